Background: an optimization exercise with open tools, aiming at small area, a short achievable clock period and few clock cycles. Do not read the settings as production practice.
RTL that was checked went through simulation tests only; none was proved equivalent to the original.
Order is by start time. A run may have started before the one above it ended, and the first run may already hold edits.
The series may have gaps, and a smaller design here may also do less where the tests do not look.
The RTL of runs 3 to 17 and 28 to 30 was laid out without a check of its function.
Power figures rest on the tool's default switching activity, not on a simulated workload.

$ cat flow/design.v
module vsa16(clock, rst, PC,instruction,ALUOutput,datain,dataout,wr);
    input	  clock;		 
	input 	  rst;
    output [11:0] PC;			 
    input [15:0]  instruction;		 
    output [15:0] ALUOutput;		 
    input [15:0]  datain;		 
    output [15:0] dataout;		 
    output	  wr;
    reg [15:0]	  Registers[0:3];	 
    reg [11:0]	  PC;			 
    reg [11:0]	  NPC;			 
    reg [15:0]	  IR;			 
    reg [15:0]	  A;			 
    reg [15:0]	  B;			 
    reg [15:0]	  ALUOutput;		 
    reg		  Cond;			 
    reg [15:0]	  LMD;			 
    reg [2:0]	  State;		 
    integer	  i;			 
    wire [2:0]	  opcode = IR[2:0];
    wire [1:0]	  adFld1 = IR[4:3];
    wire [1:0]	  adFld2 = IR[6:5];
    wire [1:0]	  adFld3 = IR[8:7];
    wire [8:0]	  immFld = IR[15:7];
    wire [6:0]	  funFld = IR[15:9];
    parameter	  IF = 3'd0,		 
		  ID = 3'd1,		 
		  EX = 3'd2,		 
		  MEM = 3'd3,		 
		  WB = 3'd4;		 
    parameter	  LW    = 3'd0,
		  SW    = 3'd1,
		  BEQZ  = 3'd2,
		  ALUop = 3'd3,
		  ADDI  = 3'd4,
		  SUBI  = 3'd5;
    parameter	  ADD = 7'd0,
		  SUB = 7'd1,
		  AND = 7'd2,
		  OR  = 7'd3,
		  XOR = 7'd4,
		  SRL = 7'd5;
    wire	  memRef = opcode == LW || opcode == SW;
    wire	  regRegALU = opcode == ALUop;
    wire	  regImmALU = opcode == ADDI || opcode == SUBI;
    wire	  branch = opcode == BEQZ;
    wire [15:0]	  Imm = {{8{immFld[8]}},immFld[7:0]};
    assign dataout = B;
    assign wr = (State == MEM) & (opcode == SW);
    task initialize;
	begin
	for (i = 0; i < 4; i = i + 1)
	    Registers[i] = 16'd0;
	PC = 12'd0;
	NPC = 12'd0;
	IR = 16'd0;
	A = 16'd0;
	B = 16'd0;
	ALUOutput = 16'd0;
	Cond = 1'd0;
	LMD = 16'd0;
	State = IF;
    end  
	endtask
    always @ (posedge clock) begin
	if (rst) initialize;
	else begin
	case (State)
	  IF: begin
	      NPC = PC + 12'd2;
	      IR = instruction;
	  end  
	  ID: begin
	      A = Registers[adFld1];
	      B = Registers[adFld2];
	  end  
	  EX: begin
	      if (memRef) begin
		  ALUOutput = A + Imm;
	      end  
	      else if (regRegALU) begin
		  if (funFld == ADD)
		      ALUOutput = A + B;
		  else if (funFld == SUB)
		      ALUOutput = A - B;
		  else if (funFld == AND)
		      ALUOutput = A & B;
		  else if (funFld == OR)
		      ALUOutput = A | B;
		  else if (funFld == XOR)
		      ALUOutput = A ^ B;
		  else if (funFld == SRL)
		      ALUOutput = {1'd0,A[15:1]};
	      end  
	      else if (regImmALU) begin
		  if (opcode == ADDI)
		      ALUOutput = A + Imm;
		  else if (opcode == SUBI)
		      ALUOutput = A - Imm;
	      end  
	      else if (branch) begin
		  ALUOutput = {4'd0,NPC} + {Imm,1'b0};
		  Cond = A == 16'd0;
	      end  
	  end  
	  MEM: begin
	      if (memRef) begin
		  if (opcode == LW)
		      LMD = datain;
	      end  
	      if (branch) begin
		  if (Cond)
		      PC = ALUOutput[11:0];
		  else
		      PC = NPC;
	      end else begin
		  PC = NPC;
	      end  
	  end  
	  WB: begin
	      if (regRegALU) begin
		  if (adFld3 != 2'd0)
		      Registers[adFld3] = ALUOutput;
	      end else if (regImmALU) begin
		  if (adFld2 != 2'd0)
		      Registers[adFld2] = ALUOutput;
	      end else if (opcode == LW) begin
		  if (adFld2 != 2'd0)
		      Registers[adFld2] = LMD;
	      end
	  end  
	endcase  
	if (State == 3'd4)
	    State = 3'd0;
	else
	    State = State + 3'd1;
	end  
    end  
endmodule  
$ cat flow/run.sh
#!/bin/bash
# synth_recipe.tcl (not shown) runs the flow's synth.tcl, then flattens the netlist and writes it again
# the make line also repeats each setting of config.mk as NAME=value (left out here)
make -C /OpenROAD-flow-scripts/flow DESIGN_CONFIG=/design/flow/config.mk WORK_HOME=/design/flow/orfs CLKGATE_MAP_FILE= SYNTH_SCRIPT=/design/flow/synth_recipe.tcl finish
$ cat flow/config.mk
export PLATFORM = sky130hd
export DESIGN_NAME = vsa16
export DESIGN_NICKNAME = vsa16
export VERILOG_FILES = /design/flow/design.v
export SDC_FILE = /design/flow/constraint.sdc
export NUM_CORES = 4
export LEC_CHECK = 0
export CAP_MARGIN = 20
export CORE_MARGIN = 2
export CORE_UTILIZATION = 40
export SLEW_MARGIN = 20
$ cat flow/constraint.sdc
create_clock -name core_clock -period 7.0 [get_ports {clock}]
set_input_delay 1.4000 -clock core_clock [delete_from_list [all_inputs] [get_ports {clock}]]
set_output_delay 1.4000 -clock core_clock [all_outputs]
set_load 0.01 [all_outputs]
==> flow_summary.toml, run 1 <==
[worst_setup_path]
path_max_fanout = 27
endpoint_kind = "output pin"
r2r_setup_slack_ps = 3420
arrival_ps = 2570
critical_path_class = "register to output pin"
cp-start-kind = "register"
cp_data_required_time_ps = 5600

[global_route]
antenna_found_initial = 0
track_usage_pct = 24.9
gr-total-overflow = 0
grt_start_max_net_pins = 96
grt_pass1_vias = 10162
grt_first_pass_wirelength_mm = 59.7

[cts]
root_buffer = "clkbuf_16"
cts_tree = "built"
clockBufferDepth = 2
hold_buffers = 0
numCtsBuffers = 17
cts_setup_buffers = 0
clk_latency_ps = 440
h-tree-depth = 4
cts_resized = 0
cts.sinks = 172
clk_pin_slew_ps = 70

[timing]
setup_violations = 0
hold_slack_ps = 456
worstMarginPinSlew_ps = 1150
slew_viol_final = 0
period_share_pct = 56.8
rsz0062_at_grt = "false"
setup_tns_ps = 0
maxSlewHeadroom_pct = 22.8
timing.final.hold_violations = 0
post-route-min-period_ps = 3970
skew_ps = 7.83
max_freq_mhz = 252

[floorplan]
dieArea_um2 = 31200
fp.dieW_um = 177
start_util_pct = 40.5
std_cell_rows = 63
coreArea_um2 = 29500
ioPinCount = 79
die_height_um = 177

[outcome]
status = "finished clean"

[synthesis]
ys_seq_area_share_pct = 28.9
synth_fp_nets = 1602
synthTopCellsByArea = "dfxtp_1 (29%), ha_1 (10%), mux4_2 (6.0%), a21oi_1 (6.0%), a211oi_1 (5.9%)"
synth_edf_count = 0
ys_async_sr_fraction_pct = 0
yosysMostFrequentCell = "nand2_1"
ys_types = 75
ys.warnings.count = 2
syn-cell-area_um2 = 11900
synth_ff_type = "dfxtp_1"
synth_area_leader_cell = "dfxtp_1"
synth_area_per_cell_um2 = 8.13
synth_common_cells = "nand2_1 (183), dfxtp_1 (172), a21oi_1 (143), nor2_1 (143), ha_1 (95)"
syn_inst = 1468
synth_top_area_share_pct = 28.9
synth-seq-cells = 172

[min_path]
hp-class = "register to register"

[power]
irDropWorstVdd_v = 0.000121
p_per_area_nw_per_um2 = 193
p_leak_nw = 4.95

[drt]
routedWlPerCell_um = 20.6
drt_iter0_drc = 986
drt-total-wl_mm = 38.8
drc_errors = 0
vias = 10897
routed_via_density = 5.78
drtPass1Iterations = 5
ant_nets = 0

[place]
place_congestion = 0.930
io_buffer_count = 78
hpwlAfterDp_mm = 28.8
dp_cells = 1854

[cells_and_area]
nets = 1617
antenna_cells = 0
syn2layout_area_growth_pct = 13.3
drive_gt1_share_pct = 7.16
fin_cells = 1885

[job]
cap_violations = 0
==> metal layers <==
layer  up-vias  track usage [%]  share of wire (%)
met5         -                0                  0
met4         0             9.75                3.4
met3        78             4.47                6.2
met2       360             39.1                 45
met1      5200             33.8                 46
li1       5259                -                  -
==> cell usage in the layout, fill, tap and decap left out, drive strengths merged, types with 15 or more instances in the layout <==
| master | count |
|---|---|
| mux4 | 32 |
| nor3 | 21 |
| clkdlybuf4s50 | 77 |
| o21ai | 70 |
| a21o | 16 |
| xnor2 | 42 |
| nand2 | 183 |
| nor2b | 29 |
| clkbuf | 21 |
| inv | 79 |
| a211oi | 94 |
| nand3 | 20 |
| ha | 95 |
| a21oi | 145 |
| buf | 18 |
| mux2i | 37 |
| xor2 | 17 |
| nor2 | 145 |
| nand2b | 15 |
| dfxtp | 172 |
==> critical path, cell delays in order (launching register included) <==
cell and delay (ps):
dfxtp_1 390, ha_1 170, ha_1 750, and3_1 290, clkdlybuf4s50_1 530
==> sequential cells by signal (all words and copies together), names as in the netlist <==
register / cells
A: 16
LMD: 16
PC: 12
State: 3
B: 16
NPC: 12
IR: 16
Registers: 64
ALUOutput: 16
Cond: 1
==> worst paths after layout <==
check        startpoint            end  cells after the start
max            State[0]             wr                      4
min reg2reg      LMD[0]         LMD[0]                      2
min              LMD[0]         LMD[0]                      2
max reg2reg      IR[15]  ALUOutput[15]                     10
==> power breakdown <==
group | switching (mW) | total, mW | leakage [nW] | internal [mW]
Clock | 0.421 | 0.945 | 0.282 | 0.523
Sequential | 0.0805 | 1.10 | 1.39 | 1.02
Combinational | 0.350 | 0.570 | 3.27 | 0.220
Total | 0.852 | 2.61 | 4.95 | 1.76
==> area by class of cell <==
class,instances,area (um^2)
well taps,390,488
clock buffers,21,470
inverters,76,285
flip-flops and latches,172,3440
repair buffers,95,906
clock inverters,10,106
fillers,2927,16000
multi-input cells,1121,7820
==> per-stage QoR <==
stage,util (%),cell area [um^2],power (mW),worst slack [ps]
after global placement,43.9,12900,1.68,3510
after floorplan,-,11900,1.48,4130
final,45.8,13500,2.61,3030
after CTS,45.8,13500,2.62,3030
after global routing,45.8,13500,2.71,2910
after detailed placement,43.9,12900,1.68,3490
==> cells by family (layout without fill, tap and decap cells) <==
| kind of cell | after synthesis | in the layout | share of synthesized area (%) |
|---|---|---|---|
| AO/OA/AOI/OAI | 429 | 429 | 23.4 |
| XOR/XNOR | 59 | 59 | 4.33 |
| adder cells (fa/ha/maj) | 100 | 100 | 10.8 |
| buffers and inverters | 175 | 202 | 5.89 |
| flip-flops | 172 | 172 | 28.9 |
| multiplexers | 74 | 74 | 9.65 |
| AND/OR/NAND/NOR | 459 | 459 | 17.1 |
Testbench counts, summed over its fixed seeds: cycles 111,786.
==> inputs of run 2 (changes only) <==
==> flow/design.v (replaced) <==
module vsa16(clock, rst, PC, instruction, ALUOutput, datain, dataout, wr);
    input         clock;
    input         rst;
    output [11:0] PC;
    input  [15:0] instruction;
    output [15:0] ALUOutput;
    input  [15:0] datain;
    output [15:0] dataout;
    output        wr;
    reg [10:0] pc_q;                 
    reg [15:0] R1, R2, R3;           
    reg [15:0] ALUOutput;            
    reg        m_we;                 
    reg        m_ld;                 
    reg [1:0]  m_rd;
    reg        wr;                   
    reg [1:0]  m_rs2;                
    assign PC = {pc_q, 1'b0};
    wire [2:0]  op  = instruction[2:0];
    wire [1:0]  rs1 = instruction[4:3];
    wire [1:0]  rs2 = instruction[6:5];
    wire [1:0]  rd  = instruction[8:7];
    wire [2:0]  fn  = instruction[11:9];    
    wire [15:0] imm = {{7{instruction[15]}}, instruction[15:7]};
    wire is_lw   = op == 3'd0;
    wire is_sw   = op == 3'd1;
    wire is_beqz = op == 3'd2;
    wire is_rr   = op == 3'd3;
    wire is_addi = op == 3'd4;
    wire is_subi = op == 3'd5;
    wire [15:0] wdata = m_ld ? datain : ALUOutput;
    wire fwd1 = m_we && m_rd == rs1;
    wire fwd2 = m_we && m_rd == rs2;
    reg [15:0] A, B;
    always @(*) begin
        if (fwd1) A = wdata;
        else case (rs1)
            2'd1: A = R1;
            2'd2: A = R2;
            2'd3: A = R3;
            default: A = 16'd0;
        endcase
        if (fwd2) B = wdata;
        else case (rs2)
            2'd1: B = R1;
            2'd2: B = R2;
            2'd3: B = R3;
            default: B = 16'd0;
        endcase
    end
    wire        sub  = is_subi | (is_rr & fn == 3'd1);
    wire [15:0] op2  = is_rr ? B : imm;
    wire [15:0] sum  = A + (sub ? ~op2 : op2) + {15'd0, sub};
    reg  [15:0] res;
    always @(*) begin
        if (!is_rr)
            res = sum;
        else case (fn)
            3'd0, 3'd1: res = sum;
            3'd2: res = A & B;
            3'd3: res = A | B;
            3'd4: res = A ^ B;
            default: res = {1'b0, A[15:1]};
        endcase
    end
    wire [1:0] dest = is_rr ? rd : ((is_lw | is_addi | is_subi) ? rs2 : 2'd0);
    wire        taken = is_beqz & (A == 16'd0);
    wire [10:0] npc   = pc_q + 11'd1;
    wire [10:0] tpc   = pc_q + 11'd1 + imm[10:0];
    reg [15:0] sd;
    always @(*) begin
        case (m_rs2)
            2'd1: sd = R1;
            2'd2: sd = R2;
            2'd3: sd = R3;
            default: sd = 16'd0;
        endcase
    end
    assign dataout = sd;
    always @(posedge clock) begin
        ALUOutput <= res;
        m_ld  <= is_lw;
        m_rd  <= dest;
        m_rs2 <= rs2;
        if (rst) begin
            pc_q <= 11'd0;
            m_we <= 1'b0;
            wr   <= 1'b0;
        end else begin
            pc_q <= taken ? tpc : npc;
            m_we <= dest != 2'd0;
            wr   <= is_sw;
        end
    end
    always @(posedge clock) begin
        if (rst) begin
            R1 <= 16'd0;
            R2 <= 16'd0;
            R3 <= 16'd0;
        end else if (m_we) begin
            if (m_rd == 2'd1) R1 <= wdata;
            if (m_rd == 2'd2) R2 <= wdata;
            if (m_rd == 2'd3) R3 <= wdata;
        end
    end
endmodule
==> flow_summary.toml, run 2 <==
[cts]
clk_pin_slew_ps = 70
cts_tree = "built"
hold_buffers = 0
clockBufferDepth = 2
cts_resized = 0
h-tree-depth = 3
root_buffer = "clkbuf_16"
clk_latency_ps = 360
cts.sinks = 82
cts_setup_buffers = 0
numCtsBuffers = 9

[floorplan]
start_util_pct = 40.6
dieArea_um2 = 19200
std_cell_rows = 49
ioPinCount = 79
coreArea_um2 = 17900
die_height_um = 139
fp.dieW_um = 139

[synthesis]
ys_seq_area_share_pct = 22.6
yosysMostFrequentCell = "nor2_1"
synth_xor_area_share_pct = 4.94
synth_top_area_share_pct = 22.6
synth_common_cells = "nor2_1 (91), dfxtp_1 (82), a211oi_1 (57), ha_1 (57), o21ai_0 (55)"
syn-cell-area_um2 = 7260
ys.warnings.count = 1
synthTopCellsByArea = "dfxtp_1 (23%), ha_1 (9.8%), mux2_2 (6.5%), a211oi_1 (5.9%), nor2_1 (4.7%)"
synth_area_leader_cell = "dfxtp_1"
synth_edf_count = 0
synth_fp_nets = 1001
ys_types = 72
synth-seq-cells = 82
synth_top_family_by_area = "compound AO/OA/AOI/OAI gates"
syn_inst = 908
synth_ff_type = "dfxtp_1"
synth_compound_area_share_pct = 28.3
ys_async_sr_fraction_pct = 0
synth_mux_area_share_pct = 11.3
synth_area_per_cell_um2 = 8.00
yosys.area_share.simple_pct = 15.5
synthAdderAreaFrac_pct = 10.4

[power]
p_leak_nw = 3.38
p_sw_mw = 0.554
clock_power_share_pct = 31.4
p_sw_share_pct = 35.2
power.internal_mw = 1.02
irDropWorstVdd_v = 0.000122
p_per_area_nw_per_um2 = 186
p_comb_share_pct = 33.4
seqPwrFrac_pct = 35.2

[timing]
hold_slack_ps = 527
skew_ps = 11.1
setup_violations = 0
setup_tns_ps = 0
maxSlewHeadroom_pct = 30.2
post-route-min-period_ps = 5580
period_share_pct = 79.7
worstMarginPinSlew_ps = 1050
timing.final.hold_violations = 0
max_freq_mhz = 179
rsz0062_at_grt = "false"
slew_viol_final = 0

[cells_and_area]
drive_gt1_share_pct = 9.89
antenna_cells = 0
syn2layout_area_growth_pct = 16.5
final_cell_mix = "nor2_1 (89), dfxtp_1 (82), clkdlybuf4s50_1 (76)"
nets = 1039
nFillCells = 1803
final_common_cell = "nor2_1"

[global_route]
track_usage_pct = 23.1
grt_first_pass_wirelength_mm = 35.7
gr-total-overflow = 0
grt_start_max_net_pins = 64
antenna_found_initial = 0
grt_pass1_vias = 6278

[worst_setup_path]
endpoint_kind = "register"
critical_path_class = "input pin to register"
r2r-start = "m_ld"
crit_start = "instruction[6]"
r2r_setup_slack_ps = 2260
timing.rr.end = "ALUOutput[12]"
arrival_ps = 5860
cp-start-kind = "input pin"
path_max_fanout = 16
cp_data_required_time_ps = 7280
r2r_cells = 15

[place]
place_congestion = 0.898
io_buffer_count = 77
hpwlAfterDp_mm = 16.9

[drt]
drtPass1Iterations = 7
drt_iter0_drc = 594
drc_errors = 0
drt-total-wl_mm = 22.6
ant_nets = 0
vias = 6836
routedWlPerCell_um = 19.2
routed_via_density = 5.80

[min_path]
hold_path_depth = 2
hp-start = "R1[15]"
hold-path-endpoint = "R1[15]"
hp-class = "register to register"

[outcome]
status = "finished clean"

[job]
cap_violations = 0
[run 2: cell count changes after synthesis, moves of 20 or more]
cell,change
nand2_1,-130
a21oi_1,-113
dfxtp_1,-90
nor2_1,-52
mux2_2,+39
ha_1,-38
a211oi_1,-36
mux4_2,-32
a22oi_1,+25
inv_1,-24
a22o_1,+20
[run 2: power groups by stage]
stage               clock network (mW)  logic [mW]  registers [mW]
global placement                     0       0.518           0.565
detailed placement                   0       0.522           0.565
CTS                              0.501       0.525           0.554
finish                           0.495       0.527           0.554
floorplan                            0       0.333           0.553
global route                     0.519       0.573           0.559
[run 2: kinds of logic (layout without fill, tap and decap cells)]
logic type / after synthesis / after routing
AND/OR/NAND/NOR: 240 / 240
adder cells (fa/ha/maj): 59 / 59
flip-flops: 82 / 82
AO/OA/AOI/OAI: 287 / 287
multiplexers: 76 / 76
other: 1 / 1
buffers and inverters: 122 / 164
XOR/XNOR: 41 / 41
[run 2: through the flow]
step | instances | cell area, um^2 | setup WS (ps) | utilization (%) | power (mW)
after detailed placement | 1164 | 8170 | 1120 | 45.6 | 1.09
after global placement | 1164 | 8170 | 1220 | 45.6 | 1.08
after global routing | 1179 | 8460 | 1100 | 47.3 | 1.65
after floorplan | 908 | 7260 | 2160 | - | 0.887
after CTS | 1179 | 8460 | 1460 | 47.3 | 1.58
final | 1179 | 8460 | 1420 | 47.3 | 1.58
[run 2: final cells by class]
type	instances	area [um^2]	area share [%]
Clock inverter	4	51.3	0.606
Clock buffer	11	243	2.87
Timing Repair Buffer	97	916	10.8
Multi-Input combinational cell	704	5120	60.6
Sequential cell	82	1640	19.4
Inverter	52	198	2.34
Tap cell	229	287	3.39
[run 2: worst max path at each step]
stage / to / depth (start not counted) / slack (ps)
finish: ALUOutput[14] / 17 / 1420
global route: ALUOutput[14] / 17 / 1100
CTS: ALUOutput[14] / 17 / 1460
detailed placement: ALUOutput[14] / 17 / 1120
global placement: ALUOutput[14] / 17 / 1220
floorplan: ALUOutput[12] / 19 / 2160
[run 2: layer usage]
layer  GRT usage (%)  wire, um
met1            32.9     10600
met2            37.2     10500
met3            2.14      1050
met4            7.23       483
met5               0         0
[run 2: critical path, cell delays in order]
cell and delay (ps):
clkdlybuf4s50_1 680, buf_4 330, mux2_1 350, a22oi_1 350
o22ai_4 140, inv_4 130, a211oi_1 90, or2_2 320
fa_1 400, nor2b_1 120, o21ai_0 100, a21boi_0 260
o21ai_0 190, a211oi_1 390, o21ai_0 230, a211o_1 300
o211ai_1 70
Testbench counts for the RTL of run 2, summed over its fixed seeds: cycles 22,626.
==> inputs of run 3 (changes only) <==
==> flow/design.v (replaced) <==
module vsa16(clock, rst, PC, instruction, ALUOutput, datain, dataout, wr);
    input         clock;
    input         rst;
    output [11:0] PC;
    input  [15:0] instruction;
    output [15:0] ALUOutput;
    input  [15:0] datain;
    output [15:0] dataout;
    output        wr;
    reg [10:0] pc_q;                 
    reg [15:0] R1, R2, R3;           
    reg [15:0] xa;                   
    reg [15:0] xb;                   
    reg        xc;                   
    reg [2:0]  xf;                   
    reg        x_we;                 
    reg        x_ld;                 
    reg [1:0]  x_rd;
    reg        wr;                   
    reg [1:0]  x_rs2;                
    assign PC = {pc_q, 1'b0};
    wire [15:0] sum = xa + xb + {15'd0, xc};
    assign ALUOutput = sum;
    reg [15:0] res;
    always @(*) begin
        case (xf)
            3'd2: res = xa & xb;
            3'd3: res = xa | xb;
            3'd4: res = xa ^ xb;
            3'd5: res = {1'b0, xa[15:1]};
            default: res = sum;
        endcase
    end
    wire [15:0] wdata = x_ld ? datain : res;
    reg [15:0] sd;
    always @(*) begin
        case (x_rs2)
            2'd1: sd = R1;
            2'd2: sd = R2;
            2'd3: sd = R3;
            default: sd = 16'd0;
        endcase
    end
    assign dataout = sd;
    wire [2:0]  op  = instruction[2:0];
    wire [1:0]  rs1 = instruction[4:3];
    wire [1:0]  rs2 = instruction[6:5];
    wire [1:0]  rd  = instruction[8:7];
    wire [2:0]  fn  = instruction[11:9];    
    wire [15:0] imm = {{7{instruction[15]}}, instruction[15:7]};
    wire is_lw   = op == 3'd0;
    wire is_sw   = op == 3'd1;
    wire is_beqz = op == 3'd2;
    wire is_rr   = op == 3'd3;
    wire is_addi = op == 3'd4;
    wire is_subi = op == 3'd5;
    wire fwd1 = x_we && x_rd == rs1;
    wire fwd2 = x_we && x_rd == rs2;
    reg [15:0] A, B;
    always @(*) begin
        if (fwd1) A = wdata;
        else case (rs1)
            2'd1: A = R1;
            2'd2: A = R2;
            2'd3: A = R3;
            default: A = 16'd0;
        endcase
        if (fwd2) B = wdata;
        else case (rs2)
            2'd1: B = R1;
            2'd2: B = R2;
            2'd3: B = R3;
            default: B = 16'd0;
        endcase
    end
    wire        sub  = is_subi | (is_rr & fn == 3'd1);
    wire [15:0] op2  = is_rr ? B : imm;
    wire [2:0]  f    = (is_rr && fn > 3'd1) ? fn : 3'd0;
    wire [1:0] dest = is_rr ? rd : ((is_lw | is_addi | is_subi) ? rs2 : 2'd0);
    wire        taken = is_beqz & (A == 16'd0);
    wire [10:0] npc   = pc_q + 11'd1;
    wire [10:0] tpc   = pc_q + 11'd1 + imm[10:0];
    always @(posedge clock) begin
        xa    <= A;
        xb    <= sub ? ~op2 : op2;
        xc    <= sub;
        xf    <= f;
        x_ld  <= is_lw;
        x_rd  <= dest;
        x_rs2 <= rs2;
        if (rst) begin
            pc_q <= 11'd0;
            x_we <= 1'b0;
            wr   <= 1'b0;
        end else begin
            pc_q <= taken ? tpc : npc;
            x_we <= dest != 2'd0;
            wr   <= is_sw;
        end
    end
    always @(posedge clock) begin
        if (rst) begin
            R1 <= 16'd0;
            R2 <= 16'd0;
            R3 <= 16'd0;
        end else if (x_we) begin
            if (x_rd == 2'd1) R1 <= wdata;
            if (x_rd == 2'd2) R2 <= wdata;
            if (x_rd == 2'd3) R3 <= wdata;
        end
    end
endmodule
--- a/flow/config.mk
+++ b/flow/config.mk
@@ -7,2 +7,3 @@
 export LEC_CHECK = 0
+export ABC_AREA = 1
 export CAP_MARGIN = 20
@@ -10,2 +11,3 @@
 export CORE_UTILIZATION = 40
+export SETUP_SLACK_MARGIN = 3.4
 export SLEW_MARGIN = 20
==> flow_summary.toml, run 3 <==
[synthesis]
synth_area_per_cell_um2 = 6.25
synth_compound_area_share_pct = 19.6
ys_async_sr_fraction_pct = 0
synth_mux_area_share_pct = 0.523
synth_ff_type = "dfxtp_1"
ys_seq_area_share_pct = 26.7
synth_fp_nets = 1305
synthAdderAreaFrac_pct = 7.81
synth_area_leader_cell = "dfxtp_1"
ys.warnings.count = 1
synth_common_cells = "nand2_1 (285), inv_1 (233), a21oi_1 (110)"
synth_edf_count = 0
synth_top_family_by_area = "simple AND/OR/NAND/NOR gates"
synth_xor_area_share_pct = 4.12
synth-seq-cells = 102
syn-cell-area_um2 = 7660
synth_top_area_share_pct = 26.7
yosys.area_share.simple_pct = 26.6
syn_inst = 1225
ys_types = 43
synthTopCellsByArea = "dfxtp_1 (27%), nand2_1 (14%), inv_1 (11%), a21oi_1 (7.2%), ha_1 (7.0%)"
yosysMostFrequentCell = "nand2_1"

[global_route]
grt_start_max_net_pins = 53
grt_first_pass_wirelength_mm = 39.7
grt_pass1_vias = 7337
antenna_found_initial = 0
gr-total-overflow = 0
track_usage_pct = 24.8

[cts]
hold_buffers = 0
cts.sinks = 102
cts_tree = "built"
clk_pin_slew_ps = 70
root_buffer = "clkbuf_16"
clockBufferDepth = 2
h-tree-depth = 3
clk_latency_ps = 350
numCtsBuffers = 9

[timing]
skew_ps = 11.6
slew_viol_final = 0
period_share_pct = 50.2
max_freq_mhz = 285
setup_tns_ps = 0
maxSlewHeadroom_pct = 30.0
rsz0062_at_grt = "true"
hold_slack_ps = 552
post-route-min-period_ps = 3510
setup_violations = 0
worstMarginPinSlew_ps = 1050
timing.final.hold_violations = 0

[power]
p_leak_nw = 4.49
clock_power_share_pct = 28.3
p_sw_mw = 0.602
p_comb_share_pct = 33.3
p_per_area_nw_per_um2 = 182
power.internal_mw = 1.07
seqPwrFrac_pct = 38.4
irDropWorstVdd_v = 0.000113
p_sw_share_pct = 36.0

[floorplan]
die_height_um = 142
coreArea_um2 = 18800
std_cell_rows = 50
dieArea_um2 = 20300
fp.dieW_um = 142
ioPinCount = 79
start_util_pct = 40.8

[job]
cap_violations = 0

[place]
io_buffer_count = 77
place_congestion = 0.941
hpwlAfterDp_mm = 18.9

[outcome]
status = "finished clean"

[drt]
drt-total-wl_mm = 25.1
routed_via_density = 5.27
drtPass1Iterations = 6
drt_iter0_drc = 680
ant_nets = 0
drc_errors = 0
routedWlPerCell_um = 16.5
vias = 8045

[cells_and_area]
drive_gt1_share_pct = 9.21
syn2layout_area_growth_pct = 19.7
antenna_cells = 0
final_cell_mix = "nand2_1 (271), inv_1 (228), a21oi_1 (107)"
nets = 1368
final_common_cell = "nand2_1"

[worst_setup_path]
endpoint_kind = "output pin"
cp-start-kind = "register"
arrival_ps = 2110
cp_data_required_time_ps = 5600
critical_path_class = "register to output pin"
path_max_fanout = 3

[min_path]
hp-class = "register to register"
-- run 3: changes by cell type after synthesis, moves of 32 or more --
cell and delta:
nand3_1 +55, a21oi_1 +80, clkbuf_1 -32, nand2_1 +232, xnor2_1 -33, inv_1 +184
mux2_2 -42, a211oi_1 -57
-- run 3: cells by family (layout without fill, tap and decap cells) --
group / Yosys count / in the layout
simple gates: 489 / 489
mux: 4 / 4
xor+xnor: 36 / 36
compound gates: 264 / 264
flops: 102 / 102
other cells: 1 / 1
fa+ha+maj: 46 / 46
buf+inv: 283 / 350
-- run 3: timing repair --
item | in CTS | in global routing
cloned | 0 | 1
pin swaps | 7 | 10
gates resized for setup | 59 | 52
setup buffers | 5 | 3
setup endpoints to repair | 41 | 44
-- run 3: worst max-delay path: stages (launching register included) --
cell	delay, ps
dfxtp_4	360
fa_2	240
inv_2	50
fa_2	360
inv_2	80
nand2_2	60
nand2_2	90
nand3_4	80
nand2_4	80
nand2_2	60
nand2_1	70
nand2_1	60
nand2_1	50
buf_2	120
-- run 3: final timing paths --
kind	from	to	cells after the start	slack, ps
setup / recovery	xa[0]	ALUOutput[14]	13	3490
hold / removal	R3[0]	R3[0]	2	550
setup reg to reg	xa[0]	pc_q[2]	20	4000
hold reg to reg	R3[0]	R3[0]	2	550
-- run 3: power groups by stage --
stage / logic (mW) / registers, mW / clock network, mW
6_report: 0.556 / 0.642 / 0.472
5_1_grt: 0.618 / 0.646 / 0.500
4_1_cts: 0.536 / 0.642 / 0.483
3_5_place_dp: 0.515 / 0.655 / 0
3_3_place_gp: 0.513 / 0.654 / 0
2_1_floorplan: 0.325 / 0.648 / 0
-- run 3: area by class of cell --
type,count,area (um^2)
Multi-Input combinational cell,840,4740
Clock inverter,3,21.3
Sequential cell,102,2060
Clock buffer,12,246
Inverter,243,918
Fill cell,2024,9600
Tap cell,234,293
Timing Repair Buffer,92,885
-- run 3: metrics by stage --
stage	setup WS [ps]	util, %	power (mW)	instances	instance area (um^2)
after floorplan	3970	-	0.973	1225	7660
after global placement	2680	45.6	1.17	1502	8550
after detailed placement	2580	45.6	1.17	1502	8550
after CTS	3190	48.2	1.66	1522	9040
after global routing	3340	48.8	1.76	1526	9170
final	3490	48.8	1.67	1526	9170
-- run 3: metal layers --
layer / global-route usage (%) / vias to the layer above / share of wire, %
met5: 0 / - / 0
li1: - / 4062 / -
met2: 38.2 / 305 / 44
met1: 36.6 / 3648 / 49
met3: 3.53 / 30 / 6.0
met4: 5.32 / 0 / 1.4
==> inputs of run 4 (changes only) <==
--- a/flow/config.mk
+++ b/flow/config.mk
@@ -11,3 +11,3 @@
 export CORE_UTILIZATION = 40
-export SETUP_SLACK_MARGIN = 3.4
+export SETUP_SLACK_MARGIN = 4.0
 export SLEW_MARGIN = 20
==> flow_summary.toml, run 4 <==
[worst_setup_path]
critical_path_class = "register to output pin"
path_max_fanout = 3
r2r_cells = 26
cp_data_required_time_ps = 5600
cp-start-kind = "register"
arrival_ps = 2110
endpoint_kind = "output pin"

[cts]
root_buffer = "clkbuf_16"
h-tree-depth = 3
clk_latency_ps = 360
cts_tree = "built"
clk_pin_slew_ps = 70
clockBufferDepth = 2
numCtsBuffers = 9
cts.sinks = 102

[synthesis]
ys.warnings.count = 1
syn_inst = 1225
synth_common_cells = "nand2_1 (285), inv_1 (233), a21oi_1 (110)"
synth-seq-cells = 102
synth_top_area_share_pct = 26.7
synth_ff_type = "dfxtp_1"
syn-cell-area_um2 = 7660
synthTopCellsByArea = "dfxtp_1 (27%), nand2_1 (14%), inv_1 (11%), a21oi_1 (7.2%), ha_1 (7.0%)"
ys_types = 43
synth_fp_nets = 1305
ys_seq_area_share_pct = 26.7
synth_area_per_cell_um2 = 6.25
synth_area_leader_cell = "dfxtp_1"
ys_async_sr_fraction_pct = 0
synth_edf_count = 0
yosysMostFrequentCell = "nand2_1"

[timing]
maxSlewHeadroom_pct = 27.6
layout_setup_ws_ps = 3490
max_freq_mhz = 285
worstMarginPinSlew_ps = 1080
post-route-min-period_ps = 3510
timing.final.hold_violations = 0
slew_viol_final = 0
period_share_pct = 50.1
setup_tns_ps = 0
setup_violations = 0
skew_ps = 11.4
rsz0062_at_grt = "true"

[power]
irDropWorstVdd_v = 0.000126
total_power_mw = 1.84
p_leak_nw = 4.85
p_per_area_nw_per_um2 = 184

[global_route]
antenna_found_initial = 0
grt_first_pass_wirelength_mm = 40.0
grt_start_max_net_pins = 53
grt_pass1_vias = 7486
gr-total-overflow = 0
track_usage_pct = 25.3

[floorplan]
die_height_um = 142
start_util_pct = 40.8
ioPinCount = 79
dieArea_um2 = 20300
std_cell_rows = 50
fp.dieW_um = 142
coreArea_um2 = 18800

[cells_and_area]
final_cell_mix = "nand2_1 (245), inv_1 (221), a21oi_1 (101)"
syn2layout_area_growth_pct = 30.4
final_common_cell = "nand2_1"
drive_gt1_share_pct = 19.0
antenna_cells = 0
final_util_pct = 53.2
nFillCells = 1908
nets = 1408
fin_cells = 1566

[drt]
drc_errors = 0
drtPass1Iterations = 6
drt_iter0_drc = 609
drt-total-wl_mm = 25.9
routed_via_density = 5.23
ant_nets = 0
routedWlPerCell_um = 16.5
vias = 8192

[min_path]
hp-class = "register to register"
hold_path_depth = 2

[place]
hpwlAfterDp_mm = 18.8
dp_cells = 1501
io_buffer_count = 77
pre_cts_slack_ps = 2520
place_congestion = 0.879

[job]
cap_violations = 0

[outcome]
status = "finished clean"
run 4: worst max-delay path: stages, from the launching register on:
cell     delay [ps]
dfxtp_2         330
fa_2            420
inv_2            70
fa_2            220
inv_4            50
nand2_4          70
nand2_4          50
nand3_4          70
nand2_4          70
nand2_2          80
nand2_1          50
nand2_1          90
nand2_2          50
buf_6           110
run 4: cells by family after synthesis:
| family | synth area share (%) |
|---|---|
| adders and majority gates | 7.81 |
| AOI/OAI and AO/OA | 19.6 |
| buffers and inverters | 14.6 |
| and+or+nand+nor | 26.6 |
| DFF | 26.7 |
| other | 0.0490 |
| muxes | 0.523 |
| xor gates and xnor gates | 4.12 |
run 4: layer usage:
metal | global-route usage, % | wire length [um]
met5 | 0 | 0
met2 | 40.5 | 11700
met1 | 35.8 | 12200
met4 | 7.30 | 550
met3 | 3.06 | 1530
run 4: worst paths after layout:
path / start / end / slack (ps)
worst min-delay path: R3[1] / R3[1] / 550
worst max-delay path: xc / ALUOutput[14] / 3490
worst min register to register: R3[1] / R3[1] / 550
worst max register to register: xc / pc_q[8] / 3650
run 4: final cells by class:
cell class | count | area (um^2) | area share [%]
multi-input combinational | 840 | 5170 | 51.8
sequential | 102 | 2080 | 20.8
timing repair buffer | 132 | 1210 | 12.1
inverter | 243 | 927 | 9.29
tap | 234 | 293 | 2.93
clock buffer | 10 | 229 | 2.29
clock inverter | 5 | 75.1 | 0.752
run 4: through the flow:
stage | hold slack (ps) | area, um^2
6_report | 548 | 9980
4_1_cts | 553 | 9770
2_1_floorplan | 505 | 7670
3_3_place_gp | 530 | 8560
5_1_grt | 588 | 9980
3_5_place_dp | 537 | 8560
run 4: what timing repair did:
action                                 4_1_cts  5_1_grt
hold buffers                                 0        0
gates resized for setup                    256       58
cloned                                       1        0
setup endpoints to repair                   66       58
pin swaps                                   34       27
endpoints found under the hold margin        0        0
buffers inserted                            41        8
run 4: where the power goes:
| group | switching [mW] | internal [mW] | total (mW) | leakage (nW) |
|---|---|---|---|---|
| logic | 0.396 | 0.271 | 0.667 | 3.85 |
| clock network | 0.220 | 0.310 | 0.529 | 0.152 |
| registers | 0.0302 | 0.615 | 0.645 | 0.841 |
==> inputs of run 5 (changes only) <==
--- a/flow/design.v
+++ b/flow/design.v
@@ -21,3 +21,4 @@
     assign PC = {pc_q, 1'b0};
-    wire [15:0] sum = xa + xb + {15'd0, xc};
+    wire [16:0] sum17 = {xa, xc} + {xb, xc};
+    wire [15:0] sum = sum17[16:1];
     assign ALUOutput = sum;
==> flow/flow/run.sh (new file) <==
#!/bin/bash
# Standard ORFS layout (standard.sh, unchanged synthesis), with two
# placement/sizing settings changed:
#  - port buffers are plain buf cells instead of the platform's default
#    delay-buffer choice;
#  - the resizer may swap cells across footprints (MATCH_CELL_FOOTPRINT=0),
#    so port buffers and other cells can be sized to the timing they see.
# Every tool's output is in orfs/logs/ (one log per ORFS step); make's own
# output is in flow_make.log.
set -euo pipefail
bash standard.sh MATCH_CELL_FOOTPRINT=0 \
  "BUFFER_PORTS_ARGS=-buffer_cell sky130_fd_sc_hd__buf_1" \
  finish > flow_make.log 2>&1
==> flow/standard.sh (new file) <==
#!/bin/bash
# synth_recipe.tcl (not shown) runs the flow's synth.tcl, then flattens the netlist and writes it again
# the make line also repeats each setting of config.mk as NAME=value (left out here)
make -C /OpenROAD-flow-scripts/flow DESIGN_CONFIG=/design/flow/config.mk WORK_HOME=/design/flow/orfs CLKGATE_MAP_FILE= SYNTH_SCRIPT=/design/flow/synth_recipe.tcl "${@:-finish}"
--- a/flow/config.mk
+++ b/flow/config.mk
@@ -11,3 +11,3 @@
 export CORE_UTILIZATION = 40
-export SETUP_SLACK_MARGIN = 4.0
+export SETUP_SLACK_MARGIN = 3.4
 export SLEW_MARGIN = 20
removed: flow/run.sh
==> flow_summary.toml, run 5 <==
[synthesis]
synth-seq-cells = 102
yosysMostFrequentCell = "nand2_1"
synthTopCellsByArea = "dfxtp_1 (27%), nand2_1 (15%), inv_1 (11%), ha_1 (7.3%), a21oi_1 (6.2%)"
ys_seq_area_share_pct = 27.0
synth_fp_nets = 1299
synth_top_area_share_pct = 27.0
synth_edf_count = 0
syn-cell-area_um2 = 7570
ys_async_sr_fraction_pct = 0
synth_area_per_cell_um2 = 6.21
ys_types = 39
ys.warnings.count = 1
synth_common_cells = "nand2_1 (295), inv_1 (231), dfxtp_1 (102)"
synth_area_leader_cell = "dfxtp_1"
syn_inst = 1219
synth_ff_type = "dfxtp_1"

[timing]
skew_ps = 10.3
period_share_pct = 49.7
setup_violations = 0
max_freq_mhz = 287
slew_viol_final = 0
setup_tns_ps = 0
maxSlewHeadroom_pct = 33.5
layout_setup_ws_ps = 3520
worstMarginPinSlew_ps = 997
post-route-min-period_ps = 3480
timing.final.hold_violations = 0
rsz0062_at_grt = "false"
hold_slack_ps = 545

[worst_setup_path]
worst_path_most_repeated_cell = "nand2_1"
critical_path_class = "register to output pin"
crit_chain = "inv_1 -> ha_1 -> nand2_1 -> nor2_2 -> nand4_1 -> nand3_1 -> nand2_1 -> nand2_1 -> buf_1"
slowest_stage = "ha_1"
r2r_cells = 11
timing.rr.end = "pc_q[8]"
cp_data_required_time_ps = 5600
slowest_delay_ps = 400
r2r_setup_slack_ps = 3860
cp-start-kind = "register"
endpoint_kind = "output pin"
arrival_ps = 2080
path_max_fanout = 6
r2r-start = "xf[2]"

[floorplan]
die_height_um = 142
ioPinCount = 79
start_util_pct = 40.6
coreArea_um2 = 18600
fp.dieW_um = 142
std_cell_rows = 50
dieArea_um2 = 20100

[cts]
root_buffer = "clkbuf_16"
numCtsBuffers = 9
clk_latency_ps = 350
cts_tree = "built"
clockBufferDepth = 2
h-tree-depth = 3
clk_pin_slew_ps = 70
hold_buffers = 0
cts.sinks = 102

[drt]
drt-met1-wl_mm = 11.5
routedWlPerCell_um = 15.6
wl_met2_mm = 10.2
ant_nets = 0
topRoutingLayerUsed = "met4"
vias = 7795
drt-total-wl_mm = 23.7
drtPass1Iterations = 5
drc_errors = 0
wl_met3_mm = 1.49
routed_via_density = 5.14
drt_iter0_drc = 495

[power]
irDropWorstVdd_v = 0.000122
p_leak_nw = 4.19
p_per_area_nw_per_um2 = 193

[global_route]
gr-total-overflow = 0
grt_pass1_vias = 6957
track_usage_pct = 23.5
grt_start_max_net_pins = 44
antenna_found_initial = 0
grt_first_pass_wirelength_mm = 37.2

[place]
pre_cts_slack_ps = 2540
hpwlAfterDp_mm = 18.2
placed_area_um2 = 8030
io_buffer_count = 77
place_congestion = 0.888

[job]
cap_violations = 0

[cells_and_area]
nets = 1359
antenna_cells = 0
final_cell_mix = "nand2_1 (289), inv_1 (230), dfxtp_1 (94)"
fin_area_um2 = 8540
final_common_cell = "nand2_1"
drive_gt1_share_pct = 6.78
syn2layout_area_growth_pct = 12.8

[min_path]
hold_path_depth = 2
hp-class = "register to register"
hold-path-endpoint = "R1[1]"
hp-start = "R1[1]"

[outcome]
status = "finished clean"
run 5: changes by cell type after synthesis, moves of 4 or more:
cell and delta:
nand2_1 +10, nor2_1 +7, a21oi_1 -16, clkbuf_1 +7, nand3_1 -5, buf_1 -4, o21ai_0 +6, and2_1 +4
o22ai_1 -6
run 5: routing by layer:
metal / up-vias / track usage [%]
li1: 4024 / -
met1: 3501 / 34.1
met5: - / 0
met3: 30 / 3.75
met4: 0 / 7.21
met2: 240 / 35.8
run 5: per-stage QoR:
stage	utilization (%)	cells	power, mW
3_3_place_gp	43.1	1498	1.11
6_report	45.8	1518	1.65
5_1_grt	45.8	1518	1.75
2_1_floorplan	-	1219	0.965
4_1_cts	45.0	1516	1.63
3_5_place_dp	43.1	1498	1.11
run 5: worst max path at each step:
stage	endpoint	cells after the start	from
after floorplan	pc_q[5]	15	instruction[3]
final	ALUOutput[11]	9	xa[7]
after global routing	ALUOutput[14]	14	xa[1]
after global placement	pc_q[5]	16	instruction[3]
after CTS	ALUOutput[15]	12	xc
after detailed placement	pc_q[7]	15	instruction[3]
run 5: cell families after synthesis:
logic type,synth area share [%]
simple gates,27.6
buf+inv,14.1
compound gates,18.8
flops,27.0
fa+ha+maj,7.80
xor+xnor,4.28
mux,0.397
other cells,0.0495
run 5: critical path, delay by kind of cell, from the launching register on:
kind | cells | cell delay, ps
buffers and inverters | 2 | 210
AND/OR/NAND/NOR | 6 | 750
flip-flops | 1 | 370
adder cells (fa/ha/maj) | 1 | 400
run 5: timing repair:
action,CTS,global route
resized for setup,12,37
cloned,1,0
pin swaps,1,3
buffers inserted,1,2
setup endpoints to repair,14,21
run 5: cell type report:
cell class              instances  area (um^2)
well taps                     234          293
clock buffers                  13          260
multi-input cells             841         4620
clock inverters                 3         42.5
repair buffers                 86          373
flip-flops and latches        102         2050
inverters                     239          901
fillers                      2062        10100
run 5: power breakdown:
part | switching (mW) | leakage (nW) | internal, mW
clock network | 0.218 | 0.146 | 0.297
registers | 0.0294 | 0.836 | 0.615
logic | 0.333 | 3.20 | 0.158
total | 0.580 | 4.19 | 1.07
==> inputs of run 6 (changes only) <==
==> flow/design.v (replaced) <==
module vsa16(clock, rst, PC, instruction, ALUOutput, datain, dataout, wr);
    input         clock;
    input         rst;
    output [11:0] PC;
    input  [15:0] instruction;
    output [15:0] ALUOutput;
    input  [15:0] datain;
    output [15:0] dataout;
    output        wr;
    reg [10:0] pc_q;                 
    reg [15:0] R1, R2, R3;           
    reg [3:1]  xs1;                  
    reg [3:1]  xs2;                  
    reg [8:0]  ximm;                 
    reg        xrr;                  
    reg        xc;                   
    reg [2:0]  xf;                   
    reg        x_we;                 
    reg        x_ld;                 
    reg [1:0]  x_rd;
    reg        wr;                   
    assign PC = {pc_q, 1'b0};
    wire [15:0] A = ({16{xs1[1]}} & R1) | ({16{xs1[2]}} & R2) | ({16{xs1[3]}} & R3);
    wire [15:0] B = ({16{xs2[1]}} & R1) | ({16{xs2[2]}} & R2) | ({16{xs2[3]}} & R3);
    wire [15:0] op2 = xrr ? (xc ? ~B : B) : {{7{ximm[8]}}, ximm};
    wire [16:0] sum17 = {A, xc} + {op2, xc};
    wire [15:0] sum = sum17[16:1];
    assign ALUOutput = sum;
    assign dataout   = B;
    reg [15:0] res;
    always @(*) begin
        case (xf)
            3'd2: res = A & B;
            3'd3: res = A | B;
            3'd4: res = A ^ B;
            3'd5: res = {1'b0, A[15:1]};
            default: res = sum;
        endcase
    end
    wire [15:0] wdata = x_ld ? datain : res;
    wire [2:0]  op  = instruction[2:0];
    wire [1:0]  rs1 = instruction[4:3];
    wire [1:0]  rs2 = instruction[6:5];
    wire [1:0]  rd  = instruction[8:7];
    wire [2:0]  fn  = instruction[11:9];    
    wire [8:0]  imm = instruction[15:7];
    wire is_lw   = op == 3'd0;
    wire is_sw   = op == 3'd1;
    wire is_beqz = op == 3'd2;
    wire is_rr   = op == 3'd3;
    wire is_addi = op == 3'd4;
    wire is_subi = op == 3'd5;
    wire sub = is_subi | (is_rr & fn == 3'd1);
    wire [1:0] dest = is_rr ? rd : ((is_lw | is_addi | is_subi) ? rs2 : 2'd0);
    wire zw = wdata == 16'd0;
    reg  za;
    always @(*) begin
        if (x_we && x_rd == rs1)
            za = zw;
        else case (rs1)
            2'd1: za = R1 == 16'd0;
            2'd2: za = R2 == 16'd0;
            2'd3: za = R3 == 16'd0;
            default: za = 1'b1;
        endcase
    end
    wire        taken = is_beqz & za;
    wire [10:0] npc   = pc_q + 11'd1;
    wire [10:0] tpc   = pc_q + 11'd1 + {{2{imm[8]}}, imm};
    always @(posedge clock) begin
        xs1  <= {rs1 == 2'd3, rs1 == 2'd2, rs1 == 2'd1};
        xs2  <= {rs2 == 2'd3, rs2 == 2'd2, rs2 == 2'd1};
        ximm <= is_subi ? ~imm : imm;
        xrr  <= is_rr;
        xc   <= sub;
        xf   <= is_rr ? fn : 3'd0;
        x_ld <= is_lw;
        x_rd <= dest;
        if (rst) begin
            pc_q <= 11'd0;
            x_we <= 1'b0;
            wr   <= 1'b0;
        end else begin
            pc_q <= taken ? tpc : npc;
            x_we <= dest != 2'd0;
            wr   <= is_sw;
        end
    end
    always @(posedge clock) begin
        if (rst) begin
            R1 <= 16'd0;
            R2 <= 16'd0;
            R3 <= 16'd0;
        end else if (x_we) begin
            if (x_rd == 2'd1) R1 <= wdata;
            if (x_rd == 2'd2) R2 <= wdata;
            if (x_rd == 2'd3) R3 <= wdata;
        end
    end
endmodule
==> flow_summary.toml, run 6 <==
[worst_setup_path]
cp-start-kind = "register"
endpoint_kind = "output pin"
critical_path_class = "register to output pin"
r2r-start = "xs2[3]"
path_max_fanout = 7
cp_data_required_time_ps = 5600
arrival_ps = 2640
crit_start = "xs2[1]"

[power]
p_leak_nw = 4.78
p_sw_share_pct = 36.0
total_power_mw = 1.45
p_comb_share_pct = 31.4
seqPwrFrac_pct = 36.4
p_sw_mw = 0.524
power.internal_mw = 0.930
p_per_area_nw_per_um2 = 155
irDropWorstVdd_v = 0.0000898
clock_power_share_pct = 32.2

[cts]
clk_latency_ps = 350
h-tree-depth = 3
cts_tree = "built"
root_buffer = "clkbuf_16"
cts.sinks = 84
clockBufferDepth = 2
numCtsBuffers = 9
clk_pin_slew_ps = 70
hold_buffers = 0

[global_route]
grt_first_pass_wirelength_mm = 37.3
gr-total-overflow = 0
track_usage_pct = 24.2
grt_pass1_vias = 7145
grt_start_max_net_pins = 29
antenna_found_initial = 0

[floorplan]
start_util_pct = 40.5
coreArea_um2 = 17800
std_cell_rows = 49
dieArea_um2 = 19100
fp.dieW_um = 138
ioPinCount = 79
die_height_um = 138

[timing]
rsz0062_at_grt = "true"
hold_slack_ps = 576
worstMarginPinSlew_ps = 1000
skew_ps = 9.33
maxSlewHeadroom_pct = 32.9
post-route-min-period_ps = 4040
timing.final.hold_violations = 0
period_share_pct = 57.7
max_freq_mhz = 248
slew_viol_final = 0
layout_setup_ws_ps = 2960
setup_violations = 0
setup_tns_ps = 0

[place]
place_congestion = 0.885
hpwlAfterDp_mm = 17.2
io_buffer_count = 77
dp_cells = 1485
pre_cts_slack_ps = 2310

[min_path]
hp-start = "R1[2]"
hp-class = "register to register"

[synthesis]
yosysMostFrequentCell = "nand2_1"
synth_fp_nets = 1311
synth_ff_type = "dfxtp_1"
ys.warnings.count = 1
syn_inst = 1217
ys_seq_area_share_pct = 23.3
synth-seq-cells = 84
synth_area_per_cell_um2 = 5.93
synth_edf_count = 0
synthTopCellsByArea = "dfxtp_1 (23%), nand2_1 (19%), inv_1 (11%), ha_1 (10%), nor2_1 (6.5%)"
synth_common_cells = "nand2_1 (369), inv_1 (205), nor2_1 (125)"
ys_types = 43
synth_area_leader_cell = "dfxtp_1"
syn-cell-area_um2 = 7220
ys_async_sr_fraction_pct = 0
synth_top_area_share_pct = 23.3

[drt]
routedWlPerCell_um = 15.1
drc_errors = 0
ant_nets = 0
vias = 8092
drtPass1Iterations = 5
drt-total-wl_mm = 24.0
drt_iter0_drc = 705
routed_via_density = 5.10

[cells_and_area]
syn2layout_area_growth_pct = 29.4
multiInputGateArea_um2 = 5200
final_cell_mix = "nand2_1 (310), inv_1 (185), nor2_1 (114)"
nets = 1446
final_common_cell = "nand2_1"
fin_cells = 1586
seqCellArea_um2 = 1710
top_regs = "R1 (16), R2 (16), R3 (16)"
nFillCells = 1816
antenna_cells = 0
drive_gt1_share_pct = 21.5

[outcome]
status = "finished clean"

[job]
cap_violations = 0
## run 6: cell types whose count changed in the layout (fill, tap and decap cells not counted), sizes merged, moves of 18 or more
cell,delta
buf,+75
o221ai,-31
o21ai,-38
inv,-24
nor2,+30
dfxtp,-18
a21oi,-43
nand3,+21
nand2,+84
## run 6: area by class of cell
type                       count  share of cell area (%)
timing repair buffer         166                    11.3
clock buffer                   9                    2.41
multi-input combinational    877                    55.6
inverter                     214                    8.63
sequential                    84                    18.3
tap                          229                    3.07
clock inverter                 7                   0.642
## run 6: kinds of logic after synthesis
logic type / after synthesis / share of synthesized area [%]
compound gates: 149 / 11.8
flops: 84 / 23.3
fa+ha+maj: 60 / 10.6
xor+xnor: 24 / 2.91
other cells: 1 / 0.0519
simple gates: 642 / 37.4
buf+inv: 257 / 13.9
## run 6: repair_timing
item | 4_1_cts | 5_1_grt
pin swaps | 45 | 50
buffers inserted | 72 | 12
resized for setup | 121 | 96
endpoints found under the setup margin | 39 | 29
cloned | 1 | 0
## run 6: path summary, 6_finish.rpt
path	end	slack (ps)	cells after the start
max reg2reg	pc_q[8]	3190	32
max	ALUOutput[13]	2960	17
min reg2reg	R1[2]	580	2
min	R1[2]	580	2
## run 6: metrics by stage
stage,util (%),instance area (um^2)
floorplan,-,7270
global placement,43.0,7660
detailed placement,43.0,7680
CTS,50.2,8950
global route,52.4,9350
finish,52.4,9350
## run 6: critical path: stages (launching register included)
cell,delay (ps)
dfxtp_4,390
buf_8,160
buf_6,110
nand2_2,70
nand3_4,90
inv_2,70
o21ai_2,50
o21ai_1,120
inv_1,70
ha_4,240
nand2_1,160
inv_1,60
nand2_1,60
nand2_1,70
a21oi_1,220
nand3_1,130
nand2_1,90
clkbuf_2,120
## run 6: routing by layer
metal  up-vias  track usage, %  part of all wire, %
li1       4073               -                    -
met1      3693            34.6                   47
met2       292            38.2                   45
met3        34            2.84                  6.4
met4         0            7.47                  2.3
met5         -               0                    0
## run 6: power by group through the flow
stage	Combinational, mW	Clock, mW	Sequential, mW
final	0.456	0.467	0.530
after global routing	0.504	0.492	0.532
after floorplan	0.251	0	0.525
after global placement	0.337	0	0.543
after CTS	0.419	0.472	0.528
after detailed placement	0.338	0	0.543
==> inputs of run 7 (changes only) <==
==> flow/design.v: back to that of run 5 <==
--- a/flow/config.mk
+++ b/flow/config.mk
@@ -11,3 +11,3 @@
 export CORE_UTILIZATION = 40
-export SETUP_SLACK_MARGIN = 3.4
+export SETUP_SLACK_MARGIN = 3.6
 export SLEW_MARGIN = 20
==> flow_summary.toml, run 7 <==
[cells_and_area]
final_cell_mix = "nand2_1 (277), inv_1 (222), o21ai_0 (89), a21oi_1 (89), nor2_1 (87)"
antenna_cells = 0
seqCellArea_um2 = 2070
syn2layout_area_growth_pct = 16.2
multiInputGateArea_um2 = 4780
drive_gt1_share_pct = 11.2
nFillCells = 2013
nets = 1369
final_common_cell = "nand2_1"

[drt]
drc_errors = 0
ant_nets = 0
drt-total-wl_mm = 24.2
vias = 7954
drtPass1Iterations = 5
routedWlPerCell_um = 15.8
drt_iter0_drc = 562
routed_via_density = 5.21

[synthesis]
syn_inst = 1219
synth_top_area_share_pct = 27.0
synth_area_leader_cell = "dfxtp_1"
synthTopCellsByArea = "dfxtp_1 (27%), nand2_1 (15%), inv_1 (11%), ha_1 (7.3%), a21oi_1 (6.2%)"
ys_async_sr_fraction_pct = 0
ys_types = 39
ys_seq_area_share_pct = 27.0
synth_area_per_cell_um2 = 6.21
synth_edf_count = 0
syn-cell-area_um2 = 7570
yosysMostFrequentCell = "nand2_1"
synth_common_cells = "nand2_1 (295), inv_1 (231), dfxtp_1 (102)"
synth_ff_type = "dfxtp_1"
synth-seq-cells = 102
ys.warnings.count = 1
synth_fp_nets = 1299

[worst_setup_path]
path_max_fanout = 3
cp-start-kind = "register"
arrival_ps = 1980
cp_top_family = "simple AND/OR/NAND/NOR gates"
crit_chain = "inv_2 -> fa_2 -> inv_2 -> nand2_2 -> nand2_2 -> nand3_2 -> nand2_2 -> nand3_2 -> nand2_1 -> nand2_1 -> nand2_1 -> buf_2"
cp_data_required_time_ps = 5600
slowest_delay_ps = 400
critical_path_class = "register to output pin"
endpoint_kind = "output pin"
slowest_stage = "fa_2"
cp_num_buf_inv = 3

[place]
io_buffer_count = 77
place_congestion = 0.888
hpwlAfterDp_mm = 18.2

[global_route]
grt_pass1_vias = 7150
grt_start_max_net_pins = 44
antenna_found_initial = 0
gr-total-overflow = 0
track_usage_pct = 24.0
grt_first_pass_wirelength_mm = 38.0

[floorplan]
std_cell_rows = 50
dieArea_um2 = 20100
fp.dieW_um = 142
die_height_um = 142
start_util_pct = 40.6
ioPinCount = 79
coreArea_um2 = 18600

[cts]
cts.sinks = 102
clockBufferDepth = 2
cts_tree = "built"
numCtsBuffers = 9
clk_pin_slew_ps = 60
root_buffer = "clkbuf_16"
hold_buffers = 0
clk_latency_ps = 360
h-tree-depth = 3

[timing]
period_share_pct = 48.3
timing.final.hold_violations = 0
slew_viol_final = 0
maxSlewHeadroom_pct = 32.5
rsz0062_at_grt = "true"
hold_slack_ps = 549
setup_violations = 0
max_freq_mhz = 296
setup_tns_ps = 0
skew_ps = 10.8
worstMarginPinSlew_ps = 1010
post-route-min-period_ps = 3380

[job]
cap_violations = 0

[power]
irDropWorstVdd_v = 0.000123
p_leak_nw = 4.28
p_per_area_nw_per_um2 = 191

[min_path]
hp-class = "register to register"

[outcome]
status = "finished clean"
-- run 7: layout make-up --
class / count / share of cell area (%)
clock buffers: 13 / 2.96
clock inverters: 3 / 0.484
inverters: 239 / 10.2
multi-input cells: 841 / 54.3
flip-flops and latches: 102 / 23.5
well taps: 234 / 3.33
repair buffers: 95 / 5.15
repair inverters: 1 / 0.0569
-- run 7: what timing repair did --
action                                  4_1_cts  5_1_grt
hold endpoints to repair                      0        0
gates resized for setup                      61       46
setup buffers                                 6        6
pin swaps                                     6       14
endpoints found under the setup margin       21       34
cloned                                        1        1
-- run 7: logic make-up (layout without fill, tap and decap cells) --
| kind of cell | Yosys count | after routing | share of synthesized area (%) |
|---|---|---|---|
| AOI/OAI and AO/OA | 249 | 249 | 18.8 |
| xor gates and xnor gates | 37 | 37 | 4.28 |
| adders and majority gates | 46 | 46 | 7.80 |
| buffers and inverters | 277 | 351 | 14.1 |
| DFF | 102 | 102 | 27.0 |
| muxes | 3 | 3 | 0.397 |
| other | 1 | 1 | 0.0495 |
| and+or+nand+nor | 504 | 505 | 27.6 |
-- run 7: metal layers --
metal	GRT usage (%)	share of wire, %	up-vias
met5	0	0	-
met4	7.42	2.1	0
met3	3.85	6.2	40
met2	36.7	43	256
met1	34.5	48	3615
li1	-	-	4043
-- run 7: worst paths after layout --
path	slack [ps]	from	end	cells after the start
worst max-delay path	3620	xc	ALUOutput[15]	12
worst min-delay path	550	R3[1]	R3[1]	2
worst max register to register	3860	xf[2]	pc_q[8]	11
worst min register to register	550	R3[1]	R3[1]	2
-- run 7: report_power, final --
part / total, mW / switching [mW] / leakage (nW) / internal [mW]
combinational: 0.524 / 0.347 / 3.30 / 0.177
clock: 0.515 / 0.218 / 0.146 / 0.297
sequential: 0.646 / 0.0300 / 0.840 / 0.616
-- run 7: through the flow --
step	area, um^2	std cells	power, mW	setup slack (ps)	util [%]
2_1_floorplan	7570	1219	0.965	3880	-
3_3_place_gp	8030	1498	1.11	2750	43.1
3_5_place_dp	8030	1498	1.11	2540	43.1
4_1_cts	8650	1521	1.67	3590	46.4
5_1_grt	8800	1528	1.78	3490	47.2
6_report	8800	1528	1.68	3620	47.2
-- run 7: tightest hold or removal path, delay by kind of cell (launching register included) --
family         cells  cell delay (ps)
AO/OA/AOI/OAI      2              190
flip-flops         1              320
==> inputs of run 8 (changes only) <==
--- a/flow/config.mk
+++ b/flow/config.mk
@@ -11,3 +11,3 @@
 export CORE_UTILIZATION = 40
-export SETUP_SLACK_MARGIN = 3.6
+export SETUP_SLACK_MARGIN = 3.8
 export SLEW_MARGIN = 20
==> flow_summary.toml, run 8 <==
[outcome]
status = "finished clean"

[floorplan]
die_height_um = 142
coreArea_um2 = 18600
fp.dieW_um = 142
start_util_pct = 40.6
std_cell_rows = 50
ioPinCount = 79
dieArea_um2 = 20100

[cts]
hold_buffers = 0
clockBufferDepth = 2
clk_pin_slew_ps = 70
cts.sinks = 102
numCtsBuffers = 9
h-tree-depth = 3
root_buffer = "clkbuf_16"
clk_latency_ps = 350
cts_tree = "built"

[place]
pre_cts_slack_ps = 2540
place_congestion = 0.888
io_buffer_count = 77
hpwlAfterDp_mm = 18.2

[drt]
vias = 8210
drc_errors = 0
drt-met1-wl_mm = 11.7
drt_iter0_drc = 606
routedWlPerCell_um = 16.4
routed_via_density = 5.24
topRoutingLayerUsed = "met4"
wl_met2_mm = 11.5
drtPass1Iterations = 5
drt-total-wl_mm = 25.7
wl_met3_mm = 1.86
ant_nets = 0

[worst_setup_path]
cp_data_required_time_ps = 5600
arrival_ps = 2010
endpoint_kind = "output pin"
critical_path_class = "register to output pin"
cp-start-kind = "register"
path_max_fanout = 6

[global_route]
grt_first_pass_wirelength_mm = 39.0
antenna_found_initial = 0
gr-total-overflow = 0
grt_start_max_net_pins = 44
grt_pass1_vias = 7385
track_usage_pct = 24.5

[cells_and_area]
drive_gt1_share_pct = 22.3
nets = 1408
final_cell_mix = "nand2_1 (232), inv_1 (208), o21ai_0 (86)"
final_common_cell = "nand2_1"
antenna_cells = 0
syn2layout_area_growth_pct = 28.2

[synthesis]
ys_seq_area_share_pct = 27.0
synth_area_per_cell_um2 = 6.21
synth_common_cells = "nand2_1 (295), inv_1 (231), dfxtp_1 (102)"
synth_top_area_share_pct = 27.0
synth_fp_nets = 1299
syn_inst = 1219
synth_ff_type = "dfxtp_1"
synth-seq-cells = 102
synth_edf_count = 0
ys_async_sr_fraction_pct = 0
syn-cell-area_um2 = 7570
ys.warnings.count = 1
synth_area_leader_cell = "dfxtp_1"
ys_types = 39
yosysMostFrequentCell = "nand2_1"
synthTopCellsByArea = "dfxtp_1 (27%), nand2_1 (15%), inv_1 (11%), ha_1 (7.3%), a21oi_1 (6.2%)"

[timing]
period_share_pct = 48.7
rsz0062_at_grt = "true"
hold_slack_ps = 545
timing.final.hold_violations = 0
setup_tns_ps = 0
worstMarginPinSlew_ps = 1040
post-route-min-period_ps = 3410
setup_violations = 0
maxSlewHeadroom_pct = 30.7
skew_ps = 10.9
layout_setup_ws_ps = 3590
max_freq_mhz = 293
slew_viol_final = 0

[power]
p_leak_nw = 4.74
irDropWorstVdd_v = 0.000122
p_per_area_nw_per_um2 = 187

[min_path]
hp-class = "register to register"

[job]
cap_violations = 0
run 8: cell counts after synthesis:
No cell type changed its count.
run 8: worst paths after layout:
path	from	endpoint	slack (ps)	cells past startpoint
max	xa[3]	ALUOutput[10]	3590	12
min	R1[1]	R1[1]	550	2
max reg2reg	xa[3]	pc_q[6]	3950	20
min reg2reg	R1[1]	R1[1]	550	2
run 8: cell type report:
class                   instances  area, um^2
fillers                      1889        8930
multi-input cells             841        5280
flip-flops and latches        102        2080
inverters                     239         917
repair buffers                134         832
well taps                     234         293
clock buffers                  13         260
clock inverters                 3        42.5
repair inverters                1        5.00
run 8: routing by layer:
layer	track usage (%)	vias up
met1	34.7	3731
met2	38.3	316
li1	-	4119
met5	0	-
met3	3.98	44
met4	7.63	0
run 8: report_power, final:
part	leakage, nW	internal, mW	total [mW]	switching [mW]
Combinational	3.75	0.240	0.649	0.409
Sequential	0.842	0.617	0.648	0.0312
Clock	0.146	0.297	0.514	0.218
run 8: cell families after synthesis:
kind of cell / after synthesis / synth area share [%]
flip-flops: 102 / 27.0
other: 1 / 0.0495
XOR/XNOR: 37 / 4.28
multiplexers: 3 / 0.397
buffers and inverters: 277 / 14.1
adder cells (fa/ha/maj): 46 / 7.80
AO/OA/AOI/OAI: 249 / 18.8
AND/OR/NAND/NOR: 504 / 27.6
run 8: worst max-delay path: stages (launching register included):
cell and delay (ps):
dfxtp_2 350, inv_2 50, ha_4 330, nand2_2 70, nand2_2 130, nand2_1 110
nand2_1 110, nand2_2 70, nand3_2 80, nand2_2 60, and2_4 160, inv_2 40
buf_6 90
run 8: per-stage QoR:
step	total power, mW	util [%]	cell area (um^2)	instances
5_1_grt	1.91	52.1	9710	1567
3_5_place_dp	1.11	43.1	8030	1498
3_3_place_gp	1.11	43.1	8030	1498
2_1_floorplan	0.965	-	7570	1219
4_1_cts	1.72	48.8	9090	1546
6_report	1.81	52.1	9710	1567
run 8: what timing repair did:
item	CTS	global route
setup endpoints to repair	38	49
hold endpoints to repair	0	0
buffers inserted	30	20
gates resized for setup	161	133
pin swaps	35	60
cloned	2	1
==> inputs of run 9 (changes only) <==
--- a/flow/config.mk
+++ b/flow/config.mk
@@ -7,3 +7,3 @@
 export LEC_CHECK = 0
-export ABC_AREA = 1
+export ABC_AREA = 0
 export CAP_MARGIN = 20
@@ -11,3 +11,3 @@
 export CORE_UTILIZATION = 40
-export SETUP_SLACK_MARGIN = 3.8
+export SETUP_SLACK_MARGIN = 3.5
 export SLEW_MARGIN = 20
==> flow_summary.toml, run 9 <==
[power]
total_power_mw = 1.80
irDropWorstVdd_v = 0.000134
p_per_area_nw_per_um2 = 194
p_leak_nw = 3.56

[global_route]
grt_start_max_net_pins = 65
grt_first_pass_wirelength_mm = 36.5
grt_pass1_vias = 6380
gr-total-overflow = 0
track_usage_pct = 23.3
antenna_found_initial = 0

[drt]
ant_nets = 0
routed_via_density = 5.81
drtPass1Iterations = 5
drt-total-wl_mm = 24.1
routedWlPerCell_um = 19.4
vias = 7217
drc_errors = 0
drt_iter0_drc = 537

[synthesis]
synth_ff_type = "dfxtp_1"
synth_common_cells = "dfxtp_1 (102), a21oi_1 (87), nand2_1 (83)"
synth_area_leader_cell = "dfxtp_1"
synthTopCellsByArea = "dfxtp_1 (28%), mux2_2 (8.0%), ha_1 (7.4%), a21oi_1 (5.9%), nand2_1 (4.2%)"
synth_area_per_cell_um2 = 8.05
synth_top_family_by_area = "compound AO/OA/AOI/OAI gates"
synth_xor_area_share_pct = 6.26
ys_types = 74
synth_mux_area_share_pct = 9.53
ys_async_sr_fraction_pct = 0
syn_inst = 922
yosys.area_share.simple_pct = 15.7
syn-cell-area_um2 = 7420
synth_top_area_share_pct = 27.5
synthAdderAreaFrac_pct = 7.96
synth-seq-cells = 102
synth_fp_nets = 1002
ys.warnings.count = 1
yosysMostFrequentCell = "dfxtp_1"
synth_compound_area_share_pct = 26.5
synth_edf_count = 0
ys_seq_area_share_pct = 27.5

[worst_setup_path]
endpoint_kind = "output pin"
r2r_setup_slack_ps = 3510
cp_num_buf_inv = 4
cp_top_family = "simple AND/OR/NAND/NOR gates"
slowest_stage = "or3_4"
path_max_fanout = 3
slowest_delay_ps = 360
cp-start-kind = "register"
arrival_ps = 2460
cp_data_required_time_ps = 5600
crit_chain = "inv_2 -> fa_2 -> and2b_2 -> o2111ai_4 -> a21oi_4 -> buf_4 -> buf_6 -> or3_4 -> and2_1 -> clkbuf_2"
critical_path_class = "register to output pin"

[min_path]
hp-class = "register to register"

[cts]
clockBufferDepth = 2
clk_latency_ps = 350
root_buffer = "clkbuf_16"
numCtsBuffers = 9
cts_tree = "built"
clk_pin_slew_ps = 70
cts.sinks = 102
h-tree-depth = 3

[cells_and_area]
final_common_cell = "dfxtp_1"
antenna_cells = 0
nets = 1089
fin_area_um2 = 9280
drive_gt1_share_pct = 25.8
final_cell_mix = "dfxtp_1 (91), nand2_1 (81), nor2_1 (74), a21oi_1 (74), buf_1 (61)"
nFillCells = 1720
syn2layout_area_growth_pct = 25.1

[job]
cap_violations = 0

[timing]
rsz0062_at_grt = "true"
post-route-min-period_ps = 3860
setup_violations = 0
slew_viol_final = 0
worstMarginPinSlew_ps = 993
timing.final.hold_violations = 0
setup_tns_ps = 0
max_freq_mhz = 259
maxSlewHeadroom_pct = 33.8
period_share_pct = 55.2
skew_ps = 7.26

[floorplan]
die_height_um = 140
dieArea_um2 = 19700
start_util_pct = 41.0
coreArea_um2 = 18100
fp.dieW_um = 140
ioPinCount = 79
std_cell_rows = 49

[place]
place_congestion = 0.900
placed_area_um2 = 7880
io_buffer_count = 77
hpwlAfterDp_mm = 16.8

[outcome]
status = "finished clean"
[run 9: cell count changes in the layout (fill, tap and decap cells not counted), sizes merged, moves of 29 or more]
cell and delta:
mux2 +53, a211oi +35, nand2 -213, xnor2 +29
inv -192, o21ai -57, nand3 -43
[run 9: timing repair]
item	4_1_cts	5_1_grt
buffers inserted	29	26
resized for setup	113	55
hold buffers	0	0
setup endpoints to repair	34	33
gates cloned	1	2
pin swaps	28	30
[run 9: cell families after synthesis]
family | count (synthesis)
AO/OA/AOI/OAI | 282
AND/OR/NAND/NOR | 255
buffers and inverters | 119
flip-flops | 102
multiplexers | 64
XOR/XNOR | 53
adder cells (fa/ha/maj) | 46
other | 1
[run 9: power breakdown]
group | internal [mW] | switching, mW
Clock | 0.285 | 0.219
Sequential | 0.614 | 0.0347
Combinational | 0.280 | 0.368
[run 9: worst paths after layout]
kind	startpoint	to	depth (start not counted)
max reg2reg	xb[0]	pc_q[10]	15
min	R1[2]	R1[2]	2
min reg2reg	R1[2]	R1[2]	2
max	xb[0]	ALUOutput[7]	10
[run 9: per-stage QoR]
stage          hold slack [ps]  cells  utilization [%]  setup slack (ps)
6_report                   485   1242             51.3              3140
5_1_grt                    514   1242             51.3              3060
4_1_cts                    487   1214             48.9              3070
3_5_place_dp               478   1169             43.6              1910
3_3_place_gp               476   1169             43.6              2010
2_1_floorplan              452    922                -              3280
[run 9: layer usage]
metal | GRT usage [%] | share of wire, % | vias to the layer above
met5 | 0 | 0 | -
met4 | 8.19 | 2.7 | 0
met3 | 3.18 | 5.8 | 35
met2 | 33.6 | 43 | 247
met1 | 35.2 | 48 | 3453
li1 | - | - | 3482
[run 9: cell type report]
cell class / instances / area [um^2] / area share (%)
clock buffers: 12 / 246 / 2.66
clock inverters: 3 / 45.0 / 0.485
inverters: 45 / 169 / 1.82
multi-input cells: 702 / 5510 / 59.4
flip-flops and latches: 102 / 2060 / 22.2
well taps: 229 / 287 / 3.09
repair buffers: 149 / 963 / 10.4
[run 9: tightest hold or removal path, cell delays in order, from the launching register on]
cell and delay (ps):
dfxtp_1 330, nand2_1 60, a21oi_1 50
==> inputs of run 10 (changes only) <==
==> flow/flow/run.sh (replaced) <==
#!/bin/bash
# Standard ORFS layout (standard.sh, unchanged register set), with
# these settings changed on make's command line:
#  - port buffers are plain buf cells instead of the platform's default
#    delay-buffer choice;
#  - the resizer may swap cells across footprints (MATCH_CELL_FOOTPRINT=0),
#    so port buffers and other cells can be sized to the timing they see;
#  - SYNTH_OPERATIONS_ARGS=-nofsm
# Every tool's output is in orfs/logs/ (one log per ORFS step); make's own
# output is in flow_make.log.
set -euo pipefail
bash standard.sh MATCH_CELL_FOOTPRINT=0 \
  "BUFFER_PORTS_ARGS=-buffer_cell sky130_fd_sc_hd__buf_1" \
  SYNTH_OPERATIONS_ARGS=-nofsm \
  finish > flow_make.log 2>&1
--- a/flow/config.mk
+++ b/flow/config.mk
@@ -7,3 +7,3 @@
 export LEC_CHECK = 0
-export ABC_AREA = 0
+export ABC_AREA = 1
 export CAP_MARGIN = 20
==> flow_summary.toml, run 10 <==
[synthesis]
synth_common_cells = "nand2_1 (230), inv_1 (185), dfxtp_1 (102)"
synth_xor_area_share_pct = 3.89
synth_top_family_by_area = "simple AND/OR/NAND/NOR gates"
synth_edf_count = 0
synth_fp_nets = 1159
synth-seq-cells = 102
synth_area_leader_cell = "dfxtp_1"
ys.warnings.count = 1
synth_mux_area_share_pct = 0
ys_async_sr_fraction_pct = 0
synth_top_area_share_pct = 28.3
syn-cell-area_um2 = 7210
synth_ff_type = "dfxtp_1"
yosys.area_share.simple_pct = 23.7
syn_inst = 1066
synthAdderAreaFrac_pct = 11.6
ys_types = 45
synthTopCellsByArea = "dfxtp_1 (28%), nand2_1 (12%), inv_1 (9.6%), ha_1 (8.0%), o21ai_0 (5.2%)"
synth_compound_area_share_pct = 19.1
synth_area_per_cell_um2 = 6.76
ys_seq_area_share_pct = 28.3
yosysMostFrequentCell = "nand2_1"

[global_route]
track_usage_pct = 22.7
gr-total-overflow = 0
grt_first_pass_wirelength_mm = 35.0
grt_start_max_net_pins = 33
antenna_found_initial = 0
grt_pass1_vias = 6570

[worst_setup_path]
r2r_cells = 25
endpoint_kind = "output pin"
critical_path_class = "register to output pin"
cp_data_required_time_ps = 5600
cp-start-kind = "register"
path_max_fanout = 2
arrival_ps = 2430

[floorplan]
fp.dieW_um = 138
die_height_um = 138
coreArea_um2 = 17800
ioPinCount = 79
start_util_pct = 40.4
dieArea_um2 = 19100
std_cell_rows = 49

[timing]
slew_viol_final = 0
skew_ps = 10.9
setup_tns_ps = 0
max_freq_mhz = 261
period_share_pct = 54.8
timing.final.hold_violations = 0
post-route-min-period_ps = 3830
maxSlewHeadroom_pct = 37.6
worstMarginPinSlew_ps = 934
layout_setup_ws_ps = 3170
setup_violations = 0
rsz0062_at_grt = "true"
hold_slack_ps = 545

[drt]
drtPass1Iterations = 5
drt-total-wl_mm = 21.9
drt_iter0_drc = 648
drc_errors = 0
routed_via_density = 5.09
routedWlPerCell_um = 15.8
ant_nets = 0
vias = 7054

[cells_and_area]
drive_gt1_share_pct = 16.4
multiInputGateArea_um2 = 4540
syn2layout_area_growth_pct = 18.3
nets = 1244
nFillCells = 1845
final_common_cell = "nand2_1"
final_util_pct = 47.8
antenna_cells = 0
fin_cells = 1385
final_cell_mix = "nand2_1 (211), inv_1 (172), dfxtp_1 (80)"
fin_area_um2 = 8530
seqCellArea_um2 = 2080

[place]
dp_cells = 1342
place_congestion = 0.896
pre_cts_slack_ps = 3090
placed_area_um2 = 7630
hpwlAfterDp_mm = 16.0
io_buffer_count = 77

[cts]
numCtsBuffers = 9
clk_pin_slew_ps = 70
cts.sinks = 102
root_buffer = "clkbuf_16"
h-tree-depth = 3
cts_tree = "built"
clk_latency_ps = 350
clockBufferDepth = 2

[power]
p_leak_nw = 3.96
total_power_mw = 1.67
irDropWorstVdd_v = 0.0000992
p_per_area_nw_per_um2 = 196

[job]
cap_violations = 0

[min_path]
hp-class = "register to register"
hold_path_depth = 2

[outcome]
status = "finished clean"
-- run 10: cell types whose count changed after synthesis, moves of 15 or more --
cell	before	now
a211oi_1	35	0
a21oi_1	87	71
a221oi_1	23	0
a22o_1	19	0
clkbuf_1	50	18
inv_1	45	185
mux2_2	53	0
nand2_1	83	230
o21ai_0	36	75
o21ai_1	3	25
o221ai_1	3	23
o22ai_1	8	23
xnor2_1	32	11
-- run 10: timing repair --
item / 4_1_cts / 5_1_grt
setup buffers: 15 / 9
resized for setup: 76 / 46
pin swaps: 25 / 18
hold buffers: 0 / 0
setup endpoints to repair: 23 / 31
gates cloned: 3 / 0
-- run 10: worst max-delay path, stage by stage (launching register included) --
cell      delay, ps
dfxtp_2         320
fa_2            390
nand2_2          80
nand2_2          70
nand3_2          80
nand2_2          70
inv_2            90
o21bai_4         80
a31o_4          250
fa_2            350
xor2_2          150
buf_2           150
-- run 10: cell type report --
type,count,area share (%)
Multi-Input combinational cell,731,53.2
Tap cell,229,3.36
Clock buffer,12,3.01
Sequential cell,102,24.4
Inverter,199,8.93
Timing Repair Buffer,108,6.62
Clock inverter,4,0.528
-- run 10: layer usage --
layer  share of wire (%)  wire [um]  GRT usage [%]  up-vias
met1                  48      10500           32.9     3179
met5                   0          0              0        -
met3                 5.6       1240           2.53       40
met4                 2.3        505           8.00        0
met2                  44       9660           35.0      237
li1                    -          -              -     3598
-- run 10: kinds of logic (layout without fill, tap and decap cells) --
| kind of cell | count (synthesis) | count (layout) |
|---|---|---|
| adders and majority gates | 59 | 59 |
| buffers and inverters | 236 | 323 |
| AOI/OAI and AO/OA | 239 | 239 |
| and+or+nand+nor | 397 | 400 |
| other | 1 | 1 |
| DFF | 102 | 102 |
| xor gates and xnor gates | 32 | 32 |
-- run 10: report_power, final --
part | switching [mW] | total [mW] | leakage [nW] | internal, mW
clock network | 0.220 | 0.516 | 0.152 | 0.295
logic | 0.313 | 0.505 | 2.97 | 0.192
registers | 0.0319 | 0.649 | 0.841 | 0.617
total | 0.565 | 1.67 | 3.96 | 1.10
-- run 10: path summary, 6_finish.rpt --
check	from	end	slack, ps
min	R2[2]	R2[2]	540
max reg2reg	xc	pc_q[8]	3450
min reg2reg	R2[2]	R2[2]	540
max	xc	ALUOutput[14]	3170
==> inputs of run 11 (changes only) <==
==> flow/design.v (replaced) <==
module vsa16(clock, rst, PC, instruction, ALUOutput, datain, dataout, wr);
    input         clock;
    input         rst;
    output [11:0] PC;
    input  [15:0] instruction;
    output [15:0] ALUOutput;
    input  [15:0] datain;
    output [15:0] dataout;
    output        wr;
    reg [10:0] pc_q;                 
    reg [15:0] R1, R2, R3;           
    reg [15:0] ALUOutput;            
    reg        m_we;                 
    reg        m_ld;                 
    reg [1:0]  m_rd;
    reg        wr;                   
    reg [1:0]  m_rs2;                
    assign PC = {pc_q, 1'b0};
    wire [2:0]  op  = instruction[2:0];
    wire [1:0]  rs1 = instruction[4:3];
    wire [1:0]  rs2 = instruction[6:5];
    wire [1:0]  rd  = instruction[8:7];
    wire [2:0]  fn  = instruction[11:9];    
    wire [15:0] imm = {{7{instruction[15]}}, instruction[15:7]};
    wire is_lw   = op == 3'd0;
    wire is_sw   = op == 3'd1;
    wire is_beqz = op == 3'd2;
    wire is_rr   = op == 3'd3;
    wire is_addi = op == 3'd4;
    wire is_subi = op == 3'd5;
    wire [15:0] wdata = m_ld ? datain : ALUOutput;
    wire fwd1 = m_we && m_rd == rs1;
    wire fwd2 = m_we && m_rd == rs2;
    reg [15:0] A, B;
    always @(*) begin
        if (fwd1) A = wdata;
        else case (rs1)
            2'd1: A = R1;
            2'd2: A = R2;
            2'd3: A = R3;
            default: A = 16'd0;
        endcase
        if (fwd2) B = wdata;
        else case (rs2)
            2'd1: B = R1;
            2'd2: B = R2;
            2'd3: B = R3;
            default: B = 16'd0;
        endcase
    end
    wire        sub  = is_subi | (is_rr & fn == 3'd1);
    wire [15:0] op2  = is_rr ? B : imm;
    wire [15:0] op2x = sub ? ~op2 : op2;
    wire [16:0] sum17 = {A, sub} + {op2x, sub};
    wire [15:0] sum  = sum17[16:1];
    reg  [15:0] res;
    always @(*) begin
        if (!is_rr)
            res = sum;
        else case (fn)
            3'd0, 3'd1: res = sum;
            3'd2: res = A & B;
            3'd3: res = A | B;
            3'd4: res = A ^ B;
            default: res = {1'b0, A[15:1]};
        endcase
    end
    wire [1:0] dest = is_rr ? rd : ((is_lw | is_addi | is_subi) ? rs2 : 2'd0);
    wire        taken = is_beqz & (A == 16'd0);
    wire [10:0] npc   = pc_q + 11'd1;
    wire [10:0] tpc   = pc_q + 11'd1 + imm[10:0];
    reg [15:0] sd;
    always @(*) begin
        case (m_rs2)
            2'd1: sd = R1;
            2'd2: sd = R2;
            2'd3: sd = R3;
            default: sd = 16'd0;
        endcase
    end
    assign dataout = sd;
    always @(posedge clock) begin
        ALUOutput <= res;
        m_ld  <= is_lw;
        m_rd  <= dest;
        m_rs2 <= rs2;
        if (rst) begin
            pc_q <= 11'd0;
            m_we <= 1'b0;
            wr   <= 1'b0;
        end else begin
            pc_q <= taken ? tpc : npc;
            m_we <= dest != 2'd0;
            wr   <= is_sw;
        end
    end
    always @(posedge clock) begin
        if (rst) begin
            R1 <= 16'd0;
            R2 <= 16'd0;
            R3 <= 16'd0;
        end else if (m_we) begin
            if (m_rd == 2'd1) R1 <= wdata;
            if (m_rd == 2'd2) R2 <= wdata;
            if (m_rd == 2'd3) R3 <= wdata;
        end
    end
endmodule
==> flow/flow/run.sh (replaced) <==
#!/bin/bash
# Standard ORFS layout (standard.sh, unchanged synthesis), with two
# placement/sizing settings changed:
#  - port buffers are plain buf cells instead of the platform's default
#    delay-buffer choice;
#  - the resizer may swap cells across footprints (MATCH_CELL_FOOTPRINT=0),
#    so port buffers and other cells can be sized to the timing they see.
# Every tool's output is in orfs/logs/ (one log per ORFS step); make's own
# output is in flow_make.log.
set -euo pipefail
bash standard.sh MATCH_CELL_FOOTPRINT=0 \
  "BUFFER_PORTS_ARGS=-buffer_cell sky130_fd_sc_hd__buf_1" \
  finish > flow_make.log 2>&1
--- a/flow/config.mk
+++ b/flow/config.mk
@@ -11,3 +11,3 @@
 export CORE_UTILIZATION = 40
-export SETUP_SLACK_MARGIN = 3.5
+export SETUP_SLACK_MARGIN = 3.6
 export SLEW_MARGIN = 20
==> flow_summary.toml, run 11 <==
[outcome]
status = "finished clean"

[synthesis]
ys.warnings.count = 1
ys_types = 45
synth-seq-cells = 82
ys_seq_area_share_pct = 23.6
synth_ff_type = "dfxtp_1"
synth_common_cells = "nand2_1 (214), inv_1 (156), o21ai_0 (138)"
syn_inst = 1067
synth_edf_count = 0
synth_area_per_cell_um2 = 6.53
yosysMostFrequentCell = "nand2_1"
syn-cell-area_um2 = 6960
synthTopCellsByArea = "dfxtp_1 (24%), nand2_1 (12%), ha_1 (10%), o21ai_0 (9.9%), inv_1 (8.4%)"
synth_area_leader_cell = "dfxtp_1"
synth_top_area_share_pct = 23.6
synth_fp_nets = 1160
ys_async_sr_fraction_pct = 0

[drt]
drt-total-wl_mm = 26.1
drtPass1Iterations = 7
drc_errors = 0
drt_iter0_drc = 943
ant_nets = 0
routed_via_density = 5.63
vias = 7986
routedWlPerCell_um = 18.4

[cts]
root_buffer = "clkbuf_16"
cts_tree = "built"
clk_pin_slew_ps = 70
h-tree-depth = 3
hold_buffers = 0
numCtsBuffers = 9
cts.sinks = 82
clk_latency_ps = 360
clockBufferDepth = 2

[worst_setup_path]
crit_chain = "clkbuf_2 -> inv_2 -> nor2_4 -> buf_12 -> buf_4 -> clkinvlp_4 -> nand2_2 -> o21ai_2 -> xor2_1 -> ha_1 -> a21oi_2 -> o21ai_1 -> a21oi_1 -> o21ai_2 -> xor2_1 -> nand2_1 -> nand2_1 -> o211ai_1 -> nand2_1"
path_max_fanout = 6
r2r-start = "m_ld"
cp_top_family = "buffers and inverters"
crit_start = "instruction[1]"
cp_num_buf_inv = 5
cp_num_cells = 19
cp-start-kind = "input pin"
r2r_setup_slack_ps = 3670
worst_path_most_repeated_cell = "nand2_1"
slowest_stage = "ha_1"
endpoint = "ALUOutput[9]"
timing.rr.end = "ALUOutput[11]"
slowest_delay_ps = 370
endpoint_kind = "register"
critical_path_class = "input pin to register"
arrival_ps = 4020
cp_data_required_time_ps = 7240
r2r_cells = 14

[cells_and_area]
nets = 1282
drive_gt1_share_pct = 22.1
fin_cells = 1419
syn2layout_area_growth_pct = 30.9
antenna_cells = 0
final_cell_mix = "nand2_1 (186), inv_1 (144), o21ai_0 (98)"
fin_area_um2 = 9110
nFillCells = 1741
final_common_cell = "nand2_1"

[timing]
worstMarginPinSlew_ps = 922
skew_ps = 15.2
setup_violations = 0
rsz0062_at_grt = "true"
setup_tns_ps = 0
timing.final.hold_violations = 0
post-route-min-period_ps = 3770
period_share_pct = 53.9
slew_viol_final = 0
max_freq_mhz = 265
maxSlewHeadroom_pct = 37.9
hold_slack_ps = 499

[power]
clock_power_share_pct = 29.5
p_per_area_nw_per_um2 = 171
seqPwrFrac_pct = 34.3
p_leak_nw = 4.00
p_comb_share_pct = 36.2
total_power_mw = 1.56
p_sw_share_pct = 39.1
irDropWorstVdd_v = 0.000128
p_sw_mw = 0.609
power.internal_mw = 0.950

[global_route]
grt_first_pass_wirelength_mm = 39.4
gr-total-overflow = 0
antenna_found_initial = 1
grt_start_max_net_pins = 56
track_usage_pct = 27.5
grt_pass1_vias = 7315

[floorplan]
start_util_pct = 40.5
ioPinCount = 79
std_cell_rows = 48
dieArea_um2 = 18500
die_height_um = 136
coreArea_um2 = 17200
fp.dieW_um = 136

[place]
dp_cells = 1333
place_congestion = 0.929
io_buffer_count = 77
placed_area_um2 = 7470
hpwlAfterDp_mm = 17.2

[job]
cap_violations = 0

[min_path]
hp-class = "register to register"
==> run 11: timing repair <==
action	CTS	global route
buffers inserted	41	20
hold endpoints to repair	0	0
setup endpoints to repair	32	30
pin swaps	37	36
gates cloned	7	2
resized for setup	156	60
==> run 11: through the flow <==
stage	utilization, %	setup slack [ps]
finish	53.0	3230
global route	53.0	3080
CTS	50.5	3340
detailed placement	43.5	1810
global placement	43.5	1850
floorplan	-	3260
==> run 11: worst min-delay path, stage by stage, from the launching register on <==
cell	delay, ps
dfxtp_1	310
inv_1	80
a21oi_1	60
==> run 11: area by class of cell <==
cell class / instances / area [um^2] / area share (%)
sequential: 82 / 1640 / 18.0
timing repair inverter: 3 / 22.5 / 0.247
tap: 225 / 282 / 3.09
clock inverter: 4 / 27.5 / 0.302
clock buffer: 12 / 246 / 2.71
multi-input combinational: 775 / 5220 / 57.3
timing repair buffer: 145 / 968 / 10.6
inverter: 173 / 704 / 7.73
==> run 11: how the worst min path moves through the flow <==
stage          cells after the start    start       to
2_1_floorplan                      2   R1[12]   R1[12]
3_3_place_gp                       2   R1[15]   R1[15]
3_5_place_dp                       2   R1[15]   R1[15]
4_1_cts                            2   R1[15]   R1[15]
5_1_grt                            1  pc_q[0]  pc_q[0]
6_report                           2   R1[14]   R1[14]
==> run 11: kinds of logic (layout without fill, tap and decap cells) <==
kind of cell | after synthesis | count (layout) | synth area share [%]
xor gates and xnor gates | 37 | 37 | 4.65
DFF | 82 | 82 | 23.6
and+or+nand+nor | 342 | 347 | 21.2
buffers and inverters | 215 | 337 | 12.3
AOI/OAI and AO/OA | 331 | 331 | 27.5
other | 1 | 1 | 0.0539
adders and majority gates | 59 | 59 | 10.7
==> run 11: power groups by stage <==
stage	Combinational (mW)	Sequential (mW)	Clock [mW]
after CTS	0.506	0.535	0.463
after global routing	0.609	0.539	0.486
after detailed placement	0.424	0.545	0
after floorplan	0.289	0.545	0
final	0.564	0.535	0.460
after global placement	0.424	0.545	0
==> run 11: metal layers <==
metal  track usage [%]  vias up  wire length [um]
met2              44.3      336             12000
met4              13.9        2              1260
met3              4.10       86              1730
met1              35.8     3729             11100
met5                 0        -                 8
li1                  -     3833                 -
==> inputs of run 12 (changes only) <==
--- a/flow/design.v
+++ b/flow/design.v
@@ -96,12 +96,10 @@
     end
+    wire [15:0] wd  = rst ? 16'd0 : wdata;
+    wire        we1 = rst | (m_we & m_rd == 2'd1);
+    wire        we2 = rst | (m_we & m_rd == 2'd2);
+    wire        we3 = rst | (m_we & m_rd == 2'd3);
     always @(posedge clock) begin
-        if (rst) begin
-            R1 <= 16'd0;
-            R2 <= 16'd0;
-            R3 <= 16'd0;
-        end else if (m_we) begin
-            if (m_rd == 2'd1) R1 <= wdata;
-            if (m_rd == 2'd2) R2 <= wdata;
-            if (m_rd == 2'd3) R3 <= wdata;
-        end
+        if (we1) R1 <= wd;
+        if (we2) R2 <= wd;
+        if (we3) R3 <= wd;
     end
==> flow_summary.toml, run 12 <==
[outcome]
status = "finished clean"

[worst_setup_path]
worst_path_most_repeated_cell = "o21ai_1"
cp_data_required_time_ps = 7210
cp-start-kind = "input pin"
critical_path_class = "input pin to register"
path_max_fanout = 6
slowest_stage = "ha_1"
endpoint_kind = "register"
slowest_delay_ps = 290
arrival_ps = 4050
crit_chain = "buf_8 -> clkinvlp_4 -> nand2_2 -> nand2_4 -> nand3_4 -> buf_6 -> o2111ai_4 -> o21ai_2 -> o21ai_1 -> xor2_1 -> ha_1 -> a21oi_1 -> o21ai_1 -> inv_1 -> nand2_1 -> or2_2 -> nand3_1 -> o21ai_0"

[cts]
cts_tree = "built"
numCtsBuffers = 9
h-tree-depth = 3
cts.sinks = 82
clockBufferDepth = 2
clk_pin_slew_ps = 70
clk_latency_ps = 350
root_buffer = "clkbuf_16"

[synthesis]
synth_top_area_share_pct = 20.9
synth-seq-cells = 82
syn-cell-area_um2 = 6910
synthTopCellsByArea = "edfxtp_1 (21%), nand2_1 (13%), ha_1 (11%), dfxtp_1 (9.9%), inv_1 (8.6%)"
synth_area_per_cell_um2 = 7.08
synth_fp_nets = 1069
ys_seq_area_share_pct = 30.7
synth_ff_type = "edfxtp_1"
ys_types = 46
synth_area_leader_cell = "edfxtp_1"
ys.warnings.count = 1
yosysMostFrequentCell = "nand2_1"
syn_inst = 975
synth_common_cells = "nand2_1 (240), inv_1 (159), o21ai_0 (82)"
synth_edf_count = 48
ys_async_sr_fraction_pct = 0

[drt]
routed_via_density = 5.47
ant_nets = 0
drt_iter0_drc = 716
drtPass1Iterations = 5
vias = 7282
drc_errors = 0
drt-total-wl_mm = 23.8
routedWlPerCell_um = 17.9

[timing]
setup_tns_ps = 0
max_freq_mhz = 261
maxSlewHeadroom_pct = 23.9
period_share_pct = 54.8
rsz0062_at_grt = "true"
setup_violations = 0
worstMarginPinSlew_ps = 1130
hold_slack_ps = 527
post-route-min-period_ps = 3830
timing.final.hold_violations = 0
skew_ps = 10.7
slew_viol_final = 0

[power]
p_sw_share_pct = 41.5
clock_power_share_pct = 21.6
p_leak_nw = 4.02
seqPwrFrac_pct = 33.8
p_sw_mw = 0.837
power.internal_mw = 1.18
p_per_area_nw_per_um2 = 230
irDropWorstVdd_v = 0.000131
total_power_mw = 2.01
p_comb_share_pct = 44.7

[cells_and_area]
final_common_cell = "nand2_1"
nFillCells = 1710
final_util_pct = 51.3
drive_gt1_share_pct = 18.6
seqCellArea_um2 = 2120
multiInputGateArea_um2 = 4630
antenna_cells = 0
final_cell_mix = "nand2_1 (221), inv_1 (150), buf_1 (72)"
nets = 1195
fin_cells = 1331
syn2layout_area_growth_pct = 26.8

[job]
cap_violations = 0

[global_route]
grt_start_max_net_pins = 33
gr-total-overflow = 0
grt_pass1_vias = 6596
antenna_found_initial = 0
track_usage_pct = 26.1
grt_first_pass_wirelength_mm = 36.4

[place]
dp_cells = 1257
place_congestion = 0.862
hpwlAfterDp_mm = 16.9
io_buffer_count = 77

[min_path]
hp-class = "register to register"

[floorplan]
dieArea_um2 = 18300
std_cell_rows = 48
die_height_um = 135
coreArea_um2 = 17100
ioPinCount = 79
start_util_pct = 40.5
fp.dieW_um = 135
run 12: cell count changes in the layout (fill, tap and decap cells not counted), sizes merged, moves of 5 or more:
cell,before,now
o21ai,157,95
clkbuf,19,14
nor3,15,10
nand2,228,243
o211ai,9,14
edfxtp,0,48
nor2,47,66
xor2,34,29
a21oi,96,55
dfxtp,82,34
inv,167,160
run 12: layout make-up:
type	count	share of cell area, %
timing repair inverter	1	0.0572
clock inverter	6	0.386
inverter	162	7.12
clock buffer	10	2.62
tap	225	3.22
sequential	82	24.2
timing repair buffer	140	9.47
multi-input combinational	705	52.9
run 12: timing repair:
action | CTS | global route
pin swaps | 41 | 17
gates resized for setup | 104 | 24
cloned | 6 | 0
setup buffers | 42 | 10
hold buffers | 0 | 0
endpoints found under the setup margin | 35 | 31
run 12: kinds of logic after synthesis:
family | after synthesis | share of synthesized area [%]
compound gates | 230 | 20.3
fa+ha+maj | 60 | 11.0
flops | 82 | 30.7
mux | 1 | 0.145
simple gates | 375 | 22.6
other cells | 1 | 0.0543
xor+xnor | 34 | 4.31
buf+inv | 192 | 10.9
run 12: per-stage QoR:
stage	instance area, um^2	worst slack, ps
5_1_grt	8760	2950
4_1_cts	8580	3230
2_1_floorplan	7110	3280
3_3_place_gp	7580	2130
6_report	8760	3170
3_5_place_dp	7580	2130
run 12: final timing paths:
check	start	to	slack [ps]	cells after the start
worst min register to register	pc_q[0]	pc_q[0]	530	1
worst max register to register	m_rd[0]	ALUOutput[7]	3810	17
worst max-delay path	instruction[6]	ALUOutput[7]	3170	18
worst min-delay path	pc_q[0]	pc_q[0]	530	1
run 12: worst max-delay path: cells and delay by family:
| kind | cells | cell delay (ps) |
|---|---|---|
| XOR/XNOR | 1 | 160 |
| AND/OR/NAND/NOR | 6 | 810 |
| AO/OA/AOI/OAI | 6 | 890 |
| adder cells (fa/ha/maj) | 1 | 290 |
| buffers and inverters | 4 | 490 |
run 12: power by group through the flow:
stage          logic, mW  clock network, mW  registers (mW)
6_report           0.900              0.434           0.680
5_1_grt            0.990              0.464           0.690
4_1_cts            0.841              0.444           0.679
3_5_place_dp       0.739                  0           0.690
3_3_place_gp       0.732                  0           0.690
2_1_floorplan      0.502                  0           0.684
run 12: per-layer routing:
layer	GRT usage [%]	wire [um]
met4	10.0	898
met2	43.2	11100
met5	0	0
met1	34.3	10400
met3	4.38	1400
==> inputs of run 13 (changes only) <==
==> flow/design.v (replaced) <==
module vsa16(clock, rst, PC, instruction, ALUOutput, datain, dataout, wr);
    input         clock;
    input         rst;
    output [11:0] PC;
    input  [15:0] instruction;
    output [15:0] ALUOutput;
    input  [15:0] datain;
    output [15:0] dataout;
    output        wr;
    reg [10:0] pc_q;                 
    reg [15:0] R1, R2, R3;           
    reg [15:0] xa;                   
    reg [15:0] xb;                   
    reg        xc;                   
    reg [3:0]  xf;                   
    reg        x_we;                 
    reg        x_ld;                 
    reg [1:0]  x_rd;
    reg        wr;                   
    reg [1:0]  x_rs2;                
    assign PC = {pc_q, 1'b0};
    wire [16:0] sum17 = {xa, xc} + {xb, xc};
    wire [15:0] sum = sum17[16:1];
    assign ALUOutput = sum;
    wire [15:0] p = xa ^ xb;
    wire [15:0] g = xa & xb;
    wire [15:0] res = ({16{xf[0]}} & sum)
                    | ({16{xf[1]}} & g)
                    | ({16{xf[2]}} & p)
                    | ({16{xf[3]}} & {1'b0, xa[15:1]});
    wire [15:0] wdata = x_ld ? datain : res;
    reg [15:0] sd;
    always @(*) begin
        case (x_rs2)
            2'd1: sd = R1;
            2'd2: sd = R2;
            2'd3: sd = R3;
            default: sd = 16'd0;
        endcase
    end
    assign dataout = sd;
    wire [2:0]  op  = instruction[2:0];
    wire [1:0]  rs1 = instruction[4:3];
    wire [1:0]  rs2 = instruction[6:5];
    wire [1:0]  rd  = instruction[8:7];
    wire [2:0]  fn  = instruction[11:9];    
    wire [15:0] imm = {{7{instruction[15]}}, instruction[15:7]};
    wire is_lw   = op == 3'd0;
    wire is_sw   = op == 3'd1;
    wire is_beqz = op == 3'd2;
    wire is_rr   = op == 3'd3;
    wire is_addi = op == 3'd4;
    wire is_subi = op == 3'd5;
    wire fwd1 = x_we && x_rd == rs1;
    wire fwd2 = x_we && x_rd == rs2;
    reg [15:0] A, B;
    always @(*) begin
        if (fwd1) A = wdata;
        else case (rs1)
            2'd1: A = R1;
            2'd2: A = R2;
            2'd3: A = R3;
            default: A = 16'd0;
        endcase
        if (fwd2) B = wdata;
        else case (rs2)
            2'd1: B = R1;
            2'd2: B = R2;
            2'd3: B = R3;
            default: B = 16'd0;
        endcase
    end
    wire        sub  = is_subi | (is_rr & fn == 3'd1);
    wire [15:0] op2  = is_rr ? B : imm;
    wire [3:0]  f    = {is_rr & fn >= 3'd5, is_rr & (fn == 3'd3 | fn == 3'd4), is_rr & (fn == 3'd2 | fn == 3'd3), ~is_rr | fn <= 3'd1};
    wire [1:0] dest = is_rr ? rd : ((is_lw | is_addi | is_subi) ? rs2 : 2'd0);
    wire        taken = is_beqz & (A == 16'd0);
    wire [10:0] npc   = pc_q + 11'd1;
    wire [10:0] tpc   = pc_q + 11'd1 + imm[10:0];
    always @(posedge clock) begin
        xa    <= A;
        xb    <= sub ? ~op2 : op2;
        xc    <= sub;
        xf    <= f;
        x_ld  <= is_lw;
        x_rd  <= dest;
        x_rs2 <= rs2;
        if (rst) begin
            pc_q <= 11'd0;
            x_we <= 1'b0;
            wr   <= 1'b0;
        end else begin
            pc_q <= taken ? tpc : npc;
            x_we <= dest != 2'd0;
            wr   <= is_sw;
        end
    end
    always @(posedge clock) begin
        if (rst) begin
            R1 <= 16'd0;
            R2 <= 16'd0;
            R3 <= 16'd0;
        end else if (x_we) begin
            if (x_rd == 2'd1) R1 <= wdata;
            if (x_rd == 2'd2) R2 <= wdata;
            if (x_rd == 2'd3) R3 <= wdata;
        end
    end
endmodule
==> flow_summary.toml, run 13 <==
[global_route]
track_usage_pct = 23.5
grt_start_max_net_pins = 53
gr-total-overflow = 0
grt_pass1_vias = 6233
grt_first_pass_wirelength_mm = 33.8
antenna_found_initial = 0

[synthesis]
synthTopCellsByArea = "dfxtp_1 (30%), nand2_1 (16%), inv_1 (6.2%), o21ai_0 (5.8%), a21oi_1 (5.7%)"
synth_area_per_cell_um2 = 6.57
synthAdderAreaFrac_pct = 5.45
syn-cell-area_um2 = 6930
synth_ff_type = "dfxtp_1"
synth-seq-cells = 103
synth_mux_area_share_pct = 0
ys_types = 41
synth_xor_area_share_pct = 4.67
synth_common_cells = "nand2_1 (304), inv_1 (114), dfxtp_1 (103)"
synth_area_leader_cell = "dfxtp_1"
synth_top_area_share_pct = 29.7
synth_fp_nets = 1118
yosysMostFrequentCell = "nand2_1"
synth_compound_area_share_pct = 20.2
ys_seq_area_share_pct = 29.7
ys.warnings.count = 1
syn_inst = 1055
synth_top_family_by_area = "simple AND/OR/NAND/NOR gates"
synth_edf_count = 0
yosys.area_share.simple_pct = 30.5
ys_async_sr_fraction_pct = 0

[worst_setup_path]
path_max_fanout = 3
cp-start-kind = "register"
critical_path_class = "register to output pin"
arrival_ps = 1990
cp_data_required_time_ps = 5600
endpoint_kind = "output pin"

[cts]
clockBufferDepth = 2
root_buffer = "clkbuf_16"
h-tree-depth = 3
cts_tree = "built"
cts.sinks = 103
clk_pin_slew_ps = 70
clk_latency_ps = 350
numCtsBuffers = 9
hold_buffers = 0

[timing]
setup_violations = 0
post-route-min-period_ps = 3390
slew_viol_final = 0
worstMarginPinSlew_ps = 865
skew_ps = 7.89
timing.final.hold_violations = 0
setup_tns_ps = 0
layout_setup_ws_ps = 3610
rsz0062_at_grt = "true"
max_freq_mhz = 295
maxSlewHeadroom_pct = 42.0
period_share_pct = 48.4
hold_slack_ps = 544

[drt]
routed_via_density = 5.30
drtPass1Iterations = 7
drt_iter0_drc = 626
routedWlPerCell_um = 16.3
drt-total-wl_mm = 21.9
drc_errors = 0
vias = 7122
ant_nets = 0

[place]
io_buffer_count = 77
place_congestion = 0.893
pre_cts_slack_ps = 3260
hpwlAfterDp_mm = 16.1

[floorplan]
ioPinCount = 79
fp.dieW_um = 136
std_cell_rows = 48
dieArea_um2 = 18400
die_height_um = 136
coreArea_um2 = 17100
start_util_pct = 40.5

[power]
p_per_area_nw_per_um2 = 206
irDropWorstVdd_v = 0.000127
p_leak_nw = 3.52

[cells_and_area]
antenna_cells = 0
nets = 1179
drive_gt1_share_pct = 12.2
nFillCells = 1812
syn2layout_area_growth_pct = 16.0
final_common_cell = "nand2_1"
final_cell_mix = "nand2_1 (290), inv_1 (109), dfxtp_1 (94)"

[outcome]
status = "finished clean"

[min_path]
hp-class = "register to register"

[job]
cap_violations = 0
## run 13: changes by cell type after synthesis, moves of 17 or more
cell and delta:
a21oi_1 +24, dfxtp_1 +69, edfxtp_1 -48, ha_1 -32, inv_1 -45, nand2_1 +64, nand3_1 +28, nor2_1 -17
## run 13: worst paths after layout
path,start,end,slack (ps),cells past startpoint
hold / removal,R1[12],R1[12],540,2
setup / recovery,xa[0],ALUOutput[15],3610,12
setup reg to reg,pc_q[2],pc_q[10],4220,17
hold reg to reg,R1[12],R1[12],540,2
## run 13: cells by family after synthesis
family                     after synthesis
AOI/OAI and AO/OA                      231
and+or+nand+nor                        485
adders and majority gates               29
xor gates and xnor gates                37
other                                    1
DFF                                    103
buffers and inverters                  169
## run 13: routing by layer
| metal | up-vias | GRT usage (%) | share of wire, % |
|---|---|---|---|
| met4 | 0 | 6.89 | 1.8 |
| met1 | 3224 | 35.8 | 50 |
| li1 | 3627 | - | - |
| met3 | 22 | 2.96 | 5.8 |
| met5 | - | 0 | 0 |
| met2 | 249 | 34.5 | 43 |
## run 13: report_power, final
part	internal (mW)	switching, mW	leakage (nW)
Combinational	0.164	0.309	2.53
Clock	0.313	0.223	0.147
Sequential	0.620	0.0303	0.845
## run 13: area by class of cell
cell class	count	area (um^2)	area share, %
Inverter	126	479	5.96
Multi-Input combinational cell	784	4490	55.8
Clock buffer	12	236	2.94
Sequential cell	103	2080	25.8
Tap cell	225	282	3.50
Clock inverter	3	68.8	0.856
Timing Repair Buffer	92	410	5.10
## run 13: stage by stage
step | total power [mW] | area, um^2 | cells | util (%)
floorplan | 0.950 | 6930 | 1055 | -
global placement | 1.08 | 7390 | 1320 | 43.2
detailed placement | 1.08 | 7390 | 1320 | 43.2
CTS | 1.62 | 7790 | 1336 | 45.5
global route | 1.74 | 8040 | 1345 | 47.0
finish | 1.66 | 8040 | 1345 | 47.0
## run 13: what timing repair did
action | in CTS | in global routing
gates cloned | 0 | 1
setup endpoints to repair | 10 | 31
buffers inserted | 1 | 7
pin swaps | 4 | 8
resized for setup | 24 | 52
## run 13: worst max-delay path, cell delays in order (launching register included)
cell,delay [ps]
dfxtp_4,370
inv_2,40
fa_2,390
inv_2,90
nand3_2,80
nand2_2,100
nand2_2,60
nand2_2,70
nand2_1,70
nand3b_1,110
nand2_1,70
inv_1,60
clkbuf_2,120
==> inputs of run 14 (changes only) <==
--- a/flow/config.mk
+++ b/flow/config.mk
@@ -11,3 +11,3 @@
 export CORE_UTILIZATION = 40
-export SETUP_SLACK_MARGIN = 3.6
+export SETUP_SLACK_MARGIN = 3.4
 export SLEW_MARGIN = 20
==> flow_summary.toml, run 14 <==
[timing]
setup_violations = 0
rsz0062_at_grt = "true"
maxSlewHeadroom_pct = 42.6
worstMarginPinSlew_ps = 857
slew_viol_final = 0
period_share_pct = 49.7
skew_ps = 6.43
post-route-min-period_ps = 3480
timing.final.hold_violations = 0
setup_tns_ps = 0
max_freq_mhz = 288

[cells_and_area]
final_util_pct = 45.2
antenna_cells = 0
final_common_cell = "nand2_1"
final_cell_mix = "nand2_1 (300), inv_1 (113), dfxtp_1 (102)"
syn2layout_area_growth_pct = 11.5
drive_gt1_share_pct = 6.93
nets = 1170

[synthesis]
ys_async_sr_fraction_pct = 0
synth_ff_type = "dfxtp_1"
synth-seq-cells = 103
synthTopCellsByArea = "dfxtp_1 (30%), nand2_1 (16%), inv_1 (6.2%), o21ai_0 (5.8%), a21oi_1 (5.7%)"
syn_inst = 1055
synth_edf_count = 0
synth_fp_nets = 1118
ys.warnings.count = 1
synth_common_cells = "nand2_1 (304), inv_1 (114), dfxtp_1 (103)"
synth_top_area_share_pct = 29.7
yosysMostFrequentCell = "nand2_1"
synth_area_leader_cell = "dfxtp_1"
synth_area_per_cell_um2 = 6.57
ys_types = 41
syn-cell-area_um2 = 6930
ys_seq_area_share_pct = 29.7

[drt]
routed_via_density = 5.26
vias = 7029
ant_nets = 0
drt-total-wl_mm = 21.3
drt_iter0_drc = 600
routedWlPerCell_um = 15.9
drtPass1Iterations = 5
drc_errors = 0

[power]
p_per_area_nw_per_um2 = 209
p_leak_nw = 3.46
irDropWorstVdd_v = 0.000129
total_power_mw = 1.61

[job]
cap_violations = 0

[place]
hpwlAfterDp_mm = 16.1
place_congestion = 0.893
io_buffer_count = 77

[min_path]
hp-start = "R3[10]"
hp-class = "register to register"
hold-path-endpoint = "R3[10]"
hold_path_depth = 2

[floorplan]
die_height_um = 136
start_util_pct = 40.5
dieArea_um2 = 18400
std_cell_rows = 48
ioPinCount = 79
fp.dieW_um = 136
coreArea_um2 = 17100

[global_route]
grt_start_max_net_pins = 53
track_usage_pct = 23.4
antenna_found_initial = 0
gr-total-overflow = 0
grt_pass1_vias = 6167
grt_first_pass_wirelength_mm = 33.5

[worst_setup_path]
r2r_setup_slack_ps = 4230
critical_path_class = "register to output pin"
r2r-start = "pc_q[2]"
timing.rr.end = "pc_q[10]"
r2r_cells = 17
path_max_fanout = 6
cp_data_required_time_ps = 5600
cp-start-kind = "register"
endpoint_kind = "output pin"
arrival_ps = 2080

[cts]
root_buffer = "clkbuf_16"
h-tree-depth = 3
clk_pin_slew_ps = 70
cts.sinks = 103
numCtsBuffers = 9
cts_tree = "built"
clockBufferDepth = 2
cts_setup_buffers = 0
clk_latency_ps = 350

[outcome]
status = "finished clean"
run 14: cell counts after synthesis:
Identical to the previous run, type by type.
run 14: logic make-up (layout without fill, tap and decap cells):
logic type	Yosys count	count (layout)	synth area share [%]
AO/OA/AOI/OAI	231	231	20.2
flip-flops	103	103	29.7
buffers and inverters	169	225	9.44
other	1	1	0.0541
XOR/XNOR	37	37	4.67
adder cells (fa/ha/maj)	29	29	5.45
AND/OR/NAND/NOR	485	485	30.5
run 14: where the power goes:
part           total [mW]  internal [mW]  switching (mW)
clock               0.533          0.313           0.220
sequential          0.644          0.619          0.0246
combinational       0.436          0.140           0.297
total                1.61           1.07           0.541
run 14: how the worst max path moves through the flow:
stage,start,to,slack [ps],cells past startpoint
5_1_grt,xa[0],ALUOutput[15],3390,12
3_3_place_gp,instruction[3],pc_q[1],3280,17
4_1_cts,xa[0],ALUOutput[15],3420,12
6_report,xa[1],ALUOutput[14],3520,9
2_1_floorplan,instruction[10],pc_q[10],4030,14
3_5_place_dp,instruction[3],pc_q[0],3260,17
run 14: worst max-delay path: stages (launching register included):
cell and delay [ps]:
dfxtp_1 310, ha_1 370, or2_1 280, nand3_1 120, nand2_1 120, nand3_1 110, nand2_1 60, nand2_1 70
and2_1 130, buf_1 160
run 14: per-layer routing:
layer | vias to the layer above | routed length [um] | track usage [%]
li1 | 3602 | - | -
met1 | 3153 | 10700 | 35.8
met2 | 252 | 8950 | 34.3
met3 | 22 | 1290 | 2.92
met4 | 0 | 329 | 6.25
met5 | - | 0 | 0
run 14: timing repair:
action / CTS / global route
hold buffers: 0 / 0
setup endpoints to repair: 1 / 9
resized for setup: 1 / 11
run 14: layout make-up:
cell class	count	area, um^2
sequential	103	2060
fill	1842	9390
inverter	126	475
clock inverter	3	68.8
multi-input combinational	783	4260
clock buffer	12	236
tap	225	282
timing repair buffer	84	342
run 14: per-stage QoR:
stage                     area (um^2)  hold slack [ps]  std cells  setup slack (ps)
final                            7730              544       1336              3520
after global routing             7730              566       1336              3390
after CTS                        7690              546       1335              3420
after detailed placement         7390              525       1320              3260
after global placement           7390              521       1320              3280
after floorplan                  6930              505       1055              4030
==> inputs of run 15 (changes only) <==
--- a/flow/design.v
+++ b/flow/design.v
@@ -21,7 +21,18 @@
     assign PC = {pc_q, 1'b0};
-    wire [16:0] sum17 = {xa, xc} + {xb, xc};
-    wire [15:0] sum = sum17[16:1];
-    assign ALUOutput = sum;
     wire [15:0] p = xa ^ xb;
     wire [15:0] g = xa & xb;
+    reg  [15:0] pg, pp;              
+    integer     l, k;
+    always @(*) begin
+        pg = {g[14:0], xc};
+        pp = {p[14:0], 1'b0};
+        for (l = 0; l < 4; l = l + 1)
+            for (k = 15; k >= 0; k = k - 1)
+                if ((k >> l) & 1) begin
+                    pg[k] = pg[k] | (pp[k] & pg[((k >> l) << l) - 1]);
+                    pp[k] = pp[k] & pp[((k >> l) << l) - 1];
+                end
+    end
+    wire [15:0] sum = p ^ pg;
+    assign ALUOutput = sum;
     wire [15:0] res = ({16{xf[0]}} & sum)
--- a/flow/config.mk
+++ b/flow/config.mk
@@ -11,3 +11,3 @@
 export CORE_UTILIZATION = 40
-export SETUP_SLACK_MARGIN = 3.4
+export SETUP_SLACK_MARGIN = 3.6
 export SLEW_MARGIN = 20
==> flow_summary.toml, run 15 <==
[outcome]
status = "finished clean"

[cts]
h-tree-depth = 3
clockBufferDepth = 2
root_buffer = "clkbuf_16"
cts_tree = "built"
clk_latency_ps = 350
clk_pin_slew_ps = 70
cts.sinks = 103
numCtsBuffers = 9

[synthesis]
ys_async_sr_fraction_pct = 0
synth_area_per_cell_um2 = 6.81
synth_top_family_by_area = "simple AND/OR/NAND/NOR gates"
synth_mux_area_share_pct = 0
syn_inst = 976
synth_area_leader_cell = "dfxtp_1"
ys.warnings.count = 1
synth_fp_nets = 1042
yosys.area_share.simple_pct = 26.9
yosysMostFrequentCell = "nand2_1"
synth_top_area_share_pct = 31.0
syn-cell-area_um2 = 6640
synth_common_cells = "nand2_1 (244), inv_1 (111), dfxtp_1 (103)"
ys_seq_area_share_pct = 31.0
synthTopCellsByArea = "dfxtp_1 (31%), nand2_1 (14%), o21ai_0 (7.2%), inv_1 (6.3%), a21oi_1 (6.3%)"
synth_compound_area_share_pct = 21.2
synth-seq-cells = 103
synthAdderAreaFrac_pct = 6.59
ys_types = 45
synth_xor_area_share_pct = 4.75
synth_ff_type = "dfxtp_1"
synth_edf_count = 0

[timing]
hold_slack_ps = 544
skew_ps = 9.12
rsz0062_at_grt = "true"
post-route-min-period_ps = 3550
worstMarginPinSlew_ps = 664
setup_violations = 0
layout_setup_ws_ps = 3450
slew_viol_final = 0
max_freq_mhz = 282
maxSlewHeadroom_pct = 55.3
setup_tns_ps = 0
timing.final.hold_violations = 0
period_share_pct = 50.7

[worst_setup_path]
critical_path_class = "register to output pin"
cp-start-kind = "register"
path_max_fanout = 4
arrival_ps = 2150
cp_data_required_time_ps = 5600
endpoint_kind = "output pin"
r2r_cells = 22

[cells_and_area]
antenna_cells = 0
final_cell_mix = "nand2_1 (228), inv_1 (106), o21ai_0 (96)"
final_common_cell = "nand2_1"
nets = 1118
drive_gt1_share_pct = 14.3
final_util_pct = 47.9
syn2layout_area_growth_pct = 18.4
nFillCells = 1684

[power]
p_leak_nw = 3.37
p_per_area_nw_per_um2 = 212
irDropWorstVdd_v = 0.000146

[drt]
ant_nets = 0
routedWlPerCell_um = 16.2
drc_errors = 0
drtPass1Iterations = 5
drt-total-wl_mm = 20.7
routed_via_density = 5.23
drt_iter0_drc = 563
vias = 6679

[min_path]
hp-class = "register to register"
hold_path_depth = 2

[global_route]
grt_start_max_net_pins = 57
grt_pass1_vias = 6074
antenna_found_initial = 0
grt_first_pass_wirelength_mm = 32.7
track_usage_pct = 23.3
gr-total-overflow = 0

[floorplan]
start_util_pct = 40.5
dieArea_um2 = 17700
std_cell_rows = 47
die_height_um = 133
fp.dieW_um = 133
coreArea_um2 = 16400
ioPinCount = 79

[place]
hpwlAfterDp_mm = 15.4
pre_cts_slack_ps = 3170
place_congestion = 0.895
io_buffer_count = 77

[job]
cap_violations = 0
[run 15: cell count changes after synthesis, moves of 6 or more]
cell / before / now
nand3_1: 68 / 47
inv_2: 9 / 2
and2_1: 16 / 10
o22ai_1: 2 / 8
o21ai_0: 80 / 96
nor2_1: 46 / 58
nand2_1: 304 / 244
o21bai_1: 7 / 1
[run 15: cell families after synthesis]
| group | after synthesis |
|---|---|
| buffers and inverters | 152 |
| other | 1 |
| adders and majority gates | 32 |
| AOI/OAI and AO/OA | 243 |
| and+or+nand+nor | 409 |
| DFF | 103 |
| xor gates and xnor gates | 36 |
[run 15: repair_timing]
item / in CTS / in global routing
gates resized for setup: 55 / 44
hold buffers: 0 / 0
pin swaps: 12 / 23
gates cloned: 0 / 1
buffers inserted: 13 / 5
setup endpoints to repair: 31 / 26
[run 15: layout make-up]
class / count / area (um^2) / share of cell area (%)
tap: 220 / 275 / 3.50
multi-input combinational: 722 / 4230 / 53.8
timing repair buffer: 101 / 524 / 6.66
inverter: 115 / 438 / 5.57
sequential: 103 / 2080 / 26.4
clock inverter: 5 / 82.6 / 1.05
clock buffer: 10 / 239 / 3.04
[run 15: worst paths after layout]
check / from / to / slack [ps]
hold / removal: R3[12] / R3[12] / 540
hold reg to reg: R3[12] / R3[12] / 540
setup reg to reg: xa[2] / pc_q[3] / 3780
setup / recovery: xa[6] / ALUOutput[8] / 3450
[run 15: worst max-delay path: stages, from the launching register on]
cell and delay, ps:
dfxtp_2 340, ha_4 300, nand2_4 70, nor2_4 110, nand3_2 70, nand2_2 70
inv_2 40, fa_2 330, or2_4 230, and2_4 140, buf_6 110
[run 15: power breakdown]
group          switching [mW]  internal (mW)  total, mW
Clock                   0.224          0.322      0.546
Combinational           0.292          0.174      0.466
Sequential             0.0332          0.621      0.654
[run 15: per-layer routing]
metal	GRT usage [%]	routed length, um
met3	2.38	1040
met2	36.1	9010
met1	34.1	10200
met5	0	0
met4	6.87	429
[run 15: stage by stage]
stage	power [mW]	cells	instance area, um^2
floorplan	0.932	976	6640
global placement	1.06	1242	7070
detailed placement	1.06	1242	7070
CTS	1.64	1270	7680
global route	1.75	1276	7870
finish	1.67	1276	7870
==> inputs of run 16 (changes only) <==
--- a/flow/config.mk
+++ b/flow/config.mk
@@ -11,3 +11,3 @@
 export CORE_UTILIZATION = 40
-export SETUP_SLACK_MARGIN = 3.6
+export SETUP_SLACK_MARGIN = 3.4
 export SLEW_MARGIN = 20
==> flow_summary.toml, run 16 <==
[drt]
drt-total-wl_mm = 20.3
routedWlPerCell_um = 16.0
routed_via_density = 5.20
drc_errors = 0
drt_iter0_drc = 588
drtPass1Iterations = 6
vias = 6613
ant_nets = 0

[cts]
cts.sinks = 103
clk_latency_ps = 350
root_buffer = "clkbuf_16"
numCtsBuffers = 9
h-tree-depth = 3
clockBufferDepth = 2
cts_tree = "built"
clk_pin_slew_ps = 70

[worst_setup_path]
cp_num_cells = 10
slowest_stage = "dfxtp_2"
r2r_cells = 22
critical_path_class = "register to output pin"
r2r_setup_slack_ps = 3670
timing.rr.end = "pc_q[3]"
endpoint_kind = "output pin"
crit_chain = "ha_4 -> nand2_2 -> nor2_2 -> nand3_2 -> nand2_2 -> inv_2 -> fa_2 -> or2_4 -> and2_4 -> buf_6"
cp-start-kind = "register"
r2r-start = "xa[6]"
arrival_ps = 2170
path_max_fanout = 4
cp_top_family = "simple AND/OR/NAND/NOR gates"
cp_num_buf_inv = 2
slowest_delay_ps = 340
worst_path_most_repeated_cell = "nand2_2"
cp_data_required_time_ps = 5600

[place]
hpwlAfterDp_mm = 15.4
place_congestion = 0.895
placed_area_um2 = 7070
dp_cells = 1242
io_buffer_count = 77

[power]
p_comb_share_pct = 26.4
total_power_mw = 1.62
p_sw_mw = 0.531
p_per_area_nw_per_um2 = 213
power.internal_mw = 1.09
p_sw_share_pct = 32.7
seqPwrFrac_pct = 40.1
p_leak_nw = 3.28
clock_power_share_pct = 33.5
irDropWorstVdd_v = 0.000146

[synthesis]
synth_common_cells = "nand2_1 (244), inv_1 (111), dfxtp_1 (103)"
ys_async_sr_fraction_pct = 0
yosysMostFrequentCell = "nand2_1"
synthTopCellsByArea = "dfxtp_1 (31%), nand2_1 (14%), o21ai_0 (7.2%), inv_1 (6.3%), a21oi_1 (6.3%)"
syn_inst = 976
synth_edf_count = 0
synth-seq-cells = 103
ys.warnings.count = 1
synth_area_per_cell_um2 = 6.81
ys_seq_area_share_pct = 31.0
synth_area_leader_cell = "dfxtp_1"
syn-cell-area_um2 = 6640
synth_ff_type = "dfxtp_1"
ys_types = 45
synth_top_area_share_pct = 31.0
synth_fp_nets = 1042

[global_route]
grt_start_max_net_pins = 57
grt_first_pass_wirelength_mm = 32.3
grt_pass1_vias = 6009
gr-total-overflow = 0
antenna_found_initial = 0
track_usage_pct = 23.0

[cells_and_area]
final_cell_mix = "nand2_1 (238), inv_1 (109), o21ai_0 (96)"
syn2layout_area_growth_pct = 14.6
fin_area_um2 = 7610
antenna_cells = 0
nets = 1114
nFillCells = 1725
drive_gt1_share_pct = 9.51
final_common_cell = "nand2_1"
fin_cells = 1272

[min_path]
hold_path_depth = 2
hp-start = "R3[12]"
hold-path-endpoint = "R3[12]"
hp-class = "register to register"

[timing]
rsz0062_at_grt = "true"
setup_tns_ps = 0
max_freq_mhz = 280
setup_violations = 0
worstMarginPinSlew_ps = 848
maxSlewHeadroom_pct = 43.3
period_share_pct = 50.9
timing.final.hold_violations = 0
slew_viol_final = 0
post-route-min-period_ps = 3570
skew_ps = 8.10

[floorplan]
ioPinCount = 79
start_util_pct = 40.5
die_height_um = 133
dieArea_um2 = 17700
coreArea_um2 = 16400
fp.dieW_um = 133
std_cell_rows = 47

[job]
cap_violations = 0

[outcome]
status = "finished clean"
[run 16: final cells by class]
class	instances	area, um^2	area share (%)
Tap cell	220	275	3.62
Sequential cell	103	2070	27.2
Inverter	115	434	5.70
Multi-Input combinational cell	721	4050	53.2
Clock inverter	5	82.6	1.08
Clock buffer	10	239	3.14
Timing Repair Buffer	98	457	6.00
[run 16: cells by family (layout without fill, tap and decap cells)]
kind of cell / after synthesis / after routing / synth area share [%]
buffers and inverters: 152 / 228 / 9.47
adders and majority gates: 32 / 32 / 6.59
AOI/OAI and AO/OA: 243 / 243 / 21.2
DFF: 103 / 103 / 31.0
and+or+nand+nor: 409 / 409 / 26.9
xor gates and xnor gates: 36 / 36 / 4.75
other: 1 / 1 / 0.0564
[run 16: timing repair]
action	4_1_cts	5_1_grt
resized for setup	16	16
endpoints found under the setup margin	7	28
gates cloned	0	0
buffers inserted	8	7
hold buffers	0	0
pin swaps	7	8
[run 16: worst max path at each step]
| stage | slack (ps) | end | startpoint |
|---|---|---|---|
| after floorplan | 3710 | ALUOutput[8] | xa[5] |
| after global placement | 3290 | pc_q[3] | instruction[3] |
| after detailed placement | 3170 | pc_q[3] | instruction[3] |
| after CTS | 3410 | ALUOutput[8] | xa[4] |
| after global routing | 3370 | ALUOutput[8] | xa[6] |
| final | 3430 | ALUOutput[8] | xa[6] |
[run 16: worst reg2reg max path, cell delays in order, from the launching register on]
cell and delay (ps):
dfxtp_2 340, ha_4 290, nand2_2 80, nor2_2 110, nand3_2 70, nand2_2 70
inv_2 40, fa_2 350, or2_4 230, nand3_1 70, nand2_1 100, nand2_1 220
o21ai_1 130, nor2_1 110, nand2_1 70, nor2_1 110, nand2_1 90, nor2_2 160
nand3_2 160, nor2_4 250, nand2_1 90, nand2_1 60, nor2_1 40
[run 16: layer usage]
metal	routed length (um)	global-route usage, %	vias up
met3	1190	2.41	20
met4	340	6.21	0
met2	8800	35.7	229
met1	9980	33.9	2963
li1	-	-	3401
met5	0	0	-
[run 16: through the flow]
| stage | utilization, % | hold slack, ps | setup WS (ps) |
|---|---|---|---|
| final | 46.4 | 544 | 3430 |
| after global placement | 43.1 | 520 | 3290 |
| after global routing | 46.4 | 568 | 3370 |
| after detailed placement | 43.1 | 528 | 3170 |
| after floorplan | - | 504 | 3710 |
| after CTS | 45.9 | 547 | 3410 |
[run 16: power groups by stage]
stage	Clock (mW)	Combinational [mW]	Sequential, mW
detailed placement	0	0.394	0.661
floorplan	0	0.278	0.654
global placement	0	0.395	0.661
CTS	0.550	0.411	0.650
global route	0.580	0.478	0.655
finish	0.544	0.428	0.652
==> inputs of run 17 (changes only) <==
--- a/flow/design.v
+++ b/flow/design.v
@@ -11,4 +11,4 @@
     reg [15:0] R1, R2, R3;           
-    reg [15:0] xa;                   
-    reg [15:0] xb;                   
+    reg [15:0] xp;                   
+    reg [15:0] xg;                   
     reg        xc;                   
@@ -21,4 +21,4 @@
     assign PC = {pc_q, 1'b0};
-    wire [15:0] p = xa ^ xb;
-    wire [15:0] g = xa & xb;
+    wire [15:0] p = xp;
+    wire [15:0] g = xg;
     reg  [15:0] pg, pp;              
@@ -30,5 +30,5 @@
             for (k = 15; k >= 0; k = k - 1)
-                if ((k >> l) & 1) begin
-                    pg[k] = pg[k] | (pp[k] & pg[((k >> l) << l) - 1]);
-                    pp[k] = pp[k] & pp[((k >> l) << l) - 1];
+                if (k >= (1 << l)) begin
+                    pg[k] = pg[k] | (pp[k] & pg[k - (1 << l)]);
+                    pp[k] = pp[k] & pp[k - (1 << l)];
                 end
@@ -40,3 +40,3 @@
                     | ({16{xf[2]}} & p)
-                    | ({16{xf[3]}} & {1'b0, xa[15:1]});
+                    | ({16{xf[3]}} & {1'b0, xp[15:1]});
     wire [15:0] wdata = x_ld ? datain : res;
@@ -84,6 +84,18 @@
     wire        sub  = is_subi | (is_rr & fn == 3'd1);
+    wire        srl  = is_rr & fn >= 3'd5;      
     wire [15:0] op2  = is_rr ? B : imm;
+    wire [15:0] op2x = srl ? 16'd0 : sub ? ~op2 : op2;
     wire [3:0]  f    = {is_rr & fn >= 3'd5, is_rr & (fn == 3'd3 | fn == 3'd4), is_rr & (fn == 3'd2 | fn == 3'd3), ~is_rr | fn <= 3'd1};
     wire [1:0] dest = is_rr ? rd : ((is_lw | is_addi | is_subi) ? rs2 : 2'd0);
-    wire        taken = is_beqz & (A == 16'd0);
+    reg za;
+    always @(*) begin
+        if (fwd1) za = wdata == 16'd0;
+        else case (rs1)
+            2'd1: za = R1 == 16'd0;
+            2'd2: za = R2 == 16'd0;
+            2'd3: za = R3 == 16'd0;
+            default: za = 1'b1;
+        endcase
+    end
+    wire        taken = is_beqz & za;
     wire [10:0] npc   = pc_q + 11'd1;
@@ -91,4 +103,4 @@
     always @(posedge clock) begin
-        xa    <= A;
-        xb    <= sub ? ~op2 : op2;
+        xp    <= A ^ op2x;
+        xg    <= A & op2x;
         xc    <= sub;
==> flow_summary.toml, run 17 <==
[job]
cap_violations = 0

[timing]
setup_tns_ps = 0
setup_violations = 0
maxSlewHeadroom_pct = 48.5
timing.final.hold_violations = 0
period_share_pct = 48.0
rsz0062_at_grt = "false"
worstMarginPinSlew_ps = 773
max_freq_mhz = 297
layout_setup_ws_ps = 3640
skew_ps = 9.59
slew_viol_final = 0
post-route-min-period_ps = 3360

[cts]
numCtsBuffers = 9
h-tree-depth = 3
cts.sinks = 103
hold_buffers = 0
clockBufferDepth = 2
clk_pin_slew_ps = 70
cts_tree = "built"
clk_latency_ps = 360
root_buffer = "clkbuf_16"

[floorplan]
fp.dieW_um = 137
ioPinCount = 79
start_util_pct = 40.9
coreArea_um2 = 17400
dieArea_um2 = 18800
std_cell_rows = 48
die_height_um = 137

[synthesis]
synth_edf_count = 0
syn_inst = 1076
synth_top_area_share_pct = 29.0
synth_fp_nets = 1139
synth_area_per_cell_um2 = 6.60
synth-seq-cells = 103
synth_area_leader_cell = "dfxtp_1"
yosysMostFrequentCell = "nand2_1"
ys_types = 47
ys_seq_area_share_pct = 29.0
synth_common_cells = "nand2_1 (250), inv_1 (133), o21ai_0 (112)"
ys.warnings.count = 1
synthTopCellsByArea = "dfxtp_1 (29%), nand2_1 (13%), o21ai_0 (7.9%), inv_1 (7.0%), a21oi_1 (6.2%)"
synth_ff_type = "dfxtp_1"
ys_async_sr_fraction_pct = 0
syn-cell-area_um2 = 7110

[min_path]
hp-class = "register to register"

[drt]
drtPass1Iterations = 6
vias = 7227
ant_nets = 0
routedWlPerCell_um = 16.0
drc_errors = 0
drt_iter0_drc = 623
routed_via_density = 5.31
drt-total-wl_mm = 21.8

[place]
io_buffer_count = 77
hpwlAfterDp_mm = 16.6
place_congestion = 0.914
pre_cts_slack_ps = 3040

[power]
p_leak_nw = 3.45
irDropWorstVdd_v = 0.000183
p_per_area_nw_per_um2 = 201

[worst_setup_path]
endpoint_kind = "register"
r2r_cells = 15
r2r_setup_slack_ps = 4180
arrival_ps = 3580
path_max_fanout = 3
r2r-start = "pc_q[0]"
cp_data_required_time_ps = 7220
critical_path_class = "input pin to register"
timing.rr.end = "pc_q[10]"
endpoint = "pc_q[10]"
cp-start-kind = "input pin"
crit_start = "instruction[7]"

[cells_and_area]
final_cell_mix = "nand2_1 (250), inv_1 (133), o21ai_0 (112)"
drive_gt1_share_pct = 8.63
final_common_cell = "nand2_1"
syn2layout_area_growth_pct = 11.4
antenna_cells = 0
nets = 1194
nFillCells = 1819

[outcome]
status = "finished clean"

[global_route]
track_usage_pct = 23.6
grt_pass1_vias = 6613
antenna_found_initial = 0
grt_start_max_net_pins = 52
grt_first_pass_wirelength_mm = 35.0
gr-total-overflow = 0
[run 17: cell count changes after synthesis, sizes merged, moves of 5 or more]
cell    before  now
nand4        9   14
nand2      248  265
clkbuf      30   41
inv        114  140
o22ai        8   16
a221oi       9   14
nor3         6   11
xor2        29   20
o21ai       98  116
nor4         1    6
and2        10   16
a21oi       83   95
[run 17: worst min path at each step]
stage / from / end / slack, ps / cells after the start
5_1_grt: R1[2] / R1[2] / 570 / 2
2_1_floorplan: R1[6] / R1[6] / 500 / 2
3_5_place_dp: R1[2] / R1[2] / 530 / 2
3_3_place_gp: R1[6] / R1[6] / 520 / 2
6_report: R2[8] / R2[8] / 550 / 2
4_1_cts: R1[6] / R1[6] / 550 / 2
[run 17: stage by stage]
step	cell area (um^2)	hold slack, ps	std cells	power, mW	utilization (%)
after floorplan	7110	504	1076	0.947	-
after global placement	7520	520	1336	1.07	43.3
after CTS	7830	547	1352	1.59	45.1
after detailed placement	7520	527	1336	1.07	43.3
after global routing	7920	573	1361	1.68	45.6
final	7920	548	1361	1.59	45.6
[run 17: final cells by class]
type                            instances  area, um^2  share of cell area (%)
Inverter                              142         537                    6.78
Clock buffer                           11         253                    3.19
Timing Repair Buffer                   92         414                    5.23
Sequential cell                       103        2060                    26.1
Timing Repair inverter                  1        5.00                  0.0632
Tap cell                              225         282                    3.56
Clock inverter                          5        53.8                   0.680
Multi-Input combinational cell        782        4310                    54.4
[run 17: power by group]
| group | leakage (nW) | switching, mW | internal (mW) | total [mW] |
|---|---|---|---|---|
| Sequential | 0.841 | 0.0517 | 0.620 | 0.672 |
| Combinational | 2.45 | 0.267 | 0.133 | 0.400 |
| Clock | 0.156 | 0.224 | 0.296 | 0.520 |
| Total | 3.45 | 0.542 | 1.05 | 1.59 |
[run 17: per-layer routing]
layer	track usage [%]	wire length (um)	vias to the layer above
li1	-	-	3708
met3	2.50	1630	36
met1	35.0	10600	3201
met4	7.96	471	0
met5	0	0	-
met2	35.3	9110	282
[run 17: kinds of logic after synthesis]
| kind of cell | share of synthesized area, % |
|---|---|
| simple gates | 27.9 |
| compound gates | 23.6 |
| buf+inv | 10.6 |
| flops | 29.0 |
| xor+xnor | 3.57 |
| fa+ha+maj | 5.21 |
| other cells | 0.0528 |
[run 17: repair_timing]
item                       CTS  global route
setup buffers                0             8
setup endpoints to repair    0            35
resized for setup            0             3
[run 17: critical path: stages]
cell and delay (ps):
buf_1 120, ha_1 230, fa_1 450, nand3_1 90
nand2_1 90, a21boi_0 340, o21ai_0 220, a21oi_1 170
nor2_1 60, nor2_1 110, inv_1 50, nand2_1 60
nand2_1 70, nand3_2 80, a21oi_2 50
==> inputs of run 18 (changes only) <==
--- a/flow/design.v
+++ b/flow/design.v
@@ -30,5 +30,5 @@
             for (k = 15; k >= 0; k = k - 1)
-                if (k >= (1 << l)) begin
-                    pg[k] = pg[k] | (pp[k] & pg[k - (1 << l)]);
-                    pp[k] = pp[k] & pp[k - (1 << l)];
+                if ((k >> l) & 1) begin
+                    pg[k] = pg[k] | (pp[k] & pg[((k >> l) << l) - 1]);
+                    pp[k] = pp[k] & pp[((k >> l) << l) - 1];
                 end
==> flow_summary.toml, run 18 <==
[cells_and_area]
final_common_cell = "nand2_1"
nets = 1109
seqCellArea_um2 = 2060
nFillCells = 1697
antenna_cells = 0
final_util_pct = 45.3
final_cell_mix = "nand2_1 (180), o21ai_0 (117), inv_1 (115)"
syn2layout_area_growth_pct = 11.2
multiInputGateArea_um2 = 4050
drive_gt1_share_pct = 6.97
fin_cells = 1268

[synthesis]
synth_fp_nets = 1059
ys.warnings.count = 1
synth_ff_type = "dfxtp_1"
yosysMostFrequentCell = "nand2_1"
synth_area_leader_cell = "dfxtp_1"
synth_common_cells = "nand2_1 (181), o21ai_0 (117), inv_1 (116)"
synth-seq-cells = 103
synthTopCellsByArea = "dfxtp_1 (31%), nand2_1 (10%), o21ai_0 (8.7%), a21oi_1 (7.1%), inv_1 (6.5%)"
synth_edf_count = 0
ys_async_sr_fraction_pct = 0
syn_inst = 993
syn-cell-area_um2 = 6730
synth_top_area_share_pct = 30.6
ys_types = 46
ys_seq_area_share_pct = 30.6
synth_area_per_cell_um2 = 6.78

[min_path]
hp-class = "register to register"
hp-start = "R3[7]"

[floorplan]
coreArea_um2 = 16500
fp.dieW_um = 134
std_cell_rows = 47
ioPinCount = 79
start_util_pct = 40.7
dieArea_um2 = 17900
die_height_um = 134

[power]
p_comb_share_pct = 24.8
clock_power_share_pct = 32.5
p_leak_nw = 3.20
power.internal_mw = 1.03
total_power_mw = 1.55
p_sw_mw = 0.522
p_sw_share_pct = 33.7
irDropWorstVdd_v = 0.000117
seqPwrFrac_pct = 42.7
p_per_area_nw_per_um2 = 207

[global_route]
grt_first_pass_wirelength_mm = 31.8
track_usage_pct = 22.3
gr-total-overflow = 0
grt_start_max_net_pins = 49
antenna_found_initial = 0
grt_pass1_vias = 5973

[worst_setup_path]
r2r_cells = 21
cp-start-kind = "register"
r2r_setup_slack_ps = 3910
endpoint = "dataout[2]"
r2r-start = "xp[0]"
endpoint_kind = "output pin"
crit_start = "x_rs2[0]"
timing.rr.end = "pc_q[4]"
cp_data_required_time_ps = 5600
critical_path_class = "register to output pin"
path_max_fanout = 9
arrival_ps = 1990

[cts]
root_buffer = "clkbuf_16"
clk_latency_ps = 360
hold_buffers = 0
numCtsBuffers = 9
cts_tree = "built"
cts.sinks = 103
clk_pin_slew_ps = 70
h-tree-depth = 3
clockBufferDepth = 2

[drt]
drt_iter0_drc = 590
vias = 6674
drc_errors = 0
ant_nets = 0
routed_via_density = 5.26
drtPass1Iterations = 7
drt-total-wl_mm = 20.0
routedWlPerCell_um = 15.8

[timing]
maxSlewHeadroom_pct = 42.8
timing.final.hold_violations = 0
skew_ps = 10.1
post-route-min-period_ps = 3390
period_share_pct = 48.4
slew_viol_final = 0
worstMarginPinSlew_ps = 858
hold_slack_ps = 544
setup_violations = 0
rsz0062_at_grt = "false"
max_freq_mhz = 295
setup_tns_ps = 0

[place]
dp_cells = 1250
place_congestion = 0.935
io_buffer_count = 77
hpwlAfterDp_mm = 15.1

[outcome]
status = "finished clean"

[job]
cap_violations = 0
==> run 18: worst min-delay path by stage <==
| stage | end | slack, ps | cells after the start |
|---|---|---|---|
| floorplan | R3[12] | 500 | 2 |
| global placement | R3[12] | 520 | 2 |
| detailed placement | R3[4] | 530 | 2 |
| CTS | R3[7] | 540 | 2 |
| global route | R3[13] | 570 | 2 |
| finish | R3[7] | 540 | 2 |
==> run 18: area by class of cell <==
cell class	instances	share of cell area, %
repair buffers	85	4.68
multi-input cells	724	54.1
well taps	220	3.68
flip-flops and latches	103	27.6
inverters	119	6.02
repair inverters	1	0.0669
clock buffers	12	3.16
clock inverters	4	0.736
==> run 18: per-layer routing <==
| layer | up-vias | global-route usage (%) | part of all wire, % | wire length (um) |
|---|---|---|---|---|
| met2 | 204 | 32.0 | 41 | 8150 |
| met1 | 2984 | 34.0 | 52 | 10400 |
| met4 | 0 | 6.62 | 1.9 | 384 |
| met3 | 25 | 3.46 | 5.3 | 1050 |
| li1 | 3461 | - | - | - |
| met5 | - | 0 | 0 | 0 |
==> run 18: metrics by stage <==
| stage | instance area, um^2 | worst slack, ps |
|---|---|---|
| after floorplan | 6730 | 3850 |
| after CTS | 7460 | 3550 |
| after detailed placement | 7170 | 3160 |
| after global placement | 7170 | 3170 |
| after global routing | 7480 | 3450 |
| final | 7480 | 3610 |
==> run 18: worst max-delay path: stages, from the launching register on <==
cell and delay, ps:
dfxtp_1 450, inv_1 120, nor2_2 360, buf_4 230
inv_1 80, o221ai_1 210, buf_1 180
==> run 18: logic make-up after synthesis <==
kind of cell | count (synthesis) | synth area share [%]
flops | 103 | 30.6
xor+xnor | 28 | 3.64
mux | 1 | 0.149
compound gates | 287 | 24.2
other cells | 1 | 0.0557
buf+inv | 166 | 9.54
fa+ha+maj | 32 | 6.06
simple gates | 375 | 25.7
==> run 18: power groups by stage <==
stage	registers, mW	logic, mW	clock network (mW)
floorplan	0.662	0.268	0
finish	0.661	0.384	0.503
global route	0.667	0.431	0.536
global placement	0.673	0.376	0
CTS	0.660	0.378	0.513
detailed placement	0.673	0.376	0
==> run 18: timing repair <==
item	4_1_cts	5_1_grt
setup buffers	0	1
gates resized for setup	1	3
endpoints found under the setup margin	2	24
cloned	0	1
Testbench counts for the RTL of run 18, summed over its fixed seeds: cycles 22,626.
==> inputs of run 19 (changes only) <==
--- a/flow/config.mk
+++ b/flow/config.mk
@@ -11,2 +11,3 @@
 export CORE_UTILIZATION = 40
+export CTS_BUF_LIST = sky130_fd_sc_hd__clkbuf_8
 export SETUP_SLACK_MARGIN = 3.4
==> flow_summary.toml, run 19 <==
[worst_setup_path]
worst_path_most_repeated_cell = "nand2_1"
cp_data_required_time_ps = 7320
crit_chain = "buf_1 -> nand2_1 -> inv_1 -> nand4_1 -> o41ai_1 -> nor3_1 -> nor3_4 -> nand2_4 -> nand2_1 -> nand2_1 -> nor2_1"
cp_num_buf_inv = 2
slowest_delay_ps = 490
endpoint_kind = "register"
path_max_fanout = 18
critical_path_class = "input pin to register"
slowest_stage = "o41ai_1"
cp_top_family = "simple AND/OR/NAND/NOR gates"
cp_num_cells = 11
arrival_ps = 3780
r2r_cells = 18
cp-start-kind = "input pin"

[power]
clock_power_share_pct = 26.1
seqPwrFrac_pct = 46.8
p_sw_share_pct = 35.6
irDropWorstVdd_v = 0.0000813
power.internal_mw = 0.909
p_per_area_nw_per_um2 = 192
total_power_mw = 1.41
p_leak_nw = 3.16
p_sw_mw = 0.503
p_comb_share_pct = 27.1

[outcome]
status = "finished clean"

[drt]
drt-met1-wl_mm = 10.3
routed_via_density = 5.28
topRoutingLayerUsed = "met4"
drt-total-wl_mm = 19.8
wl_met3_mm = 1.06
vias = 6684
drtPass1Iterations = 5
wl_met2_mm = 8.04
ant_nets = 0
drc_errors = 0
drt_iter0_drc = 573
routedWlPerCell_um = 15.6

[floorplan]
start_util_pct = 40.7
ioPinCount = 79
dieArea_um2 = 17900
fp.dieW_um = 134
std_cell_rows = 47
die_height_um = 134
coreArea_um2 = 16500

[synthesis]
yosysMostFrequentCell = "nand2_1"
ys_async_sr_fraction_pct = 0
ys_types = 46
ys.warnings.count = 1
synth-seq-cells = 103
synthTopCellsByArea = "dfxtp_1 (31%), nand2_1 (10%), o21ai_0 (8.7%), a21oi_1 (7.1%), inv_1 (6.5%)"
synth_ff_type = "dfxtp_1"
ys_seq_area_share_pct = 30.6
synth_edf_count = 0
synth_common_cells = "nand2_1 (181), o21ai_0 (117), inv_1 (116)"
synth_area_per_cell_um2 = 6.78
syn_inst = 993
synth_fp_nets = 1059
synth_top_area_share_pct = 30.6
synth_area_leader_cell = "dfxtp_1"
syn-cell-area_um2 = 6730

[timing]
post-route-min-period_ps = 3460
layout_setup_ws_ps = 3540
timing.final.hold_violations = 0
max_freq_mhz = 289
worstMarginPinSlew_ps = 837
hold_slack_ps = 548
skew_ps = 14.0
setup_tns_ps = 0
period_share_pct = 49.4
setup_violations = 0
rsz0062_at_grt = "false"
slew_viol_final = 0
maxSlewHeadroom_pct = 44.2

[cts]
cts_tree = "built"
clockBufferDepth = 2
cts_setup_buffers = 0
hold_buffers = 0
clk_latency_ps = 380
clk_pin_slew_ps = 90
h-tree-depth = 3
cts_resized = 1
cts.sinks = 103
root_buffer = "clkbuf_8"
numCtsBuffers = 9

[cells_and_area]
final_common_cell = "nand2_1"
syn2layout_area_growth_pct = 9.37
nFillCells = 1710
fin_cells = 1266
drive_gt1_share_pct = 6.60
nets = 1107
final_cell_mix = "nand2_1 (181), inv_1 (119), o21ai_0 (117)"
antenna_cells = 0

[place]
io_buffer_count = 77
place_congestion = 0.935
hpwlAfterDp_mm = 15.1
dp_cells = 1250
pre_cts_slack_ps = 3160

[global_route]
gr-total-overflow = 0
grt_first_pass_wirelength_mm = 31.7
track_usage_pct = 22.1
antenna_found_initial = 0
grt_start_max_net_pins = 49
grt_pass1_vias = 5991

[min_path]
hold_path_depth = 2
hp-class = "register to register"

[job]
cap_violations = 0
==> run 19: cell type report <==
cell class / instances / area, um^2 / area share [%]
Timing Repair Buffer: 84 / 343 / 4.66
Clock inverter: 7 / 66.3 / 0.901
Inverter: 119 / 447 / 6.07
Clock buffer: 9 / 124 / 1.68
Sequential cell: 103 / 2060 / 28.0
Tap cell: 220 / 275 / 3.74
Multi-Input combinational cell: 724 / 4040 / 54.9
==> run 19: path summary, 6_finish.rpt <==
kind,from,end,slack (ps)
min reg2reg,R3[7],R3[7],550
max reg2reg,xp[0],xp[7],3920
max,instruction[4],pc_q[4],3540
min,R3[7],R3[7],550
==> run 19: kinds of logic (layout without fill, tap and decap cells) <==
logic type / count (synthesis) / in the layout / synth area share [%]
simple gates: 375 / 375 / 25.7
compound gates: 287 / 287 / 24.2
buf+inv: 166 / 219 / 9.54
flops: 103 / 103 / 30.6
fa+ha+maj: 32 / 32 / 6.06
xor+xnor: 28 / 28 / 3.64
other cells: 1 / 1 / 0.0557
mux: 1 / 1 / 0.149
==> run 19: power groups by stage <==
| stage | Combinational [mW] | Clock [mW] | Sequential (mW) |
|---|---|---|---|
| after global placement | 0.376 | 0 | 0.673 |
| final | 0.383 | 0.368 | 0.660 |
| after floorplan | 0.268 | 0 | 0.662 |
| after detailed placement | 0.376 | 0 | 0.673 |
| after CTS | 0.378 | 0.381 | 0.660 |
| after global routing | 0.430 | 0.401 | 0.667 |
==> run 19: tightest hold or removal path, stage by stage (launching register included) <==
cell     delay, ps
dfxtp_1        320
o21ai_0        140
a21oi_1         50
==> run 19: metal layers <==
| layer | up-vias | global-route usage (%) |
|---|---|---|
| li1 | 3458 | - |
| met1 | 2982 | 33.9 |
| met2 | 214 | 31.7 |
| met3 | 30 | 2.78 |
| met4 | 0 | 7.51 |
| met5 | - | 0 |
==> run 19: through the flow <==
step,utilization (%),area [um^2]
2_1_floorplan,-,6730
3_3_place_gp,43.4,7170
3_5_place_dp,43.4,7170
4_1_cts,44.5,7360
5_1_grt,44.5,7360
6_report,44.5,7360
==> inputs of run 20 (changes only) <==
--- a/flow/design.v
+++ b/flow/design.v
@@ -13,3 +13,2 @@
     reg [15:0] xg;                   
-    reg        xc;                   
     reg [3:0]  xf;                   
@@ -26,4 +25,4 @@
     always @(*) begin
-        pg = {g[14:0], xc};
-        pp = {p[14:0], 1'b0};
+        pg = g;
+        pp = p;
         for (l = 0; l < 4; l = l + 1)
@@ -35,3 +34,3 @@
     end
-    wire [15:0] sum = p ^ pg;
+    wire [15:0] sum = p ^ {pg[14:0], 1'b0};
     assign ALUOutput = sum;
@@ -87,2 +86,4 @@
     wire [15:0] op2x = srl ? 16'd0 : sub ? ~op2 : op2;
+    wire [15:0] pa   = A ^ op2x;
+    wire [15:0] ga   = A & op2x;
     wire [3:0]  f    = {is_rr & fn >= 3'd5, is_rr & (fn == 3'd3 | fn == 3'd4), is_rr & (fn == 3'd2 | fn == 3'd3), ~is_rr | fn <= 3'd1};
@@ -103,5 +104,4 @@
     always @(posedge clock) begin
-        xp    <= A ^ op2x;
-        xg    <= A & op2x;
-        xc    <= sub;
+        xp    <= {pa[15:1], pa[0] ^ sub};
+        xg    <= {ga[15:1], ga[0] | (pa[0] & sub)};
         xf    <= f;
==> flow_summary.toml, run 20 <==
[place]
dp_cells = 1258
hpwlAfterDp_mm = 15.8
pre_cts_slack_ps = 2990
place_congestion = 0.951
io_buffer_count = 77

[synthesis]
syn-cell-area_um2 = 6720
synth_area_leader_cell = "dfxtp_1"
yosys.area_share.simple_pct = 26.6
yosysMostFrequentCell = "nand2_1"
synth_fp_nets = 1065
ys.warnings.count = 1
synth_top_family_by_area = "simple AND/OR/NAND/NOR gates"
ys_async_sr_fraction_pct = 0
synthTopCellsByArea = "dfxtp_1 (30%), nand2_1 (12%), o21ai_0 (8.1%), a21oi_1 (7.1%), inv_1 (6.0%)"
synth_edf_count = 0
synth-seq-cells = 102
ys_types = 46
synth_ff_type = "dfxtp_1"
synth_mux_area_share_pct = 0
synthAdderAreaFrac_pct = 6.18
syn_inst = 999
synth_compound_area_share_pct = 24.1
synth_area_per_cell_um2 = 6.73
synth_top_area_share_pct = 30.4
synth_common_cells = "nand2_1 (213), o21ai_0 (109), inv_1 (108)"
ys_seq_area_share_pct = 30.4
synth_xor_area_share_pct = 2.87

[drt]
drc_errors = 0
routed_via_density = 5.37
drtPass1Iterations = 5
routedWlPerCell_um = 16.3
ant_nets = 0
vias = 6844
drt_iter0_drc = 620
drt-total-wl_mm = 20.8

[timing]
timing.final.hold_violations = 0
period_share_pct = 49.2
hold_slack_ps = 554
slew_viol_final = 0
layout_setup_ws_ps = 3560
setup_tns_ps = 0
maxSlewHeadroom_pct = 46.3
post-route-min-period_ps = 3440
rsz0062_at_grt = "false"
skew_ps = 10.1
worstMarginPinSlew_ps = 806
max_freq_mhz = 290
setup_violations = 0

[cts]
h-tree-depth = 3
cts.sinks = 102
cts_tree = "built"
numCtsBuffers = 9
clk_pin_slew_ps = 100
clk_latency_ps = 390
root_buffer = "clkbuf_8"
cts_setup_buffers = 0
clockBufferDepth = 2

[worst_setup_path]
timing.rr.end = "pc_q[9]"
arrival_ps = 2040
slowest_stage = "dfxtp_1"
r2r-start = "xp[1]"
r2r_cells = 22
slowest_delay_ps = 340
r2r_setup_slack_ps = 3830
critical_path_class = "register to output pin"
cp_data_required_time_ps = 5600
cp-start-kind = "register"
crit_chain = "ha_1 -> inv_1 -> nand2_1 -> nand2_1 -> nand2_2 -> nand2_2 -> nand2_4 -> ha_1 -> o21ai_0 -> and2_1 -> buf_1"
path_max_fanout = 7
endpoint_kind = "output pin"

[global_route]
grt_start_max_net_pins = 49
grt_first_pass_wirelength_mm = 32.8
globalRouteMet1Util_pct = 34.7
busiest_layer = "met1"
antenna_found_initial = 0
grt_pass1_vias = 6017
track_usage_pct = 23.1
grt_util_met2_pct = 33.0
gr-total-overflow = 0
grt.met3_usage_pct = 2.85

[cells_and_area]
seqCellArea_um2 = 2040
nets = 1116
final_common_cell = "nand2_1"
multiInputGateArea_um2 = 4050
drive_gt1_share_pct = 6.45
syn2layout_area_growth_pct = 8.77
fin_cells = 1275
nFillCells = 1809
final_cell_mix = "nand2_1 (213), inv_1 (110), o21ai_0 (109)"
antenna_cells = 0

[min_path]
hold-path-endpoint = "R2[7]"
hold_path_depth = 2
hp-start = "R2[7]"
hp-class = "register to register"

[outcome]
status = "finished clean"

[floorplan]
std_cell_rows = 47
coreArea_um2 = 16500
ioPinCount = 79
die_height_um = 134
start_util_pct = 40.7
dieArea_um2 = 17900
fp.dieW_um = 134

[power]
p_per_area_nw_per_um2 = 188
irDropWorstVdd_v = 0.0000796
p_leak_nw = 3.12
total_power_mw = 1.37

[job]
cap_violations = 0
[run 20: cell count changes after synthesis, sizes merged, moves of 5 or more]
cell	previous run	this run
nand2	204	234
nand3	29	48
nor2	78	66
nor3	22	12
o21ai	119	109
o221ai	23	32
inv	118	110
o22ai	24	17
nand4	16	10
nor4	4	9
[run 20: worst max-delay path by stage]
stage | from | to | slack (ps) | depth (start not counted)
global placement | instruction[6] | xp[0] | 3070 | 11
finish | xp[1] | ALUOutput[9] | 3560 | 11
global route | xp[1] | pc_q[2] | 3400 | 22
CTS | instruction[5] | xp[0] | 3420 | 12
detailed placement | instruction[5] | xp[0] | 2990 | 12
floorplan | instruction[5] | xp[0] | 3690 | 11
[run 20: worst max-delay path, delay by kind of cell, from the launching register on]
family / cells / cell delay, ps
adders and majority gates: 2 / 400
and+or+nand+nor: 6 / 540
AOI/OAI and AO/OA: 1 / 180
buffers and inverters: 2 / 190
DFF: 1 / 340
[run 20: stage by stage]
stage	util, %	area, um^2
after floorplan	-	6720
after global placement	43.1	7130
after detailed placement	43.1	7130
after CTS	44.2	7300
after global routing	44.2	7310
final	44.2	7310
[run 20: area by class of cell]
cell class / count / area share (%)
clock inverter: 6 / 0.411
multi-input combinational: 738 / 55.4
timing repair buffer: 84 / 4.67
sequential: 102 / 27.9
tap: 220 / 3.77
clock buffer: 10 / 1.88
timing repair inverter: 1 / 0.0685
inverter: 114 / 5.91
[run 20: per-layer routing]
layer  wire length (um)  vias up  part of all wire, %
li1                   -     3485                    -
met1              10300     3069                   50
met2               8550      250                   41
met3               1290       40                  6.2
met4                637        0                  3.1
met5                  0        -                    0
[run 20: where the power goes]
group	switching (mW)	leakage, nW	internal [mW]
logic	0.250	2.18	0.119
registers	0.0401	0.833	0.614
clock network	0.211	0.100	0.136
total	0.502	3.12	0.869
[run 20: cells by family after synthesis]
| family | Yosys count |
|---|---|
| XOR/XNOR | 22 |
| other | 1 |
| flip-flops | 102 |
| buffers and inverters | 159 |
| adder cells (fa/ha/maj) | 32 |
| AND/OR/NAND/NOR | 404 |
| AO/OA/AOI/OAI | 279 |
[run 20: timing repair]
| action | CTS | global route |
|---|---|---|
| endpoints found under the hold margin | 0 | 0 |
| resized for setup | 0 | 4 |
| hold buffers | 0 | 0 |
| endpoints found under the setup margin | 0 | 11 |
Testbench counts for the RTL of run 20, summed over its fixed seeds: cycles 22,626.
==> inputs of run 21 (changes only) <==
--- a/flow/config.mk
+++ b/flow/config.mk
@@ -12,3 +12,3 @@
 export CTS_BUF_LIST = sky130_fd_sc_hd__clkbuf_8
-export SETUP_SLACK_MARGIN = 3.4
+export SETUP_SLACK_MARGIN = 3.5
 export SLEW_MARGIN = 20
==> flow_summary.toml, run 21 <==
[outcome]
status = "finished clean"

[power]
p_sw_share_pct = 36.6
p_leak_nw = 3.16
power.internal_mw = 0.879
clock_power_share_pct = 25.1
p_per_area_nw_per_um2 = 187
total_power_mw = 1.39
irDropWorstVdd_v = 0.0000792
p_sw_mw = 0.508
p_comb_share_pct = 27.7
seqPwrFrac_pct = 47.3

[cts]
clk_latency_ps = 390
cts.sinks = 102
h-tree-depth = 3
clk_pin_slew_ps = 100
root_buffer = "clkbuf_8"
numCtsBuffers = 9
cts_tree = "built"
clockBufferDepth = 2

[timing]
rsz0062_at_grt = "true"
post-route-min-period_ps = 3380
period_share_pct = 48.3
setup_tns_ps = 0
maxSlewHeadroom_pct = 45.7
max_freq_mhz = 296
slew_viol_final = 0
setup_violations = 0
hold_slack_ps = 554
skew_ps = 12.7
layout_setup_ws_ps = 3620
worstMarginPinSlew_ps = 814
timing.final.hold_violations = 0

[worst_setup_path]
r2r_setup_slack_ps = 3940
slowest_stage = "dfxtp_2"
worst_path_most_repeated_cell = "nand2_1"
timing.rr.end = "pc_q[9]"
crit_start = "xp[1]"
cp_data_required_time_ps = 5600
crit_chain = "ha_1 -> inv_1 -> nand2_1 -> nand2_1 -> nand2_2 -> nand2_2 -> nand2_4 -> buf_4 -> nand2_2 -> nand2_1 -> nand2_1 -> and2_1 -> buf_1"
cp_num_buf_inv = 3
slowest_delay_ps = 330
endpoint_kind = "output pin"
arrival_ps = 1980
path_max_fanout = 7
cp_top_family = "simple AND/OR/NAND/NOR gates"
r2r-start = "xp[1]"
critical_path_class = "register to output pin"
cp-start-kind = "register"
r2r_cells = 18

[floorplan]
coreArea_um2 = 16500
start_util_pct = 40.7
die_height_um = 134
dieArea_um2 = 17900
ioPinCount = 79
std_cell_rows = 47
fp.dieW_um = 134

[cells_and_area]
antenna_cells = 0
multiInputGateArea_um2 = 4080
nFillCells = 1801
seqCellArea_um2 = 2040
syn2layout_area_growth_pct = 10.2
nets = 1124
final_cell_mix = "nand2_1 (212), inv_1 (109), o21ai_0 (108)"
drive_gt1_share_pct = 7.71
final_common_cell = "nand2_1"
final_util_pct = 44.8

[min_path]
hold-path-endpoint = "R2[7]"
hp-start = "R2[7]"
hp-class = "register to register"
hold_path_depth = 2

[job]
cap_violations = 0

[drt]
routed_via_density = 5.38
drc_errors = 0
routedWlPerCell_um = 16.4
vias = 6903
drt_iter0_drc = 641
drtPass1Iterations = 9
drt-total-wl_mm = 21.0
ant_nets = 0

[synthesis]
synth_area_leader_cell = "dfxtp_1"
ys_types = 46
synthTopCellsByArea = "dfxtp_1 (30%), nand2_1 (12%), o21ai_0 (8.1%), a21oi_1 (7.1%), inv_1 (6.0%)"
yosysMostFrequentCell = "nand2_1"
syn_inst = 999
synth_ff_type = "dfxtp_1"
synth_area_per_cell_um2 = 6.73
synth_fp_nets = 1065
syn-cell-area_um2 = 6720
ys_seq_area_share_pct = 30.4
synth_edf_count = 0
synth-seq-cells = 102
ys.warnings.count = 1
synth_top_area_share_pct = 30.4
ys_async_sr_fraction_pct = 0
synth_common_cells = "nand2_1 (213), o21ai_0 (109), inv_1 (108)"

[place]
place_congestion = 0.951
hpwlAfterDp_mm = 15.8
pre_cts_slack_ps = 2990
io_buffer_count = 77

[global_route]
grt_first_pass_wirelength_mm = 32.8
track_usage_pct = 23.1
grt_start_max_net_pins = 49
grt_pass1_vias = 6018
antenna_found_initial = 0
gr-total-overflow = 0
-- run 21: cells by family after synthesis --
group | share of synthesized area [%]
AOI/OAI and AO/OA | 24.1
buffers and inverters | 9.79
DFF | 30.4
adders and majority gates | 6.18
other | 0.0558
and+or+nand+nor | 26.6
xor gates and xnor gates | 2.87
-- run 21: layout make-up --
class,count,area share (%)
Clock buffer,10,1.86
Clock inverter,6,0.406
Inverter,114,5.88
Multi-Input combinational cell,738,55.1
Sequential cell,102,27.6
Tap cell,220,3.72
Timing Repair Buffer,91,5.34
Timing Repair inverter,2,0.135
-- run 21: stage by stage --
stage	std cells	instance area, um^2
6_report	1283	7400
5_1_grt	1283	7400
4_1_cts	1274	7300
3_5_place_dp	1258	7130
3_3_place_gp	1258	7130
2_1_floorplan	999	6720
-- run 21: power groups by stage --
stage / clock network, mW / logic, mW / registers [mW]
detailed placement: 0 / 0.362 / 0.667
finish: 0.348 / 0.383 / 0.655
CTS: 0.352 / 0.364 / 0.654
global route: 0.378 / 0.426 / 0.661
floorplan: 0 / 0.257 / 0.656
global placement: 0 / 0.360 / 0.667
-- run 21: worst register-to-register path, stage by stage, from the launching register on --
cell      delay, ps
dfxtp_2         330
ha_1            180
inv_1            50
nand2_1          60
ha_1            300
nand2_1          80
nand2_1          60
o22ai_1         640
nand2_2          90
nor2_1          120
nand3b_1         80
nor2_1          120
nand2_1          70
nor2_2          110
nand2_2          90
nand2_4         160
nand2_2         200
nand2_1         110
a21oi_1          60
-- run 21: routing by layer --
metal	share of wire [%]	vias up	GRT usage (%)
li1	-	3499	-
met1	50	3111	34.7
met2	41	250	33.0
met3	5.5	43	2.85
met4	3.0	0	9.93
met5	0	-	0
-- run 21: how the worst max path moves through the flow --
stage / end / depth (start not counted) / slack (ps)
2_1_floorplan: xp[0] / 11 / 3690
5_1_grt: xp[0] / 12 / 3410
4_1_cts: ALUOutput[9] / 11 / 3530
3_3_place_gp: xp[0] / 11 / 3070
6_report: ALUOutput[14] / 13 / 3620
3_5_place_dp: xp[0] / 12 / 2990
-- run 21: timing repair --
action                                  CTS  global route
hold buffers                              0             0
resized for setup                         2            12
cloned                                    0             2
pin swaps                                 0             7
endpoints found under the setup margin    1            26
setup buffers                             0             7
==> inputs of run 22 (changes only) <==
--- a/flow/config.mk
+++ b/flow/config.mk
@@ -11,4 +11,4 @@
 export CORE_UTILIZATION = 40
-export CTS_BUF_LIST = sky130_fd_sc_hd__clkbuf_8
-export SETUP_SLACK_MARGIN = 3.5
+export CTS_BUF_LIST = sky130_fd_sc_hd__clkbuf_4 sky130_fd_sc_hd__clkbuf_8
+export SETUP_SLACK_MARGIN = 3.4
 export SLEW_MARGIN = 20
==> flow_summary.toml, run 22 <==
[timing]
maxSlewHeadroom_pct = 45.7
setup_violations = 0
slew_viol_final = 0
hold_slack_ps = 554
worstMarginPinSlew_ps = 814
setup_tns_ps = 0
max_freq_mhz = 290
layout_setup_ws_ps = 3550
period_share_pct = 49.2
rsz0062_at_grt = "false"
timing.final.hold_violations = 0
post-route-min-period_ps = 3450
skew_ps = 9.91

[synthesis]
synth_fp_nets = 1065
syn_inst = 999
ys_async_sr_fraction_pct = 0
synth_area_leader_cell = "dfxtp_1"
ys_seq_area_share_pct = 30.4
synth_area_per_cell_um2 = 6.73
yosysMostFrequentCell = "nand2_1"
synth_common_cells = "nand2_1 (213), o21ai_0 (109), inv_1 (108)"
synth_ff_type = "dfxtp_1"
ys_types = 46
synth-seq-cells = 102
synthTopCellsByArea = "dfxtp_1 (30%), nand2_1 (12%), o21ai_0 (8.1%), a21oi_1 (7.1%), inv_1 (6.0%)"
ys.warnings.count = 1
syn-cell-area_um2 = 6720
synth_top_area_share_pct = 30.4
synth_edf_count = 0

[worst_setup_path]
slowest_delay_ps = 340
critical_path_class = "register to output pin"
r2r_cells = 22
cp_num_buf_inv = 2
slowest_stage = "dfxtp_1"
cp_num_cells = 11
path_max_fanout = 7
cp-start-kind = "register"
cp_top_family = "simple AND/OR/NAND/NOR gates"
cp_data_required_time_ps = 5600
arrival_ps = 2050
endpoint_kind = "output pin"
crit_chain = "ha_1 -> inv_1 -> nand2_1 -> nand2_1 -> nand2_2 -> nand2_2 -> nand2_4 -> ha_1 -> o21ai_0 -> and2_1 -> buf_1"

[floorplan]
coreArea_um2 = 16500
std_cell_rows = 47
ioPinCount = 79
die_height_um = 134
dieArea_um2 = 17900
start_util_pct = 40.7
fp.dieW_um = 134

[cts]
clk_latency_ps = 390
root_buffer = "clkbuf_8"
cts.sinks = 102
clk_pin_slew_ps = 100
cts_tree = "built"
numCtsBuffers = 9
clockBufferDepth = 2
cts_resized = 0
h-tree-depth = 3
hold_buffers = 0
cts_setup_buffers = 0

[cells_and_area]
drive_gt1_share_pct = 6.73
nets = 1116
final_cell_mix = "nand2_1 (213), o21ai_0 (109), inv_1 (107)"
syn2layout_area_growth_pct = 8.94
final_common_cell = "nand2_1"
antenna_cells = 0

[job]
cap_violations = 0

[place]
hpwlAfterDp_mm = 15.8
place_congestion = 0.951
io_buffer_count = 77
pre_cts_slack_ps = 2990

[drt]
drc_errors = 0
vias = 6840
drtPass1Iterations = 5
drt_iter0_drc = 620
drt-total-wl_mm = 20.8
routedWlPerCell_um = 16.3
routed_via_density = 5.36
ant_nets = 0

[global_route]
grt_first_pass_wirelength_mm = 32.8
gr-total-overflow = 0
track_usage_pct = 23.1
antenna_found_initial = 0
grt_start_max_net_pins = 49
grt_pass1_vias = 6015

[min_path]
hp-class = "register to register"
hold_path_depth = 2

[power]
p_per_area_nw_per_um2 = 189
p_leak_nw = 3.11
irDropWorstVdd_v = 0.0000799

[outcome]
status = "finished clean"
-- run 22: final timing paths --
path,start,to,slack (ps)
min,R2[7],R2[7],550
max,xp[1],ALUOutput[9],3550
max reg2reg,xp[1],pc_q[9],3800
min reg2reg,R2[7],R2[7],550
-- run 22: metrics by stage --
step           area, um^2  util [%]  total power, mW  cells
2_1_floorplan        6720         -            0.913    999
3_3_place_gp         7130      43.1             1.03   1258
3_5_place_dp         7130      43.1             1.03   1258
4_1_cts              7310      44.2             1.39   1274
5_1_grt              7320      44.3             1.47   1275
6_report             7320      44.3             1.39   1275
-- run 22: power by group --
| part | internal (mW) | total, mW | switching [mW] | leakage, nW |
|---|---|---|---|---|
| Combinational | 0.119 | 0.369 | 0.250 | 2.18 |
| Clock | 0.152 | 0.363 | 0.211 | 0.0981 |
| Sequential | 0.614 | 0.654 | 0.0402 | 0.833 |
-- run 22: area by class of cell --
cell class              count  area, um^2
clock buffers              13         160
clock inverters             3        18.8
fillers                  1804        9200
inverters                 114         432
multi-input cells         738        4050
flip-flops and latches    102        2040
well taps                 220         275
repair buffers             84         342
repair inverters            1        5.00
-- run 22: layer usage --
layer / global-route usage (%) / up-vias / share of wire, %
li1: - / 3485 / -
met1: 34.6 / 3064 / 49
met2: 33.0 / 245 / 41
met3: 2.85 / 46 / 6.2
met4: 9.93 / 0 / 3.2
met5: 0 / - / 0
-- run 22: logic make-up after synthesis --
kind of cell               share of synthesized area [%]
DFF                                                 30.4
buffers and inverters                               9.79
xor gates and xnor gates                            2.87
AOI/OAI and AO/OA                                   24.1
and+or+nand+nor                                     26.6
other                                             0.0558
adders and majority gates                           6.18
-- run 22: worst register-to-register path, cell delays in order, from the launching register on --
cell      delay, ps
dfxtp_1         340
ha_1            190
inv_1            50
nand2_1          60
nand2_1          80
nand2_2          70
nand2_2          80
nand2_4         100
ha_1            320
nand2_1          70
nand3_1         100
o22ai_2         360
nand2_1          90
nor2_1          130
nand3b_1         90
nor2_1          120
nand2_1          80
nor2_2          120
nand2_2          90
nand2_4         160
nand2_2         200
nand2_1         110
a21oi_1          60
==> inputs of run 23 (changes only) <==
--- a/flow/config.mk
+++ b/flow/config.mk
@@ -11,4 +11,4 @@
 export CORE_UTILIZATION = 40
-export CTS_BUF_LIST = sky130_fd_sc_hd__clkbuf_4 sky130_fd_sc_hd__clkbuf_8
-export SETUP_SLACK_MARGIN = 3.4
+export CTS_BUF_LIST = sky130_fd_sc_hd__clkbuf_8
+export SETUP_SLACK_MARGIN = 3.2
 export SLEW_MARGIN = 20
==> flow_summary.toml, run 23 <==
[outcome]
status = "finished clean"

[cts]
numCtsBuffers = 9
clk_pin_slew_ps = 100
root_buffer = "clkbuf_8"
clockBufferDepth = 2
h-tree-depth = 3
cts_setup_buffers = 0
clk_latency_ps = 390
cts.sinks = 102
cts_tree = "built"

[drt]
routed_via_density = 5.37
drtPass1Iterations = 5
drc_errors = 0
routedWlPerCell_um = 16.2
drt-total-wl_mm = 20.6
ant_nets = 0
vias = 6844
drt_iter0_drc = 568

[worst_setup_path]
crit_chain = "buf_1 -> xnor2_1 -> nand2_1 -> nor2_1 -> clkinvlp_4 -> o211ai_1 -> o21ai_0 -> a21oi_1 -> o21ai_0 -> fa_1 -> inv_1"
r2r_setup_slack_ps = 3830
slowest_stage = "fa_1"
cp_data_required_time_ps = 7300
arrival_ps = 3760
path_max_fanout = 27
slowest_delay_ps = 520
cp_num_buf_inv = 3
r2r-start = "xp[1]"
timing.rr.end = "pc_q[9]"
endpoint_kind = "register"
r2r_cells = 22
cp_top_family = "buffers and inverters"
critical_path_class = "input pin to register"
worst_path_most_repeated_cell = "o21ai_0"
cp-start-kind = "input pin"

[global_route]
grt_pass1_vias = 6017
track_usage_pct = 23.1
grt_first_pass_wirelength_mm = 32.8
gr-total-overflow = 0
antenna_found_initial = 0
grt_start_max_net_pins = 49

[synthesis]
syn_inst = 999
synth-seq-cells = 102
synth_compound_area_share_pct = 24.1
ys_types = 46
synth_mux_area_share_pct = 0
synth_fp_nets = 1065
synth_top_area_share_pct = 30.4
yosysMostFrequentCell = "nand2_1"
syn-cell-area_um2 = 6720
synth_area_leader_cell = "dfxtp_1"
synth_xor_area_share_pct = 2.87
synth_edf_count = 0
ys_seq_area_share_pct = 30.4
ys.warnings.count = 1
synthAdderAreaFrac_pct = 6.18
synth_top_family_by_area = "simple AND/OR/NAND/NOR gates"
synth_ff_type = "dfxtp_1"
synth_area_per_cell_um2 = 6.73
yosys.area_share.simple_pct = 26.6
synth_common_cells = "nand2_1 (213), o21ai_0 (109), inv_1 (108)"
synthTopCellsByArea = "dfxtp_1 (30%), nand2_1 (12%), o21ai_0 (8.1%), a21oi_1 (7.1%), inv_1 (6.0%)"
ys_async_sr_fraction_pct = 0

[timing]
setup_violations = 0
maxSlewHeadroom_pct = 41.1
period_share_pct = 49.5
setup_tns_ps = 0
slew_viol_final = 0
post-route-min-period_ps = 3460
worstMarginPinSlew_ps = 880
timing.final.hold_violations = 0
rsz0062_at_grt = "false"
max_freq_mhz = 289
skew_ps = 11.4

[power]
irDropWorstVdd_v = 0.0000796
p_leak_nw = 3.12
p_per_area_nw_per_um2 = 187

[cells_and_area]
fin_area_um2 = 7300
final_common_cell = "nand2_1"
antenna_cells = 0
final_cell_mix = "nand2_1 (213), inv_1 (110), o21ai_0 (109)"
syn2layout_area_growth_pct = 8.62
drive_gt1_share_pct = 6.17
nets = 1115

[floorplan]
std_cell_rows = 47
start_util_pct = 40.7
die_height_um = 134
ioPinCount = 79
fp.dieW_um = 134
coreArea_um2 = 16500
dieArea_um2 = 17900

[job]
cap_violations = 0

[place]
placed_area_um2 = 7130
hpwlAfterDp_mm = 15.8
io_buffer_count = 77
place_congestion = 0.951

[min_path]
hp-class = "register to register"
hold_path_depth = 2
hp-start = "R2[7]"
hold-path-endpoint = "R2[7]"
-- run 23: changes by cell type in the layout (fill, tap and decap cells not counted), sizes merged --
cell and delta:
clkbuf -3, clkinvlp -1, inv +3
-- run 23: how the worst max path moves through the flow --
stage	endpoint	cells past startpoint	start	slack, ps
6_report	xp[0]	11	instruction[6]	3540
4_1_cts	xp[0]	12	instruction[5]	3420
3_3_place_gp	xp[0]	11	instruction[6]	3070
5_1_grt	xp[0]	11	instruction[6]	3290
3_5_place_dp	xp[0]	12	instruction[5]	2990
2_1_floorplan	xp[0]	11	instruction[5]	3690
-- run 23: metrics by stage --
step	std cells	power [mW]	hold WS (ps)	util, %	setup WS [ps]
finish	1274	1.37	553	44.2	3540
global route	1274	1.45	575	44.2	3290
CTS	1274	1.37	555	44.2	3420
detailed placement	1258	1.03	528	43.1	2990
global placement	1258	1.03	521	43.1	3070
floorplan	999	0.913	505	-	3690
-- run 23: where the power goes --
part	switching, mW	total, mW	internal [mW]
Sequential	0.0402	0.655	0.614
Combinational	0.249	0.368	0.119
Clock	0.209	0.344	0.136
Total	0.498	1.37	0.869
-- run 23: kinds of logic (layout without fill, tap and decap cells) --
kind of cell             Yosys count  count (layout)
AND/OR/NAND/NOR                  404             404
AO/OA/AOI/OAI                    279             279
buffers and inverters            159             214
flip-flops                       102             102
adder cells (fa/ha/maj)           32              32
XOR/XNOR                          22              22
other                              1               1
-- run 23: area by class of cell --
class,instances,area [um^2]
clock buffer,10,138
sequential,102,2040
multi-input combinational,738,4040
fill,1811,9230
tap,220,275
timing repair buffer,84,342
clock inverter,6,30.0
inverter,114,432
-- run 23: worst reg2reg max path, cell delays in order, from the launching register on --
cell and delay [ps]:
dfxtp_1 340, ha_1 190, inv_1 50, nand2_1 60, nand2_1 80, nand2_2 70
nand2_2 80, nand2_4 100, ha_1 320, nand2_1 70, nand3_1 100, o22ai_2 340
nand2_1 90, nor2_1 120, nand3b_1 80, nor2_1 120, nand2_1 70, nor2_2 110
nand2_2 90, nand2_4 160, nand2_2 190, nand2_1 110, a21oi_1 60
-- run 23: metal layers --
layer | global-route usage (%) | wire length, um
met2 | 33.0 | 8360
met1 | 34.7 | 10400
met3 | 2.85 | 1190
met4 | 9.93 | 649
met5 | 0 | 0
-- run 23: what timing repair did --
item / 4_1_cts / 5_1_grt
hold buffers: 0 / 0
resized for setup: 0 / 2
endpoints found under the setup margin: 0 / 1
==> inputs of run 24 (changes only) <==
--- a/flow/config.mk
+++ b/flow/config.mk
@@ -12,3 +12,3 @@
 export CTS_BUF_LIST = sky130_fd_sc_hd__clkbuf_8
-export SETUP_SLACK_MARGIN = 3.2
+export SETUP_SLACK_MARGIN = 3.8
 export SLEW_MARGIN = 20
==> flow_summary.toml, run 24 <==
[worst_setup_path]
path_max_fanout = 7
critical_path_class = "register to output pin"
endpoint_kind = "output pin"
arrival_ps = 1900
cp-start-kind = "register"
cp_data_required_time_ps = 5600

[cts]
numCtsBuffers = 9
clockBufferDepth = 2
clk_pin_slew_ps = 100
cts_tree = "built"
h-tree-depth = 3
cts.sinks = 102
root_buffer = "clkbuf_8"
clk_latency_ps = 390

[global_route]
grt_pass1_vias = 6065
globalRouteMet1Util_pct = 33.4
antenna_found_initial = 0
grt.met3_usage_pct = 3.54
grt_first_pass_wirelength_mm = 32.2
busiest_layer = "met2"
grt_util_met2_pct = 34.2
track_usage_pct = 22.8
grt_start_max_net_pins = 33
gr-total-overflow = 0

[floorplan]
ioPinCount = 79
start_util_pct = 40.7
fp.dieW_um = 134
coreArea_um2 = 16500
die_height_um = 134
dieArea_um2 = 17900
std_cell_rows = 47

[synthesis]
synth_edf_count = 0
syn-cell-area_um2 = 6720
ys_types = 46
synth_area_leader_cell = "dfxtp_1"
synth_area_per_cell_um2 = 6.73
synth_common_cells = "nand2_1 (213), o21ai_0 (109), inv_1 (108)"
synthAdderAreaFrac_pct = 6.18
ys_seq_area_share_pct = 30.4
ys.warnings.count = 1
synth_top_area_share_pct = 30.4
yosysMostFrequentCell = "nand2_1"
synth_top_family_by_area = "simple AND/OR/NAND/NOR gates"
yosys.area_share.simple_pct = 26.6
synth_xor_area_share_pct = 2.87
synth_mux_area_share_pct = 0
synth_compound_area_share_pct = 24.1
syn_inst = 999
synth-seq-cells = 102
synth_ff_type = "dfxtp_1"
ys_async_sr_fraction_pct = 0
synthTopCellsByArea = "dfxtp_1 (30%), nand2_1 (12%), o21ai_0 (8.1%), a21oi_1 (7.1%), inv_1 (6.0%)"
synth_fp_nets = 1065

[timing]
slew_viol_final = 0
rsz0062_at_grt = "true"
max_freq_mhz = 303
maxSlewHeadroom_pct = 52.4
setup_tns_ps = 0
period_share_pct = 47.2
post-route-min-period_ps = 3300
setup_violations = 0
skew_ps = 10.0
worstMarginPinSlew_ps = 714
timing.final.hold_violations = 0

[cells_and_area]
antenna_cells = 0
nets = 1130
drive_gt1_share_pct = 11.8
multiInputGateArea_um2 = 4180
nFillCells = 1776
seqCellArea_um2 = 2050
syn2layout_area_growth_pct = 13.5
final_cell_mix = "nand2_1 (205), o21ai_0 (106), inv_1 (103)"
final_common_cell = "nand2_1"

[power]
total_power_mw = 1.43
p_per_area_nw_per_um2 = 188
irDropWorstVdd_v = 0.0000931
p_leak_nw = 3.24

[drt]
drt-total-wl_mm = 20.7
routedWlPerCell_um = 16.1
vias = 6880
drc_errors = 0
drt_iter0_drc = 678
ant_nets = 0
drtPass1Iterations = 5
routed_via_density = 5.34

[place]
hpwlAfterDp_mm = 15.7
io_buffer_count = 77
place_congestion = 0.955

[min_path]
hp-class = "register to register"

[job]
cap_violations = 0

[outcome]
status = "finished clean"
run 24: cell counts after synthesis:
Identical to the previous run, type by type.
run 24: where the power goes:
part           switching [mW]  internal, mW  total (mW)  leakage, nW
clock network           0.211         0.170       0.381        0.102
registers              0.0421         0.615       0.657        0.834
logic                   0.255         0.139       0.394         2.31
total                   0.508         0.924        1.43         3.24
run 24: cell families (layout without fill, tap and decap cells):
kind of cell / count (synthesis) / count (layout)
fa+ha+maj: 32 / 32
xor+xnor: 22 / 22
compound gates: 279 / 279
other cells: 1 / 1
simple gates: 404 / 405
flops: 102 / 102
buf+inv: 159 / 228
run 24: timing repair:
| action | CTS | global route |
|---|---|---|
| cloned | 1 | 1 |
| gates resized for setup | 25 | 44 |
| buffers inserted | 2 | 11 |
| endpoints found under the setup margin | 53 | 56 |
| endpoints found under the hold margin | 0 | 0 |
| pin swaps | 11 | 12 |
| hold buffers | 0 | 0 |
run 24: critical path, stage by stage (launching register included):
cell and delay [ps]:
dfxtp_4 370, ha_4 160, inv_2 40, nand2_2 50
nand2_2 50, nand2_2 70, nand2_2 90, nand2_4 90
buf_4 160, nand2_4 70, nand3_1 80, and2_1 160
clkbuf_2 120
run 24: worst paths after layout:
check / from / end / slack [ps] / cells after the start
worst max-delay path: xg[0] / ALUOutput[11] / 3700 / 12
worst min-delay path: R2[11] / R2[11] / 540 / 2
worst max register to register: xg[0] / pc_q[10] / 4080 / 22
worst min register to register: R2[11] / R2[11] / 540 / 2
run 24: routing by layer:
layer,part of all wire (%),vias up
met1,50,3133
met3,4.9,28
met2,44,202
li1,-,3517
met5,0,-
met4,2.0,0
run 24: metrics by stage:
stage / instance area, um^2 / worst slack, ps / util, % / cells / hold slack (ps)
after CTS: 7420 / 3650 / 44.9 / 1277 / 543
final: 7630 / 3700 / 46.2 / 1289 / 541
after global placement: 7120 / 2940 / 43.1 / 1257 / 523
after floorplan: 6720 / 3810 / - / 999 / 505
after global routing: 7630 / 3610 / 46.2 / 1289 / 585
after detailed placement: 7140 / 2880 / 43.2 / 1258 / 528
run 24: cell type report:
class | count | area share [%]
Clock inverter | 3 | 0.328
Clock buffer | 13 | 2.35
Multi-Input combinational cell | 739 | 54.8
Sequential cell | 102 | 26.8
Timing Repair Buffer | 97 | 6.28
Inverter | 114 | 5.77
Timing Repair inverter | 1 | 0.0656
Tap cell | 220 | 3.61
==> inputs of run 25 (changes only) <==
--- a/flow/config.mk
+++ b/flow/config.mk
@@ -12,3 +12,3 @@
 export CTS_BUF_LIST = sky130_fd_sc_hd__clkbuf_8
-export SETUP_SLACK_MARGIN = 3.8
+export SETUP_SLACK_MARGIN = 3.7
 export SLEW_MARGIN = 20
==> flow_summary.toml, run 25 <==
[outcome]
status = "finished clean"

[synthesis]
synth_top_area_share_pct = 30.4
ys_async_sr_fraction_pct = 0
synth-seq-cells = 102
ys_types = 46
synth_fp_nets = 1065
ys_seq_area_share_pct = 30.4
synth_area_per_cell_um2 = 6.73
syn-cell-area_um2 = 6720
synth_ff_type = "dfxtp_1"
synth_common_cells = "nand2_1 (213), o21ai_0 (109), inv_1 (108)"
ys.warnings.count = 1
synth_area_leader_cell = "dfxtp_1"
syn_inst = 999
yosysMostFrequentCell = "nand2_1"
synth_edf_count = 0
synthTopCellsByArea = "dfxtp_1 (30%), nand2_1 (12%), o21ai_0 (8.1%), a21oi_1 (7.1%), inv_1 (6.0%)"

[worst_setup_path]
crit_start = "xg[0]"
slowest_stage = "dfxtp_2"
cp_top_family = "simple AND/OR/NAND/NOR gates"
arrival_ps = 1930
worst_path_most_repeated_cell = "nand2_2"
cp-start-kind = "register"
cp_num_cells = 13
path_max_fanout = 6
slowest_delay_ps = 360
timing.rr.end = "pc_q[10]"
r2r_cells = 21
r2r-start = "xg[0]"
r2r_setup_slack_ps = 4000
cp_data_required_time_ps = 5600
cp_num_buf_inv = 3
endpoint = "ALUOutput[14]"
crit_chain = "ha_2 -> inv_2 -> nand2_2 -> nand2_2 -> nand2_2 -> nand2_2 -> nand2_4 -> buf_6 -> nand2_4 -> nand2_2 -> nand2_2 -> and2_1 -> buf_2"
endpoint_kind = "output pin"
critical_path_class = "register to output pin"

[timing]
timing.final.hold_violations = 0
slew_viol_final = 0
setup_violations = 0
max_freq_mhz = 301
skew_ps = 14.5
hold_slack_ps = 552
maxSlewHeadroom_pct = 51.3
setup_tns_ps = 0
rsz0062_at_grt = "true"
layout_setup_ws_ps = 3670
post-route-min-period_ps = 3330
worstMarginPinSlew_ps = 730
period_share_pct = 47.5

[floorplan]
ioPinCount = 79
coreArea_um2 = 16500
die_height_um = 134
start_util_pct = 40.7
std_cell_rows = 47
fp.dieW_um = 134
dieArea_um2 = 17900

[drt]
wl_met2_mm = 8.78
drc_errors = 0
drt-met1-wl_mm = 10.1
drt_iter0_drc = 524
wl_met3_mm = 1.38
routed_via_density = 5.37
routedWlPerCell_um = 16.1
topRoutingLayerUsed = "met4"
vias = 6891
ant_nets = 0
drtPass1Iterations = 5
drt-total-wl_mm = 20.7

[cells_and_area]
final_util_pct = 45.8
fin_area_um2 = 7570
drive_gt1_share_pct = 11.2
nets = 1125
syn2layout_area_growth_pct = 12.7
antenna_cells = 0
final_common_cell = "nand2_1"
final_cell_mix = "nand2_1 (202), o21ai_0 (107), inv_1 (105)"
fin_cells = 1284

[place]
io_buffer_count = 77
dp_cells = 1258
pre_cts_slack_ps = 3080
placed_area_um2 = 7130
hpwlAfterDp_mm = 15.6
place_congestion = 0.957

[power]
irDropWorstVdd_v = 0.0000820
total_power_mw = 1.47
p_per_area_nw_per_um2 = 194
p_leak_nw = 3.24

[global_route]
gr-total-overflow = 0
grt_pass1_vias = 6054
grt_first_pass_wirelength_mm = 32.9
track_usage_pct = 23.2
antenna_found_initial = 0
grt_start_max_net_pins = 49

[cts]
clk_latency_ps = 400
numCtsBuffers = 9
clk_pin_slew_ps = 100
h-tree-depth = 3
root_buffer = "clkbuf_8"
cts_tree = "built"
clockBufferDepth = 2
cts.sinks = 102

[min_path]
hp-class = "register to register"

[job]
cap_violations = 0
[run 25: cell count changes in the layout (fill, tap and decap cells not counted), moves of 3 or more]
cell      delta
nor2_4       -3
buf_1        +4
clkinv_2     +3
clkbuf_2     -6
nand2_1      -3
buf_4        -4
nand2_2      +3
clkbuf_8     -4
[run 25: layout make-up]
type,instances,area (um^2)
Timing Repair Buffer,93,440
Sequential cell,102,2050
Multi-Input combinational cell,738,4160
Clock inverter,7,87.6
Clock buffer,9,124
Fill cell,1764,8950
Inverter,114,434
Tap cell,220,275
Timing Repair inverter,1,5.00
[run 25: worst min-delay path by stage]
stage               slack (ps)  endpoint  cells past startpoint    from
finish                     550    R2[11]                      2  R2[11]
global route               580     R3[3]                      2   R3[3]
CTS                        560     R2[7]                      2   R2[7]
detailed placement         530     R2[7]                      2   R2[7]
global placement           520     R2[5]                      2   R2[5]
floorplan                  500     R2[9]                      2   R2[9]
[run 25: repair_timing]
action | CTS | global route
hold buffers | 0 | 0
buffers inserted | 2 | 7
setup endpoints to repair | 22 | 34
gates cloned | 1 | 0
endpoints found under the hold margin | 0 | 0
pin swaps | 1 | 17
gates resized for setup | 9 | 56
[run 25: tightest hold or removal path, stage by stage, from the launching register on]
cell	delay, ps
dfxtp_1	330
o21ai_0	80
a21oi_1	100
[run 25: logic make-up (layout without fill, tap and decap cells)]
kind of cell	count (synthesis)	count (layout)	share of synthesized area, %
AOI/OAI and AO/OA	279	279	24.1
adders and majority gates	32	32	6.18
xor gates and xnor gates	22	22	2.87
buffers and inverters	159	224	9.79
DFF	102	102	30.4
other	1	1	0.0558
and+or+nand+nor	404	404	26.6
[run 25: report_power, final]
part / total, mW / leakage, nW / internal, mW / switching [mW]
logic: 0.393 / 2.29 / 0.137 / 0.256
clock network: 0.420 / 0.115 / 0.200 / 0.220
registers: 0.656 / 0.834 / 0.615 / 0.0413
total: 1.47 / 3.24 / 0.952 / 0.517
[run 25: layer usage]
layer,track usage [%],vias to the layer above
li1,-,3498
met1,34.0,3141
met2,34.5,222
met3,4.19,30
met4,7.27,0
met5,0,-
==> inputs of run 26 (changes only) <==
--- a/flow/config.mk
+++ b/flow/config.mk
@@ -12,3 +12,3 @@
 export CTS_BUF_LIST = sky130_fd_sc_hd__clkbuf_8
-export SETUP_SLACK_MARGIN = 3.7
+export SETUP_SLACK_MARGIN = 3.6
 export SLEW_MARGIN = 20
==> flow_summary.toml, run 26 <==
[outcome]
status = "finished clean"

[worst_setup_path]
critical_path_class = "register to output pin"
cp_top_family = "simple AND/OR/NAND/NOR gates"
cp_data_required_time_ps = 5600
worst_path_most_repeated_cell = "nand2_2"
r2r_cells = 22
crit_chain = "ha_4 -> inv_2 -> nand2_2 -> nand2_2 -> nand2_2 -> nand2_2 -> nand2_4 -> ha_4 -> nor2_4 -> nand2_2 -> and2_1 -> buf_2"
cp-start-kind = "register"
slowest_stage = "dfxtp_2"
arrival_ps = 1930
cp_num_cells = 12
endpoint_kind = "output pin"
r2r_setup_slack_ps = 4020
path_max_fanout = 7
slowest_delay_ps = 350
cp_num_buf_inv = 2
crit_start = "xg[0]"
r2r-start = "xg[0]"

[cells_and_area]
final_cell_mix = "nand2_1 (209), o21ai_0 (108), inv_1 (107)"
final_common_cell = "nand2_1"
nets = 1127
syn2layout_area_growth_pct = 11.5
drive_gt1_share_pct = 9.38
antenna_cells = 0
fin_cells = 1286
fin_area_um2 = 7490

[timing]
period_share_pct = 47.6
setup_tns_ps = 0
post-route-min-period_ps = 3330
maxSlewHeadroom_pct = 51.8
setup_violations = 0
slew_viol_final = 0
rsz0062_at_grt = "true"
skew_ps = 12.3
timing.final.hold_violations = 0
worstMarginPinSlew_ps = 723
max_freq_mhz = 300

[global_route]
antenna_found_initial = 0
grt_pass1_vias = 6041
grt_first_pass_wirelength_mm = 33.0
gr-total-overflow = 0
grt_start_max_net_pins = 49
track_usage_pct = 23.2

[cts]
clockBufferDepth = 2
cts.sinks = 102
h-tree-depth = 3
cts_tree = "built"
numCtsBuffers = 9
clk_latency_ps = 390
clk_pin_slew_ps = 100
root_buffer = "clkbuf_8"

[drt]
vias = 6962
drt_iter0_drc = 611
routedWlPerCell_um = 16.4
drc_errors = 0
drtPass1Iterations = 6
ant_nets = 0
routed_via_density = 5.41
drt-total-wl_mm = 21.1

[power]
irDropWorstVdd_v = 0.0000793
p_per_area_nw_per_um2 = 186
p_leak_nw = 3.18

[floorplan]
start_util_pct = 40.7
die_height_um = 134
dieArea_um2 = 17900
coreArea_um2 = 16500
std_cell_rows = 47
fp.dieW_um = 134
ioPinCount = 79

[synthesis]
ys.warnings.count = 1
synth_top_area_share_pct = 30.4
ys_types = 46
synth_edf_count = 0
syn_inst = 999
synth_ff_type = "dfxtp_1"
synth_area_per_cell_um2 = 6.73
ys_seq_area_share_pct = 30.4
synthTopCellsByArea = "dfxtp_1 (30%), nand2_1 (12%), o21ai_0 (8.1%), a21oi_1 (7.1%), inv_1 (6.0%)"
ys_async_sr_fraction_pct = 0
synth_common_cells = "nand2_1 (213), o21ai_0 (109), inv_1 (108)"
syn-cell-area_um2 = 6720
synth_fp_nets = 1065
synth-seq-cells = 102
synth_area_leader_cell = "dfxtp_1"
yosysMostFrequentCell = "nand2_1"

[place]
place_congestion = 0.951
placed_area_um2 = 7130
io_buffer_count = 77
dp_cells = 1258
hpwlAfterDp_mm = 15.8

[min_path]
hp-class = "register to register"
hp-start = "R2[7]"
hold_path_depth = 2

[job]
cap_violations = 0
[run 26: cell counts after synthesis]
Identical to the previous run, type by type.
[run 26: cell type report]
| class | instances | area [um^2] |
|---|---|---|
| Timing Repair inverter | 2 | 12.5 |
| Clock buffer | 10 | 138 |
| Fill cell | 1789 | 9030 |
| Multi-Input combinational cell | 738 | 4130 |
| Timing Repair Buffer | 94 | 429 |
| Clock inverter | 6 | 30.0 |
| Tap cell | 220 | 275 |
| Sequential cell | 102 | 2050 |
| Inverter | 114 | 435 |
[run 26: cell families (layout without fill, tap and decap cells)]
group                    count (synthesis)  in the layout  share of synthesized area (%)
AND/OR/NAND/NOR                        404            404                           26.6
AO/OA/AOI/OAI                          279            279                           24.1
buffers and inverters                  159            226                           9.79
flip-flops                             102            102                           30.4
adder cells (fa/ha/maj)                 32             32                           6.18
XOR/XNOR                                22             22                           2.87
other                                    1              1                         0.0558
[run 26: per-layer routing]
layer	vias to the layer above	wire length, um	part of all wire, %	track usage (%)
met5	-	0	0	0
met4	0	667	3.2	9.87
met3	55	1220	5.8	2.78
met2	250	8680	41	33.3
met1	3149	10500	50	34.8
li1	3508	-	-	-
[run 26: through the flow]
stage | util, % | hold slack (ps) | power, mW | worst slack, ps
after floorplan | - | 505 | 0.913 | 3690
after global placement | 43.1 | 521 | 1.03 | 3070
after detailed placement | 43.1 | 528 | 1.03 | 2990
after CTS | 44.3 | 555 | 1.37 | 3610
after global routing | 45.3 | 575 | 1.47 | 3570
final | 45.3 | 555 | 1.39 | 3670
[run 26: power by group]
group | total (mW) | switching (mW) | internal, mW
Clock | 0.347 | 0.211 | 0.136
Sequential | 0.656 | 0.0414 | 0.615
Combinational | 0.388 | 0.256 | 0.132
Total | 1.39 | 0.509 | 0.882
[run 26: final timing paths]
path,end
max,ALUOutput[9]
min reg2reg,R2[7]
min,R2[7]
max reg2reg,pc_q[9]
[run 26: timing repair]
item	in CTS	in global routing
endpoints found under the setup margin	4	30
gates resized for setup	6	33
hold buffers	0	0
gates cloned	1	1
setup buffers	1	9
pin swaps	1	9
[run 26: worst min-delay path, cell delays in order, from the launching register on]
cell,delay (ps)
dfxtp_1,340
o21ai_0,80
a21oi_1,100
==> inputs of run 27 (changes only) <==
--- a/flow/config.mk
+++ b/flow/config.mk
@@ -11,3 +11,3 @@
 export CORE_UTILIZATION = 40
-export CTS_BUF_LIST = sky130_fd_sc_hd__clkbuf_8
+export CTS_BUF_LIST = sky130_fd_sc_hd__clkbuf_4 sky130_fd_sc_hd__clkbuf_8
 export SETUP_SLACK_MARGIN = 3.6
==> flow_summary.toml, run 27 <==
[global_route]
busiest_layer = "met1"
grt_start_max_net_pins = 49
grt_pass1_vias = 6041
gr-total-overflow = 0
grt_first_pass_wirelength_mm = 33.0
grt_util_met2_pct = 33.3
antenna_found_initial = 0
track_usage_pct = 23.2
grt.met3_usage_pct = 2.78
globalRouteMet1Util_pct = 34.8

[power]
p_leak_nw = 3.18
irDropWorstVdd_v = 0.0000800
total_power_mw = 1.41
p_comb_share_pct = 27.6
power.internal_mw = 0.898
seqPwrFrac_pct = 46.7
p_sw_mw = 0.509
p_per_area_nw_per_um2 = 188
p_sw_share_pct = 36.1
clock_power_share_pct = 25.7

[floorplan]
die_height_um = 134
dieArea_um2 = 17900
ioPinCount = 79
start_util_pct = 40.7
std_cell_rows = 47
fp.dieW_um = 134
coreArea_um2 = 16500

[synthesis]
ys_types = 46
synth_top_area_share_pct = 30.4
synth_common_cells = "nand2_1 (213), o21ai_0 (109), inv_1 (108)"
synth_area_per_cell_um2 = 6.73
ys_seq_area_share_pct = 30.4
synthTopCellsByArea = "dfxtp_1 (30%), nand2_1 (12%), o21ai_0 (8.1%), a21oi_1 (7.1%), inv_1 (6.0%)"
syn_inst = 999
ys_async_sr_fraction_pct = 0
syn-cell-area_um2 = 6720
yosysMostFrequentCell = "nand2_1"
synth-seq-cells = 102
synth_area_leader_cell = "dfxtp_1"
synth_fp_nets = 1065
synth_edf_count = 0
ys.warnings.count = 1
synth_ff_type = "dfxtp_1"

[place]
pre_cts_slack_ps = 2990
place_congestion = 0.951
hpwlAfterDp_mm = 15.8
io_buffer_count = 77

[worst_setup_path]
r2r-start = "xg[0]"
arrival_ps = 1930
cp_data_required_time_ps = 5600
timing.rr.end = "pc_q[9]"
r2r_cells = 22
path_max_fanout = 7
endpoint_kind = "output pin"
critical_path_class = "register to output pin"
cp-start-kind = "register"
r2r_setup_slack_ps = 4000

[cells_and_area]
nFillCells = 1784
nets = 1127
antenna_cells = 0
drive_gt1_share_pct = 9.66
syn2layout_area_growth_pct = 11.7
final_cell_mix = "nand2_1 (209), o21ai_0 (108), inv_1 (104)"
final_common_cell = "nand2_1"

[cts]
numCtsBuffers = 9
clockBufferDepth = 2
clk_pin_slew_ps = 100
clk_latency_ps = 400
h-tree-depth = 3
hold_buffers = 0
root_buffer = "clkbuf_8"
cts.sinks = 102
cts_tree = "built"

[timing]
post-route-min-period_ps = 3330
layout_setup_ws_ps = 3670
timing.final.hold_violations = 0
worstMarginPinSlew_ps = 725
slew_viol_final = 0
period_share_pct = 47.6
max_freq_mhz = 300
setup_tns_ps = 0
maxSlewHeadroom_pct = 51.7
setup_violations = 0
skew_ps = 11.1
rsz0062_at_grt = "true"

[drt]
vias = 6953
drc_errors = 0
ant_nets = 0
drt-total-wl_mm = 21.0
routed_via_density = 5.41
routedWlPerCell_um = 16.4
drtPass1Iterations = 7
drt_iter0_drc = 621

[min_path]
hold-path-endpoint = "R2[7]"
hold_path_depth = 2
hp-start = "R2[7]"
hp-class = "register to register"

[outcome]
status = "finished clean"

[job]
cap_violations = 0
-- run 27: changes by cell type in the layout (fill, tap and decap cells not counted), sizes merged --
cell / previous run / this run
clkbuf: 11 / 14
inv: 114 / 111
-- run 27: worst max-delay path, stage by stage (launching register included) --
cell and delay (ps):
dfxtp_2 350, ha_4 150, inv_2 40, nand2_2 50, nand2_2 60, nand2_2 70, nand2_2 90, nand2_4 100
ha_4 200, nor2_4 100, nand2_2 50, and2_1 140, buf_2 130
-- run 27: cell type report --
cell class | count | area (um^2) | area share [%]
inverters | 114 | 435 | 5.80
clock inverters | 3 | 18.8 | 0.250
repair buffers | 94 | 429 | 5.72
clock buffers | 13 | 160 | 2.13
well taps | 220 | 275 | 3.67
multi-input cells | 738 | 4130 | 55.0
flip-flops and latches | 102 | 2050 | 27.3
repair inverters | 2 | 12.5 | 0.167
-- run 27: kinds of logic (layout without fill, tap and decap cells) --
family	after synthesis	count (layout)	synth area share, %
xor+xnor	22	22	2.87
other cells	1	1	0.0558
compound gates	279	279	24.1
fa+ha+maj	32	32	6.18
flops	102	102	30.4
simple gates	404	404	26.6
buf+inv	159	226	9.79
-- run 27: power groups by stage --
stage | combinational, mW | sequential, mW | clock [mW]
2_1_floorplan | 0.257 | 0.656 | 0
5_1_grt | 0.432 | 0.662 | 0.393
3_3_place_gp | 0.360 | 0.667 | 0
6_report | 0.389 | 0.656 | 0.362
4_1_cts | 0.365 | 0.654 | 0.368
3_5_place_dp | 0.362 | 0.667 | 0
-- run 27: repair_timing --
action | 4_1_cts | 5_1_grt
gates resized for setup | 6 | 33
pin swaps | 1 | 9
setup endpoints to repair | 4 | 30
cloned | 1 | 1
buffers inserted | 1 | 9
-- run 27: per-layer routing --
| layer | share of wire, % | up-vias | routed length [um] |
|---|---|---|---|
| li1 | - | 3506 | - |
| met1 | 50 | 3162 | 10400 |
| met2 | 42 | 238 | 8750 |
| met3 | 5.7 | 47 | 1200 |
| met4 | 3.1 | 0 | 647 |
| met5 | 0 | - | 0 |
-- run 27: worst max-delay path by stage --
| stage | start | slack, ps | endpoint |
|---|---|---|---|
| after detailed placement | instruction[5] | 2990 | xp[0] |
| final | xg[0] | 3670 | ALUOutput[9] |
| after CTS | xp[1] | 3610 | ALUOutput[9] |
| after global placement | instruction[6] | 3070 | xp[0] |
| after global routing | xg[0] | 3570 | ALUOutput[9] |
| after floorplan | instruction[5] | 3690 | xp[0] |
-- run 27: through the flow --
stage | instance area (um^2) | hold WS [ps] | util (%) | cells
CTS | 7330 | 555 | 44.4 | 1276
global placement | 7130 | 521 | 43.1 | 1258
floorplan | 6720 | 505 | - | 999
detailed placement | 7130 | 528 | 43.1 | 1258
global route | 7500 | 575 | 45.4 | 1286
finish | 7500 | 553 | 45.4 | 1286
==> inputs of run 28 (changes only) <==
--- a/flow/design.v
+++ b/flow/design.v
@@ -63,21 +63,7 @@
     wire is_subi = op == 3'd5;
-    wire fwd1 = x_we && x_rd == rs1;
-    wire fwd2 = x_we && x_rd == rs2;
-    reg [15:0] A, B;
-    always @(*) begin
-        if (fwd1) A = wdata;
-        else case (rs1)
-            2'd1: A = R1;
-            2'd2: A = R2;
-            2'd3: A = R3;
-            default: A = 16'd0;
-        endcase
-        if (fwd2) B = wdata;
-        else case (rs2)
-            2'd1: B = R1;
-            2'd2: B = R2;
-            2'd3: B = R3;
-            default: B = 16'd0;
-        endcase
-    end
+    wire [15:0] E1 = (x_we && x_rd == 2'd1) ? wdata : R1;
+    wire [15:0] E2 = (x_we && x_rd == 2'd2) ? wdata : R2;
+    wire [15:0] E3 = (x_we && x_rd == 2'd3) ? wdata : R3;
+    wire [15:0] A = ({16{rs1 == 2'd1}} & E1) | ({16{rs1 == 2'd2}} & E2) | ({16{rs1 == 2'd3}} & E3);
+    wire [15:0] B = ({16{rs2 == 2'd1}} & E1) | ({16{rs2 == 2'd2}} & E2) | ({16{rs2 == 2'd3}} & E3);
     wire        sub  = is_subi | (is_rr & fn == 3'd1);
@@ -90,12 +76,3 @@
     wire [1:0] dest = is_rr ? rd : ((is_lw | is_addi | is_subi) ? rs2 : 2'd0);
-    reg za;
-    always @(*) begin
-        if (fwd1) za = wdata == 16'd0;
-        else case (rs1)
-            2'd1: za = R1 == 16'd0;
-            2'd2: za = R2 == 16'd0;
-            2'd3: za = R3 == 16'd0;
-            default: za = 1'b1;
-        endcase
-    end
+    wire za = (rs1 == 2'd0) | (rs1 == 2'd1 & E1 == 16'd0) | (rs1 == 2'd2 & E2 == 16'd0) | (rs1 == 2'd3 & E3 == 16'd0);
     wire        taken = is_beqz & za;
--- a/flow/config.mk
+++ b/flow/config.mk
@@ -11,4 +11,4 @@
 export CORE_UTILIZATION = 40
-export CTS_BUF_LIST = sky130_fd_sc_hd__clkbuf_4 sky130_fd_sc_hd__clkbuf_8
-export SETUP_SLACK_MARGIN = 3.6
+export CTS_BUF_LIST = sky130_fd_sc_hd__clkbuf_8
+export SETUP_SLACK_MARGIN = 3.4
 export SLEW_MARGIN = 20
==> flow_summary.toml, run 28 <==
[cells_and_area]
final_common_cell = "nand2_1"
drive_gt1_share_pct = 6.91
antenna_cells = 0
final_cell_mix = "nand2_1 (284), nor2_1 (120), inv_1 (102)"
syn2layout_area_growth_pct = 13.4
nets = 1132

[floorplan]
dieArea_um2 = 17300
ioPinCount = 79
std_cell_rows = 46
start_util_pct = 40.9
fp.dieW_um = 131
die_height_um = 131
coreArea_um2 = 15900

[synthesis]
ys.warnings.count = 1
syn-cell-area_um2 = 6490
synth-seq-cells = 102
synth_fp_nets = 1067
ys_seq_area_share_pct = 31.5
synth_edf_count = 0
synth_area_leader_cell = "dfxtp_1"
syn_inst = 1001
ys_async_sr_fraction_pct = 0
synth_ff_type = "dfxtp_1"
synth_area_per_cell_um2 = 6.49
ys_types = 37
synth_common_cells = "nand2_1 (289), nor2_1 (120), inv_1 (103)"
yosysMostFrequentCell = "nand2_1"
synthTopCellsByArea = "dfxtp_1 (31%), nand2_1 (17%), nor2_1 (6.9%), nand3_1 (6.7%), inv_1 (6.0%)"
synth_top_area_share_pct = 31.5

[drt]
ant_nets = 0
drc_errors = 0
drtPass1Iterations = 5
drt-total-wl_mm = 22.2
drt_iter0_drc = 649
routed_via_density = 5.24
routedWlPerCell_um = 17.2
vias = 6750

[timing]
slew_viol_final = 0
setup_violations = 0
max_freq_mhz = 294
period_share_pct = 48.6
setup_tns_ps = 0
rsz0062_at_grt = "false"
post-route-min-period_ps = 3400
timing.final.hold_violations = 0
maxSlewHeadroom_pct = 29.9
worstMarginPinSlew_ps = 1050
skew_ps = 12.3

[worst_setup_path]
endpoint_kind = "output pin"
r2r_setup_slack_ps = 3740
cp-start-kind = "register"
arrival_ps = 2000
critical_path_class = "register to output pin"
crit_chain = "ha_1 -> inv_1 -> nand2_1 -> nand2_1 -> nand2_2 -> nand2_2 -> nand2_4 -> nand2_2 -> nand2_1 -> nand2_2 -> nand3_1 -> and2_1 -> clkbuf_2"
worst_path_most_repeated_cell = "nand2_2"
cp_data_required_time_ps = 5600
path_max_fanout = 8
slowest_stage = "dfxtp_2"
slowest_delay_ps = 350

[place]
io_buffer_count = 77
place_congestion = 0.973
hpwlAfterDp_mm = 16.6

[power]
irDropWorstVdd_v = 0.000103
total_power_mw = 1.52
p_per_area_nw_per_um2 = 206
p_leak_nw = 3.44

[cts]
root_buffer = "clkbuf_8"
h-tree-depth = 3
cts_tree = "built"
numCtsBuffers = 9
clk_pin_slew_ps = 110
clk_latency_ps = 400
cts.sinks = 102
clockBufferDepth = 2

[job]
cap_violations = 0

[global_route]
track_usage_pct = 25.7
grt_start_max_net_pins = 52
grt_pass1_vias = 6307
grt_first_pass_wirelength_mm = 34.7
gr-total-overflow = 0
antenna_found_initial = 0

[outcome]
status = "finished clean"

[min_path]
hp-class = "register to register"
[run 28: worst max-delay path: cells and delay by family, from the launching register on]
kind	cells	cell delay (ps)
and+or+nand+nor	10	900
buffers and inverters	2	170
DFF	1	350
adders and majority gates	1	180
[run 28: metrics by stage]
step                setup slack (ps)  instance area [um^2]  utilization [%]  cells  hold WS (ps)
finish                          3600                  7360             46.4   1287           507
global route                    3410                  7360             46.4   1287           532
CTS                             3410                  7240             45.6   1282           505
detailed placement              3100                  6910             43.5   1259           487
global placement                3180                  6910             43.5   1259           491
floorplan                       3810                  6490                -   1001           467
[run 28: logic make-up after synthesis]
| kind of cell | Yosys count | synth area share [%] |
|---|---|---|
| simple gates | 542 | 34.8 |
| buf+inv | 150 | 9.21 |
| compound gates | 141 | 13.6 |
| flops | 102 | 31.5 |
| xor+xnor | 33 | 4.45 |
| fa+ha+maj | 32 | 6.40 |
| other cells | 1 | 0.0578 |
[run 28: routing by layer]
metal / GRT usage (%) / vias up / share of wire (%)
li1: - / 3376 / -
met1: 35.0 / 3068 / 45
met2: 40.2 / 264 / 44
met3: 4.67 / 42 / 7.6
met4: 10.6 / 0 / 3.1
met5: 0 / - / 0
[run 28: power by group]
| part | internal, mW | switching [mW] |
|---|---|---|
| clock network | 0.275 | 0.225 |
| registers | 0.613 | 0.0388 |
| logic | 0.126 | 0.237 |
| total | 1.01 | 0.501 |
[run 28: cell type report]
cell class	count	area [um^2]
Clock inverter	7	145
Sequential cell	102	2050
Inverter	110	422
Tap cell	216	270
Clock buffer	9	124
Timing Repair Buffer	94	432
Multi-Input combinational cell	749	3920
Fill cell	1743	8520
[run 28: timing repair]
action / 4_1_cts / 5_1_grt
gates resized for setup: 5 / 19
hold buffers: 0 / 0
cloned: 0 / 0
setup buffers: 7 / 5
endpoints found under the setup margin: 21 / 18
pin swaps: 0 / 4
[run 28: worst paths after layout]
kind,startpoint,cells past startpoint,end
max,xp[1],13,ALUOutput[15]
min,R2[11],2,R2[11]
max reg2reg,xp[1],27,pc_q[7]
min reg2reg,R2[11],2,R2[11]
==> inputs of run 29 (changes only) <==
--- a/flow/config.mk
+++ b/flow/config.mk
@@ -12,3 +12,3 @@
 export CTS_BUF_LIST = sky130_fd_sc_hd__clkbuf_8
-export SETUP_SLACK_MARGIN = 3.4
+export SETUP_SLACK_MARGIN = 3.6
 export SLEW_MARGIN = 20
==> flow_summary.toml, run 29 <==
[global_route]
grt_pass1_vias = 6371
antenna_found_initial = 0
grt_start_max_net_pins = 52
gr-total-overflow = 0
grt_first_pass_wirelength_mm = 34.9
track_usage_pct = 25.8

[place]
io_buffer_count = 77
hpwlAfterDp_mm = 16.6
pre_cts_slack_ps = 3100
dp_cells = 1259
place_congestion = 0.973

[cts]
cts.sinks = 102
root_buffer = "clkbuf_8"
cts_tree = "built"
clk_latency_ps = 400
numCtsBuffers = 9
hold_buffers = 0
clk_pin_slew_ps = 110
clockBufferDepth = 2
h-tree-depth = 3

[worst_setup_path]
endpoint_kind = "output pin"
cp_top_family = "simple AND/OR/NAND/NOR gates"
cp_data_required_time_ps = 5600
cp_num_buf_inv = 2
arrival_ps = 1950
slowest_delay_ps = 360
cp-start-kind = "register"
critical_path_class = "register to output pin"
path_max_fanout = 5
crit_start = "xg[0]"
crit_chain = "ha_2 -> inv_1 -> nand2_2 -> nand2_2 -> nand2_4 -> nand2_4 -> nand2_4 -> nand2_2 -> nand2_2 -> nand2_4 -> nand2_1 -> nand2_1 -> and2_4 -> buf_2"
slowest_stage = "dfxtp_2"
r2r-start = "xp[1]"

[power]
total_power_mw = 1.53
irDropWorstVdd_v = 0.000104
p_leak_nw = 3.54
p_per_area_nw_per_um2 = 204

[timing]
setup_tns_ps = 0
period_share_pct = 47.8
max_freq_mhz = 299
worstMarginPinSlew_ps = 1060
hold_slack_ps = 507
maxSlewHeadroom_pct = 29.1
setup_violations = 0
timing.final.hold_violations = 0
rsz0062_at_grt = "true"
post-route-min-period_ps = 3350
slew_viol_final = 0
layout_setup_ws_ps = 3650
skew_ps = 14.7

[synthesis]
synth_edf_count = 0
synth_ff_type = "dfxtp_1"
synthTopCellsByArea = "dfxtp_1 (31%), nand2_1 (17%), nor2_1 (6.9%), nand3_1 (6.7%), inv_1 (6.0%)"
synth_top_area_share_pct = 31.5
synth_fp_nets = 1067
ys.warnings.count = 1
syn-cell-area_um2 = 6490
synth-seq-cells = 102
ys_types = 37
ys_seq_area_share_pct = 31.5
synth_area_per_cell_um2 = 6.49
yosysMostFrequentCell = "nand2_1"
synth_common_cells = "nand2_1 (289), nor2_1 (120), inv_1 (103)"
synth_area_leader_cell = "dfxtp_1"
ys_async_sr_fraction_pct = 0
syn_inst = 1001

[floorplan]
fp.dieW_um = 131
dieArea_um2 = 17300
die_height_um = 131
start_util_pct = 40.9
coreArea_um2 = 15900
std_cell_rows = 46
ioPinCount = 79

[drt]
drt-total-wl_mm = 22.4
drt_iter0_drc = 645
routedWlPerCell_um = 17.3
ant_nets = 0
routed_via_density = 5.30
drtPass1Iterations = 5
drc_errors = 0
vias = 6848

[outcome]
status = "finished clean"

[job]
cap_violations = 0

[cells_and_area]
drive_gt1_share_pct = 10.1
antenna_cells = 0
final_cell_mix = "nand2_1 (274), nor2_1 (118), inv_1 (101)"
nFillCells = 1735
seqCellArea_um2 = 2050
multiInputGateArea_um2 = 4020
nets = 1138
final_common_cell = "nand2_1"
syn2layout_area_growth_pct = 15.9
fin_cells = 1293

[min_path]
hp-start = "R2[11]"
hp-class = "register to register"
[run 29: cell counts after synthesis]
No cell type changed its count.
[run 29: timing repair]
| action | CTS | global route |
|---|---|---|
| resized for setup | 21 | 48 |
| setup endpoints to repair | 29 | 23 |
| pin swaps | 7 | 14 |
| buffers inserted | 13 | 5 |
[run 29: area by class of cell]
class	count	share of cell area, %
Clock inverter	7	1.93
Tap cell	216	3.59
Clock buffer	9	1.65
Inverter	110	5.60
Sequential cell	102	27.3
Timing Repair Buffer	100	6.55
Multi-Input combinational cell	749	53.4
[run 29: cells by family after synthesis]
logic type	count (synthesis)	share of synthesized area, %
flops	102	31.5
fa+ha+maj	32	6.40
simple gates	542	34.8
other cells	1	0.0578
compound gates	141	13.6
xor+xnor	33	4.45
buf+inv	150	9.21
[run 29: worst register-to-register path: stages (launching register included)]
cell and delay, ps:
dfxtp_2 340, ha_2 170, inv_1 60, nand2_2 60, nand2_2 70, nand2_4 70
ha_1 300, nand2_1 70, nand3_1 90, o22ai_2 240, nand2_1 130, nand2_1 130
nand2_1 80, nor2_1 90, nand3_1 90, nor2_1 90, nand3_1 100, nor2_1 120
nand3_1 80, nand2_1 80, nand2_2 60, nand2_4 150, buf_4 150, nand3_1 60
nand2_1 60, nor2_1 50
[run 29: layer usage]
layer | routed length [um] | part of all wire [%] | GRT usage [%] | vias to the layer above
met3 | 1500 | 6.7 | 4.32 | 37
li1 | - | - | - | 3388
met2 | 9990 | 45 | 40.7 | 255
met4 | 627 | 2.8 | 10.6 | 0
met5 | 0 | 0 | 0 | -
met1 | 10300 | 46 | 35.1 | 3168
[run 29: path summary, 6_finish.rpt]
path | to | slack [ps] | cells past startpoint
setup / recovery | ALUOutput[15] | 3650 | 14
setup reg to reg | pc_q[2] | 3920 | 25
hold reg to reg | R2[11] | 510 | 2
hold / removal | R2[11] | 510 | 2
[run 29: metrics by stage]
| stage | utilization, % | cell area [um^2] |
|---|---|---|
| floorplan | - | 6490 |
| global placement | 43.5 | 6910 |
| detailed placement | 43.5 | 6910 |
| CTS | 46.1 | 7320 |
| global route | 47.4 | 7520 |
| finish | 47.4 | 7520 |
[run 29: power by group]
part,switching (mW),internal (mW),leakage (nW),total (mW)
clock,0.224,0.275,0.130,0.499
sequential,0.0392,0.613,0.834,0.652
combinational,0.243,0.136,2.58,0.380
==> inputs of run 30 (changes only) <==
--- a/flow/config.mk
+++ b/flow/config.mk
@@ -12,3 +12,3 @@
 export CTS_BUF_LIST = sky130_fd_sc_hd__clkbuf_8
-export SETUP_SLACK_MARGIN = 3.6
+export SETUP_SLACK_MARGIN = 3.5
 export SLEW_MARGIN = 20
==> flow_summary.toml, run 30 <==
[outcome]
status = "finished clean"

[cts]
numCtsBuffers = 9
h-tree-depth = 3
cts_tree = "built"
hold_buffers = 0
clockBufferDepth = 2
clk_pin_slew_ps = 110
root_buffer = "clkbuf_8"
clk_latency_ps = 390
cts.sinks = 102

[cells_and_area]
drive_gt1_share_pct = 7.73
final_common_cell = "nand2_1"
nets = 1135
antenna_cells = 0
final_util_pct = 46.8
syn2layout_area_growth_pct = 14.5
fin_cells = 1290
nFillCells = 1740
final_cell_mix = "nand2_1 (282), nor2_1 (120), inv_1 (102)"

[global_route]
busiest_layer = "met2"
grt_start_max_net_pins = 52
grt.met3_usage_pct = 4.67
antenna_found_initial = 0
track_usage_pct = 25.7
grt_util_met2_pct = 40.3
gr-total-overflow = 0
globalRouteMet1Util_pct = 34.9
grt_pass1_vias = 6319
grt_first_pass_wirelength_mm = 34.7

[worst_setup_path]
endpoint_kind = "output pin"
arrival_ps = 1960
timing.rr.end = "pc_q[2]"
r2r-start = "xp[1]"
critical_path_class = "register to output pin"
r2r_cells = 27
r2r_setup_slack_ps = 3820
cp_data_required_time_ps = 5600
path_max_fanout = 14
cp-start-kind = "register"

[synthesis]
synth_edf_count = 0
syn-cell-area_um2 = 6490
synth_top_area_share_pct = 31.5
ys_types = 37
synth_area_leader_cell = "dfxtp_1"
ys_async_sr_fraction_pct = 0
ys_seq_area_share_pct = 31.5
synth-seq-cells = 102
synth_area_per_cell_um2 = 6.49
syn_inst = 1001
synth_fp_nets = 1067
synth_common_cells = "nand2_1 (289), nor2_1 (120), inv_1 (103)"
synth_ff_type = "dfxtp_1"
yosysMostFrequentCell = "nand2_1"
ys.warnings.count = 1
synthTopCellsByArea = "dfxtp_1 (31%), nand2_1 (17%), nor2_1 (6.9%), nand3_1 (6.7%), inv_1 (6.0%)"

[drt]
drt-total-wl_mm = 22.2
drt_iter0_drc = 627
routed_via_density = 5.30
ant_nets = 0
vias = 6839
routedWlPerCell_um = 17.2
drc_errors = 0
drtPass1Iterations = 5

[floorplan]
die_height_um = 131
fp.dieW_um = 131
std_cell_rows = 46
dieArea_um2 = 17300
start_util_pct = 40.9
ioPinCount = 79
coreArea_um2 = 15900

[place]
dp_cells = 1259
io_buffer_count = 77
hpwlAfterDp_mm = 16.6
pre_cts_slack_ps = 3100
place_congestion = 0.973

[timing]
setup_tns_ps = 0
period_share_pct = 48.0
skew_ps = 11.7
max_freq_mhz = 298
worstMarginPinSlew_ps = 1040
post-route-min-period_ps = 3360
rsz0062_at_grt = "true"
setup_violations = 0
layout_setup_ws_ps = 3640
slew_viol_final = 0
maxSlewHeadroom_pct = 31.0
timing.final.hold_violations = 0

[power]
power.internal_mw = 1.02
p_sw_share_pct = 32.9
p_comb_share_pct = 24.3
irDropWorstVdd_v = 0.000103
p_sw_mw = 0.500
clock_power_share_pct = 32.8
p_leak_nw = 3.50
p_per_area_nw_per_um2 = 204
total_power_mw = 1.52
seqPwrFrac_pct = 42.9

[min_path]
hp-start = "R2[11]"
hold_path_depth = 2
hp-class = "register to register"
hold-path-endpoint = "R2[11]"

[job]
cap_violations = 0
-- run 30: power groups by stage --
stage,logic (mW),clock network (mW),registers [mW]
after floorplan,0.241,0,0.653
after global placement,0.340,0,0.666
after detailed placement,0.341,0,0.665
final,0.369,0.497,0.652
after global routing,0.413,0.526,0.657
after CTS,0.347,0.502,0.652
-- run 30: worst max-delay path, cell delays in order, from the launching register on --
cell      delay, ps
dfxtp_4         430
nor2_1          120
buf_4           230
inv_1           170
o211ai_1        400
clkbuf_2        220
-- run 30: logic make-up (layout without fill, tap and decap cells) --
group | Yosys count | in the layout | synth area share, %
AOI/OAI and AO/OA | 141 | 141 | 13.6
buffers and inverters | 150 | 223 | 9.21
DFF | 102 | 102 | 31.5
and+or+nand+nor | 542 | 542 | 34.8
other | 1 | 1 | 0.0578
xor gates and xnor gates | 33 | 33 | 4.45
adders and majority gates | 32 | 32 | 6.40
-- run 30: through the flow --
step / cell area, um^2 / hold slack (ps)
2_1_floorplan: 6490 / 467
3_3_place_gp: 6910 / 491
3_5_place_dp: 6910 / 487
4_1_cts: 7250 / 505
5_1_grt: 7440 / 532
6_report: 7440 / 509
-- run 30: layer usage --
layer	routed length [um]	share of wire [%]
met5	0	0
met4	665	3.0
met3	1550	7.0
met2	9910	45
met1	10100	45
-- run 30: cell type report --
| type | instances | area [um^2] | share of cell area (%) |
|---|---|---|---|
| clock buffers | 9 | 124 | 1.67 |
| well taps | 216 | 270 | 3.63 |
| multi-input cells | 749 | 3960 | 53.3 |
| inverters | 110 | 422 | 5.67 |
| repair buffers | 97 | 462 | 6.21 |
| flip-flops and latches | 102 | 2050 | 27.6 |
| clock inverters | 7 | 145 | 1.95 |
-- run 30: what timing repair did --
| item | 4_1_cts | 5_1_grt |
|---|---|---|
| hold endpoints to repair | 0 | 0 |
| setup endpoints to repair | 24 | 20 |
| setup buffers | 7 | 8 |
| pin swaps | 0 | 7 |
| resized for setup | 10 | 27 |
-- run 30: worst max path at each step --
stage,start,end,slack (ps),cells after the start
after floorplan,instruction[2],xp[12],3810,11
after global placement,datain[0],pc_q[8],3180,19
after detailed placement,instruction[3],pc_q[3],3100,15
after CTS,xp[1],ALUOutput[15],3500,14
after global routing,xp[1],pc_q[7],3500,27
final,x_rs2[1],dataout[8],3640,5
==> inputs of run 31 (changes only) <==
--- a/flow/design.v
+++ b/flow/design.v
@@ -63,7 +63,21 @@
     wire is_subi = op == 3'd5;
-    wire [15:0] E1 = (x_we && x_rd == 2'd1) ? wdata : R1;
-    wire [15:0] E2 = (x_we && x_rd == 2'd2) ? wdata : R2;
-    wire [15:0] E3 = (x_we && x_rd == 2'd3) ? wdata : R3;
-    wire [15:0] A = ({16{rs1 == 2'd1}} & E1) | ({16{rs1 == 2'd2}} & E2) | ({16{rs1 == 2'd3}} & E3);
-    wire [15:0] B = ({16{rs2 == 2'd1}} & E1) | ({16{rs2 == 2'd2}} & E2) | ({16{rs2 == 2'd3}} & E3);
+    wire fwd1 = x_we && x_rd == rs1;
+    wire fwd2 = x_we && x_rd == rs2;
+    reg [15:0] A, B;
+    always @(*) begin
+        if (fwd1) A = wdata;
+        else case (rs1)
+            2'd1: A = R1;
+            2'd2: A = R2;
+            2'd3: A = R3;
+            default: A = 16'd0;
+        endcase
+        if (fwd2) B = wdata;
+        else case (rs2)
+            2'd1: B = R1;
+            2'd2: B = R2;
+            2'd3: B = R3;
+            default: B = 16'd0;
+        endcase
+    end
     wire        sub  = is_subi | (is_rr & fn == 3'd1);
@@ -76,3 +90,12 @@
     wire [1:0] dest = is_rr ? rd : ((is_lw | is_addi | is_subi) ? rs2 : 2'd0);
-    wire za = (rs1 == 2'd0) | (rs1 == 2'd1 & E1 == 16'd0) | (rs1 == 2'd2 & E2 == 16'd0) | (rs1 == 2'd3 & E3 == 16'd0);
+    reg za;
+    always @(*) begin
+        if (fwd1) za = wdata == 16'd0;
+        else case (rs1)
+            2'd1: za = R1 == 16'd0;
+            2'd2: za = R2 == 16'd0;
+            2'd3: za = R3 == 16'd0;
+            default: za = 1'b1;
+        endcase
+    end
     wire        taken = is_beqz & za;
--- a/flow/config.mk
+++ b/flow/config.mk
@@ -10,5 +10,5 @@
 export CORE_MARGIN = 2
-export CORE_UTILIZATION = 40
+export CORE_UTILIZATION = 55
 export CTS_BUF_LIST = sky130_fd_sc_hd__clkbuf_8
-export SETUP_SLACK_MARGIN = 3.5
+export SETUP_SLACK_MARGIN = 3.6
 export SLEW_MARGIN = 20
==> flow_summary.toml, run 31 <==
[worst_setup_path]
endpoint_kind = "output pin"
cp_data_required_time_ps = 5600
cp-start-kind = "register"
path_max_fanout = 7
critical_path_class = "register to output pin"
arrival_ps = 1930

[global_route]
grt_start_max_net_pins = 49
track_usage_pct = 30.7
grt_pass1_vias = 6167
globalRouteMet1Util_pct = 44.5
grt.met3_usage_pct = 4.50
antenna_found_initial = 0
grt_util_met2_pct = 47.7
busiest_layer = "met2"
grt_first_pass_wirelength_mm = 31.9
gr-total-overflow = 0

[synthesis]
yosysMostFrequentCell = "nand2_1"
synth_fp_nets = 1065
syn-cell-area_um2 = 6720
synth_area_per_cell_um2 = 6.73
ys_types = 46
synth-seq-cells = 102
synth_area_leader_cell = "dfxtp_1"
synthTopCellsByArea = "dfxtp_1 (30%), nand2_1 (12%), o21ai_0 (8.1%), a21oi_1 (7.1%), inv_1 (6.0%)"
ys_async_sr_fraction_pct = 0
ys_seq_area_share_pct = 30.4
syn_inst = 999
ys.warnings.count = 1
synth_top_area_share_pct = 30.4
synth_common_cells = "nand2_1 (213), o21ai_0 (109), inv_1 (108)"
synth_edf_count = 0
synth_ff_type = "dfxtp_1"

[place]
place_congestion = 0.985
hpwlAfterDp_mm = 15.3
io_buffer_count = 77
dp_cells = 1184

[cells_and_area]
nets = 1124
final_common_cell = "nand2_1"
antenna_cells = 0
seqCellArea_um2 = 2040
final_cell_mix = "nand2_1 (209), o21ai_0 (108), inv_1 (105)"
syn2layout_area_growth_pct = 9.53
final_util_pct = 61.5
drive_gt1_share_pct = 8.76
nFillCells = 1199
multiInputGateArea_um2 = 4100
fin_cells = 1209

[drt]
drc_errors = 0
routedWlPerCell_um = 16.6
drt-total-wl_mm = 20.1
drtPass1Iterations = 7
drt_iter0_drc = 880
ant_nets = 0
routed_via_density = 5.79
vias = 7005

[floorplan]
ioPinCount = 79
coreArea_um2 = 12000
start_util_pct = 56.2
dieArea_um2 = 13100
std_cell_rows = 40
fp.dieW_um = 115
die_height_um = 115

[min_path]
hp-class = "register to register"

[job]
cap_violations = 0

[cts]
hold_buffers = 0
clk_pin_slew_ps = 100
root_buffer = "clkbuf_8"
clockBufferDepth = 2
h-tree-depth = 3
cts_tree = "built"
cts.sinks = 102
numCtsBuffers = 9
clk_latency_ps = 370

[timing]
period_share_pct = 47.5
skew_ps = 11.9
post-route-min-period_ps = 3330
max_freq_mhz = 301
rsz0062_at_grt = "true"
maxSlewHeadroom_pct = 40.9
timing.final.hold_violations = 0
setup_violations = 0
setup_tns_ps = 0
worstMarginPinSlew_ps = 884
slew_viol_final = 0

[power]
irDropWorstVdd_v = 0.000143
p_per_area_nw_per_um2 = 191
p_leak_nw = 3.15

[outcome]
status = "finished clean"
## run 31: timing repair
item | 4_1_cts | 5_1_grt
buffers inserted | 0 | 8
pin swaps | 0 | 11
endpoints found under the setup margin | 8 | 20
cloned | 1 | 1
gates resized for setup | 5 | 24
## run 31: per-layer routing
layer	vias up	routed length (um)
met3	36	1590
met1	3128	9410
li1	3498	-
met4	0	316
met2	343	8750
met5	-	0
## run 31: cell type report
type                       count  area share (%)
clock buffer                   9            1.68
sequential                   102            27.8
timing repair inverter         2           0.170
clock inverter                 6           0.884
inverter                     114            5.92
tap                          147            2.50
multi-input combinational    738            55.7
timing repair buffer          91            5.39
## run 31: path summary, 6_finish.rpt
| kind | endpoint | from | slack, ps | depth (start not counted) |
|---|---|---|---|---|
| max reg2reg | pc_q[4] | xg[0] | 3980 | 22 |
| min | R2[9] | R2[9] | 550 | 2 |
| max | ALUOutput[9] | xg[0] | 3670 | 12 |
| min reg2reg | R2[9] | R2[9] | 550 | 2 |
## run 31: cells by family (layout without fill, tap and decap cells)
group | after synthesis | count (layout) | share of synthesized area [%]
other cells | 1 | 1 | 0.0558
fa+ha+maj | 32 | 32 | 6.18
buf+inv | 159 | 222 | 9.79
flops | 102 | 102 | 30.4
xor+xnor | 22 | 22 | 2.87
compound gates | 279 | 279 | 24.1
simple gates | 404 | 404 | 26.6
## run 31: power breakdown
group	switching (mW)	internal, mW	total (mW)
sequential	0.0401	0.615	0.655
clock	0.210	0.163	0.373
combinational	0.251	0.125	0.375
total	0.501	0.902	1.40
## run 31: critical path: stages, from the launching register on
cell and delay [ps]:
dfxtp_2 340, ha_2 180, inv_2 40, nand2_2 50, nand2_2 60, nand2_2 60
nand2_2 90, nand2_4 120, ha_4 200, nor2_2 100, nand2_1 70, and2_1 130
buf_2 130
## run 31: stage by stage
| stage | hold WS, ps | cell area, um^2 | setup WS [ps] | total power, mW |
|---|---|---|---|---|
| floorplan | 505 | 6720 | 3690 | 0.913 |
| global placement | 522 | 7030 | 3080 | 1.02 |
| detailed placement | 533 | 7030 | 3040 | 1.02 |
| CTS | 557 | 7230 | 3610 | 1.39 |
| global route | 594 | 7360 | 3580 | 1.48 |
| finish | 554 | 7360 | 3670 | 1.40 |
Testbench counts for the RTL of run 31, summed over its fixed seeds: cycles 22,626.

-- afterwards: timing with drivers on the ports --
How much do the figures lean on ideal ports? The routed layouts below were timed once more, with nothing changed but the port constraints.
Step 1 assumes that a clkbuf_16 drives the clock port and a buf_2 every other input.
Step 2 also shifts input and output timing later by t, the mid clock arrival at the registers, as if the neighbouring blocks saw the same clock.
Slacks: ideal ports / drivers / drivers and shift; pairs: ideal ports / drivers.
run	t, ns	slack for setup (ns)	hold WS [ns]
run 1	0.487	3.026 / 2.976 / 3.417	0.456 / 0.456 / 0.456
run 2	0.391	1.424 / 1.440 / 1.049	0.527 / 0.527 / 0.527
run 3	0.390	3.487 / 3.445 / 3.145	0.552 / 0.552 / 0.552
run 4	0.402	3.492 / 3.444 / 3.491	0.548 / 0.548 / 0.548
run 5	0.387	3.519 / 3.483 / 3.294	0.545 / 0.545 / 0.545
run 6	0.391	2.963 / 2.921 / 3.185	0.576 / 0.576 / 0.576
run 7	0.387	3.616 / 3.579 / 3.374	0.549 / 0.549 / 0.549
run 8	0.385	3.593 / 3.556 / 3.396	0.545 / 0.545 / 0.545
run 9	0.390	3.136 / 3.095 / 2.985	0.485 / 0.485 / 0.485
run 10	0.394	3.166 / 3.120 / 3.214	0.545 / 0.545 / 0.545
run 11	0.399	3.226 / 3.227 / 2.828	0.499 / 0.499 / 0.499
run 12	0.390	3.167 / 3.170 / 2.780	0.527 / 0.527 / 0.527
run 13	0.393	3.613 / 3.570 / 3.408	0.544 / 0.544 / 0.544
run 14	0.391	3.522 / 3.481 / 3.236	0.544 / 0.544 / 0.544
run 15	0.384	3.451 / 3.411 / 3.420	0.544 / 0.544 / 0.544
run 16	0.382	3.434 / 3.394 / 3.198	0.544 / 0.544 / 0.544
run 17	0.396	3.637 / 3.654 / 3.258	0.548 / 0.548 / 0.548
run 18	0.396	3.609 / 3.565 / 3.245	0.544 / 0.544 / 0.544
run 19	0.417	3.544 / 3.517 / 3.147	0.548 / 0.548 / 0.548
run 20	0.425	3.557 / 3.519 / 3.207	0.554 / 0.554 / 0.554
run 21	0.427	3.617 / 3.578 / 3.208	0.554 / 0.554 / 0.554
run 22	0.425	3.554 / 3.515 / 3.241	0.554 / 0.554 / 0.554
run 23	0.424	3.537 / 3.512 / 3.118	0.553 / 0.553 / 0.553
run 24	0.429	3.699 / 3.656 / 3.545	0.541 / 0.541 / 0.541
run 25	0.437	3.673 / 3.632 / 3.409	0.552 / 0.552 / 0.552
run 26	0.427	3.671 / 3.632 / 3.329	0.555 / 0.555 / 0.555
run 27	0.428	3.669 / 3.630 / 3.320	0.553 / 0.553 / 0.553
run 28	0.431	3.597 / 3.556 / 3.311	0.507 / 0.507 / 0.507
run 29	0.432	3.655 / 3.613 / 3.301	0.507 / 0.507 / 0.507
run 30	0.430	3.639 / 3.597 / 3.289	0.509 / 0.509 / 0.509
run 31	0.401	3.674 / 3.640 / 3.314	0.554 / 0.554 / 0.554
After both steps setup and hold are still met in every run listed. The setup slack of run 23, which loses most, moves by -0.025 ns with the drivers and by -0.419 ns with both steps.
